From an optimization exercise on the open Yosys and OpenROAD flow, aimed at small area, a short achievable clock period and few clock cycles; shortcuts taken in it are not production practice. At most, simulation tests tie the RTL to the original design; equivalence was not proved. Runs are listed by start time; runs that overlapped did not see each other's results, and the first one shown may already differ from the original design. Some runs may be left out. An edit can pass the tests and still lose a function that they never use. For run 1, only the layout was checked, not whether the RTL still works. Power figures rest on the tool's default switching activity, not on a simulated workload.

==> flow/design.v <==
module DPDDecode(i, o);
input [9:0] i;
output [11:0] o;
wire a,b,c,d,e,f,g,h,ii,j,k,m;
wire y,x,w,v,u,t,s,r,q,p;
assign {p,q,r,s,t,u,v,w,x,y} = i;
assign a = (v & w) & (~s | t | ~x);
assign b = p & (~v | ~w | (s & ~t & x));
assign c = q & (~v | ~w | (s & ~t & x));
assign d = r;
assign e = v & ((~w & x) | (~t & x) | (s & x));
assign f = (s & (~v | ~x)) | (p & ~s & t & v & w & x);
assign g = (t & (~v | ~x)) | (q & ~s & t & w);
assign h = u;
assign ii = v & ((~w & ~x) | (w & x & (s | t)));
assign j = (~v & w) | (s & v & ~w & x) | (p & w & (~x | (~s & ~t)));
assign k = (~v & x) | (t & ~w & x) | (q & v & w & (~x | (~s & ~t)));
assign m = y;
assign o = {a,b,c,d,e,f,g,h,ii,j,k,m};
endmodule
module DPDDecodeN(i, o);
parameter N=11;
input [N*10-1:0] i;
output [N*12-1:0] o;
genvar g;
generate begin : gDPD
	for (g = 0; g < N; g = g + 1)
		DPDDecode u1 (i[g*10+9:g*10], o[g*12+11:g*12]);
end
endgenerate
endmodule
module dfp_mul128(clk, ld, a, b, o, sign_exe, inf, overflow, underflow, done);
input clk;
input ld;
input [127:0] a;
input [127:0] b;
output [298:0] o;
output reg sign_exe;
output reg inf;
output reg overflow;
output reg underflow;
output reg done;
wire [135:0] ad, bd;
DPDDecodeN #(.N(11)) uda (a[109:0], ad[131:0]);
DPDDecodeN #(.N(11)) udb (b[109:0], bd[131:0]);
assign ad[135:132] = a[126:125]==2'b11 ? {3'b100,a[122]} : {1'b0,a[124:122]};
assign bd[135:132] = b[126:125]==2'b11 ? {3'b100,b[122]} : {1'b0,b[124:122]};
wire [13:0] aexp = {a[126:125]==2'b11 ? a[124:123] : a[126:125], a[121:110]};
wire [13:0] bexp = {b[126:125]==2'b11 ? b[124:123] : b[126:125], b[121:110]};
reg [15:0] sum_ex;
reg anan, bnan, ainf, binf, asig, bsig, az, bz, sa, sb;
always @(posedge clk) begin
	sum_ex <= {2'b0,aexp} + {2'b0,bexp} - 16'h17FF;
	anan <= a[126:122]==5'b11111;
	bnan <= b[126:122]==5'b11111;
	asig <= a[121];
	bsig <= b[121];
	ainf <= a[126:122]==5'b11110;
	binf <= b[126:122]==5'b11110;
	az <= aexp==14'd0 && ad==136'd0;
	bz <= bexp==14'd0 && bd==136'd0;
	sa <= a[127];
	sb <= b[127];
end
wire under = &sum_ex[15:14];
wire over = sum_ex > 16'h2FFF;
wire qnanout = (ainf & bz) | (binf & az);
wire nanany = anan | bnan | qnanout;
wire zsig = anan | bnan | ainf | binf | over | under;	 
function [3:0] dbl;	 
input [3:0] d;
	dbl = d >= 4'd5 ? (d << 1) - 4'd10 : (d << 1);
endfunction
reg [135:0] rb1;
always @(posedge clk) rb1 <= bd;
wire [139:0] mb1 = {4'd0, rb1[135:0]};
wire [139:0] mb2;
assign mb2[3:0] = dbl(rb1[3:0]) + (4'd0 >= 4'd5 ? 4'd1 : 4'd0);
assign mb2[7:4] = dbl(rb1[7:4]) + (rb1[3:0] >= 4'd5 ? 4'd1 : 4'd0);
assign mb2[11:8] = dbl(rb1[11:8]) + (rb1[7:4] >= 4'd5 ? 4'd1 : 4'd0);
assign mb2[15:12] = dbl(rb1[15:12]) + (rb1[11:8] >= 4'd5 ? 4'd1 : 4'd0);
assign mb2[19:16] = dbl(rb1[19:16]) + (rb1[15:12] >= 4'd5 ? 4'd1 : 4'd0);
assign mb2[23:20] = dbl(rb1[23:20]) + (rb1[19:16] >= 4'd5 ? 4'd1 : 4'd0);
assign mb2[27:24] = dbl(rb1[27:24]) + (rb1[23:20] >= 4'd5 ? 4'd1 : 4'd0);
assign mb2[31:28] = dbl(rb1[31:28]) + (rb1[27:24] >= 4'd5 ? 4'd1 : 4'd0);
assign mb2[35:32] = dbl(rb1[35:32]) + (rb1[31:28] >= 4'd5 ? 4'd1 : 4'd0);
assign mb2[39:36] = dbl(rb1[39:36]) + (rb1[35:32] >= 4'd5 ? 4'd1 : 4'd0);
assign mb2[43:40] = dbl(rb1[43:40]) + (rb1[39:36] >= 4'd5 ? 4'd1 : 4'd0);
assign mb2[47:44] = dbl(rb1[47:44]) + (rb1[43:40] >= 4'd5 ? 4'd1 : 4'd0);
assign mb2[51:48] = dbl(rb1[51:48]) + (rb1[47:44] >= 4'd5 ? 4'd1 : 4'd0);
assign mb2[55:52] = dbl(rb1[55:52]) + (rb1[51:48] >= 4'd5 ? 4'd1 : 4'd0);
assign mb2[59:56] = dbl(rb1[59:56]) + (rb1[55:52] >= 4'd5 ? 4'd1 : 4'd0);
assign mb2[63:60] = dbl(rb1[63:60]) + (rb1[59:56] >= 4'd5 ? 4'd1 : 4'd0);
assign mb2[67:64] = dbl(rb1[67:64]) + (rb1[63:60] >= 4'd5 ? 4'd1 : 4'd0);
assign mb2[71:68] = dbl(rb1[71:68]) + (rb1[67:64] >= 4'd5 ? 4'd1 : 4'd0);
assign mb2[75:72] = dbl(rb1[75:72]) + (rb1[71:68] >= 4'd5 ? 4'd1 : 4'd0);
assign mb2[79:76] = dbl(rb1[79:76]) + (rb1[75:72] >= 4'd5 ? 4'd1 : 4'd0);
assign mb2[83:80] = dbl(rb1[83:80]) + (rb1[79:76] >= 4'd5 ? 4'd1 : 4'd0);
assign mb2[87:84] = dbl(rb1[87:84]) + (rb1[83:80] >= 4'd5 ? 4'd1 : 4'd0);
assign mb2[91:88] = dbl(rb1[91:88]) + (rb1[87:84] >= 4'd5 ? 4'd1 : 4'd0);
assign mb2[95:92] = dbl(rb1[95:92]) + (rb1[91:88] >= 4'd5 ? 4'd1 : 4'd0);
assign mb2[99:96] = dbl(rb1[99:96]) + (rb1[95:92] >= 4'd5 ? 4'd1 : 4'd0);
assign mb2[103:100] = dbl(rb1[103:100]) + (rb1[99:96] >= 4'd5 ? 4'd1 : 4'd0);
assign mb2[107:104] = dbl(rb1[107:104]) + (rb1[103:100] >= 4'd5 ? 4'd1 : 4'd0);
assign mb2[111:108] = dbl(rb1[111:108]) + (rb1[107:104] >= 4'd5 ? 4'd1 : 4'd0);
assign mb2[115:112] = dbl(rb1[115:112]) + (rb1[111:108] >= 4'd5 ? 4'd1 : 4'd0);
assign mb2[119:116] = dbl(rb1[119:116]) + (rb1[115:112] >= 4'd5 ? 4'd1 : 4'd0);
assign mb2[123:120] = dbl(rb1[123:120]) + (rb1[119:116] >= 4'd5 ? 4'd1 : 4'd0);
assign mb2[127:124] = dbl(rb1[127:124]) + (rb1[123:120] >= 4'd5 ? 4'd1 : 4'd0);
assign mb2[131:128] = dbl(rb1[131:128]) + (rb1[127:124] >= 4'd5 ? 4'd1 : 4'd0);
assign mb2[135:132] = dbl(rb1[135:132]) + (rb1[131:128] >= 4'd5 ? 4'd1 : 4'd0);
assign mb2[139:136] = dbl(4'd0) + (rb1[135:132] >= 4'd5 ? 4'd1 : 4'd0);
wire [139:0] mb4;
assign mb4[3:0] = dbl(mb2[3:0]) + (4'd0 >= 4'd5 ? 4'd1 : 4'd0);
assign mb4[7:4] = dbl(mb2[7:4]) + (mb2[3:0] >= 4'd5 ? 4'd1 : 4'd0);
assign mb4[11:8] = dbl(mb2[11:8]) + (mb2[7:4] >= 4'd5 ? 4'd1 : 4'd0);
assign mb4[15:12] = dbl(mb2[15:12]) + (mb2[11:8] >= 4'd5 ? 4'd1 : 4'd0);
assign mb4[19:16] = dbl(mb2[19:16]) + (mb2[15:12] >= 4'd5 ? 4'd1 : 4'd0);
assign mb4[23:20] = dbl(mb2[23:20]) + (mb2[19:16] >= 4'd5 ? 4'd1 : 4'd0);
assign mb4[27:24] = dbl(mb2[27:24]) + (mb2[23:20] >= 4'd5 ? 4'd1 : 4'd0);
assign mb4[31:28] = dbl(mb2[31:28]) + (mb2[27:24] >= 4'd5 ? 4'd1 : 4'd0);
assign mb4[35:32] = dbl(mb2[35:32]) + (mb2[31:28] >= 4'd5 ? 4'd1 : 4'd0);
assign mb4[39:36] = dbl(mb2[39:36]) + (mb2[35:32] >= 4'd5 ? 4'd1 : 4'd0);
assign mb4[43:40] = dbl(mb2[43:40]) + (mb2[39:36] >= 4'd5 ? 4'd1 : 4'd0);
assign mb4[47:44] = dbl(mb2[47:44]) + (mb2[43:40] >= 4'd5 ? 4'd1 : 4'd0);
assign mb4[51:48] = dbl(mb2[51:48]) + (mb2[47:44] >= 4'd5 ? 4'd1 : 4'd0);
assign mb4[55:52] = dbl(mb2[55:52]) + (mb2[51:48] >= 4'd5 ? 4'd1 : 4'd0);
assign mb4[59:56] = dbl(mb2[59:56]) + (mb2[55:52] >= 4'd5 ? 4'd1 : 4'd0);
assign mb4[63:60] = dbl(mb2[63:60]) + (mb2[59:56] >= 4'd5 ? 4'd1 : 4'd0);
assign mb4[67:64] = dbl(mb2[67:64]) + (mb2[63:60] >= 4'd5 ? 4'd1 : 4'd0);
assign mb4[71:68] = dbl(mb2[71:68]) + (mb2[67:64] >= 4'd5 ? 4'd1 : 4'd0);
assign mb4[75:72] = dbl(mb2[75:72]) + (mb2[71:68] >= 4'd5 ? 4'd1 : 4'd0);
assign mb4[79:76] = dbl(mb2[79:76]) + (mb2[75:72] >= 4'd5 ? 4'd1 : 4'd0);
assign mb4[83:80] = dbl(mb2[83:80]) + (mb2[79:76] >= 4'd5 ? 4'd1 : 4'd0);
assign mb4[87:84] = dbl(mb2[87:84]) + (mb2[83:80] >= 4'd5 ? 4'd1 : 4'd0);
assign mb4[91:88] = dbl(mb2[91:88]) + (mb2[87:84] >= 4'd5 ? 4'd1 : 4'd0);
assign mb4[95:92] = dbl(mb2[95:92]) + (mb2[91:88] >= 4'd5 ? 4'd1 : 4'd0);
assign mb4[99:96] = dbl(mb2[99:96]) + (mb2[95:92] >= 4'd5 ? 4'd1 : 4'd0);
assign mb4[103:100] = dbl(mb2[103:100]) + (mb2[99:96] >= 4'd5 ? 4'd1 : 4'd0);
assign mb4[107:104] = dbl(mb2[107:104]) + (mb2[103:100] >= 4'd5 ? 4'd1 : 4'd0);
assign mb4[111:108] = dbl(mb2[111:108]) + (mb2[107:104] >= 4'd5 ? 4'd1 : 4'd0);
assign mb4[115:112] = dbl(mb2[115:112]) + (mb2[111:108] >= 4'd5 ? 4'd1 : 4'd0);
assign mb4[119:116] = dbl(mb2[119:116]) + (mb2[115:112] >= 4'd5 ? 4'd1 : 4'd0);
assign mb4[123:120] = dbl(mb2[123:120]) + (mb2[119:116] >= 4'd5 ? 4'd1 : 4'd0);
assign mb4[127:124] = dbl(mb2[127:124]) + (mb2[123:120] >= 4'd5 ? 4'd1 : 4'd0);
assign mb4[131:128] = dbl(mb2[131:128]) + (mb2[127:124] >= 4'd5 ? 4'd1 : 4'd0);
assign mb4[135:132] = dbl(mb2[135:132]) + (mb2[131:128] >= 4'd5 ? 4'd1 : 4'd0);
assign mb4[139:136] = dbl(mb2[139:136]) + (mb2[135:132] >= 4'd5 ? 4'd1 : 4'd0);
wire [139:0] mb5;
assign mb5[3:0] = (rb1[0] ? 4'd5 : 4'd0) + {1'b0, 3'd0};
assign mb5[7:4] = (rb1[4] ? 4'd5 : 4'd0) + {1'b0, rb1[3:1]};
assign mb5[11:8] = (rb1[8] ? 4'd5 : 4'd0) + {1'b0, rb1[7:5]};
assign mb5[15:12] = (rb1[12] ? 4'd5 : 4'd0) + {1'b0, rb1[11:9]};
assign mb5[19:16] = (rb1[16] ? 4'd5 : 4'd0) + {1'b0, rb1[15:13]};
assign mb5[23:20] = (rb1[20] ? 4'd5 : 4'd0) + {1'b0, rb1[19:17]};
assign mb5[27:24] = (rb1[24] ? 4'd5 : 4'd0) + {1'b0, rb1[23:21]};
assign mb5[31:28] = (rb1[28] ? 4'd5 : 4'd0) + {1'b0, rb1[27:25]};
assign mb5[35:32] = (rb1[32] ? 4'd5 : 4'd0) + {1'b0, rb1[31:29]};
assign mb5[39:36] = (rb1[36] ? 4'd5 : 4'd0) + {1'b0, rb1[35:33]};
assign mb5[43:40] = (rb1[40] ? 4'd5 : 4'd0) + {1'b0, rb1[39:37]};
assign mb5[47:44] = (rb1[44] ? 4'd5 : 4'd0) + {1'b0, rb1[43:41]};
assign mb5[51:48] = (rb1[48] ? 4'd5 : 4'd0) + {1'b0, rb1[47:45]};
assign mb5[55:52] = (rb1[52] ? 4'd5 : 4'd0) + {1'b0, rb1[51:49]};
assign mb5[59:56] = (rb1[56] ? 4'd5 : 4'd0) + {1'b0, rb1[55:53]};
assign mb5[63:60] = (rb1[60] ? 4'd5 : 4'd0) + {1'b0, rb1[59:57]};
assign mb5[67:64] = (rb1[64] ? 4'd5 : 4'd0) + {1'b0, rb1[63:61]};
assign mb5[71:68] = (rb1[68] ? 4'd5 : 4'd0) + {1'b0, rb1[67:65]};
assign mb5[75:72] = (rb1[72] ? 4'd5 : 4'd0) + {1'b0, rb1[71:69]};
assign mb5[79:76] = (rb1[76] ? 4'd5 : 4'd0) + {1'b0, rb1[75:73]};
assign mb5[83:80] = (rb1[80] ? 4'd5 : 4'd0) + {1'b0, rb1[79:77]};
assign mb5[87:84] = (rb1[84] ? 4'd5 : 4'd0) + {1'b0, rb1[83:81]};
assign mb5[91:88] = (rb1[88] ? 4'd5 : 4'd0) + {1'b0, rb1[87:85]};
assign mb5[95:92] = (rb1[92] ? 4'd5 : 4'd0) + {1'b0, rb1[91:89]};
assign mb5[99:96] = (rb1[96] ? 4'd5 : 4'd0) + {1'b0, rb1[95:93]};
assign mb5[103:100] = (rb1[100] ? 4'd5 : 4'd0) + {1'b0, rb1[99:97]};
assign mb5[107:104] = (rb1[104] ? 4'd5 : 4'd0) + {1'b0, rb1[103:101]};
assign mb5[111:108] = (rb1[108] ? 4'd5 : 4'd0) + {1'b0, rb1[107:105]};
assign mb5[115:112] = (rb1[112] ? 4'd5 : 4'd0) + {1'b0, rb1[111:109]};
assign mb5[119:116] = (rb1[116] ? 4'd5 : 4'd0) + {1'b0, rb1[115:113]};
assign mb5[123:120] = (rb1[120] ? 4'd5 : 4'd0) + {1'b0, rb1[119:117]};
assign mb5[127:124] = (rb1[124] ? 4'd5 : 4'd0) + {1'b0, rb1[123:121]};
assign mb5[131:128] = (rb1[128] ? 4'd5 : 4'd0) + {1'b0, rb1[127:125]};
assign mb5[135:132] = (rb1[132] ? 4'd5 : 4'd0) + {1'b0, rb1[131:129]};
assign mb5[139:136] = (1'b0 ? 4'd5 : 4'd0) + {1'b0, rb1[135:133]};
function [4:0] enc;
input [3:0] d;
	case (d)
	4'd1: enc = 5'b10000;
	4'd2: enc = 5'b00010;
	4'd3: enc = 5'b10010;
	4'd4: enc = 5'b01000;
	4'd5: enc = 5'b00100;
	4'd6: enc = 5'b01010;
	4'd7: enc = 5'b00110;
	4'd8: enc = 5'b01001;
	4'd9: enc = 5'b00101;
	default: enc = 5'b00000;
	endcase
endfunction
reg [5:0] cnt;		 
reg [9:0] grp;
always @*
	if (ld)
		grp = {enc(ad[7:4]), enc(ad[3:0])};
	else
		case (cnt)
		6'd0: grp = {enc(ad[15:12]), enc(ad[11:8])};
		6'd1: grp = {enc(ad[23:20]), enc(ad[19:16])};
		6'd2: grp = {enc(ad[31:28]), enc(ad[27:24])};
		6'd3: grp = {enc(ad[39:36]), enc(ad[35:32])};
		6'd4: grp = {enc(ad[47:44]), enc(ad[43:40])};
		6'd5: grp = {enc(ad[55:52]), enc(ad[51:48])};
		6'd6: grp = {enc(ad[63:60]), enc(ad[59:56])};
		6'd7: grp = {enc(ad[71:68]), enc(ad[67:64])};
		6'd8: grp = {enc(ad[79:76]), enc(ad[75:72])};
		6'd9: grp = {enc(ad[87:84]), enc(ad[83:80])};
		6'd10: grp = {enc(ad[95:92]), enc(ad[91:88])};
		6'd11: grp = {enc(ad[103:100]), enc(ad[99:96])};
		6'd12: grp = {enc(ad[111:108]), enc(ad[107:104])};
		6'd13: grp = {enc(ad[119:116]), enc(ad[115:112])};
		6'd14: grp = {enc(ad[127:124]), enc(ad[123:120])};
		6'd15: grp = {enc(ad[135:132]), enc(ad[131:128])};
		default: grp = 10'd0;
		endcase
reg [9:0] sel;	 
always @(posedge clk) begin
	cnt <= ld ? 6'd0 : (cnt == 6'd19) ? cnt : cnt + 6'd1;
	sel <= grp;
	done <= !ld && cnt == 6'd18;
end
function [6:0] dm10;	 
input [5:0] t;
reg [2:0] q;
reg [5:0] r;
begin
	q = t >= 6'd50 ? 3'd5 : t >= 6'd40 ? 3'd4 : t >= 6'd30 ? 3'd3 : t >= 6'd20 ? 3'd2 : t >= 6'd10 ? 3'd1 : 3'd0;
	r = t - q * 6'd10;
	dm10 = {q, r[3:0]};
end
endfunction
reg [203:0] R;	 
reg [11:0] stage;	 
reg [143:0] lo;	 
wire [6:0] d0 = dm10(R[5:0]);
wire [6:0] d1 = dm10(R[11:6]);
wire [6:0] d2 = dm10(R[17:12]);
wire [6:0] d3 = dm10(R[23:18]);
wire [6:0] d4 = dm10(R[29:24]);
wire [6:0] d5 = dm10(R[35:30]);
wire [6:0] d6 = dm10(R[41:36]);
wire [6:0] d7 = dm10(R[47:42]);
wire [6:0] d8 = dm10(R[53:48]);
wire [6:0] d9 = dm10(R[59:54]);
wire [6:0] d10 = dm10(R[65:60]);
wire [6:0] d11 = dm10(R[71:66]);
wire [6:0] d12 = dm10(R[77:72]);
wire [6:0] d13 = dm10(R[83:78]);
wire [6:0] d14 = dm10(R[89:84]);
wire [6:0] d15 = dm10(R[95:90]);
wire [6:0] d16 = dm10(R[101:96]);
wire [6:0] d17 = dm10(R[107:102]);
wire [6:0] d18 = dm10(R[113:108]);
wire [6:0] d19 = dm10(R[119:114]);
wire [6:0] d20 = dm10(R[125:120]);
wire [6:0] d21 = dm10(R[131:126]);
wire [6:0] d22 = dm10(R[137:132]);
wire [6:0] d23 = dm10(R[143:138]);
wire [6:0] d24 = dm10(R[149:144]);
wire [6:0] d25 = dm10(R[155:150]);
wire [6:0] d26 = dm10(R[161:156]);
wire [6:0] d27 = dm10(R[167:162]);
wire [6:0] d28 = dm10(R[173:168]);
wire [6:0] d29 = dm10(R[179:174]);
wire [6:0] d30 = dm10(R[185:180]);
wire [6:0] d31 = dm10(R[191:186]);
wire [6:0] d32 = dm10(R[197:192]);
wire [6:0] d33 = dm10(R[203:198]);
wire [6:0] q0 = dm10(stage[5:0]);
wire [6:0] q1 = dm10(stage[11:6]);
wire [7:0] bdig;
wire [4:0] u0 = {1'b0, q0[3:0]};
wire bc0 = u0 >= 5'd10;
wire [4:0] uf0 = bc0 ? u0 - 5'd10 : u0;
assign bdig[3:0] = uf0[3:0];
wire [4:0] u1 = {1'b0, q1[3:0]} + {2'd0, q0[6:4]} + {4'd0, bc0};
wire bc1 = u1 >= 5'd10;
wire [4:0] uf1 = bc1 ? u1 - 5'd10 : u1;
assign bdig[7:4] = uf1[3:0];
wire bg = bc1;
wire [3:0] c0_o0 = d0[3:0];
wire [2:0] c0_o1 = q1[6:4];
wire [3:0] c0_o2 = (({4{sel[4]}} & mb1[3:0]) | ({4{sel[3]}} & mb4[3:0]) | ({4{sel[2]}} & mb5[3:0]));
wire [3:0] c0_o3 = (({4{sel[1]}} & mb2[3:0]) | ({4{sel[0]}} & mb4[3:0]));
wire c0_s1 = c0_o0[0] ^ c0_o1[0];
wire c0_c1 = c0_o0[0] & c0_o1[0];
wire c0_s2 = c0_o0[1] ^ c0_o1[1] ^ c0_o2[1];
wire c0_c2 = (c0_o0[1] & c0_o1[1]) | (c0_o0[1] & c0_o2[1]) | (c0_o1[1] & c0_o2[1]);
wire c0_s3 = c0_o0[2] ^ c0_o1[2] ^ c0_o2[2];
wire c0_c3 = (c0_o0[2] & c0_o1[2]) | (c0_o0[2] & c0_o2[2]) | (c0_o1[2] & c0_o2[2]);
wire c0_s4 = c0_o0[3] ^ c0_o2[3];
wire c0_c4 = c0_o0[3] & c0_o2[3];
wire c0_s5 = c0_o2[0] ^ c0_o3[0];
wire c0_c5 = c0_o2[0] & c0_o3[0];
wire c0_s6 = c0_o3[1] ^ c0_s2 ^ c0_c1;
wire c0_c6 = (c0_o3[1] & c0_s2) | (c0_o3[1] & c0_c1) | (c0_s2 & c0_c1);
wire c0_s7 = c0_o3[2] ^ c0_s3 ^ c0_c2;
wire c0_c7 = (c0_o3[2] & c0_s3) | (c0_o3[2] & c0_c2) | (c0_s3 & c0_c2);
wire c0_s8 = c0_o3[3] ^ c0_s4 ^ c0_c3;
wire c0_c8 = (c0_o3[3] & c0_s4) | (c0_o3[3] & c0_c3) | (c0_s4 & c0_c3);
wire [5:0] c0_a = {1'b0, c0_c4, c0_s8, c0_s7, c0_s6, c0_s1};
wire [5:0] c0_b = {1'b0, c0_c8, c0_c7, c0_c6, c0_c5, c0_s5};
wire [5:0] t0 = c0_a + c0_b + {5'd0, bg};
wire [3:0] c1_o0 = d1[3:0];
wire [2:0] c1_o1 = d0[6:4];
wire [3:0] c1_o2 = (({4{sel[4]}} & mb1[7:4]) | ({4{sel[3]}} & mb4[7:4]) | ({4{sel[2]}} & mb5[7:4]));
wire [3:0] c1_o3 = (({4{sel[1]}} & mb2[7:4]) | ({4{sel[0]}} & mb4[7:4]));
wire [3:0] c1_o4 = (({4{sel[9]}} & mb1[3:0]) | ({4{sel[8]}} & mb4[3:0]) | ({4{sel[7]}} & mb5[3:0]));
wire [3:0] c1_o5 = (({4{sel[6]}} & mb2[3:0]) | ({4{sel[5]}} & mb4[3:0]));
wire c1_s9 = c1_o0[0] ^ c1_o1[0] ^ c1_o2[0];
wire c1_c9 = (c1_o0[0] & c1_o1[0]) | (c1_o0[0] & c1_o2[0]) | (c1_o1[0] & c1_o2[0]);
wire c1_s10 = c1_o0[1] ^ c1_o1[1] ^ c1_o2[1];
wire c1_c10 = (c1_o0[1] & c1_o1[1]) | (c1_o0[1] & c1_o2[1]) | (c1_o1[1] & c1_o2[1]);
wire c1_s11 = c1_o3[1] ^ c1_o4[1];
wire c1_c11 = c1_o3[1] & c1_o4[1];
wire c1_s12 = c1_o0[2] ^ c1_o1[2] ^ c1_o2[2];
wire c1_c12 = (c1_o0[2] & c1_o1[2]) | (c1_o0[2] & c1_o2[2]) | (c1_o1[2] & c1_o2[2]);
wire c1_s13 = c1_o3[2] ^ c1_o4[2] ^ c1_o5[2];
wire c1_c13 = (c1_o3[2] & c1_o4[2]) | (c1_o3[2] & c1_o5[2]) | (c1_o4[2] & c1_o5[2]);
wire c1_s14 = c1_o0[3] ^ c1_o2[3] ^ c1_o3[3];
wire c1_c14 = (c1_o0[3] & c1_o2[3]) | (c1_o0[3] & c1_o3[3]) | (c1_o2[3] & c1_o3[3]);
wire c1_s15 = c1_o4[3] ^ c1_o5[3];
wire c1_c15 = c1_o4[3] & c1_o5[3];
wire c1_s16 = c1_o3[0] ^ c1_o4[0];
wire c1_c16 = c1_o3[0] & c1_o4[0];
wire c1_s17 = c1_o5[1] ^ c1_s10 ^ c1_s11;
wire c1_c17 = (c1_o5[1] & c1_s10) | (c1_o5[1] & c1_s11) | (c1_s10 & c1_s11);
wire c1_s18 = c1_s12 ^ c1_s13 ^ c1_c10;
wire c1_c18 = (c1_s12 & c1_s13) | (c1_s12 & c1_c10) | (c1_s13 & c1_c10);
wire c1_s19 = c1_s14 ^ c1_s15 ^ c1_c12;
wire c1_c19 = (c1_s14 & c1_s15) | (c1_s14 & c1_c12) | (c1_s15 & c1_c12);
wire c1_s20 = c1_o5[0] ^ c1_s9;
wire c1_c20 = c1_o5[0] & c1_s9;
wire c1_s21 = c1_c9 ^ c1_s17 ^ c1_c16;
wire c1_c21 = (c1_c9 & c1_s17) | (c1_c9 & c1_c16) | (c1_s17 & c1_c16);
wire c1_s22 = c1_c11 ^ c1_s18 ^ c1_c17;
wire c1_c22 = (c1_c11 & c1_s18) | (c1_c11 & c1_c17) | (c1_s18 & c1_c17);
wire c1_s23 = c1_c13 ^ c1_s19 ^ c1_c18;
wire c1_c23 = (c1_c13 & c1_s19) | (c1_c13 & c1_c18) | (c1_s19 & c1_c18);
wire c1_s24 = c1_c14 ^ c1_c15 ^ c1_c19;
wire c1_c24 = (c1_c14 & c1_c15) | (c1_c14 & c1_c19) | (c1_c15 & c1_c19);
wire [5:0] c1_a = {c1_c24, c1_s24, c1_s23, c1_s22, c1_s21, c1_s16};
wire [5:0] c1_b = {1'b0, c1_c23, c1_c22, c1_c21, c1_c20, c1_s20};
wire [5:0] t1 = c1_a + c1_b;
wire [3:0] c2_o0 = d2[3:0];
wire [2:0] c2_o1 = d1[6:4];
wire [3:0] c2_o2 = (({4{sel[4]}} & mb1[11:8]) | ({4{sel[3]}} & mb4[11:8]) | ({4{sel[2]}} & mb5[11:8]));
wire [3:0] c2_o3 = (({4{sel[1]}} & mb2[11:8]) | ({4{sel[0]}} & mb4[11:8]));
wire [3:0] c2_o4 = (({4{sel[9]}} & mb1[7:4]) | ({4{sel[8]}} & mb4[7:4]) | ({4{sel[7]}} & mb5[7:4]));
wire [3:0] c2_o5 = (({4{sel[6]}} & mb2[7:4]) | ({4{sel[5]}} & mb4[7:4]));
wire c2_s25 = c2_o0[0] ^ c2_o1[0] ^ c2_o2[0];
wire c2_c25 = (c2_o0[0] & c2_o1[0]) | (c2_o0[0] & c2_o2[0]) | (c2_o1[0] & c2_o2[0]);
wire c2_s26 = c2_o0[1] ^ c2_o1[1] ^ c2_o2[1];
wire c2_c26 = (c2_o0[1] & c2_o1[1]) | (c2_o0[1] & c2_o2[1]) | (c2_o1[1] & c2_o2[1]);
wire c2_s27 = c2_o3[1] ^ c2_o4[1];
wire c2_c27 = c2_o3[1] & c2_o4[1];
wire c2_s28 = c2_o0[2] ^ c2_o1[2] ^ c2_o2[2];
wire c2_c28 = (c2_o0[2] & c2_o1[2]) | (c2_o0[2] & c2_o2[2]) | (c2_o1[2] & c2_o2[2]);
wire c2_s29 = c2_o3[2] ^ c2_o4[2] ^ c2_o5[2];
wire c2_c29 = (c2_o3[2] & c2_o4[2]) | (c2_o3[2] & c2_o5[2]) | (c2_o4[2] & c2_o5[2]);
wire c2_s30 = c2_o0[3] ^ c2_o2[3] ^ c2_o3[3];
wire c2_c30 = (c2_o0[3] & c2_o2[3]) | (c2_o0[3] & c2_o3[3]) | (c2_o2[3] & c2_o3[3]);
wire c2_s31 = c2_o4[3] ^ c2_o5[3];
wire c2_c31 = c2_o4[3] & c2_o5[3];
wire c2_s32 = c2_o3[0] ^ c2_o4[0];
wire c2_c32 = c2_o3[0] & c2_o4[0];
wire c2_s33 = c2_o5[1] ^ c2_s26 ^ c2_s27;
wire c2_c33 = (c2_o5[1] & c2_s26) | (c2_o5[1] & c2_s27) | (c2_s26 & c2_s27);
wire c2_s34 = c2_s28 ^ c2_s29 ^ c2_c26;
wire c2_c34 = (c2_s28 & c2_s29) | (c2_s28 & c2_c26) | (c2_s29 & c2_c26);
wire c2_s35 = c2_s30 ^ c2_s31 ^ c2_c28;
wire c2_c35 = (c2_s30 & c2_s31) | (c2_s30 & c2_c28) | (c2_s31 & c2_c28);
wire c2_s36 = c2_o5[0] ^ c2_s25;
wire c2_c36 = c2_o5[0] & c2_s25;
wire c2_s37 = c2_c25 ^ c2_s33 ^ c2_c32;
wire c2_c37 = (c2_c25 & c2_s33) | (c2_c25 & c2_c32) | (c2_s33 & c2_c32);
wire c2_s38 = c2_c27 ^ c2_s34 ^ c2_c33;
wire c2_c38 = (c2_c27 & c2_s34) | (c2_c27 & c2_c33) | (c2_s34 & c2_c33);
wire c2_s39 = c2_c29 ^ c2_s35 ^ c2_c34;
wire c2_c39 = (c2_c29 & c2_s35) | (c2_c29 & c2_c34) | (c2_s35 & c2_c34);
wire c2_s40 = c2_c30 ^ c2_c31 ^ c2_c35;
wire c2_c40 = (c2_c30 & c2_c31) | (c2_c30 & c2_c35) | (c2_c31 & c2_c35);
wire [5:0] c2_a = {c2_c40, c2_s40, c2_s39, c2_s38, c2_s37, c2_s32};
wire [5:0] c2_b = {1'b0, c2_c39, c2_c38, c2_c37, c2_c36, c2_s36};
wire [5:0] t2 = c2_a + c2_b;
wire [3:0] c3_o0 = d3[3:0];
wire [2:0] c3_o1 = d2[6:4];
wire [3:0] c3_o2 = (({4{sel[4]}} & mb1[15:12]) | ({4{sel[3]}} & mb4[15:12]) | ({4{sel[2]}} & mb5[15:12]));
wire [3:0] c3_o3 = (({4{sel[1]}} & mb2[15:12]) | ({4{sel[0]}} & mb4[15:12]));
wire [3:0] c3_o4 = (({4{sel[9]}} & mb1[11:8]) | ({4{sel[8]}} & mb4[11:8]) | ({4{sel[7]}} & mb5[11:8]));
wire [3:0] c3_o5 = (({4{sel[6]}} & mb2[11:8]) | ({4{sel[5]}} & mb4[11:8]));
wire c3_s41 = c3_o0[0] ^ c3_o1[0] ^ c3_o2[0];
wire c3_c41 = (c3_o0[0] & c3_o1[0]) | (c3_o0[0] & c3_o2[0]) | (c3_o1[0] & c3_o2[0]);
wire c3_s42 = c3_o0[1] ^ c3_o1[1] ^ c3_o2[1];
wire c3_c42 = (c3_o0[1] & c3_o1[1]) | (c3_o0[1] & c3_o2[1]) | (c3_o1[1] & c3_o2[1]);
wire c3_s43 = c3_o3[1] ^ c3_o4[1];
wire c3_c43 = c3_o3[1] & c3_o4[1];
wire c3_s44 = c3_o0[2] ^ c3_o1[2] ^ c3_o2[2];
wire c3_c44 = (c3_o0[2] & c3_o1[2]) | (c3_o0[2] & c3_o2[2]) | (c3_o1[2] & c3_o2[2]);
wire c3_s45 = c3_o3[2] ^ c3_o4[2] ^ c3_o5[2];
wire c3_c45 = (c3_o3[2] & c3_o4[2]) | (c3_o3[2] & c3_o5[2]) | (c3_o4[2] & c3_o5[2]);
wire c3_s46 = c3_o0[3] ^ c3_o2[3] ^ c3_o3[3];
wire c3_c46 = (c3_o0[3] & c3_o2[3]) | (c3_o0[3] & c3_o3[3]) | (c3_o2[3] & c3_o3[3]);
wire c3_s47 = c3_o4[3] ^ c3_o5[3];
wire c3_c47 = c3_o4[3] & c3_o5[3];
wire c3_s48 = c3_o3[0] ^ c3_o4[0];
wire c3_c48 = c3_o3[0] & c3_o4[0];
wire c3_s49 = c3_o5[1] ^ c3_s42 ^ c3_s43;
wire c3_c49 = (c3_o5[1] & c3_s42) | (c3_o5[1] & c3_s43) | (c3_s42 & c3_s43);
wire c3_s50 = c3_s44 ^ c3_s45 ^ c3_c42;
wire c3_c50 = (c3_s44 & c3_s45) | (c3_s44 & c3_c42) | (c3_s45 & c3_c42);
wire c3_s51 = c3_s46 ^ c3_s47 ^ c3_c44;
wire c3_c51 = (c3_s46 & c3_s47) | (c3_s46 & c3_c44) | (c3_s47 & c3_c44);
wire c3_s52 = c3_o5[0] ^ c3_s41;
wire c3_c52 = c3_o5[0] & c3_s41;
wire c3_s53 = c3_c41 ^ c3_s49 ^ c3_c48;
wire c3_c53 = (c3_c41 & c3_s49) | (c3_c41 & c3_c48) | (c3_s49 & c3_c48);
wire c3_s54 = c3_c43 ^ c3_s50 ^ c3_c49;
wire c3_c54 = (c3_c43 & c3_s50) | (c3_c43 & c3_c49) | (c3_s50 & c3_c49);
wire c3_s55 = c3_c45 ^ c3_s51 ^ c3_c50;
wire c3_c55 = (c3_c45 & c3_s51) | (c3_c45 & c3_c50) | (c3_s51 & c3_c50);
wire c3_s56 = c3_c46 ^ c3_c47 ^ c3_c51;
wire c3_c56 = (c3_c46 & c3_c47) | (c3_c46 & c3_c51) | (c3_c47 & c3_c51);
wire [5:0] c3_a = {c3_c56, c3_s56, c3_s55, c3_s54, c3_s53, c3_s48};
wire [5:0] c3_b = {1'b0, c3_c55, c3_c54, c3_c53, c3_c52, c3_s52};
wire [5:0] t3 = c3_a + c3_b;
wire [3:0] c4_o0 = d4[3:0];
wire [2:0] c4_o1 = d3[6:4];
wire [3:0] c4_o2 = (({4{sel[4]}} & mb1[19:16]) | ({4{sel[3]}} & mb4[19:16]) | ({4{sel[2]}} & mb5[19:16]));
wire [3:0] c4_o3 = (({4{sel[1]}} & mb2[19:16]) | ({4{sel[0]}} & mb4[19:16]));
wire [3:0] c4_o4 = (({4{sel[9]}} & mb1[15:12]) | ({4{sel[8]}} & mb4[15:12]) | ({4{sel[7]}} & mb5[15:12]));
wire [3:0] c4_o5 = (({4{sel[6]}} & mb2[15:12]) | ({4{sel[5]}} & mb4[15:12]));
wire c4_s57 = c4_o0[0] ^ c4_o1[0] ^ c4_o2[0];
wire c4_c57 = (c4_o0[0] & c4_o1[0]) | (c4_o0[0] & c4_o2[0]) | (c4_o1[0] & c4_o2[0]);
wire c4_s58 = c4_o0[1] ^ c4_o1[1] ^ c4_o2[1];
wire c4_c58 = (c4_o0[1] & c4_o1[1]) | (c4_o0[1] & c4_o2[1]) | (c4_o1[1] & c4_o2[1]);
wire c4_s59 = c4_o3[1] ^ c4_o4[1];
wire c4_c59 = c4_o3[1] & c4_o4[1];
wire c4_s60 = c4_o0[2] ^ c4_o1[2] ^ c4_o2[2];
wire c4_c60 = (c4_o0[2] & c4_o1[2]) | (c4_o0[2] & c4_o2[2]) | (c4_o1[2] & c4_o2[2]);
wire c4_s61 = c4_o3[2] ^ c4_o4[2] ^ c4_o5[2];
wire c4_c61 = (c4_o3[2] & c4_o4[2]) | (c4_o3[2] & c4_o5[2]) | (c4_o4[2] & c4_o5[2]);
wire c4_s62 = c4_o0[3] ^ c4_o2[3] ^ c4_o3[3];
wire c4_c62 = (c4_o0[3] & c4_o2[3]) | (c4_o0[3] & c4_o3[3]) | (c4_o2[3] & c4_o3[3]);
wire c4_s63 = c4_o4[3] ^ c4_o5[3];
wire c4_c63 = c4_o4[3] & c4_o5[3];
wire c4_s64 = c4_o3[0] ^ c4_o4[0];
wire c4_c64 = c4_o3[0] & c4_o4[0];
wire c4_s65 = c4_o5[1] ^ c4_s58 ^ c4_s59;
wire c4_c65 = (c4_o5[1] & c4_s58) | (c4_o5[1] & c4_s59) | (c4_s58 & c4_s59);
wire c4_s66 = c4_s60 ^ c4_s61 ^ c4_c58;
wire c4_c66 = (c4_s60 & c4_s61) | (c4_s60 & c4_c58) | (c4_s61 & c4_c58);
wire c4_s67 = c4_s62 ^ c4_s63 ^ c4_c60;
wire c4_c67 = (c4_s62 & c4_s63) | (c4_s62 & c4_c60) | (c4_s63 & c4_c60);
wire c4_s68 = c4_o5[0] ^ c4_s57;
wire c4_c68 = c4_o5[0] & c4_s57;
wire c4_s69 = c4_c57 ^ c4_s65 ^ c4_c64;
wire c4_c69 = (c4_c57 & c4_s65) | (c4_c57 & c4_c64) | (c4_s65 & c4_c64);
wire c4_s70 = c4_c59 ^ c4_s66 ^ c4_c65;
wire c4_c70 = (c4_c59 & c4_s66) | (c4_c59 & c4_c65) | (c4_s66 & c4_c65);
wire c4_s71 = c4_c61 ^ c4_s67 ^ c4_c66;
wire c4_c71 = (c4_c61 & c4_s67) | (c4_c61 & c4_c66) | (c4_s67 & c4_c66);
wire c4_s72 = c4_c62 ^ c4_c63 ^ c4_c67;
wire c4_c72 = (c4_c62 & c4_c63) | (c4_c62 & c4_c67) | (c4_c63 & c4_c67);
wire [5:0] c4_a = {c4_c72, c4_s72, c4_s71, c4_s70, c4_s69, c4_s64};
wire [5:0] c4_b = {1'b0, c4_c71, c4_c70, c4_c69, c4_c68, c4_s68};
wire [5:0] t4 = c4_a + c4_b;
wire [3:0] c5_o0 = d5[3:0];
wire [2:0] c5_o1 = d4[6:4];
wire [3:0] c5_o2 = (({4{sel[4]}} & mb1[23:20]) | ({4{sel[3]}} & mb4[23:20]) | ({4{sel[2]}} & mb5[23:20]));
wire [3:0] c5_o3 = (({4{sel[1]}} & mb2[23:20]) | ({4{sel[0]}} & mb4[23:20]));
wire [3:0] c5_o4 = (({4{sel[9]}} & mb1[19:16]) | ({4{sel[8]}} & mb4[19:16]) | ({4{sel[7]}} & mb5[19:16]));
wire [3:0] c5_o5 = (({4{sel[6]}} & mb2[19:16]) | ({4{sel[5]}} & mb4[19:16]));
wire c5_s73 = c5_o0[0] ^ c5_o1[0] ^ c5_o2[0];
wire c5_c73 = (c5_o0[0] & c5_o1[0]) | (c5_o0[0] & c5_o2[0]) | (c5_o1[0] & c5_o2[0]);
wire c5_s74 = c5_o0[1] ^ c5_o1[1] ^ c5_o2[1];
wire c5_c74 = (c5_o0[1] & c5_o1[1]) | (c5_o0[1] & c5_o2[1]) | (c5_o1[1] & c5_o2[1]);
wire c5_s75 = c5_o3[1] ^ c5_o4[1];
wire c5_c75 = c5_o3[1] & c5_o4[1];
wire c5_s76 = c5_o0[2] ^ c5_o1[2] ^ c5_o2[2];
wire c5_c76 = (c5_o0[2] & c5_o1[2]) | (c5_o0[2] & c5_o2[2]) | (c5_o1[2] & c5_o2[2]);
wire c5_s77 = c5_o3[2] ^ c5_o4[2] ^ c5_o5[2];
wire c5_c77 = (c5_o3[2] & c5_o4[2]) | (c5_o3[2] & c5_o5[2]) | (c5_o4[2] & c5_o5[2]);
wire c5_s78 = c5_o0[3] ^ c5_o2[3] ^ c5_o3[3];
wire c5_c78 = (c5_o0[3] & c5_o2[3]) | (c5_o0[3] & c5_o3[3]) | (c5_o2[3] & c5_o3[3]);
wire c5_s79 = c5_o4[3] ^ c5_o5[3];
wire c5_c79 = c5_o4[3] & c5_o5[3];
wire c5_s80 = c5_o3[0] ^ c5_o4[0];
wire c5_c80 = c5_o3[0] & c5_o4[0];
wire c5_s81 = c5_o5[1] ^ c5_s74 ^ c5_s75;
wire c5_c81 = (c5_o5[1] & c5_s74) | (c5_o5[1] & c5_s75) | (c5_s74 & c5_s75);
wire c5_s82 = c5_s76 ^ c5_s77 ^ c5_c74;
wire c5_c82 = (c5_s76 & c5_s77) | (c5_s76 & c5_c74) | (c5_s77 & c5_c74);
wire c5_s83 = c5_s78 ^ c5_s79 ^ c5_c76;
wire c5_c83 = (c5_s78 & c5_s79) | (c5_s78 & c5_c76) | (c5_s79 & c5_c76);
wire c5_s84 = c5_o5[0] ^ c5_s73;
wire c5_c84 = c5_o5[0] & c5_s73;
wire c5_s85 = c5_c73 ^ c5_s81 ^ c5_c80;
wire c5_c85 = (c5_c73 & c5_s81) | (c5_c73 & c5_c80) | (c5_s81 & c5_c80);
wire c5_s86 = c5_c75 ^ c5_s82 ^ c5_c81;
wire c5_c86 = (c5_c75 & c5_s82) | (c5_c75 & c5_c81) | (c5_s82 & c5_c81);
wire c5_s87 = c5_c77 ^ c5_s83 ^ c5_c82;
wire c5_c87 = (c5_c77 & c5_s83) | (c5_c77 & c5_c82) | (c5_s83 & c5_c82);
wire c5_s88 = c5_c78 ^ c5_c79 ^ c5_c83;
wire c5_c88 = (c5_c78 & c5_c79) | (c5_c78 & c5_c83) | (c5_c79 & c5_c83);
wire [5:0] c5_a = {c5_c88, c5_s88, c5_s87, c5_s86, c5_s85, c5_s80};
wire [5:0] c5_b = {1'b0, c5_c87, c5_c86, c5_c85, c5_c84, c5_s84};
wire [5:0] t5 = c5_a + c5_b;
wire [3:0] c6_o0 = d6[3:0];
wire [2:0] c6_o1 = d5[6:4];
wire [3:0] c6_o2 = (({4{sel[4]}} & mb1[27:24]) | ({4{sel[3]}} & mb4[27:24]) | ({4{sel[2]}} & mb5[27:24]));
wire [3:0] c6_o3 = (({4{sel[1]}} & mb2[27:24]) | ({4{sel[0]}} & mb4[27:24]));
wire [3:0] c6_o4 = (({4{sel[9]}} & mb1[23:20]) | ({4{sel[8]}} & mb4[23:20]) | ({4{sel[7]}} & mb5[23:20]));
wire [3:0] c6_o5 = (({4{sel[6]}} & mb2[23:20]) | ({4{sel[5]}} & mb4[23:20]));
wire c6_s89 = c6_o0[0] ^ c6_o1[0] ^ c6_o2[0];
wire c6_c89 = (c6_o0[0] & c6_o1[0]) | (c6_o0[0] & c6_o2[0]) | (c6_o1[0] & c6_o2[0]);
wire c6_s90 = c6_o0[1] ^ c6_o1[1] ^ c6_o2[1];
wire c6_c90 = (c6_o0[1] & c6_o1[1]) | (c6_o0[1] & c6_o2[1]) | (c6_o1[1] & c6_o2[1]);
wire c6_s91 = c6_o3[1] ^ c6_o4[1];
wire c6_c91 = c6_o3[1] & c6_o4[1];
wire c6_s92 = c6_o0[2] ^ c6_o1[2] ^ c6_o2[2];
wire c6_c92 = (c6_o0[2] & c6_o1[2]) | (c6_o0[2] & c6_o2[2]) | (c6_o1[2] & c6_o2[2]);
wire c6_s93 = c6_o3[2] ^ c6_o4[2] ^ c6_o5[2];
wire c6_c93 = (c6_o3[2] & c6_o4[2]) | (c6_o3[2] & c6_o5[2]) | (c6_o4[2] & c6_o5[2]);
wire c6_s94 = c6_o0[3] ^ c6_o2[3] ^ c6_o3[3];
wire c6_c94 = (c6_o0[3] & c6_o2[3]) | (c6_o0[3] & c6_o3[3]) | (c6_o2[3] & c6_o3[3]);
wire c6_s95 = c6_o4[3] ^ c6_o5[3];
wire c6_c95 = c6_o4[3] & c6_o5[3];
wire c6_s96 = c6_o3[0] ^ c6_o4[0];
wire c6_c96 = c6_o3[0] & c6_o4[0];
wire c6_s97 = c6_o5[1] ^ c6_s90 ^ c6_s91;
wire c6_c97 = (c6_o5[1] & c6_s90) | (c6_o5[1] & c6_s91) | (c6_s90 & c6_s91);
wire c6_s98 = c6_s92 ^ c6_s93 ^ c6_c90;
wire c6_c98 = (c6_s92 & c6_s93) | (c6_s92 & c6_c90) | (c6_s93 & c6_c90);
wire c6_s99 = c6_s94 ^ c6_s95 ^ c6_c92;
wire c6_c99 = (c6_s94 & c6_s95) | (c6_s94 & c6_c92) | (c6_s95 & c6_c92);
wire c6_s100 = c6_o5[0] ^ c6_s89;
wire c6_c100 = c6_o5[0] & c6_s89;
wire c6_s101 = c6_c89 ^ c6_s97 ^ c6_c96;
wire c6_c101 = (c6_c89 & c6_s97) | (c6_c89 & c6_c96) | (c6_s97 & c6_c96);
wire c6_s102 = c6_c91 ^ c6_s98 ^ c6_c97;
wire c6_c102 = (c6_c91 & c6_s98) | (c6_c91 & c6_c97) | (c6_s98 & c6_c97);
wire c6_s103 = c6_c93 ^ c6_s99 ^ c6_c98;
wire c6_c103 = (c6_c93 & c6_s99) | (c6_c93 & c6_c98) | (c6_s99 & c6_c98);
wire c6_s104 = c6_c94 ^ c6_c95 ^ c6_c99;
wire c6_c104 = (c6_c94 & c6_c95) | (c6_c94 & c6_c99) | (c6_c95 & c6_c99);
wire [5:0] c6_a = {c6_c104, c6_s104, c6_s103, c6_s102, c6_s101, c6_s96};
wire [5:0] c6_b = {1'b0, c6_c103, c6_c102, c6_c101, c6_c100, c6_s100};
wire [5:0] t6 = c6_a + c6_b;
wire [3:0] c7_o0 = d7[3:0];
wire [2:0] c7_o1 = d6[6:4];
wire [3:0] c7_o2 = (({4{sel[4]}} & mb1[31:28]) | ({4{sel[3]}} & mb4[31:28]) | ({4{sel[2]}} & mb5[31:28]));
wire [3:0] c7_o3 = (({4{sel[1]}} & mb2[31:28]) | ({4{sel[0]}} & mb4[31:28]));
wire [3:0] c7_o4 = (({4{sel[9]}} & mb1[27:24]) | ({4{sel[8]}} & mb4[27:24]) | ({4{sel[7]}} & mb5[27:24]));
wire [3:0] c7_o5 = (({4{sel[6]}} & mb2[27:24]) | ({4{sel[5]}} & mb4[27:24]));
wire c7_s105 = c7_o0[0] ^ c7_o1[0] ^ c7_o2[0];
wire c7_c105 = (c7_o0[0] & c7_o1[0]) | (c7_o0[0] & c7_o2[0]) | (c7_o1[0] & c7_o2[0]);
wire c7_s106 = c7_o0[1] ^ c7_o1[1] ^ c7_o2[1];
wire c7_c106 = (c7_o0[1] & c7_o1[1]) | (c7_o0[1] & c7_o2[1]) | (c7_o1[1] & c7_o2[1]);
wire c7_s107 = c7_o3[1] ^ c7_o4[1];
wire c7_c107 = c7_o3[1] & c7_o4[1];
wire c7_s108 = c7_o0[2] ^ c7_o1[2] ^ c7_o2[2];
wire c7_c108 = (c7_o0[2] & c7_o1[2]) | (c7_o0[2] & c7_o2[2]) | (c7_o1[2] & c7_o2[2]);
wire c7_s109 = c7_o3[2] ^ c7_o4[2] ^ c7_o5[2];
wire c7_c109 = (c7_o3[2] & c7_o4[2]) | (c7_o3[2] & c7_o5[2]) | (c7_o4[2] & c7_o5[2]);
wire c7_s110 = c7_o0[3] ^ c7_o2[3] ^ c7_o3[3];
wire c7_c110 = (c7_o0[3] & c7_o2[3]) | (c7_o0[3] & c7_o3[3]) | (c7_o2[3] & c7_o3[3]);
wire c7_s111 = c7_o4[3] ^ c7_o5[3];
wire c7_c111 = c7_o4[3] & c7_o5[3];
wire c7_s112 = c7_o3[0] ^ c7_o4[0];
wire c7_c112 = c7_o3[0] & c7_o4[0];
wire c7_s113 = c7_o5[1] ^ c7_s106 ^ c7_s107;
wire c7_c113 = (c7_o5[1] & c7_s106) | (c7_o5[1] & c7_s107) | (c7_s106 & c7_s107);
wire c7_s114 = c7_s108 ^ c7_s109 ^ c7_c106;
wire c7_c114 = (c7_s108 & c7_s109) | (c7_s108 & c7_c106) | (c7_s109 & c7_c106);
wire c7_s115 = c7_s110 ^ c7_s111 ^ c7_c108;
wire c7_c115 = (c7_s110 & c7_s111) | (c7_s110 & c7_c108) | (c7_s111 & c7_c108);
wire c7_s116 = c7_o5[0] ^ c7_s105;
wire c7_c116 = c7_o5[0] & c7_s105;
wire c7_s117 = c7_c105 ^ c7_s113 ^ c7_c112;
wire c7_c117 = (c7_c105 & c7_s113) | (c7_c105 & c7_c112) | (c7_s113 & c7_c112);
wire c7_s118 = c7_c107 ^ c7_s114 ^ c7_c113;
wire c7_c118 = (c7_c107 & c7_s114) | (c7_c107 & c7_c113) | (c7_s114 & c7_c113);
wire c7_s119 = c7_c109 ^ c7_s115 ^ c7_c114;
wire c7_c119 = (c7_c109 & c7_s115) | (c7_c109 & c7_c114) | (c7_s115 & c7_c114);
wire c7_s120 = c7_c110 ^ c7_c111 ^ c7_c115;
wire c7_c120 = (c7_c110 & c7_c111) | (c7_c110 & c7_c115) | (c7_c111 & c7_c115);
wire [5:0] c7_a = {c7_c120, c7_s120, c7_s119, c7_s118, c7_s117, c7_s112};
wire [5:0] c7_b = {1'b0, c7_c119, c7_c118, c7_c117, c7_c116, c7_s116};
wire [5:0] t7 = c7_a + c7_b;
wire [3:0] c8_o0 = d8[3:0];
wire [2:0] c8_o1 = d7[6:4];
wire [3:0] c8_o2 = (({4{sel[4]}} & mb1[35:32]) | ({4{sel[3]}} & mb4[35:32]) | ({4{sel[2]}} & mb5[35:32]));
wire [3:0] c8_o3 = (({4{sel[1]}} & mb2[35:32]) | ({4{sel[0]}} & mb4[35:32]));
wire [3:0] c8_o4 = (({4{sel[9]}} & mb1[31:28]) | ({4{sel[8]}} & mb4[31:28]) | ({4{sel[7]}} & mb5[31:28]));
wire [3:0] c8_o5 = (({4{sel[6]}} & mb2[31:28]) | ({4{sel[5]}} & mb4[31:28]));
wire c8_s121 = c8_o0[0] ^ c8_o1[0] ^ c8_o2[0];
wire c8_c121 = (c8_o0[0] & c8_o1[0]) | (c8_o0[0] & c8_o2[0]) | (c8_o1[0] & c8_o2[0]);
wire c8_s122 = c8_o0[1] ^ c8_o1[1] ^ c8_o2[1];
wire c8_c122 = (c8_o0[1] & c8_o1[1]) | (c8_o0[1] & c8_o2[1]) | (c8_o1[1] & c8_o2[1]);
wire c8_s123 = c8_o3[1] ^ c8_o4[1];
wire c8_c123 = c8_o3[1] & c8_o4[1];
wire c8_s124 = c8_o0[2] ^ c8_o1[2] ^ c8_o2[2];
wire c8_c124 = (c8_o0[2] & c8_o1[2]) | (c8_o0[2] & c8_o2[2]) | (c8_o1[2] & c8_o2[2]);
wire c8_s125 = c8_o3[2] ^ c8_o4[2] ^ c8_o5[2];
wire c8_c125 = (c8_o3[2] & c8_o4[2]) | (c8_o3[2] & c8_o5[2]) | (c8_o4[2] & c8_o5[2]);
wire c8_s126 = c8_o0[3] ^ c8_o2[3] ^ c8_o3[3];
wire c8_c126 = (c8_o0[3] & c8_o2[3]) | (c8_o0[3] & c8_o3[3]) | (c8_o2[3] & c8_o3[3]);
wire c8_s127 = c8_o4[3] ^ c8_o5[3];
wire c8_c127 = c8_o4[3] & c8_o5[3];
wire c8_s128 = c8_o3[0] ^ c8_o4[0];
wire c8_c128 = c8_o3[0] & c8_o4[0];
wire c8_s129 = c8_o5[1] ^ c8_s122 ^ c8_s123;
wire c8_c129 = (c8_o5[1] & c8_s122) | (c8_o5[1] & c8_s123) | (c8_s122 & c8_s123);
wire c8_s130 = c8_s124 ^ c8_s125 ^ c8_c122;
wire c8_c130 = (c8_s124 & c8_s125) | (c8_s124 & c8_c122) | (c8_s125 & c8_c122);
wire c8_s131 = c8_s126 ^ c8_s127 ^ c8_c124;
wire c8_c131 = (c8_s126 & c8_s127) | (c8_s126 & c8_c124) | (c8_s127 & c8_c124);
wire c8_s132 = c8_o5[0] ^ c8_s121;
wire c8_c132 = c8_o5[0] & c8_s121;
wire c8_s133 = c8_c121 ^ c8_s129 ^ c8_c128;
wire c8_c133 = (c8_c121 & c8_s129) | (c8_c121 & c8_c128) | (c8_s129 & c8_c128);
wire c8_s134 = c8_c123 ^ c8_s130 ^ c8_c129;
wire c8_c134 = (c8_c123 & c8_s130) | (c8_c123 & c8_c129) | (c8_s130 & c8_c129);
wire c8_s135 = c8_c125 ^ c8_s131 ^ c8_c130;
wire c8_c135 = (c8_c125 & c8_s131) | (c8_c125 & c8_c130) | (c8_s131 & c8_c130);
wire c8_s136 = c8_c126 ^ c8_c127 ^ c8_c131;
wire c8_c136 = (c8_c126 & c8_c127) | (c8_c126 & c8_c131) | (c8_c127 & c8_c131);
wire [5:0] c8_a = {c8_c136, c8_s136, c8_s135, c8_s134, c8_s133, c8_s128};
wire [5:0] c8_b = {1'b0, c8_c135, c8_c134, c8_c133, c8_c132, c8_s132};
wire [5:0] t8 = c8_a + c8_b;
wire [3:0] c9_o0 = d9[3:0];
wire [2:0] c9_o1 = d8[6:4];
wire [3:0] c9_o2 = (({4{sel[4]}} & mb1[39:36]) | ({4{sel[3]}} & mb4[39:36]) | ({4{sel[2]}} & mb5[39:36]));
wire [3:0] c9_o3 = (({4{sel[1]}} & mb2[39:36]) | ({4{sel[0]}} & mb4[39:36]));
wire [3:0] c9_o4 = (({4{sel[9]}} & mb1[35:32]) | ({4{sel[8]}} & mb4[35:32]) | ({4{sel[7]}} & mb5[35:32]));
wire [3:0] c9_o5 = (({4{sel[6]}} & mb2[35:32]) | ({4{sel[5]}} & mb4[35:32]));
wire c9_s137 = c9_o0[0] ^ c9_o1[0] ^ c9_o2[0];
wire c9_c137 = (c9_o0[0] & c9_o1[0]) | (c9_o0[0] & c9_o2[0]) | (c9_o1[0] & c9_o2[0]);
wire c9_s138 = c9_o0[1] ^ c9_o1[1] ^ c9_o2[1];
wire c9_c138 = (c9_o0[1] & c9_o1[1]) | (c9_o0[1] & c9_o2[1]) | (c9_o1[1] & c9_o2[1]);
wire c9_s139 = c9_o3[1] ^ c9_o4[1];
wire c9_c139 = c9_o3[1] & c9_o4[1];
wire c9_s140 = c9_o0[2] ^ c9_o1[2] ^ c9_o2[2];
wire c9_c140 = (c9_o0[2] & c9_o1[2]) | (c9_o0[2] & c9_o2[2]) | (c9_o1[2] & c9_o2[2]);
wire c9_s141 = c9_o3[2] ^ c9_o4[2] ^ c9_o5[2];
wire c9_c141 = (c9_o3[2] & c9_o4[2]) | (c9_o3[2] & c9_o5[2]) | (c9_o4[2] & c9_o5[2]);
wire c9_s142 = c9_o0[3] ^ c9_o2[3] ^ c9_o3[3];
wire c9_c142 = (c9_o0[3] & c9_o2[3]) | (c9_o0[3] & c9_o3[3]) | (c9_o2[3] & c9_o3[3]);
wire c9_s143 = c9_o4[3] ^ c9_o5[3];
wire c9_c143 = c9_o4[3] & c9_o5[3];
wire c9_s144 = c9_o3[0] ^ c9_o4[0];
wire c9_c144 = c9_o3[0] & c9_o4[0];
wire c9_s145 = c9_o5[1] ^ c9_s138 ^ c9_s139;
wire c9_c145 = (c9_o5[1] & c9_s138) | (c9_o5[1] & c9_s139) | (c9_s138 & c9_s139);
wire c9_s146 = c9_s140 ^ c9_s141 ^ c9_c138;
wire c9_c146 = (c9_s140 & c9_s141) | (c9_s140 & c9_c138) | (c9_s141 & c9_c138);
wire c9_s147 = c9_s142 ^ c9_s143 ^ c9_c140;
wire c9_c147 = (c9_s142 & c9_s143) | (c9_s142 & c9_c140) | (c9_s143 & c9_c140);
wire c9_s148 = c9_o5[0] ^ c9_s137;
wire c9_c148 = c9_o5[0] & c9_s137;
wire c9_s149 = c9_c137 ^ c9_s145 ^ c9_c144;
wire c9_c149 = (c9_c137 & c9_s145) | (c9_c137 & c9_c144) | (c9_s145 & c9_c144);
wire c9_s150 = c9_c139 ^ c9_s146 ^ c9_c145;
wire c9_c150 = (c9_c139 & c9_s146) | (c9_c139 & c9_c145) | (c9_s146 & c9_c145);
wire c9_s151 = c9_c141 ^ c9_s147 ^ c9_c146;
wire c9_c151 = (c9_c141 & c9_s147) | (c9_c141 & c9_c146) | (c9_s147 & c9_c146);
wire c9_s152 = c9_c142 ^ c9_c143 ^ c9_c147;
wire c9_c152 = (c9_c142 & c9_c143) | (c9_c142 & c9_c147) | (c9_c143 & c9_c147);
wire [5:0] c9_a = {c9_c152, c9_s152, c9_s151, c9_s150, c9_s149, c9_s144};
wire [5:0] c9_b = {1'b0, c9_c151, c9_c150, c9_c149, c9_c148, c9_s148};
wire [5:0] t9 = c9_a + c9_b;
wire [3:0] c10_o0 = d10[3:0];
wire [2:0] c10_o1 = d9[6:4];
wire [3:0] c10_o2 = (({4{sel[4]}} & mb1[43:40]) | ({4{sel[3]}} & mb4[43:40]) | ({4{sel[2]}} & mb5[43:40]));
wire [3:0] c10_o3 = (({4{sel[1]}} & mb2[43:40]) | ({4{sel[0]}} & mb4[43:40]));
wire [3:0] c10_o4 = (({4{sel[9]}} & mb1[39:36]) | ({4{sel[8]}} & mb4[39:36]) | ({4{sel[7]}} & mb5[39:36]));
wire [3:0] c10_o5 = (({4{sel[6]}} & mb2[39:36]) | ({4{sel[5]}} & mb4[39:36]));
wire c10_s153 = c10_o0[0] ^ c10_o1[0] ^ c10_o2[0];
wire c10_c153 = (c10_o0[0] & c10_o1[0]) | (c10_o0[0] & c10_o2[0]) | (c10_o1[0] & c10_o2[0]);
wire c10_s154 = c10_o0[1] ^ c10_o1[1] ^ c10_o2[1];
wire c10_c154 = (c10_o0[1] & c10_o1[1]) | (c10_o0[1] & c10_o2[1]) | (c10_o1[1] & c10_o2[1]);
wire c10_s155 = c10_o3[1] ^ c10_o4[1];
wire c10_c155 = c10_o3[1] & c10_o4[1];
wire c10_s156 = c10_o0[2] ^ c10_o1[2] ^ c10_o2[2];
wire c10_c156 = (c10_o0[2] & c10_o1[2]) | (c10_o0[2] & c10_o2[2]) | (c10_o1[2] & c10_o2[2]);
wire c10_s157 = c10_o3[2] ^ c10_o4[2] ^ c10_o5[2];
wire c10_c157 = (c10_o3[2] & c10_o4[2]) | (c10_o3[2] & c10_o5[2]) | (c10_o4[2] & c10_o5[2]);
wire c10_s158 = c10_o0[3] ^ c10_o2[3] ^ c10_o3[3];
wire c10_c158 = (c10_o0[3] & c10_o2[3]) | (c10_o0[3] & c10_o3[3]) | (c10_o2[3] & c10_o3[3]);
wire c10_s159 = c10_o4[3] ^ c10_o5[3];
wire c10_c159 = c10_o4[3] & c10_o5[3];
wire c10_s160 = c10_o3[0] ^ c10_o4[0];
wire c10_c160 = c10_o3[0] & c10_o4[0];
wire c10_s161 = c10_o5[1] ^ c10_s154 ^ c10_s155;
wire c10_c161 = (c10_o5[1] & c10_s154) | (c10_o5[1] & c10_s155) | (c10_s154 & c10_s155);
wire c10_s162 = c10_s156 ^ c10_s157 ^ c10_c154;
wire c10_c162 = (c10_s156 & c10_s157) | (c10_s156 & c10_c154) | (c10_s157 & c10_c154);
wire c10_s163 = c10_s158 ^ c10_s159 ^ c10_c156;
wire c10_c163 = (c10_s158 & c10_s159) | (c10_s158 & c10_c156) | (c10_s159 & c10_c156);
wire c10_s164 = c10_o5[0] ^ c10_s153;
wire c10_c164 = c10_o5[0] & c10_s153;
wire c10_s165 = c10_c153 ^ c10_s161 ^ c10_c160;
wire c10_c165 = (c10_c153 & c10_s161) | (c10_c153 & c10_c160) | (c10_s161 & c10_c160);
wire c10_s166 = c10_c155 ^ c10_s162 ^ c10_c161;
wire c10_c166 = (c10_c155 & c10_s162) | (c10_c155 & c10_c161) | (c10_s162 & c10_c161);
wire c10_s167 = c10_c157 ^ c10_s163 ^ c10_c162;
wire c10_c167 = (c10_c157 & c10_s163) | (c10_c157 & c10_c162) | (c10_s163 & c10_c162);
wire c10_s168 = c10_c158 ^ c10_c159 ^ c10_c163;
wire c10_c168 = (c10_c158 & c10_c159) | (c10_c158 & c10_c163) | (c10_c159 & c10_c163);
wire [5:0] c10_a = {c10_c168, c10_s168, c10_s167, c10_s166, c10_s165, c10_s160};
wire [5:0] c10_b = {1'b0, c10_c167, c10_c166, c10_c165, c10_c164, c10_s164};
wire [5:0] t10 = c10_a + c10_b;
wire [3:0] c11_o0 = d11[3:0];
wire [2:0] c11_o1 = d10[6:4];
wire [3:0] c11_o2 = (({4{sel[4]}} & mb1[47:44]) | ({4{sel[3]}} & mb4[47:44]) | ({4{sel[2]}} & mb5[47:44]));
wire [3:0] c11_o3 = (({4{sel[1]}} & mb2[47:44]) | ({4{sel[0]}} & mb4[47:44]));
wire [3:0] c11_o4 = (({4{sel[9]}} & mb1[43:40]) | ({4{sel[8]}} & mb4[43:40]) | ({4{sel[7]}} & mb5[43:40]));
wire [3:0] c11_o5 = (({4{sel[6]}} & mb2[43:40]) | ({4{sel[5]}} & mb4[43:40]));
wire c11_s169 = c11_o0[0] ^ c11_o1[0] ^ c11_o2[0];
wire c11_c169 = (c11_o0[0] & c11_o1[0]) | (c11_o0[0] & c11_o2[0]) | (c11_o1[0] & c11_o2[0]);
wire c11_s170 = c11_o0[1] ^ c11_o1[1] ^ c11_o2[1];
wire c11_c170 = (c11_o0[1] & c11_o1[1]) | (c11_o0[1] & c11_o2[1]) | (c11_o1[1] & c11_o2[1]);
wire c11_s171 = c11_o3[1] ^ c11_o4[1];
wire c11_c171 = c11_o3[1] & c11_o4[1];
wire c11_s172 = c11_o0[2] ^ c11_o1[2] ^ c11_o2[2];
wire c11_c172 = (c11_o0[2] & c11_o1[2]) | (c11_o0[2] & c11_o2[2]) | (c11_o1[2] & c11_o2[2]);
wire c11_s173 = c11_o3[2] ^ c11_o4[2] ^ c11_o5[2];
wire c11_c173 = (c11_o3[2] & c11_o4[2]) | (c11_o3[2] & c11_o5[2]) | (c11_o4[2] & c11_o5[2]);
wire c11_s174 = c11_o0[3] ^ c11_o2[3] ^ c11_o3[3];
wire c11_c174 = (c11_o0[3] & c11_o2[3]) | (c11_o0[3] & c11_o3[3]) | (c11_o2[3] & c11_o3[3]);
wire c11_s175 = c11_o4[3] ^ c11_o5[3];
wire c11_c175 = c11_o4[3] & c11_o5[3];
wire c11_s176 = c11_o3[0] ^ c11_o4[0];
wire c11_c176 = c11_o3[0] & c11_o4[0];
wire c11_s177 = c11_o5[1] ^ c11_s170 ^ c11_s171;
wire c11_c177 = (c11_o5[1] & c11_s170) | (c11_o5[1] & c11_s171) | (c11_s170 & c11_s171);
wire c11_s178 = c11_s172 ^ c11_s173 ^ c11_c170;
wire c11_c178 = (c11_s172 & c11_s173) | (c11_s172 & c11_c170) | (c11_s173 & c11_c170);
wire c11_s179 = c11_s174 ^ c11_s175 ^ c11_c172;
wire c11_c179 = (c11_s174 & c11_s175) | (c11_s174 & c11_c172) | (c11_s175 & c11_c172);
wire c11_s180 = c11_o5[0] ^ c11_s169;
wire c11_c180 = c11_o5[0] & c11_s169;
wire c11_s181 = c11_c169 ^ c11_s177 ^ c11_c176;
wire c11_c181 = (c11_c169 & c11_s177) | (c11_c169 & c11_c176) | (c11_s177 & c11_c176);
wire c11_s182 = c11_c171 ^ c11_s178 ^ c11_c177;
wire c11_c182 = (c11_c171 & c11_s178) | (c11_c171 & c11_c177) | (c11_s178 & c11_c177);
wire c11_s183 = c11_c173 ^ c11_s179 ^ c11_c178;
wire c11_c183 = (c11_c173 & c11_s179) | (c11_c173 & c11_c178) | (c11_s179 & c11_c178);
wire c11_s184 = c11_c174 ^ c11_c175 ^ c11_c179;
wire c11_c184 = (c11_c174 & c11_c175) | (c11_c174 & c11_c179) | (c11_c175 & c11_c179);
wire [5:0] c11_a = {c11_c184, c11_s184, c11_s183, c11_s182, c11_s181, c11_s176};
wire [5:0] c11_b = {1'b0, c11_c183, c11_c182, c11_c181, c11_c180, c11_s180};
wire [5:0] t11 = c11_a + c11_b;
wire [3:0] c12_o0 = d12[3:0];
wire [2:0] c12_o1 = d11[6:4];
wire [3:0] c12_o2 = (({4{sel[4]}} & mb1[51:48]) | ({4{sel[3]}} & mb4[51:48]) | ({4{sel[2]}} & mb5[51:48]));
wire [3:0] c12_o3 = (({4{sel[1]}} & mb2[51:48]) | ({4{sel[0]}} & mb4[51:48]));
wire [3:0] c12_o4 = (({4{sel[9]}} & mb1[47:44]) | ({4{sel[8]}} & mb4[47:44]) | ({4{sel[7]}} & mb5[47:44]));
wire [3:0] c12_o5 = (({4{sel[6]}} & mb2[47:44]) | ({4{sel[5]}} & mb4[47:44]));
wire c12_s185 = c12_o0[0] ^ c12_o1[0] ^ c12_o2[0];
wire c12_c185 = (c12_o0[0] & c12_o1[0]) | (c12_o0[0] & c12_o2[0]) | (c12_o1[0] & c12_o2[0]);
wire c12_s186 = c12_o0[1] ^ c12_o1[1] ^ c12_o2[1];
wire c12_c186 = (c12_o0[1] & c12_o1[1]) | (c12_o0[1] & c12_o2[1]) | (c12_o1[1] & c12_o2[1]);
wire c12_s187 = c12_o3[1] ^ c12_o4[1];
wire c12_c187 = c12_o3[1] & c12_o4[1];
wire c12_s188 = c12_o0[2] ^ c12_o1[2] ^ c12_o2[2];
wire c12_c188 = (c12_o0[2] & c12_o1[2]) | (c12_o0[2] & c12_o2[2]) | (c12_o1[2] & c12_o2[2]);
wire c12_s189 = c12_o3[2] ^ c12_o4[2] ^ c12_o5[2];
wire c12_c189 = (c12_o3[2] & c12_o4[2]) | (c12_o3[2] & c12_o5[2]) | (c12_o4[2] & c12_o5[2]);
wire c12_s190 = c12_o0[3] ^ c12_o2[3] ^ c12_o3[3];
wire c12_c190 = (c12_o0[3] & c12_o2[3]) | (c12_o0[3] & c12_o3[3]) | (c12_o2[3] & c12_o3[3]);
wire c12_s191 = c12_o4[3] ^ c12_o5[3];
wire c12_c191 = c12_o4[3] & c12_o5[3];
wire c12_s192 = c12_o3[0] ^ c12_o4[0];
wire c12_c192 = c12_o3[0] & c12_o4[0];
wire c12_s193 = c12_o5[1] ^ c12_s186 ^ c12_s187;
wire c12_c193 = (c12_o5[1] & c12_s186) | (c12_o5[1] & c12_s187) | (c12_s186 & c12_s187);
wire c12_s194 = c12_s188 ^ c12_s189 ^ c12_c186;
wire c12_c194 = (c12_s188 & c12_s189) | (c12_s188 & c12_c186) | (c12_s189 & c12_c186);
wire c12_s195 = c12_s190 ^ c12_s191 ^ c12_c188;
wire c12_c195 = (c12_s190 & c12_s191) | (c12_s190 & c12_c188) | (c12_s191 & c12_c188);
wire c12_s196 = c12_o5[0] ^ c12_s185;
wire c12_c196 = c12_o5[0] & c12_s185;
wire c12_s197 = c12_c185 ^ c12_s193 ^ c12_c192;
wire c12_c197 = (c12_c185 & c12_s193) | (c12_c185 & c12_c192) | (c12_s193 & c12_c192);
wire c12_s198 = c12_c187 ^ c12_s194 ^ c12_c193;
wire c12_c198 = (c12_c187 & c12_s194) | (c12_c187 & c12_c193) | (c12_s194 & c12_c193);
wire c12_s199 = c12_c189 ^ c12_s195 ^ c12_c194;
wire c12_c199 = (c12_c189 & c12_s195) | (c12_c189 & c12_c194) | (c12_s195 & c12_c194);
wire c12_s200 = c12_c190 ^ c12_c191 ^ c12_c195;
wire c12_c200 = (c12_c190 & c12_c191) | (c12_c190 & c12_c195) | (c12_c191 & c12_c195);
wire [5:0] c12_a = {c12_c200, c12_s200, c12_s199, c12_s198, c12_s197, c12_s192};
wire [5:0] c12_b = {1'b0, c12_c199, c12_c198, c12_c197, c12_c196, c12_s196};
wire [5:0] t12 = c12_a + c12_b;
wire [3:0] c13_o0 = d13[3:0];
wire [2:0] c13_o1 = d12[6:4];
wire [3:0] c13_o2 = (({4{sel[4]}} & mb1[55:52]) | ({4{sel[3]}} & mb4[55:52]) | ({4{sel[2]}} & mb5[55:52]));
wire [3:0] c13_o3 = (({4{sel[1]}} & mb2[55:52]) | ({4{sel[0]}} & mb4[55:52]));
wire [3:0] c13_o4 = (({4{sel[9]}} & mb1[51:48]) | ({4{sel[8]}} & mb4[51:48]) | ({4{sel[7]}} & mb5[51:48]));
wire [3:0] c13_o5 = (({4{sel[6]}} & mb2[51:48]) | ({4{sel[5]}} & mb4[51:48]));
wire c13_s201 = c13_o0[0] ^ c13_o1[0] ^ c13_o2[0];
wire c13_c201 = (c13_o0[0] & c13_o1[0]) | (c13_o0[0] & c13_o2[0]) | (c13_o1[0] & c13_o2[0]);
wire c13_s202 = c13_o0[1] ^ c13_o1[1] ^ c13_o2[1];
wire c13_c202 = (c13_o0[1] & c13_o1[1]) | (c13_o0[1] & c13_o2[1]) | (c13_o1[1] & c13_o2[1]);
wire c13_s203 = c13_o3[1] ^ c13_o4[1];
wire c13_c203 = c13_o3[1] & c13_o4[1];
wire c13_s204 = c13_o0[2] ^ c13_o1[2] ^ c13_o2[2];
wire c13_c204 = (c13_o0[2] & c13_o1[2]) | (c13_o0[2] & c13_o2[2]) | (c13_o1[2] & c13_o2[2]);
wire c13_s205 = c13_o3[2] ^ c13_o4[2] ^ c13_o5[2];
wire c13_c205 = (c13_o3[2] & c13_o4[2]) | (c13_o3[2] & c13_o5[2]) | (c13_o4[2] & c13_o5[2]);
wire c13_s206 = c13_o0[3] ^ c13_o2[3] ^ c13_o3[3];
wire c13_c206 = (c13_o0[3] & c13_o2[3]) | (c13_o0[3] & c13_o3[3]) | (c13_o2[3] & c13_o3[3]);
wire c13_s207 = c13_o4[3] ^ c13_o5[3];
wire c13_c207 = c13_o4[3] & c13_o5[3];
wire c13_s208 = c13_o3[0] ^ c13_o4[0];
wire c13_c208 = c13_o3[0] & c13_o4[0];
wire c13_s209 = c13_o5[1] ^ c13_s202 ^ c13_s203;
wire c13_c209 = (c13_o5[1] & c13_s202) | (c13_o5[1] & c13_s203) | (c13_s202 & c13_s203);
wire c13_s210 = c13_s204 ^ c13_s205 ^ c13_c202;
wire c13_c210 = (c13_s204 & c13_s205) | (c13_s204 & c13_c202) | (c13_s205 & c13_c202);
wire c13_s211 = c13_s206 ^ c13_s207 ^ c13_c204;
wire c13_c211 = (c13_s206 & c13_s207) | (c13_s206 & c13_c204) | (c13_s207 & c13_c204);
wire c13_s212 = c13_o5[0] ^ c13_s201;
wire c13_c212 = c13_o5[0] & c13_s201;
wire c13_s213 = c13_c201 ^ c13_s209 ^ c13_c208;
wire c13_c213 = (c13_c201 & c13_s209) | (c13_c201 & c13_c208) | (c13_s209 & c13_c208);
wire c13_s214 = c13_c203 ^ c13_s210 ^ c13_c209;
wire c13_c214 = (c13_c203 & c13_s210) | (c13_c203 & c13_c209) | (c13_s210 & c13_c209);
wire c13_s215 = c13_c205 ^ c13_s211 ^ c13_c210;
wire c13_c215 = (c13_c205 & c13_s211) | (c13_c205 & c13_c210) | (c13_s211 & c13_c210);
wire c13_s216 = c13_c206 ^ c13_c207 ^ c13_c211;
wire c13_c216 = (c13_c206 & c13_c207) | (c13_c206 & c13_c211) | (c13_c207 & c13_c211);
wire [5:0] c13_a = {c13_c216, c13_s216, c13_s215, c13_s214, c13_s213, c13_s208};
wire [5:0] c13_b = {1'b0, c13_c215, c13_c214, c13_c213, c13_c212, c13_s212};
wire [5:0] t13 = c13_a + c13_b;
wire [3:0] c14_o0 = d14[3:0];
wire [2:0] c14_o1 = d13[6:4];
wire [3:0] c14_o2 = (({4{sel[4]}} & mb1[59:56]) | ({4{sel[3]}} & mb4[59:56]) | ({4{sel[2]}} & mb5[59:56]));
wire [3:0] c14_o3 = (({4{sel[1]}} & mb2[59:56]) | ({4{sel[0]}} & mb4[59:56]));
wire [3:0] c14_o4 = (({4{sel[9]}} & mb1[55:52]) | ({4{sel[8]}} & mb4[55:52]) | ({4{sel[7]}} & mb5[55:52]));
wire [3:0] c14_o5 = (({4{sel[6]}} & mb2[55:52]) | ({4{sel[5]}} & mb4[55:52]));
wire c14_s217 = c14_o0[0] ^ c14_o1[0] ^ c14_o2[0];
wire c14_c217 = (c14_o0[0] & c14_o1[0]) | (c14_o0[0] & c14_o2[0]) | (c14_o1[0] & c14_o2[0]);
wire c14_s218 = c14_o0[1] ^ c14_o1[1] ^ c14_o2[1];
wire c14_c218 = (c14_o0[1] & c14_o1[1]) | (c14_o0[1] & c14_o2[1]) | (c14_o1[1] & c14_o2[1]);
wire c14_s219 = c14_o3[1] ^ c14_o4[1];
wire c14_c219 = c14_o3[1] & c14_o4[1];
wire c14_s220 = c14_o0[2] ^ c14_o1[2] ^ c14_o2[2];
wire c14_c220 = (c14_o0[2] & c14_o1[2]) | (c14_o0[2] & c14_o2[2]) | (c14_o1[2] & c14_o2[2]);
wire c14_s221 = c14_o3[2] ^ c14_o4[2] ^ c14_o5[2];
wire c14_c221 = (c14_o3[2] & c14_o4[2]) | (c14_o3[2] & c14_o5[2]) | (c14_o4[2] & c14_o5[2]);
wire c14_s222 = c14_o0[3] ^ c14_o2[3] ^ c14_o3[3];
wire c14_c222 = (c14_o0[3] & c14_o2[3]) | (c14_o0[3] & c14_o3[3]) | (c14_o2[3] & c14_o3[3]);
wire c14_s223 = c14_o4[3] ^ c14_o5[3];
wire c14_c223 = c14_o4[3] & c14_o5[3];
wire c14_s224 = c14_o3[0] ^ c14_o4[0];
wire c14_c224 = c14_o3[0] & c14_o4[0];
wire c14_s225 = c14_o5[1] ^ c14_s218 ^ c14_s219;
wire c14_c225 = (c14_o5[1] & c14_s218) | (c14_o5[1] & c14_s219) | (c14_s218 & c14_s219);
wire c14_s226 = c14_s220 ^ c14_s221 ^ c14_c218;
wire c14_c226 = (c14_s220 & c14_s221) | (c14_s220 & c14_c218) | (c14_s221 & c14_c218);
wire c14_s227 = c14_s222 ^ c14_s223 ^ c14_c220;
wire c14_c227 = (c14_s222 & c14_s223) | (c14_s222 & c14_c220) | (c14_s223 & c14_c220);
wire c14_s228 = c14_o5[0] ^ c14_s217;
wire c14_c228 = c14_o5[0] & c14_s217;
wire c14_s229 = c14_c217 ^ c14_s225 ^ c14_c224;
wire c14_c229 = (c14_c217 & c14_s225) | (c14_c217 & c14_c224) | (c14_s225 & c14_c224);
wire c14_s230 = c14_c219 ^ c14_s226 ^ c14_c225;
wire c14_c230 = (c14_c219 & c14_s226) | (c14_c219 & c14_c225) | (c14_s226 & c14_c225);
wire c14_s231 = c14_c221 ^ c14_s227 ^ c14_c226;
wire c14_c231 = (c14_c221 & c14_s227) | (c14_c221 & c14_c226) | (c14_s227 & c14_c226);
wire c14_s232 = c14_c222 ^ c14_c223 ^ c14_c227;
wire c14_c232 = (c14_c222 & c14_c223) | (c14_c222 & c14_c227) | (c14_c223 & c14_c227);
wire [5:0] c14_a = {c14_c232, c14_s232, c14_s231, c14_s230, c14_s229, c14_s224};
wire [5:0] c14_b = {1'b0, c14_c231, c14_c230, c14_c229, c14_c228, c14_s228};
wire [5:0] t14 = c14_a + c14_b;
wire [3:0] c15_o0 = d15[3:0];
wire [2:0] c15_o1 = d14[6:4];
wire [3:0] c15_o2 = (({4{sel[4]}} & mb1[63:60]) | ({4{sel[3]}} & mb4[63:60]) | ({4{sel[2]}} & mb5[63:60]));
wire [3:0] c15_o3 = (({4{sel[1]}} & mb2[63:60]) | ({4{sel[0]}} & mb4[63:60]));
wire [3:0] c15_o4 = (({4{sel[9]}} & mb1[59:56]) | ({4{sel[8]}} & mb4[59:56]) | ({4{sel[7]}} & mb5[59:56]));
wire [3:0] c15_o5 = (({4{sel[6]}} & mb2[59:56]) | ({4{sel[5]}} & mb4[59:56]));
wire c15_s233 = c15_o0[0] ^ c15_o1[0] ^ c15_o2[0];
wire c15_c233 = (c15_o0[0] & c15_o1[0]) | (c15_o0[0] & c15_o2[0]) | (c15_o1[0] & c15_o2[0]);
wire c15_s234 = c15_o0[1] ^ c15_o1[1] ^ c15_o2[1];
wire c15_c234 = (c15_o0[1] & c15_o1[1]) | (c15_o0[1] & c15_o2[1]) | (c15_o1[1] & c15_o2[1]);
wire c15_s235 = c15_o3[1] ^ c15_o4[1];
wire c15_c235 = c15_o3[1] & c15_o4[1];
wire c15_s236 = c15_o0[2] ^ c15_o1[2] ^ c15_o2[2];
wire c15_c236 = (c15_o0[2] & c15_o1[2]) | (c15_o0[2] & c15_o2[2]) | (c15_o1[2] & c15_o2[2]);
wire c15_s237 = c15_o3[2] ^ c15_o4[2] ^ c15_o5[2];
wire c15_c237 = (c15_o3[2] & c15_o4[2]) | (c15_o3[2] & c15_o5[2]) | (c15_o4[2] & c15_o5[2]);
wire c15_s238 = c15_o0[3] ^ c15_o2[3] ^ c15_o3[3];
wire c15_c238 = (c15_o0[3] & c15_o2[3]) | (c15_o0[3] & c15_o3[3]) | (c15_o2[3] & c15_o3[3]);
wire c15_s239 = c15_o4[3] ^ c15_o5[3];
wire c15_c239 = c15_o4[3] & c15_o5[3];
wire c15_s240 = c15_o3[0] ^ c15_o4[0];
wire c15_c240 = c15_o3[0] & c15_o4[0];
wire c15_s241 = c15_o5[1] ^ c15_s234 ^ c15_s235;
wire c15_c241 = (c15_o5[1] & c15_s234) | (c15_o5[1] & c15_s235) | (c15_s234 & c15_s235);
wire c15_s242 = c15_s236 ^ c15_s237 ^ c15_c234;
wire c15_c242 = (c15_s236 & c15_s237) | (c15_s236 & c15_c234) | (c15_s237 & c15_c234);
wire c15_s243 = c15_s238 ^ c15_s239 ^ c15_c236;
wire c15_c243 = (c15_s238 & c15_s239) | (c15_s238 & c15_c236) | (c15_s239 & c15_c236);
wire c15_s244 = c15_o5[0] ^ c15_s233;
wire c15_c244 = c15_o5[0] & c15_s233;
wire c15_s245 = c15_c233 ^ c15_s241 ^ c15_c240;
wire c15_c245 = (c15_c233 & c15_s241) | (c15_c233 & c15_c240) | (c15_s241 & c15_c240);
wire c15_s246 = c15_c235 ^ c15_s242 ^ c15_c241;
wire c15_c246 = (c15_c235 & c15_s242) | (c15_c235 & c15_c241) | (c15_s242 & c15_c241);
wire c15_s247 = c15_c237 ^ c15_s243 ^ c15_c242;
wire c15_c247 = (c15_c237 & c15_s243) | (c15_c237 & c15_c242) | (c15_s243 & c15_c242);
wire c15_s248 = c15_c238 ^ c15_c239 ^ c15_c243;
wire c15_c248 = (c15_c238 & c15_c239) | (c15_c238 & c15_c243) | (c15_c239 & c15_c243);
wire [5:0] c15_a = {c15_c248, c15_s248, c15_s247, c15_s246, c15_s245, c15_s240};
wire [5:0] c15_b = {1'b0, c15_c247, c15_c246, c15_c245, c15_c244, c15_s244};
wire [5:0] t15 = c15_a + c15_b;
wire [3:0] c16_o0 = d16[3:0];
wire [2:0] c16_o1 = d15[6:4];
wire [3:0] c16_o2 = (({4{sel[4]}} & mb1[67:64]) | ({4{sel[3]}} & mb4[67:64]) | ({4{sel[2]}} & mb5[67:64]));
wire [3:0] c16_o3 = (({4{sel[1]}} & mb2[67:64]) | ({4{sel[0]}} & mb4[67:64]));
wire [3:0] c16_o4 = (({4{sel[9]}} & mb1[63:60]) | ({4{sel[8]}} & mb4[63:60]) | ({4{sel[7]}} & mb5[63:60]));
wire [3:0] c16_o5 = (({4{sel[6]}} & mb2[63:60]) | ({4{sel[5]}} & mb4[63:60]));
wire c16_s249 = c16_o0[0] ^ c16_o1[0] ^ c16_o2[0];
wire c16_c249 = (c16_o0[0] & c16_o1[0]) | (c16_o0[0] & c16_o2[0]) | (c16_o1[0] & c16_o2[0]);
wire c16_s250 = c16_o0[1] ^ c16_o1[1] ^ c16_o2[1];
wire c16_c250 = (c16_o0[1] & c16_o1[1]) | (c16_o0[1] & c16_o2[1]) | (c16_o1[1] & c16_o2[1]);
wire c16_s251 = c16_o3[1] ^ c16_o4[1];
wire c16_c251 = c16_o3[1] & c16_o4[1];
wire c16_s252 = c16_o0[2] ^ c16_o1[2] ^ c16_o2[2];
wire c16_c252 = (c16_o0[2] & c16_o1[2]) | (c16_o0[2] & c16_o2[2]) | (c16_o1[2] & c16_o2[2]);
wire c16_s253 = c16_o3[2] ^ c16_o4[2] ^ c16_o5[2];
wire c16_c253 = (c16_o3[2] & c16_o4[2]) | (c16_o3[2] & c16_o5[2]) | (c16_o4[2] & c16_o5[2]);
wire c16_s254 = c16_o0[3] ^ c16_o2[3] ^ c16_o3[3];
wire c16_c254 = (c16_o0[3] & c16_o2[3]) | (c16_o0[3] & c16_o3[3]) | (c16_o2[3] & c16_o3[3]);
wire c16_s255 = c16_o4[3] ^ c16_o5[3];
wire c16_c255 = c16_o4[3] & c16_o5[3];
wire c16_s256 = c16_o3[0] ^ c16_o4[0];
wire c16_c256 = c16_o3[0] & c16_o4[0];
wire c16_s257 = c16_o5[1] ^ c16_s250 ^ c16_s251;
wire c16_c257 = (c16_o5[1] & c16_s250) | (c16_o5[1] & c16_s251) | (c16_s250 & c16_s251);
wire c16_s258 = c16_s252 ^ c16_s253 ^ c16_c250;
wire c16_c258 = (c16_s252 & c16_s253) | (c16_s252 & c16_c250) | (c16_s253 & c16_c250);
wire c16_s259 = c16_s254 ^ c16_s255 ^ c16_c252;
wire c16_c259 = (c16_s254 & c16_s255) | (c16_s254 & c16_c252) | (c16_s255 & c16_c252);
wire c16_s260 = c16_o5[0] ^ c16_s249;
wire c16_c260 = c16_o5[0] & c16_s249;
wire c16_s261 = c16_c249 ^ c16_s257 ^ c16_c256;
wire c16_c261 = (c16_c249 & c16_s257) | (c16_c249 & c16_c256) | (c16_s257 & c16_c256);
wire c16_s262 = c16_c251 ^ c16_s258 ^ c16_c257;
wire c16_c262 = (c16_c251 & c16_s258) | (c16_c251 & c16_c257) | (c16_s258 & c16_c257);
wire c16_s263 = c16_c253 ^ c16_s259 ^ c16_c258;
wire c16_c263 = (c16_c253 & c16_s259) | (c16_c253 & c16_c258) | (c16_s259 & c16_c258);
wire c16_s264 = c16_c254 ^ c16_c255 ^ c16_c259;
wire c16_c264 = (c16_c254 & c16_c255) | (c16_c254 & c16_c259) | (c16_c255 & c16_c259);
wire [5:0] c16_a = {c16_c264, c16_s264, c16_s263, c16_s262, c16_s261, c16_s256};
wire [5:0] c16_b = {1'b0, c16_c263, c16_c262, c16_c261, c16_c260, c16_s260};
wire [5:0] t16 = c16_a + c16_b;
wire [3:0] c17_o0 = d17[3:0];
wire [2:0] c17_o1 = d16[6:4];
wire [3:0] c17_o2 = (({4{sel[4]}} & mb1[71:68]) | ({4{sel[3]}} & mb4[71:68]) | ({4{sel[2]}} & mb5[71:68]));
wire [3:0] c17_o3 = (({4{sel[1]}} & mb2[71:68]) | ({4{sel[0]}} & mb4[71:68]));
wire [3:0] c17_o4 = (({4{sel[9]}} & mb1[67:64]) | ({4{sel[8]}} & mb4[67:64]) | ({4{sel[7]}} & mb5[67:64]));
wire [3:0] c17_o5 = (({4{sel[6]}} & mb2[67:64]) | ({4{sel[5]}} & mb4[67:64]));
wire c17_s265 = c17_o0[0] ^ c17_o1[0] ^ c17_o2[0];
wire c17_c265 = (c17_o0[0] & c17_o1[0]) | (c17_o0[0] & c17_o2[0]) | (c17_o1[0] & c17_o2[0]);
wire c17_s266 = c17_o0[1] ^ c17_o1[1] ^ c17_o2[1];
wire c17_c266 = (c17_o0[1] & c17_o1[1]) | (c17_o0[1] & c17_o2[1]) | (c17_o1[1] & c17_o2[1]);
wire c17_s267 = c17_o3[1] ^ c17_o4[1];
wire c17_c267 = c17_o3[1] & c17_o4[1];
wire c17_s268 = c17_o0[2] ^ c17_o1[2] ^ c17_o2[2];
wire c17_c268 = (c17_o0[2] & c17_o1[2]) | (c17_o0[2] & c17_o2[2]) | (c17_o1[2] & c17_o2[2]);
wire c17_s269 = c17_o3[2] ^ c17_o4[2] ^ c17_o5[2];
wire c17_c269 = (c17_o3[2] & c17_o4[2]) | (c17_o3[2] & c17_o5[2]) | (c17_o4[2] & c17_o5[2]);
wire c17_s270 = c17_o0[3] ^ c17_o2[3] ^ c17_o3[3];
wire c17_c270 = (c17_o0[3] & c17_o2[3]) | (c17_o0[3] & c17_o3[3]) | (c17_o2[3] & c17_o3[3]);
wire c17_s271 = c17_o4[3] ^ c17_o5[3];
wire c17_c271 = c17_o4[3] & c17_o5[3];
wire c17_s272 = c17_o3[0] ^ c17_o4[0];
wire c17_c272 = c17_o3[0] & c17_o4[0];
wire c17_s273 = c17_o5[1] ^ c17_s266 ^ c17_s267;
wire c17_c273 = (c17_o5[1] & c17_s266) | (c17_o5[1] & c17_s267) | (c17_s266 & c17_s267);
wire c17_s274 = c17_s268 ^ c17_s269 ^ c17_c266;
wire c17_c274 = (c17_s268 & c17_s269) | (c17_s268 & c17_c266) | (c17_s269 & c17_c266);
wire c17_s275 = c17_s270 ^ c17_s271 ^ c17_c268;
wire c17_c275 = (c17_s270 & c17_s271) | (c17_s270 & c17_c268) | (c17_s271 & c17_c268);
wire c17_s276 = c17_o5[0] ^ c17_s265;
wire c17_c276 = c17_o5[0] & c17_s265;
wire c17_s277 = c17_c265 ^ c17_s273 ^ c17_c272;
wire c17_c277 = (c17_c265 & c17_s273) | (c17_c265 & c17_c272) | (c17_s273 & c17_c272);
wire c17_s278 = c17_c267 ^ c17_s274 ^ c17_c273;
wire c17_c278 = (c17_c267 & c17_s274) | (c17_c267 & c17_c273) | (c17_s274 & c17_c273);
wire c17_s279 = c17_c269 ^ c17_s275 ^ c17_c274;
wire c17_c279 = (c17_c269 & c17_s275) | (c17_c269 & c17_c274) | (c17_s275 & c17_c274);
wire c17_s280 = c17_c270 ^ c17_c271 ^ c17_c275;
wire c17_c280 = (c17_c270 & c17_c271) | (c17_c270 & c17_c275) | (c17_c271 & c17_c275);
wire [5:0] c17_a = {c17_c280, c17_s280, c17_s279, c17_s278, c17_s277, c17_s272};
wire [5:0] c17_b = {1'b0, c17_c279, c17_c278, c17_c277, c17_c276, c17_s276};
wire [5:0] t17 = c17_a + c17_b;
wire [3:0] c18_o0 = d18[3:0];
wire [2:0] c18_o1 = d17[6:4];
wire [3:0] c18_o2 = (({4{sel[4]}} & mb1[75:72]) | ({4{sel[3]}} & mb4[75:72]) | ({4{sel[2]}} & mb5[75:72]));
wire [3:0] c18_o3 = (({4{sel[1]}} & mb2[75:72]) | ({4{sel[0]}} & mb4[75:72]));
wire [3:0] c18_o4 = (({4{sel[9]}} & mb1[71:68]) | ({4{sel[8]}} & mb4[71:68]) | ({4{sel[7]}} & mb5[71:68]));
wire [3:0] c18_o5 = (({4{sel[6]}} & mb2[71:68]) | ({4{sel[5]}} & mb4[71:68]));
wire c18_s281 = c18_o0[0] ^ c18_o1[0] ^ c18_o2[0];
wire c18_c281 = (c18_o0[0] & c18_o1[0]) | (c18_o0[0] & c18_o2[0]) | (c18_o1[0] & c18_o2[0]);
wire c18_s282 = c18_o0[1] ^ c18_o1[1] ^ c18_o2[1];
wire c18_c282 = (c18_o0[1] & c18_o1[1]) | (c18_o0[1] & c18_o2[1]) | (c18_o1[1] & c18_o2[1]);
wire c18_s283 = c18_o3[1] ^ c18_o4[1];
wire c18_c283 = c18_o3[1] & c18_o4[1];
wire c18_s284 = c18_o0[2] ^ c18_o1[2] ^ c18_o2[2];
wire c18_c284 = (c18_o0[2] & c18_o1[2]) | (c18_o0[2] & c18_o2[2]) | (c18_o1[2] & c18_o2[2]);
wire c18_s285 = c18_o3[2] ^ c18_o4[2] ^ c18_o5[2];
wire c18_c285 = (c18_o3[2] & c18_o4[2]) | (c18_o3[2] & c18_o5[2]) | (c18_o4[2] & c18_o5[2]);
wire c18_s286 = c18_o0[3] ^ c18_o2[3] ^ c18_o3[3];
wire c18_c286 = (c18_o0[3] & c18_o2[3]) | (c18_o0[3] & c18_o3[3]) | (c18_o2[3] & c18_o3[3]);
wire c18_s287 = c18_o4[3] ^ c18_o5[3];
wire c18_c287 = c18_o4[3] & c18_o5[3];
wire c18_s288 = c18_o3[0] ^ c18_o4[0];
wire c18_c288 = c18_o3[0] & c18_o4[0];
wire c18_s289 = c18_o5[1] ^ c18_s282 ^ c18_s283;
wire c18_c289 = (c18_o5[1] & c18_s282) | (c18_o5[1] & c18_s283) | (c18_s282 & c18_s283);
wire c18_s290 = c18_s284 ^ c18_s285 ^ c18_c282;
wire c18_c290 = (c18_s284 & c18_s285) | (c18_s284 & c18_c282) | (c18_s285 & c18_c282);
wire c18_s291 = c18_s286 ^ c18_s287 ^ c18_c284;
wire c18_c291 = (c18_s286 & c18_s287) | (c18_s286 & c18_c284) | (c18_s287 & c18_c284);
wire c18_s292 = c18_o5[0] ^ c18_s281;
wire c18_c292 = c18_o5[0] & c18_s281;
wire c18_s293 = c18_c281 ^ c18_s289 ^ c18_c288;
wire c18_c293 = (c18_c281 & c18_s289) | (c18_c281 & c18_c288) | (c18_s289 & c18_c288);
wire c18_s294 = c18_c283 ^ c18_s290 ^ c18_c289;
wire c18_c294 = (c18_c283 & c18_s290) | (c18_c283 & c18_c289) | (c18_s290 & c18_c289);
wire c18_s295 = c18_c285 ^ c18_s291 ^ c18_c290;
wire c18_c295 = (c18_c285 & c18_s291) | (c18_c285 & c18_c290) | (c18_s291 & c18_c290);
wire c18_s296 = c18_c286 ^ c18_c287 ^ c18_c291;
wire c18_c296 = (c18_c286 & c18_c287) | (c18_c286 & c18_c291) | (c18_c287 & c18_c291);
wire [5:0] c18_a = {c18_c296, c18_s296, c18_s295, c18_s294, c18_s293, c18_s288};
wire [5:0] c18_b = {1'b0, c18_c295, c18_c294, c18_c293, c18_c292, c18_s292};
wire [5:0] t18 = c18_a + c18_b;
wire [3:0] c19_o0 = d19[3:0];
wire [2:0] c19_o1 = d18[6:4];
wire [3:0] c19_o2 = (({4{sel[4]}} & mb1[79:76]) | ({4{sel[3]}} & mb4[79:76]) | ({4{sel[2]}} & mb5[79:76]));
wire [3:0] c19_o3 = (({4{sel[1]}} & mb2[79:76]) | ({4{sel[0]}} & mb4[79:76]));
wire [3:0] c19_o4 = (({4{sel[9]}} & mb1[75:72]) | ({4{sel[8]}} & mb4[75:72]) | ({4{sel[7]}} & mb5[75:72]));
wire [3:0] c19_o5 = (({4{sel[6]}} & mb2[75:72]) | ({4{sel[5]}} & mb4[75:72]));
wire c19_s297 = c19_o0[0] ^ c19_o1[0] ^ c19_o2[0];
wire c19_c297 = (c19_o0[0] & c19_o1[0]) | (c19_o0[0] & c19_o2[0]) | (c19_o1[0] & c19_o2[0]);
wire c19_s298 = c19_o0[1] ^ c19_o1[1] ^ c19_o2[1];
wire c19_c298 = (c19_o0[1] & c19_o1[1]) | (c19_o0[1] & c19_o2[1]) | (c19_o1[1] & c19_o2[1]);
wire c19_s299 = c19_o3[1] ^ c19_o4[1];
wire c19_c299 = c19_o3[1] & c19_o4[1];
wire c19_s300 = c19_o0[2] ^ c19_o1[2] ^ c19_o2[2];
wire c19_c300 = (c19_o0[2] & c19_o1[2]) | (c19_o0[2] & c19_o2[2]) | (c19_o1[2] & c19_o2[2]);
wire c19_s301 = c19_o3[2] ^ c19_o4[2] ^ c19_o5[2];
wire c19_c301 = (c19_o3[2] & c19_o4[2]) | (c19_o3[2] & c19_o5[2]) | (c19_o4[2] & c19_o5[2]);
wire c19_s302 = c19_o0[3] ^ c19_o2[3] ^ c19_o3[3];
wire c19_c302 = (c19_o0[3] & c19_o2[3]) | (c19_o0[3] & c19_o3[3]) | (c19_o2[3] & c19_o3[3]);
wire c19_s303 = c19_o4[3] ^ c19_o5[3];
wire c19_c303 = c19_o4[3] & c19_o5[3];
wire c19_s304 = c19_o3[0] ^ c19_o4[0];
wire c19_c304 = c19_o3[0] & c19_o4[0];
wire c19_s305 = c19_o5[1] ^ c19_s298 ^ c19_s299;
wire c19_c305 = (c19_o5[1] & c19_s298) | (c19_o5[1] & c19_s299) | (c19_s298 & c19_s299);
wire c19_s306 = c19_s300 ^ c19_s301 ^ c19_c298;
wire c19_c306 = (c19_s300 & c19_s301) | (c19_s300 & c19_c298) | (c19_s301 & c19_c298);
wire c19_s307 = c19_s302 ^ c19_s303 ^ c19_c300;
wire c19_c307 = (c19_s302 & c19_s303) | (c19_s302 & c19_c300) | (c19_s303 & c19_c300);
wire c19_s308 = c19_o5[0] ^ c19_s297;
wire c19_c308 = c19_o5[0] & c19_s297;
wire c19_s309 = c19_c297 ^ c19_s305 ^ c19_c304;
wire c19_c309 = (c19_c297 & c19_s305) | (c19_c297 & c19_c304) | (c19_s305 & c19_c304);
wire c19_s310 = c19_c299 ^ c19_s306 ^ c19_c305;
wire c19_c310 = (c19_c299 & c19_s306) | (c19_c299 & c19_c305) | (c19_s306 & c19_c305);
wire c19_s311 = c19_c301 ^ c19_s307 ^ c19_c306;
wire c19_c311 = (c19_c301 & c19_s307) | (c19_c301 & c19_c306) | (c19_s307 & c19_c306);
wire c19_s312 = c19_c302 ^ c19_c303 ^ c19_c307;
wire c19_c312 = (c19_c302 & c19_c303) | (c19_c302 & c19_c307) | (c19_c303 & c19_c307);
wire [5:0] c19_a = {c19_c312, c19_s312, c19_s311, c19_s310, c19_s309, c19_s304};
wire [5:0] c19_b = {1'b0, c19_c311, c19_c310, c19_c309, c19_c308, c19_s308};
wire [5:0] t19 = c19_a + c19_b;
wire [3:0] c20_o0 = d20[3:0];
wire [2:0] c20_o1 = d19[6:4];
wire [3:0] c20_o2 = (({4{sel[4]}} & mb1[83:80]) | ({4{sel[3]}} & mb4[83:80]) | ({4{sel[2]}} & mb5[83:80]));
wire [3:0] c20_o3 = (({4{sel[1]}} & mb2[83:80]) | ({4{sel[0]}} & mb4[83:80]));
wire [3:0] c20_o4 = (({4{sel[9]}} & mb1[79:76]) | ({4{sel[8]}} & mb4[79:76]) | ({4{sel[7]}} & mb5[79:76]));
wire [3:0] c20_o5 = (({4{sel[6]}} & mb2[79:76]) | ({4{sel[5]}} & mb4[79:76]));
wire c20_s313 = c20_o0[0] ^ c20_o1[0] ^ c20_o2[0];
wire c20_c313 = (c20_o0[0] & c20_o1[0]) | (c20_o0[0] & c20_o2[0]) | (c20_o1[0] & c20_o2[0]);
wire c20_s314 = c20_o0[1] ^ c20_o1[1] ^ c20_o2[1];
wire c20_c314 = (c20_o0[1] & c20_o1[1]) | (c20_o0[1] & c20_o2[1]) | (c20_o1[1] & c20_o2[1]);
wire c20_s315 = c20_o3[1] ^ c20_o4[1];
wire c20_c315 = c20_o3[1] & c20_o4[1];
wire c20_s316 = c20_o0[2] ^ c20_o1[2] ^ c20_o2[2];
wire c20_c316 = (c20_o0[2] & c20_o1[2]) | (c20_o0[2] & c20_o2[2]) | (c20_o1[2] & c20_o2[2]);
wire c20_s317 = c20_o3[2] ^ c20_o4[2] ^ c20_o5[2];
wire c20_c317 = (c20_o3[2] & c20_o4[2]) | (c20_o3[2] & c20_o5[2]) | (c20_o4[2] & c20_o5[2]);
wire c20_s318 = c20_o0[3] ^ c20_o2[3] ^ c20_o3[3];
wire c20_c318 = (c20_o0[3] & c20_o2[3]) | (c20_o0[3] & c20_o3[3]) | (c20_o2[3] & c20_o3[3]);
wire c20_s319 = c20_o4[3] ^ c20_o5[3];
wire c20_c319 = c20_o4[3] & c20_o5[3];
wire c20_s320 = c20_o3[0] ^ c20_o4[0];
wire c20_c320 = c20_o3[0] & c20_o4[0];
wire c20_s321 = c20_o5[1] ^ c20_s314 ^ c20_s315;
wire c20_c321 = (c20_o5[1] & c20_s314) | (c20_o5[1] & c20_s315) | (c20_s314 & c20_s315);
wire c20_s322 = c20_s316 ^ c20_s317 ^ c20_c314;
wire c20_c322 = (c20_s316 & c20_s317) | (c20_s316 & c20_c314) | (c20_s317 & c20_c314);
wire c20_s323 = c20_s318 ^ c20_s319 ^ c20_c316;
wire c20_c323 = (c20_s318 & c20_s319) | (c20_s318 & c20_c316) | (c20_s319 & c20_c316);
wire c20_s324 = c20_o5[0] ^ c20_s313;
wire c20_c324 = c20_o5[0] & c20_s313;
wire c20_s325 = c20_c313 ^ c20_s321 ^ c20_c320;
wire c20_c325 = (c20_c313 & c20_s321) | (c20_c313 & c20_c320) | (c20_s321 & c20_c320);
wire c20_s326 = c20_c315 ^ c20_s322 ^ c20_c321;
wire c20_c326 = (c20_c315 & c20_s322) | (c20_c315 & c20_c321) | (c20_s322 & c20_c321);
wire c20_s327 = c20_c317 ^ c20_s323 ^ c20_c322;
wire c20_c327 = (c20_c317 & c20_s323) | (c20_c317 & c20_c322) | (c20_s323 & c20_c322);
wire c20_s328 = c20_c318 ^ c20_c319 ^ c20_c323;
wire c20_c328 = (c20_c318 & c20_c319) | (c20_c318 & c20_c323) | (c20_c319 & c20_c323);
wire [5:0] c20_a = {c20_c328, c20_s328, c20_s327, c20_s326, c20_s325, c20_s320};
wire [5:0] c20_b = {1'b0, c20_c327, c20_c326, c20_c325, c20_c324, c20_s324};
wire [5:0] t20 = c20_a + c20_b;
wire [3:0] c21_o0 = d21[3:0];
wire [2:0] c21_o1 = d20[6:4];
wire [3:0] c21_o2 = (({4{sel[4]}} & mb1[87:84]) | ({4{sel[3]}} & mb4[87:84]) | ({4{sel[2]}} & mb5[87:84]));
wire [3:0] c21_o3 = (({4{sel[1]}} & mb2[87:84]) | ({4{sel[0]}} & mb4[87:84]));
wire [3:0] c21_o4 = (({4{sel[9]}} & mb1[83:80]) | ({4{sel[8]}} & mb4[83:80]) | ({4{sel[7]}} & mb5[83:80]));
wire [3:0] c21_o5 = (({4{sel[6]}} & mb2[83:80]) | ({4{sel[5]}} & mb4[83:80]));
wire c21_s329 = c21_o0[0] ^ c21_o1[0] ^ c21_o2[0];
wire c21_c329 = (c21_o0[0] & c21_o1[0]) | (c21_o0[0] & c21_o2[0]) | (c21_o1[0] & c21_o2[0]);
wire c21_s330 = c21_o0[1] ^ c21_o1[1] ^ c21_o2[1];
wire c21_c330 = (c21_o0[1] & c21_o1[1]) | (c21_o0[1] & c21_o2[1]) | (c21_o1[1] & c21_o2[1]);
wire c21_s331 = c21_o3[1] ^ c21_o4[1];
wire c21_c331 = c21_o3[1] & c21_o4[1];
wire c21_s332 = c21_o0[2] ^ c21_o1[2] ^ c21_o2[2];
wire c21_c332 = (c21_o0[2] & c21_o1[2]) | (c21_o0[2] & c21_o2[2]) | (c21_o1[2] & c21_o2[2]);
wire c21_s333 = c21_o3[2] ^ c21_o4[2] ^ c21_o5[2];
wire c21_c333 = (c21_o3[2] & c21_o4[2]) | (c21_o3[2] & c21_o5[2]) | (c21_o4[2] & c21_o5[2]);
wire c21_s334 = c21_o0[3] ^ c21_o2[3] ^ c21_o3[3];
wire c21_c334 = (c21_o0[3] & c21_o2[3]) | (c21_o0[3] & c21_o3[3]) | (c21_o2[3] & c21_o3[3]);
wire c21_s335 = c21_o4[3] ^ c21_o5[3];
wire c21_c335 = c21_o4[3] & c21_o5[3];
wire c21_s336 = c21_o3[0] ^ c21_o4[0];
wire c21_c336 = c21_o3[0] & c21_o4[0];
wire c21_s337 = c21_o5[1] ^ c21_s330 ^ c21_s331;
wire c21_c337 = (c21_o5[1] & c21_s330) | (c21_o5[1] & c21_s331) | (c21_s330 & c21_s331);
wire c21_s338 = c21_s332 ^ c21_s333 ^ c21_c330;
wire c21_c338 = (c21_s332 & c21_s333) | (c21_s332 & c21_c330) | (c21_s333 & c21_c330);
wire c21_s339 = c21_s334 ^ c21_s335 ^ c21_c332;
wire c21_c339 = (c21_s334 & c21_s335) | (c21_s334 & c21_c332) | (c21_s335 & c21_c332);
wire c21_s340 = c21_o5[0] ^ c21_s329;
wire c21_c340 = c21_o5[0] & c21_s329;
wire c21_s341 = c21_c329 ^ c21_s337 ^ c21_c336;
wire c21_c341 = (c21_c329 & c21_s337) | (c21_c329 & c21_c336) | (c21_s337 & c21_c336);
wire c21_s342 = c21_c331 ^ c21_s338 ^ c21_c337;
wire c21_c342 = (c21_c331 & c21_s338) | (c21_c331 & c21_c337) | (c21_s338 & c21_c337);
wire c21_s343 = c21_c333 ^ c21_s339 ^ c21_c338;
wire c21_c343 = (c21_c333 & c21_s339) | (c21_c333 & c21_c338) | (c21_s339 & c21_c338);
wire c21_s344 = c21_c334 ^ c21_c335 ^ c21_c339;
wire c21_c344 = (c21_c334 & c21_c335) | (c21_c334 & c21_c339) | (c21_c335 & c21_c339);
wire [5:0] c21_a = {c21_c344, c21_s344, c21_s343, c21_s342, c21_s341, c21_s336};
wire [5:0] c21_b = {1'b0, c21_c343, c21_c342, c21_c341, c21_c340, c21_s340};
wire [5:0] t21 = c21_a + c21_b;
wire [3:0] c22_o0 = d22[3:0];
wire [2:0] c22_o1 = d21[6:4];
wire [3:0] c22_o2 = (({4{sel[4]}} & mb1[91:88]) | ({4{sel[3]}} & mb4[91:88]) | ({4{sel[2]}} & mb5[91:88]));
wire [3:0] c22_o3 = (({4{sel[1]}} & mb2[91:88]) | ({4{sel[0]}} & mb4[91:88]));
wire [3:0] c22_o4 = (({4{sel[9]}} & mb1[87:84]) | ({4{sel[8]}} & mb4[87:84]) | ({4{sel[7]}} & mb5[87:84]));
wire [3:0] c22_o5 = (({4{sel[6]}} & mb2[87:84]) | ({4{sel[5]}} & mb4[87:84]));
wire c22_s345 = c22_o0[0] ^ c22_o1[0] ^ c22_o2[0];
wire c22_c345 = (c22_o0[0] & c22_o1[0]) | (c22_o0[0] & c22_o2[0]) | (c22_o1[0] & c22_o2[0]);
wire c22_s346 = c22_o0[1] ^ c22_o1[1] ^ c22_o2[1];
wire c22_c346 = (c22_o0[1] & c22_o1[1]) | (c22_o0[1] & c22_o2[1]) | (c22_o1[1] & c22_o2[1]);
wire c22_s347 = c22_o3[1] ^ c22_o4[1];
wire c22_c347 = c22_o3[1] & c22_o4[1];
wire c22_s348 = c22_o0[2] ^ c22_o1[2] ^ c22_o2[2];
wire c22_c348 = (c22_o0[2] & c22_o1[2]) | (c22_o0[2] & c22_o2[2]) | (c22_o1[2] & c22_o2[2]);
wire c22_s349 = c22_o3[2] ^ c22_o4[2] ^ c22_o5[2];
wire c22_c349 = (c22_o3[2] & c22_o4[2]) | (c22_o3[2] & c22_o5[2]) | (c22_o4[2] & c22_o5[2]);
wire c22_s350 = c22_o0[3] ^ c22_o2[3] ^ c22_o3[3];
wire c22_c350 = (c22_o0[3] & c22_o2[3]) | (c22_o0[3] & c22_o3[3]) | (c22_o2[3] & c22_o3[3]);
wire c22_s351 = c22_o4[3] ^ c22_o5[3];
wire c22_c351 = c22_o4[3] & c22_o5[3];
wire c22_s352 = c22_o3[0] ^ c22_o4[0];
wire c22_c352 = c22_o3[0] & c22_o4[0];
wire c22_s353 = c22_o5[1] ^ c22_s346 ^ c22_s347;
wire c22_c353 = (c22_o5[1] & c22_s346) | (c22_o5[1] & c22_s347) | (c22_s346 & c22_s347);
wire c22_s354 = c22_s348 ^ c22_s349 ^ c22_c346;
wire c22_c354 = (c22_s348 & c22_s349) | (c22_s348 & c22_c346) | (c22_s349 & c22_c346);
wire c22_s355 = c22_s350 ^ c22_s351 ^ c22_c348;
wire c22_c355 = (c22_s350 & c22_s351) | (c22_s350 & c22_c348) | (c22_s351 & c22_c348);
wire c22_s356 = c22_o5[0] ^ c22_s345;
wire c22_c356 = c22_o5[0] & c22_s345;
wire c22_s357 = c22_c345 ^ c22_s353 ^ c22_c352;
wire c22_c357 = (c22_c345 & c22_s353) | (c22_c345 & c22_c352) | (c22_s353 & c22_c352);
wire c22_s358 = c22_c347 ^ c22_s354 ^ c22_c353;
wire c22_c358 = (c22_c347 & c22_s354) | (c22_c347 & c22_c353) | (c22_s354 & c22_c353);
wire c22_s359 = c22_c349 ^ c22_s355 ^ c22_c354;
wire c22_c359 = (c22_c349 & c22_s355) | (c22_c349 & c22_c354) | (c22_s355 & c22_c354);
wire c22_s360 = c22_c350 ^ c22_c351 ^ c22_c355;
wire c22_c360 = (c22_c350 & c22_c351) | (c22_c350 & c22_c355) | (c22_c351 & c22_c355);
wire [5:0] c22_a = {c22_c360, c22_s360, c22_s359, c22_s358, c22_s357, c22_s352};
wire [5:0] c22_b = {1'b0, c22_c359, c22_c358, c22_c357, c22_c356, c22_s356};
wire [5:0] t22 = c22_a + c22_b;
wire [3:0] c23_o0 = d23[3:0];
wire [2:0] c23_o1 = d22[6:4];
wire [3:0] c23_o2 = (({4{sel[4]}} & mb1[95:92]) | ({4{sel[3]}} & mb4[95:92]) | ({4{sel[2]}} & mb5[95:92]));
wire [3:0] c23_o3 = (({4{sel[1]}} & mb2[95:92]) | ({4{sel[0]}} & mb4[95:92]));
wire [3:0] c23_o4 = (({4{sel[9]}} & mb1[91:88]) | ({4{sel[8]}} & mb4[91:88]) | ({4{sel[7]}} & mb5[91:88]));
wire [3:0] c23_o5 = (({4{sel[6]}} & mb2[91:88]) | ({4{sel[5]}} & mb4[91:88]));
wire c23_s361 = c23_o0[0] ^ c23_o1[0] ^ c23_o2[0];
wire c23_c361 = (c23_o0[0] & c23_o1[0]) | (c23_o0[0] & c23_o2[0]) | (c23_o1[0] & c23_o2[0]);
wire c23_s362 = c23_o0[1] ^ c23_o1[1] ^ c23_o2[1];
wire c23_c362 = (c23_o0[1] & c23_o1[1]) | (c23_o0[1] & c23_o2[1]) | (c23_o1[1] & c23_o2[1]);
wire c23_s363 = c23_o3[1] ^ c23_o4[1];
wire c23_c363 = c23_o3[1] & c23_o4[1];
wire c23_s364 = c23_o0[2] ^ c23_o1[2] ^ c23_o2[2];
wire c23_c364 = (c23_o0[2] & c23_o1[2]) | (c23_o0[2] & c23_o2[2]) | (c23_o1[2] & c23_o2[2]);
wire c23_s365 = c23_o3[2] ^ c23_o4[2] ^ c23_o5[2];
wire c23_c365 = (c23_o3[2] & c23_o4[2]) | (c23_o3[2] & c23_o5[2]) | (c23_o4[2] & c23_o5[2]);
wire c23_s366 = c23_o0[3] ^ c23_o2[3] ^ c23_o3[3];
wire c23_c366 = (c23_o0[3] & c23_o2[3]) | (c23_o0[3] & c23_o3[3]) | (c23_o2[3] & c23_o3[3]);
wire c23_s367 = c23_o4[3] ^ c23_o5[3];
wire c23_c367 = c23_o4[3] & c23_o5[3];
wire c23_s368 = c23_o3[0] ^ c23_o4[0];
wire c23_c368 = c23_o3[0] & c23_o4[0];
wire c23_s369 = c23_o5[1] ^ c23_s362 ^ c23_s363;
wire c23_c369 = (c23_o5[1] & c23_s362) | (c23_o5[1] & c23_s363) | (c23_s362 & c23_s363);
wire c23_s370 = c23_s364 ^ c23_s365 ^ c23_c362;
wire c23_c370 = (c23_s364 & c23_s365) | (c23_s364 & c23_c362) | (c23_s365 & c23_c362);
wire c23_s371 = c23_s366 ^ c23_s367 ^ c23_c364;
wire c23_c371 = (c23_s366 & c23_s367) | (c23_s366 & c23_c364) | (c23_s367 & c23_c364);
wire c23_s372 = c23_o5[0] ^ c23_s361;
wire c23_c372 = c23_o5[0] & c23_s361;
wire c23_s373 = c23_c361 ^ c23_s369 ^ c23_c368;
wire c23_c373 = (c23_c361 & c23_s369) | (c23_c361 & c23_c368) | (c23_s369 & c23_c368);
wire c23_s374 = c23_c363 ^ c23_s370 ^ c23_c369;
wire c23_c374 = (c23_c363 & c23_s370) | (c23_c363 & c23_c369) | (c23_s370 & c23_c369);
wire c23_s375 = c23_c365 ^ c23_s371 ^ c23_c370;
wire c23_c375 = (c23_c365 & c23_s371) | (c23_c365 & c23_c370) | (c23_s371 & c23_c370);
wire c23_s376 = c23_c366 ^ c23_c367 ^ c23_c371;
wire c23_c376 = (c23_c366 & c23_c367) | (c23_c366 & c23_c371) | (c23_c367 & c23_c371);
wire [5:0] c23_a = {c23_c376, c23_s376, c23_s375, c23_s374, c23_s373, c23_s368};
wire [5:0] c23_b = {1'b0, c23_c375, c23_c374, c23_c373, c23_c372, c23_s372};
wire [5:0] t23 = c23_a + c23_b;
wire [3:0] c24_o0 = d24[3:0];
wire [2:0] c24_o1 = d23[6:4];
wire [3:0] c24_o2 = (({4{sel[4]}} & mb1[99:96]) | ({4{sel[3]}} & mb4[99:96]) | ({4{sel[2]}} & mb5[99:96]));
wire [3:0] c24_o3 = (({4{sel[1]}} & mb2[99:96]) | ({4{sel[0]}} & mb4[99:96]));
wire [3:0] c24_o4 = (({4{sel[9]}} & mb1[95:92]) | ({4{sel[8]}} & mb4[95:92]) | ({4{sel[7]}} & mb5[95:92]));
wire [3:0] c24_o5 = (({4{sel[6]}} & mb2[95:92]) | ({4{sel[5]}} & mb4[95:92]));
wire c24_s377 = c24_o0[0] ^ c24_o1[0] ^ c24_o2[0];
wire c24_c377 = (c24_o0[0] & c24_o1[0]) | (c24_o0[0] & c24_o2[0]) | (c24_o1[0] & c24_o2[0]);
wire c24_s378 = c24_o0[1] ^ c24_o1[1] ^ c24_o2[1];
wire c24_c378 = (c24_o0[1] & c24_o1[1]) | (c24_o0[1] & c24_o2[1]) | (c24_o1[1] & c24_o2[1]);
wire c24_s379 = c24_o3[1] ^ c24_o4[1];
wire c24_c379 = c24_o3[1] & c24_o4[1];
wire c24_s380 = c24_o0[2] ^ c24_o1[2] ^ c24_o2[2];
wire c24_c380 = (c24_o0[2] & c24_o1[2]) | (c24_o0[2] & c24_o2[2]) | (c24_o1[2] & c24_o2[2]);
wire c24_s381 = c24_o3[2] ^ c24_o4[2] ^ c24_o5[2];
wire c24_c381 = (c24_o3[2] & c24_o4[2]) | (c24_o3[2] & c24_o5[2]) | (c24_o4[2] & c24_o5[2]);
wire c24_s382 = c24_o0[3] ^ c24_o2[3] ^ c24_o3[3];
wire c24_c382 = (c24_o0[3] & c24_o2[3]) | (c24_o0[3] & c24_o3[3]) | (c24_o2[3] & c24_o3[3]);
wire c24_s383 = c24_o4[3] ^ c24_o5[3];
wire c24_c383 = c24_o4[3] & c24_o5[3];
wire c24_s384 = c24_o3[0] ^ c24_o4[0];
wire c24_c384 = c24_o3[0] & c24_o4[0];
wire c24_s385 = c24_o5[1] ^ c24_s378 ^ c24_s379;
wire c24_c385 = (c24_o5[1] & c24_s378) | (c24_o5[1] & c24_s379) | (c24_s378 & c24_s379);
wire c24_s386 = c24_s380 ^ c24_s381 ^ c24_c378;
wire c24_c386 = (c24_s380 & c24_s381) | (c24_s380 & c24_c378) | (c24_s381 & c24_c378);
wire c24_s387 = c24_s382 ^ c24_s383 ^ c24_c380;
wire c24_c387 = (c24_s382 & c24_s383) | (c24_s382 & c24_c380) | (c24_s383 & c24_c380);
wire c24_s388 = c24_o5[0] ^ c24_s377;
wire c24_c388 = c24_o5[0] & c24_s377;
wire c24_s389 = c24_c377 ^ c24_s385 ^ c24_c384;
wire c24_c389 = (c24_c377 & c24_s385) | (c24_c377 & c24_c384) | (c24_s385 & c24_c384);
wire c24_s390 = c24_c379 ^ c24_s386 ^ c24_c385;
wire c24_c390 = (c24_c379 & c24_s386) | (c24_c379 & c24_c385) | (c24_s386 & c24_c385);
wire c24_s391 = c24_c381 ^ c24_s387 ^ c24_c386;
wire c24_c391 = (c24_c381 & c24_s387) | (c24_c381 & c24_c386) | (c24_s387 & c24_c386);
wire c24_s392 = c24_c382 ^ c24_c383 ^ c24_c387;
wire c24_c392 = (c24_c382 & c24_c383) | (c24_c382 & c24_c387) | (c24_c383 & c24_c387);
wire [5:0] c24_a = {c24_c392, c24_s392, c24_s391, c24_s390, c24_s389, c24_s384};
wire [5:0] c24_b = {1'b0, c24_c391, c24_c390, c24_c389, c24_c388, c24_s388};
wire [5:0] t24 = c24_a + c24_b;
wire [3:0] c25_o0 = d25[3:0];
wire [2:0] c25_o1 = d24[6:4];
wire [3:0] c25_o2 = (({4{sel[4]}} & mb1[103:100]) | ({4{sel[3]}} & mb4[103:100]) | ({4{sel[2]}} & mb5[103:100]));
wire [3:0] c25_o3 = (({4{sel[1]}} & mb2[103:100]) | ({4{sel[0]}} & mb4[103:100]));
wire [3:0] c25_o4 = (({4{sel[9]}} & mb1[99:96]) | ({4{sel[8]}} & mb4[99:96]) | ({4{sel[7]}} & mb5[99:96]));
wire [3:0] c25_o5 = (({4{sel[6]}} & mb2[99:96]) | ({4{sel[5]}} & mb4[99:96]));
wire c25_s393 = c25_o0[0] ^ c25_o1[0] ^ c25_o2[0];
wire c25_c393 = (c25_o0[0] & c25_o1[0]) | (c25_o0[0] & c25_o2[0]) | (c25_o1[0] & c25_o2[0]);
wire c25_s394 = c25_o0[1] ^ c25_o1[1] ^ c25_o2[1];
wire c25_c394 = (c25_o0[1] & c25_o1[1]) | (c25_o0[1] & c25_o2[1]) | (c25_o1[1] & c25_o2[1]);
wire c25_s395 = c25_o3[1] ^ c25_o4[1];
wire c25_c395 = c25_o3[1] & c25_o4[1];
wire c25_s396 = c25_o0[2] ^ c25_o1[2] ^ c25_o2[2];
wire c25_c396 = (c25_o0[2] & c25_o1[2]) | (c25_o0[2] & c25_o2[2]) | (c25_o1[2] & c25_o2[2]);
wire c25_s397 = c25_o3[2] ^ c25_o4[2] ^ c25_o5[2];
wire c25_c397 = (c25_o3[2] & c25_o4[2]) | (c25_o3[2] & c25_o5[2]) | (c25_o4[2] & c25_o5[2]);
wire c25_s398 = c25_o0[3] ^ c25_o2[3] ^ c25_o3[3];
wire c25_c398 = (c25_o0[3] & c25_o2[3]) | (c25_o0[3] & c25_o3[3]) | (c25_o2[3] & c25_o3[3]);
wire c25_s399 = c25_o4[3] ^ c25_o5[3];
wire c25_c399 = c25_o4[3] & c25_o5[3];
wire c25_s400 = c25_o3[0] ^ c25_o4[0];
wire c25_c400 = c25_o3[0] & c25_o4[0];
wire c25_s401 = c25_o5[1] ^ c25_s394 ^ c25_s395;
wire c25_c401 = (c25_o5[1] & c25_s394) | (c25_o5[1] & c25_s395) | (c25_s394 & c25_s395);
wire c25_s402 = c25_s396 ^ c25_s397 ^ c25_c394;
wire c25_c402 = (c25_s396 & c25_s397) | (c25_s396 & c25_c394) | (c25_s397 & c25_c394);
wire c25_s403 = c25_s398 ^ c25_s399 ^ c25_c396;
wire c25_c403 = (c25_s398 & c25_s399) | (c25_s398 & c25_c396) | (c25_s399 & c25_c396);
wire c25_s404 = c25_o5[0] ^ c25_s393;
wire c25_c404 = c25_o5[0] & c25_s393;
wire c25_s405 = c25_c393 ^ c25_s401 ^ c25_c400;
wire c25_c405 = (c25_c393 & c25_s401) | (c25_c393 & c25_c400) | (c25_s401 & c25_c400);
wire c25_s406 = c25_c395 ^ c25_s402 ^ c25_c401;
wire c25_c406 = (c25_c395 & c25_s402) | (c25_c395 & c25_c401) | (c25_s402 & c25_c401);
wire c25_s407 = c25_c397 ^ c25_s403 ^ c25_c402;
wire c25_c407 = (c25_c397 & c25_s403) | (c25_c397 & c25_c402) | (c25_s403 & c25_c402);
wire c25_s408 = c25_c398 ^ c25_c399 ^ c25_c403;
wire c25_c408 = (c25_c398 & c25_c399) | (c25_c398 & c25_c403) | (c25_c399 & c25_c403);
wire [5:0] c25_a = {c25_c408, c25_s408, c25_s407, c25_s406, c25_s405, c25_s400};
wire [5:0] c25_b = {1'b0, c25_c407, c25_c406, c25_c405, c25_c404, c25_s404};
wire [5:0] t25 = c25_a + c25_b;
wire [3:0] c26_o0 = d26[3:0];
wire [2:0] c26_o1 = d25[6:4];
wire [3:0] c26_o2 = (({4{sel[4]}} & mb1[107:104]) | ({4{sel[3]}} & mb4[107:104]) | ({4{sel[2]}} & mb5[107:104]));
wire [3:0] c26_o3 = (({4{sel[1]}} & mb2[107:104]) | ({4{sel[0]}} & mb4[107:104]));
wire [3:0] c26_o4 = (({4{sel[9]}} & mb1[103:100]) | ({4{sel[8]}} & mb4[103:100]) | ({4{sel[7]}} & mb5[103:100]));
wire [3:0] c26_o5 = (({4{sel[6]}} & mb2[103:100]) | ({4{sel[5]}} & mb4[103:100]));
wire c26_s409 = c26_o0[0] ^ c26_o1[0] ^ c26_o2[0];
wire c26_c409 = (c26_o0[0] & c26_o1[0]) | (c26_o0[0] & c26_o2[0]) | (c26_o1[0] & c26_o2[0]);
wire c26_s410 = c26_o0[1] ^ c26_o1[1] ^ c26_o2[1];
wire c26_c410 = (c26_o0[1] & c26_o1[1]) | (c26_o0[1] & c26_o2[1]) | (c26_o1[1] & c26_o2[1]);
wire c26_s411 = c26_o3[1] ^ c26_o4[1];
wire c26_c411 = c26_o3[1] & c26_o4[1];
wire c26_s412 = c26_o0[2] ^ c26_o1[2] ^ c26_o2[2];
wire c26_c412 = (c26_o0[2] & c26_o1[2]) | (c26_o0[2] & c26_o2[2]) | (c26_o1[2] & c26_o2[2]);
wire c26_s413 = c26_o3[2] ^ c26_o4[2] ^ c26_o5[2];
wire c26_c413 = (c26_o3[2] & c26_o4[2]) | (c26_o3[2] & c26_o5[2]) | (c26_o4[2] & c26_o5[2]);
wire c26_s414 = c26_o0[3] ^ c26_o2[3] ^ c26_o3[3];
wire c26_c414 = (c26_o0[3] & c26_o2[3]) | (c26_o0[3] & c26_o3[3]) | (c26_o2[3] & c26_o3[3]);
wire c26_s415 = c26_o4[3] ^ c26_o5[3];
wire c26_c415 = c26_o4[3] & c26_o5[3];
wire c26_s416 = c26_o3[0] ^ c26_o4[0];
wire c26_c416 = c26_o3[0] & c26_o4[0];
wire c26_s417 = c26_o5[1] ^ c26_s410 ^ c26_s411;
wire c26_c417 = (c26_o5[1] & c26_s410) | (c26_o5[1] & c26_s411) | (c26_s410 & c26_s411);
wire c26_s418 = c26_s412 ^ c26_s413 ^ c26_c410;
wire c26_c418 = (c26_s412 & c26_s413) | (c26_s412 & c26_c410) | (c26_s413 & c26_c410);
wire c26_s419 = c26_s414 ^ c26_s415 ^ c26_c412;
wire c26_c419 = (c26_s414 & c26_s415) | (c26_s414 & c26_c412) | (c26_s415 & c26_c412);
wire c26_s420 = c26_o5[0] ^ c26_s409;
wire c26_c420 = c26_o5[0] & c26_s409;
wire c26_s421 = c26_c409 ^ c26_s417 ^ c26_c416;
wire c26_c421 = (c26_c409 & c26_s417) | (c26_c409 & c26_c416) | (c26_s417 & c26_c416);
wire c26_s422 = c26_c411 ^ c26_s418 ^ c26_c417;
wire c26_c422 = (c26_c411 & c26_s418) | (c26_c411 & c26_c417) | (c26_s418 & c26_c417);
wire c26_s423 = c26_c413 ^ c26_s419 ^ c26_c418;
wire c26_c423 = (c26_c413 & c26_s419) | (c26_c413 & c26_c418) | (c26_s419 & c26_c418);
wire c26_s424 = c26_c414 ^ c26_c415 ^ c26_c419;
wire c26_c424 = (c26_c414 & c26_c415) | (c26_c414 & c26_c419) | (c26_c415 & c26_c419);
wire [5:0] c26_a = {c26_c424, c26_s424, c26_s423, c26_s422, c26_s421, c26_s416};
wire [5:0] c26_b = {1'b0, c26_c423, c26_c422, c26_c421, c26_c420, c26_s420};
wire [5:0] t26 = c26_a + c26_b;
wire [3:0] c27_o0 = d27[3:0];
wire [2:0] c27_o1 = d26[6:4];
wire [3:0] c27_o2 = (({4{sel[4]}} & mb1[111:108]) | ({4{sel[3]}} & mb4[111:108]) | ({4{sel[2]}} & mb5[111:108]));
wire [3:0] c27_o3 = (({4{sel[1]}} & mb2[111:108]) | ({4{sel[0]}} & mb4[111:108]));
wire [3:0] c27_o4 = (({4{sel[9]}} & mb1[107:104]) | ({4{sel[8]}} & mb4[107:104]) | ({4{sel[7]}} & mb5[107:104]));
wire [3:0] c27_o5 = (({4{sel[6]}} & mb2[107:104]) | ({4{sel[5]}} & mb4[107:104]));
wire c27_s425 = c27_o0[0] ^ c27_o1[0] ^ c27_o2[0];
wire c27_c425 = (c27_o0[0] & c27_o1[0]) | (c27_o0[0] & c27_o2[0]) | (c27_o1[0] & c27_o2[0]);
wire c27_s426 = c27_o0[1] ^ c27_o1[1] ^ c27_o2[1];
wire c27_c426 = (c27_o0[1] & c27_o1[1]) | (c27_o0[1] & c27_o2[1]) | (c27_o1[1] & c27_o2[1]);
wire c27_s427 = c27_o3[1] ^ c27_o4[1];
wire c27_c427 = c27_o3[1] & c27_o4[1];
wire c27_s428 = c27_o0[2] ^ c27_o1[2] ^ c27_o2[2];
wire c27_c428 = (c27_o0[2] & c27_o1[2]) | (c27_o0[2] & c27_o2[2]) | (c27_o1[2] & c27_o2[2]);
wire c27_s429 = c27_o3[2] ^ c27_o4[2] ^ c27_o5[2];
wire c27_c429 = (c27_o3[2] & c27_o4[2]) | (c27_o3[2] & c27_o5[2]) | (c27_o4[2] & c27_o5[2]);
wire c27_s430 = c27_o0[3] ^ c27_o2[3] ^ c27_o3[3];
wire c27_c430 = (c27_o0[3] & c27_o2[3]) | (c27_o0[3] & c27_o3[3]) | (c27_o2[3] & c27_o3[3]);
wire c27_s431 = c27_o4[3] ^ c27_o5[3];
wire c27_c431 = c27_o4[3] & c27_o5[3];
wire c27_s432 = c27_o3[0] ^ c27_o4[0];
wire c27_c432 = c27_o3[0] & c27_o4[0];
wire c27_s433 = c27_o5[1] ^ c27_s426 ^ c27_s427;
wire c27_c433 = (c27_o5[1] & c27_s426) | (c27_o5[1] & c27_s427) | (c27_s426 & c27_s427);
wire c27_s434 = c27_s428 ^ c27_s429 ^ c27_c426;
wire c27_c434 = (c27_s428 & c27_s429) | (c27_s428 & c27_c426) | (c27_s429 & c27_c426);
wire c27_s435 = c27_s430 ^ c27_s431 ^ c27_c428;
wire c27_c435 = (c27_s430 & c27_s431) | (c27_s430 & c27_c428) | (c27_s431 & c27_c428);
wire c27_s436 = c27_o5[0] ^ c27_s425;
wire c27_c436 = c27_o5[0] & c27_s425;
wire c27_s437 = c27_c425 ^ c27_s433 ^ c27_c432;
wire c27_c437 = (c27_c425 & c27_s433) | (c27_c425 & c27_c432) | (c27_s433 & c27_c432);
wire c27_s438 = c27_c427 ^ c27_s434 ^ c27_c433;
wire c27_c438 = (c27_c427 & c27_s434) | (c27_c427 & c27_c433) | (c27_s434 & c27_c433);
wire c27_s439 = c27_c429 ^ c27_s435 ^ c27_c434;
wire c27_c439 = (c27_c429 & c27_s435) | (c27_c429 & c27_c434) | (c27_s435 & c27_c434);
wire c27_s440 = c27_c430 ^ c27_c431 ^ c27_c435;
wire c27_c440 = (c27_c430 & c27_c431) | (c27_c430 & c27_c435) | (c27_c431 & c27_c435);
wire [5:0] c27_a = {c27_c440, c27_s440, c27_s439, c27_s438, c27_s437, c27_s432};
wire [5:0] c27_b = {1'b0, c27_c439, c27_c438, c27_c437, c27_c436, c27_s436};
wire [5:0] t27 = c27_a + c27_b;
wire [3:0] c28_o0 = d28[3:0];
wire [2:0] c28_o1 = d27[6:4];
wire [3:0] c28_o2 = (({4{sel[4]}} & mb1[115:112]) | ({4{sel[3]}} & mb4[115:112]) | ({4{sel[2]}} & mb5[115:112]));
wire [3:0] c28_o3 = (({4{sel[1]}} & mb2[115:112]) | ({4{sel[0]}} & mb4[115:112]));
wire [3:0] c28_o4 = (({4{sel[9]}} & mb1[111:108]) | ({4{sel[8]}} & mb4[111:108]) | ({4{sel[7]}} & mb5[111:108]));
wire [3:0] c28_o5 = (({4{sel[6]}} & mb2[111:108]) | ({4{sel[5]}} & mb4[111:108]));
wire c28_s441 = c28_o0[0] ^ c28_o1[0] ^ c28_o2[0];
wire c28_c441 = (c28_o0[0] & c28_o1[0]) | (c28_o0[0] & c28_o2[0]) | (c28_o1[0] & c28_o2[0]);
wire c28_s442 = c28_o0[1] ^ c28_o1[1] ^ c28_o2[1];
wire c28_c442 = (c28_o0[1] & c28_o1[1]) | (c28_o0[1] & c28_o2[1]) | (c28_o1[1] & c28_o2[1]);
wire c28_s443 = c28_o3[1] ^ c28_o4[1];
wire c28_c443 = c28_o3[1] & c28_o4[1];
wire c28_s444 = c28_o0[2] ^ c28_o1[2] ^ c28_o2[2];
wire c28_c444 = (c28_o0[2] & c28_o1[2]) | (c28_o0[2] & c28_o2[2]) | (c28_o1[2] & c28_o2[2]);
wire c28_s445 = c28_o3[2] ^ c28_o4[2] ^ c28_o5[2];
wire c28_c445 = (c28_o3[2] & c28_o4[2]) | (c28_o3[2] & c28_o5[2]) | (c28_o4[2] & c28_o5[2]);
wire c28_s446 = c28_o0[3] ^ c28_o2[3] ^ c28_o3[3];
wire c28_c446 = (c28_o0[3] & c28_o2[3]) | (c28_o0[3] & c28_o3[3]) | (c28_o2[3] & c28_o3[3]);
wire c28_s447 = c28_o4[3] ^ c28_o5[3];
wire c28_c447 = c28_o4[3] & c28_o5[3];
wire c28_s448 = c28_o3[0] ^ c28_o4[0];
wire c28_c448 = c28_o3[0] & c28_o4[0];
wire c28_s449 = c28_o5[1] ^ c28_s442 ^ c28_s443;
wire c28_c449 = (c28_o5[1] & c28_s442) | (c28_o5[1] & c28_s443) | (c28_s442 & c28_s443);
wire c28_s450 = c28_s444 ^ c28_s445 ^ c28_c442;
wire c28_c450 = (c28_s444 & c28_s445) | (c28_s444 & c28_c442) | (c28_s445 & c28_c442);
wire c28_s451 = c28_s446 ^ c28_s447 ^ c28_c444;
wire c28_c451 = (c28_s446 & c28_s447) | (c28_s446 & c28_c444) | (c28_s447 & c28_c444);
wire c28_s452 = c28_o5[0] ^ c28_s441;
wire c28_c452 = c28_o5[0] & c28_s441;
wire c28_s453 = c28_c441 ^ c28_s449 ^ c28_c448;
wire c28_c453 = (c28_c441 & c28_s449) | (c28_c441 & c28_c448) | (c28_s449 & c28_c448);
wire c28_s454 = c28_c443 ^ c28_s450 ^ c28_c449;
wire c28_c454 = (c28_c443 & c28_s450) | (c28_c443 & c28_c449) | (c28_s450 & c28_c449);
wire c28_s455 = c28_c445 ^ c28_s451 ^ c28_c450;
wire c28_c455 = (c28_c445 & c28_s451) | (c28_c445 & c28_c450) | (c28_s451 & c28_c450);
wire c28_s456 = c28_c446 ^ c28_c447 ^ c28_c451;
wire c28_c456 = (c28_c446 & c28_c447) | (c28_c446 & c28_c451) | (c28_c447 & c28_c451);
wire [5:0] c28_a = {c28_c456, c28_s456, c28_s455, c28_s454, c28_s453, c28_s448};
wire [5:0] c28_b = {1'b0, c28_c455, c28_c454, c28_c453, c28_c452, c28_s452};
wire [5:0] t28 = c28_a + c28_b;
wire [3:0] c29_o0 = d29[3:0];
wire [2:0] c29_o1 = d28[6:4];
wire [3:0] c29_o2 = (({4{sel[4]}} & mb1[119:116]) | ({4{sel[3]}} & mb4[119:116]) | ({4{sel[2]}} & mb5[119:116]));
wire [3:0] c29_o3 = (({4{sel[1]}} & mb2[119:116]) | ({4{sel[0]}} & mb4[119:116]));
wire [3:0] c29_o4 = (({4{sel[9]}} & mb1[115:112]) | ({4{sel[8]}} & mb4[115:112]) | ({4{sel[7]}} & mb5[115:112]));
wire [3:0] c29_o5 = (({4{sel[6]}} & mb2[115:112]) | ({4{sel[5]}} & mb4[115:112]));
wire c29_s457 = c29_o0[0] ^ c29_o1[0] ^ c29_o2[0];
wire c29_c457 = (c29_o0[0] & c29_o1[0]) | (c29_o0[0] & c29_o2[0]) | (c29_o1[0] & c29_o2[0]);
wire c29_s458 = c29_o0[1] ^ c29_o1[1] ^ c29_o2[1];
wire c29_c458 = (c29_o0[1] & c29_o1[1]) | (c29_o0[1] & c29_o2[1]) | (c29_o1[1] & c29_o2[1]);
wire c29_s459 = c29_o3[1] ^ c29_o4[1];
wire c29_c459 = c29_o3[1] & c29_o4[1];
wire c29_s460 = c29_o0[2] ^ c29_o1[2] ^ c29_o2[2];
wire c29_c460 = (c29_o0[2] & c29_o1[2]) | (c29_o0[2] & c29_o2[2]) | (c29_o1[2] & c29_o2[2]);
wire c29_s461 = c29_o3[2] ^ c29_o4[2] ^ c29_o5[2];
wire c29_c461 = (c29_o3[2] & c29_o4[2]) | (c29_o3[2] & c29_o5[2]) | (c29_o4[2] & c29_o5[2]);
wire c29_s462 = c29_o0[3] ^ c29_o2[3] ^ c29_o3[3];
wire c29_c462 = (c29_o0[3] & c29_o2[3]) | (c29_o0[3] & c29_o3[3]) | (c29_o2[3] & c29_o3[3]);
wire c29_s463 = c29_o4[3] ^ c29_o5[3];
wire c29_c463 = c29_o4[3] & c29_o5[3];
wire c29_s464 = c29_o3[0] ^ c29_o4[0];
wire c29_c464 = c29_o3[0] & c29_o4[0];
wire c29_s465 = c29_o5[1] ^ c29_s458 ^ c29_s459;
wire c29_c465 = (c29_o5[1] & c29_s458) | (c29_o5[1] & c29_s459) | (c29_s458 & c29_s459);
wire c29_s466 = c29_s460 ^ c29_s461 ^ c29_c458;
wire c29_c466 = (c29_s460 & c29_s461) | (c29_s460 & c29_c458) | (c29_s461 & c29_c458);
wire c29_s467 = c29_s462 ^ c29_s463 ^ c29_c460;
wire c29_c467 = (c29_s462 & c29_s463) | (c29_s462 & c29_c460) | (c29_s463 & c29_c460);
wire c29_s468 = c29_o5[0] ^ c29_s457;
wire c29_c468 = c29_o5[0] & c29_s457;
wire c29_s469 = c29_c457 ^ c29_s465 ^ c29_c464;
wire c29_c469 = (c29_c457 & c29_s465) | (c29_c457 & c29_c464) | (c29_s465 & c29_c464);
wire c29_s470 = c29_c459 ^ c29_s466 ^ c29_c465;
wire c29_c470 = (c29_c459 & c29_s466) | (c29_c459 & c29_c465) | (c29_s466 & c29_c465);
wire c29_s471 = c29_c461 ^ c29_s467 ^ c29_c466;
wire c29_c471 = (c29_c461 & c29_s467) | (c29_c461 & c29_c466) | (c29_s467 & c29_c466);
wire c29_s472 = c29_c462 ^ c29_c463 ^ c29_c467;
wire c29_c472 = (c29_c462 & c29_c463) | (c29_c462 & c29_c467) | (c29_c463 & c29_c467);
wire [5:0] c29_a = {c29_c472, c29_s472, c29_s471, c29_s470, c29_s469, c29_s464};
wire [5:0] c29_b = {1'b0, c29_c471, c29_c470, c29_c469, c29_c468, c29_s468};
wire [5:0] t29 = c29_a + c29_b;
wire [3:0] c30_o0 = d30[3:0];
wire [2:0] c30_o1 = d29[6:4];
wire [3:0] c30_o2 = (({4{sel[4]}} & mb1[123:120]) | ({4{sel[3]}} & mb4[123:120]) | ({4{sel[2]}} & mb5[123:120]));
wire [3:0] c30_o3 = (({4{sel[1]}} & mb2[123:120]) | ({4{sel[0]}} & mb4[123:120]));
wire [3:0] c30_o4 = (({4{sel[9]}} & mb1[119:116]) | ({4{sel[8]}} & mb4[119:116]) | ({4{sel[7]}} & mb5[119:116]));
wire [3:0] c30_o5 = (({4{sel[6]}} & mb2[119:116]) | ({4{sel[5]}} & mb4[119:116]));
wire c30_s473 = c30_o0[0] ^ c30_o1[0] ^ c30_o2[0];
wire c30_c473 = (c30_o0[0] & c30_o1[0]) | (c30_o0[0] & c30_o2[0]) | (c30_o1[0] & c30_o2[0]);
wire c30_s474 = c30_o0[1] ^ c30_o1[1] ^ c30_o2[1];
wire c30_c474 = (c30_o0[1] & c30_o1[1]) | (c30_o0[1] & c30_o2[1]) | (c30_o1[1] & c30_o2[1]);
wire c30_s475 = c30_o3[1] ^ c30_o4[1];
wire c30_c475 = c30_o3[1] & c30_o4[1];
wire c30_s476 = c30_o0[2] ^ c30_o1[2] ^ c30_o2[2];
wire c30_c476 = (c30_o0[2] & c30_o1[2]) | (c30_o0[2] & c30_o2[2]) | (c30_o1[2] & c30_o2[2]);
wire c30_s477 = c30_o3[2] ^ c30_o4[2] ^ c30_o5[2];
wire c30_c477 = (c30_o3[2] & c30_o4[2]) | (c30_o3[2] & c30_o5[2]) | (c30_o4[2] & c30_o5[2]);
wire c30_s478 = c30_o0[3] ^ c30_o2[3] ^ c30_o3[3];
wire c30_c478 = (c30_o0[3] & c30_o2[3]) | (c30_o0[3] & c30_o3[3]) | (c30_o2[3] & c30_o3[3]);
wire c30_s479 = c30_o4[3] ^ c30_o5[3];
wire c30_c479 = c30_o4[3] & c30_o5[3];
wire c30_s480 = c30_o3[0] ^ c30_o4[0];
wire c30_c480 = c30_o3[0] & c30_o4[0];
wire c30_s481 = c30_o5[1] ^ c30_s474 ^ c30_s475;
wire c30_c481 = (c30_o5[1] & c30_s474) | (c30_o5[1] & c30_s475) | (c30_s474 & c30_s475);
wire c30_s482 = c30_s476 ^ c30_s477 ^ c30_c474;
wire c30_c482 = (c30_s476 & c30_s477) | (c30_s476 & c30_c474) | (c30_s477 & c30_c474);
wire c30_s483 = c30_s478 ^ c30_s479 ^ c30_c476;
wire c30_c483 = (c30_s478 & c30_s479) | (c30_s478 & c30_c476) | (c30_s479 & c30_c476);
wire c30_s484 = c30_o5[0] ^ c30_s473;
wire c30_c484 = c30_o5[0] & c30_s473;
wire c30_s485 = c30_c473 ^ c30_s481 ^ c30_c480;
wire c30_c485 = (c30_c473 & c30_s481) | (c30_c473 & c30_c480) | (c30_s481 & c30_c480);
wire c30_s486 = c30_c475 ^ c30_s482 ^ c30_c481;
wire c30_c486 = (c30_c475 & c30_s482) | (c30_c475 & c30_c481) | (c30_s482 & c30_c481);
wire c30_s487 = c30_c477 ^ c30_s483 ^ c30_c482;
wire c30_c487 = (c30_c477 & c30_s483) | (c30_c477 & c30_c482) | (c30_s483 & c30_c482);
wire c30_s488 = c30_c478 ^ c30_c479 ^ c30_c483;
wire c30_c488 = (c30_c478 & c30_c479) | (c30_c478 & c30_c483) | (c30_c479 & c30_c483);
wire [5:0] c30_a = {c30_c488, c30_s488, c30_s487, c30_s486, c30_s485, c30_s480};
wire [5:0] c30_b = {1'b0, c30_c487, c30_c486, c30_c485, c30_c484, c30_s484};
wire [5:0] t30 = c30_a + c30_b;
wire [3:0] c31_o0 = d31[3:0];
wire [2:0] c31_o1 = d30[6:4];
wire [3:0] c31_o2 = (({4{sel[4]}} & mb1[127:124]) | ({4{sel[3]}} & mb4[127:124]) | ({4{sel[2]}} & mb5[127:124]));
wire [3:0] c31_o3 = (({4{sel[1]}} & mb2[127:124]) | ({4{sel[0]}} & mb4[127:124]));
wire [3:0] c31_o4 = (({4{sel[9]}} & mb1[123:120]) | ({4{sel[8]}} & mb4[123:120]) | ({4{sel[7]}} & mb5[123:120]));
wire [3:0] c31_o5 = (({4{sel[6]}} & mb2[123:120]) | ({4{sel[5]}} & mb4[123:120]));
wire c31_s489 = c31_o0[0] ^ c31_o1[0] ^ c31_o2[0];
wire c31_c489 = (c31_o0[0] & c31_o1[0]) | (c31_o0[0] & c31_o2[0]) | (c31_o1[0] & c31_o2[0]);
wire c31_s490 = c31_o0[1] ^ c31_o1[1] ^ c31_o2[1];
wire c31_c490 = (c31_o0[1] & c31_o1[1]) | (c31_o0[1] & c31_o2[1]) | (c31_o1[1] & c31_o2[1]);
wire c31_s491 = c31_o3[1] ^ c31_o4[1];
wire c31_c491 = c31_o3[1] & c31_o4[1];
wire c31_s492 = c31_o0[2] ^ c31_o1[2] ^ c31_o2[2];
wire c31_c492 = (c31_o0[2] & c31_o1[2]) | (c31_o0[2] & c31_o2[2]) | (c31_o1[2] & c31_o2[2]);
wire c31_s493 = c31_o3[2] ^ c31_o4[2] ^ c31_o5[2];
wire c31_c493 = (c31_o3[2] & c31_o4[2]) | (c31_o3[2] & c31_o5[2]) | (c31_o4[2] & c31_o5[2]);
wire c31_s494 = c31_o0[3] ^ c31_o2[3] ^ c31_o3[3];
wire c31_c494 = (c31_o0[3] & c31_o2[3]) | (c31_o0[3] & c31_o3[3]) | (c31_o2[3] & c31_o3[3]);
wire c31_s495 = c31_o4[3] ^ c31_o5[3];
wire c31_c495 = c31_o4[3] & c31_o5[3];
wire c31_s496 = c31_o3[0] ^ c31_o4[0];
wire c31_c496 = c31_o3[0] & c31_o4[0];
wire c31_s497 = c31_o5[1] ^ c31_s490 ^ c31_s491;
wire c31_c497 = (c31_o5[1] & c31_s490) | (c31_o5[1] & c31_s491) | (c31_s490 & c31_s491);
wire c31_s498 = c31_s492 ^ c31_s493 ^ c31_c490;
wire c31_c498 = (c31_s492 & c31_s493) | (c31_s492 & c31_c490) | (c31_s493 & c31_c490);
wire c31_s499 = c31_s494 ^ c31_s495 ^ c31_c492;
wire c31_c499 = (c31_s494 & c31_s495) | (c31_s494 & c31_c492) | (c31_s495 & c31_c492);
wire c31_s500 = c31_o5[0] ^ c31_s489;
wire c31_c500 = c31_o5[0] & c31_s489;
wire c31_s501 = c31_c489 ^ c31_s497 ^ c31_c496;
wire c31_c501 = (c31_c489 & c31_s497) | (c31_c489 & c31_c496) | (c31_s497 & c31_c496);
wire c31_s502 = c31_c491 ^ c31_s498 ^ c31_c497;
wire c31_c502 = (c31_c491 & c31_s498) | (c31_c491 & c31_c497) | (c31_s498 & c31_c497);
wire c31_s503 = c31_c493 ^ c31_s499 ^ c31_c498;
wire c31_c503 = (c31_c493 & c31_s499) | (c31_c493 & c31_c498) | (c31_s499 & c31_c498);
wire c31_s504 = c31_c494 ^ c31_c495 ^ c31_c499;
wire c31_c504 = (c31_c494 & c31_c495) | (c31_c494 & c31_c499) | (c31_c495 & c31_c499);
wire [5:0] c31_a = {c31_c504, c31_s504, c31_s503, c31_s502, c31_s501, c31_s496};
wire [5:0] c31_b = {1'b0, c31_c503, c31_c502, c31_c501, c31_c500, c31_s500};
wire [5:0] t31 = c31_a + c31_b;
wire [3:0] c32_o0 = d32[3:0];
wire [2:0] c32_o1 = d31[6:4];
wire [3:0] c32_o2 = (({4{sel[4]}} & mb1[131:128]) | ({4{sel[3]}} & mb4[131:128]) | ({4{sel[2]}} & mb5[131:128]));
wire [3:0] c32_o3 = (({4{sel[1]}} & mb2[131:128]) | ({4{sel[0]}} & mb4[131:128]));
wire [3:0] c32_o4 = (({4{sel[9]}} & mb1[127:124]) | ({4{sel[8]}} & mb4[127:124]) | ({4{sel[7]}} & mb5[127:124]));
wire [3:0] c32_o5 = (({4{sel[6]}} & mb2[127:124]) | ({4{sel[5]}} & mb4[127:124]));
wire c32_s505 = c32_o0[0] ^ c32_o1[0] ^ c32_o2[0];
wire c32_c505 = (c32_o0[0] & c32_o1[0]) | (c32_o0[0] & c32_o2[0]) | (c32_o1[0] & c32_o2[0]);
wire c32_s506 = c32_o0[1] ^ c32_o1[1] ^ c32_o2[1];
wire c32_c506 = (c32_o0[1] & c32_o1[1]) | (c32_o0[1] & c32_o2[1]) | (c32_o1[1] & c32_o2[1]);
wire c32_s507 = c32_o3[1] ^ c32_o4[1];
wire c32_c507 = c32_o3[1] & c32_o4[1];
wire c32_s508 = c32_o0[2] ^ c32_o1[2] ^ c32_o2[2];
wire c32_c508 = (c32_o0[2] & c32_o1[2]) | (c32_o0[2] & c32_o2[2]) | (c32_o1[2] & c32_o2[2]);
wire c32_s509 = c32_o3[2] ^ c32_o4[2] ^ c32_o5[2];
wire c32_c509 = (c32_o3[2] & c32_o4[2]) | (c32_o3[2] & c32_o5[2]) | (c32_o4[2] & c32_o5[2]);
wire c32_s510 = c32_o0[3] ^ c32_o2[3] ^ c32_o3[3];
wire c32_c510 = (c32_o0[3] & c32_o2[3]) | (c32_o0[3] & c32_o3[3]) | (c32_o2[3] & c32_o3[3]);
wire c32_s511 = c32_o4[3] ^ c32_o5[3];
wire c32_c511 = c32_o4[3] & c32_o5[3];
wire c32_s512 = c32_o3[0] ^ c32_o4[0];
wire c32_c512 = c32_o3[0] & c32_o4[0];
wire c32_s513 = c32_o5[1] ^ c32_s506 ^ c32_s507;
wire c32_c513 = (c32_o5[1] & c32_s506) | (c32_o5[1] & c32_s507) | (c32_s506 & c32_s507);
wire c32_s514 = c32_s508 ^ c32_s509 ^ c32_c506;
wire c32_c514 = (c32_s508 & c32_s509) | (c32_s508 & c32_c506) | (c32_s509 & c32_c506);
wire c32_s515 = c32_s510 ^ c32_s511 ^ c32_c508;
wire c32_c515 = (c32_s510 & c32_s511) | (c32_s510 & c32_c508) | (c32_s511 & c32_c508);
wire c32_s516 = c32_o5[0] ^ c32_s505;
wire c32_c516 = c32_o5[0] & c32_s505;
wire c32_s517 = c32_c505 ^ c32_s513 ^ c32_c512;
wire c32_c517 = (c32_c505 & c32_s513) | (c32_c505 & c32_c512) | (c32_s513 & c32_c512);
wire c32_s518 = c32_c507 ^ c32_s514 ^ c32_c513;
wire c32_c518 = (c32_c507 & c32_s514) | (c32_c507 & c32_c513) | (c32_s514 & c32_c513);
wire c32_s519 = c32_c509 ^ c32_s515 ^ c32_c514;
wire c32_c519 = (c32_c509 & c32_s515) | (c32_c509 & c32_c514) | (c32_s515 & c32_c514);
wire c32_s520 = c32_c510 ^ c32_c511 ^ c32_c515;
wire c32_c520 = (c32_c510 & c32_c511) | (c32_c510 & c32_c515) | (c32_c511 & c32_c515);
wire [5:0] c32_a = {c32_c520, c32_s520, c32_s519, c32_s518, c32_s517, c32_s512};
wire [5:0] c32_b = {1'b0, c32_c519, c32_c518, c32_c517, c32_c516, c32_s516};
wire [5:0] t32 = c32_a + c32_b;
wire [3:0] c33_o0 = d33[3:0];
wire [2:0] c33_o1 = d32[6:4];
wire [3:0] c33_o2 = (({4{sel[4]}} & mb1[135:132]) | ({4{sel[3]}} & mb4[135:132]) | ({4{sel[2]}} & mb5[135:132]));
wire [3:0] c33_o3 = (({4{sel[1]}} & mb2[135:132]) | ({4{sel[0]}} & mb4[135:132]));
wire [3:0] c33_o4 = (({4{sel[9]}} & mb1[131:128]) | ({4{sel[8]}} & mb4[131:128]) | ({4{sel[7]}} & mb5[131:128]));
wire [3:0] c33_o5 = (({4{sel[6]}} & mb2[131:128]) | ({4{sel[5]}} & mb4[131:128]));
wire c33_s521 = c33_o0[0] ^ c33_o1[0] ^ c33_o2[0];
wire c33_c521 = (c33_o0[0] & c33_o1[0]) | (c33_o0[0] & c33_o2[0]) | (c33_o1[0] & c33_o2[0]);
wire c33_s522 = c33_o0[1] ^ c33_o1[1] ^ c33_o2[1];
wire c33_c522 = (c33_o0[1] & c33_o1[1]) | (c33_o0[1] & c33_o2[1]) | (c33_o1[1] & c33_o2[1]);
wire c33_s523 = c33_o3[1] ^ c33_o4[1];
wire c33_c523 = c33_o3[1] & c33_o4[1];
wire c33_s524 = c33_o0[2] ^ c33_o1[2] ^ c33_o2[2];
wire c33_c524 = (c33_o0[2] & c33_o1[2]) | (c33_o0[2] & c33_o2[2]) | (c33_o1[2] & c33_o2[2]);
wire c33_s525 = c33_o3[2] ^ c33_o4[2] ^ c33_o5[2];
wire c33_c525 = (c33_o3[2] & c33_o4[2]) | (c33_o3[2] & c33_o5[2]) | (c33_o4[2] & c33_o5[2]);
wire c33_s526 = c33_o0[3] ^ c33_o2[3] ^ c33_o3[3];
wire c33_c526 = (c33_o0[3] & c33_o2[3]) | (c33_o0[3] & c33_o3[3]) | (c33_o2[3] & c33_o3[3]);
wire c33_s527 = c33_o4[3] ^ c33_o5[3];
wire c33_c527 = c33_o4[3] & c33_o5[3];
wire c33_s528 = c33_o3[0] ^ c33_o4[0];
wire c33_c528 = c33_o3[0] & c33_o4[0];
wire c33_s529 = c33_o5[1] ^ c33_s522 ^ c33_s523;
wire c33_c529 = (c33_o5[1] & c33_s522) | (c33_o5[1] & c33_s523) | (c33_s522 & c33_s523);
wire c33_s530 = c33_s524 ^ c33_s525 ^ c33_c522;
wire c33_c530 = (c33_s524 & c33_s525) | (c33_s524 & c33_c522) | (c33_s525 & c33_c522);
wire c33_s531 = c33_s526 ^ c33_s527 ^ c33_c524;
wire c33_c531 = (c33_s526 & c33_s527) | (c33_s526 & c33_c524) | (c33_s527 & c33_c524);
wire c33_s532 = c33_o5[0] ^ c33_s521;
wire c33_c532 = c33_o5[0] & c33_s521;
wire c33_s533 = c33_c521 ^ c33_s529 ^ c33_c528;
wire c33_c533 = (c33_c521 & c33_s529) | (c33_c521 & c33_c528) | (c33_s529 & c33_c528);
wire c33_s534 = c33_c523 ^ c33_s530 ^ c33_c529;
wire c33_c534 = (c33_c523 & c33_s530) | (c33_c523 & c33_c529) | (c33_s530 & c33_c529);
wire c33_s535 = c33_c525 ^ c33_s531 ^ c33_c530;
wire c33_c535 = (c33_c525 & c33_s531) | (c33_c525 & c33_c530) | (c33_s531 & c33_c530);
wire c33_s536 = c33_c526 ^ c33_c527 ^ c33_c531;
wire c33_c536 = (c33_c526 & c33_c527) | (c33_c526 & c33_c531) | (c33_c527 & c33_c531);
wire [5:0] c33_a = {c33_c536, c33_s536, c33_s535, c33_s534, c33_s533, c33_s528};
wire [5:0] c33_b = {1'b0, c33_c535, c33_c534, c33_c533, c33_c532, c33_s532};
wire [5:0] t33 = c33_a + c33_b;
wire [2:0] c34_o0 = d33[6:4];
wire [3:0] c34_o1 = (({4{sel[4]}} & mb1[139:136]) | ({4{sel[3]}} & mb4[139:136]) | ({4{sel[2]}} & mb5[139:136]));
wire [3:0] c34_o2 = (({4{sel[1]}} & mb2[139:136]) | ({4{sel[0]}} & mb4[139:136]));
wire [3:0] c34_o3 = (({4{sel[9]}} & mb1[135:132]) | ({4{sel[8]}} & mb4[135:132]) | ({4{sel[7]}} & mb5[135:132]));
wire [3:0] c34_o4 = (({4{sel[6]}} & mb2[135:132]) | ({4{sel[5]}} & mb4[135:132]));
wire c34_s537 = c34_o0[0] ^ c34_o1[0];
wire c34_c537 = c34_o0[0] & c34_o1[0];
wire c34_s538 = c34_o0[1] ^ c34_o1[1] ^ c34_o2[1];
wire c34_c538 = (c34_o0[1] & c34_o1[1]) | (c34_o0[1] & c34_o2[1]) | (c34_o1[1] & c34_o2[1]);
wire c34_s539 = c34_o0[2] ^ c34_o1[2] ^ c34_o2[2];
wire c34_c539 = (c34_o0[2] & c34_o1[2]) | (c34_o0[2] & c34_o2[2]) | (c34_o1[2] & c34_o2[2]);
wire c34_s540 = c34_o1[3] ^ c34_o2[3];
wire c34_c540 = c34_o1[3] & c34_o2[3];
wire c34_s541 = c34_o2[0] ^ c34_o3[0];
wire c34_c541 = c34_o2[0] & c34_o3[0];
wire c34_s542 = c34_o3[1] ^ c34_o4[1] ^ c34_s538;
wire c34_c542 = (c34_o3[1] & c34_o4[1]) | (c34_o3[1] & c34_s538) | (c34_o4[1] & c34_s538);
wire c34_s543 = c34_o3[2] ^ c34_o4[2] ^ c34_s539;
wire c34_c543 = (c34_o3[2] & c34_o4[2]) | (c34_o3[2] & c34_s539) | (c34_o4[2] & c34_s539);
wire c34_s544 = c34_o3[3] ^ c34_o4[3] ^ c34_s540;
wire c34_c544 = (c34_o3[3] & c34_o4[3]) | (c34_o3[3] & c34_s540) | (c34_o4[3] & c34_s540);
wire c34_s545 = c34_o4[0] ^ c34_s537;
wire c34_c545 = c34_o4[0] & c34_s537;
wire c34_s546 = c34_c537 ^ c34_s542 ^ c34_c541;
wire c34_c546 = (c34_c537 & c34_s542) | (c34_c537 & c34_c541) | (c34_s542 & c34_c541);
wire c34_s547 = c34_c538 ^ c34_s543 ^ c34_c542;
wire c34_c547 = (c34_c538 & c34_s543) | (c34_c538 & c34_c542) | (c34_s543 & c34_c542);
wire c34_s548 = c34_c539 ^ c34_s544 ^ c34_c543;
wire c34_c548 = (c34_c539 & c34_s544) | (c34_c539 & c34_c543) | (c34_s544 & c34_c543);
wire c34_s549 = c34_c540 ^ c34_c544;
wire c34_c549 = c34_c540 & c34_c544;
wire [5:0] c34_a = {c34_c549, c34_s549, c34_s548, c34_s547, c34_s546, c34_s541};
wire [5:0] c34_b = {1'b0, c34_c548, c34_c547, c34_c546, c34_c545, c34_s545};
wire [5:0] t34 = c34_a + c34_b;
wire [3:0] c35_o0 = (({4{sel[9]}} & mb1[139:136]) | ({4{sel[8]}} & mb4[139:136]) | ({4{sel[7]}} & mb5[139:136]));
wire [3:0] c35_o1 = (({4{sel[6]}} & mb2[139:136]) | ({4{sel[5]}} & mb4[139:136]));
wire [5:0] c35_a = {1'b0, 1'b0, c35_o0[3], c35_o0[2], c35_o0[1], c35_o0[0]};
wire [5:0] c35_b = {1'b0, 1'b0, c35_o1[3], c35_o1[2], c35_o1[1], c35_o1[0]};
wire [5:0] t35 = c35_a + c35_b;
always @(posedge clk) begin
	R <= ld ? 204'd0 : {t35, t34, t33, t32, t31, t30, t29, t28, t27, t26, t25, t24, t23, t22, t21, t20, t19, t18, t17, t16, t15, t14, t13, t12, t11, t10, t9, t8, t7, t6, t5, t4, t3, t2};
	stage <= ld ? 12'd0 : {t1, t0};
	lo <= {zsig ? 8'd0 : bdig, lo[143:8]};
end
wire [203:0] v = {R[191:0], stage};
reg [33:0] g0, p0, gg, pp;
reg [135:0] hi_sum;
reg [5:0] vi, v0, v1;
integer i, dd;
always @* begin
	for (i = 0; i < 34; i = i + 1) begin
		vi = v[i*6 +: 6];
		g0[i] = vi >= 6'd10;
		p0[i] = vi == 6'd9;
	end
	gg = g0;
	pp = p0;
	for (dd = 1; dd < 34; dd = dd * 2) begin
		gg = gg | (pp & (gg << dd));
		pp = pp & (pp << dd);
	end
	for (i = 0; i < 34; i = i + 1) begin
		vi = v[i*6 +: 6];
		v0 = vi >= 6'd10 ? vi - 6'd10 : vi;
		v1 = vi >= 6'd9 ? vi - 6'd9 : vi + 6'd1;
		hi_sum[i*4 +: 4] = (i > 0 && gg[i > 0 ? i-1 : 0]) ? v1[3:0] : v0[3:0];
	end
end
reg [135:0] hi;
reg f_nan, f_qnan, f_snan, f_inf, f_sign;
reg [13:0] f_exp;
always @(posedge clk) begin
	hi <= anan ? {8'h10, a} : bnan ? {8'h10, b} : qnanout ? ((136'd1 << 104) | 136'd4) :
		zsig ? 136'd0 : hi_sum;
	f_nan <= nanany;
	f_qnan <= qnanout | (anan & ~asig) | (bnan & ~bsig);
	f_snan <= qnanout ? 1'b0 : (anan & asig) | (bnan & bsig);
	f_inf <= ainf | binf | over;
	f_sign <= sa ^ sb;
	f_exp <= (nanany | ainf | binf | over) ? 14'h2FFF : sum_ex[13:0];
	sign_exe <= sa & sb;
	inf <= over;
	overflow <= over;
	underflow <= under;
end
assign o = {f_nan, f_qnan, f_snan, f_inf, f_sign, f_exp, hi, lo[135:0], 8'h00};
endmodule
==> flow/run.sh <==
#!/bin/bash
# synth_recipe.tcl (not shown) runs the flow's synth.tcl, then flattens the netlist and writes it again
# the make line also repeats each setting of config.mk as NAME=value (left out here)
make -C /OpenROAD-flow-scripts/flow DESIGN_CONFIG=/design/flow/config.mk WORK_HOME=/design/flow/orfs CLKGATE_MAP_FILE= SYNTH_SCRIPT=/design/flow/synth_recipe.tcl finish
==> flow/config.mk <==
export PLATFORM = sky130hd
export DESIGN_NAME = dfp_mul128
export DESIGN_NICKNAME = dfp_mul128
export VERILOG_FILES = /design/flow/design.v
export SDC_FILE = /design/flow/constraint.sdc
export NUM_CORES = 4
export LEC_CHECK = 0
export CAP_MARGIN = 20
export CORE_MARGIN = 2
export CORE_UTILIZATION = 40
export SLEW_MARGIN = 20
==> flow/constraint.sdc <==
create_clock -name core_clock -period 5.0 [get_ports {clk}]
set_input_delay 1.0000 -clock core_clock [delete_from_list [all_inputs] [get_ports {clk}]]
set_output_delay 1.0000 -clock core_clock [all_outputs]
set_load 0.01 [all_outputs]
==> results.ini, run 1 <==
[run_status]
outcome=finished with violations
failed_checks=negative setup slack

[drt]
dr.pass1.iters=14
vias_per_cell=5.695
drt-initial-drc-count=7563
totalWireLength_mm=293.3
drc=0
ant_nets=0
vias=68620
wl_per_cell_um=24.34

[floorplanning]
core_area_um2=174200
row_count=153
fp.dieArea_um2=178800
top_level_ports=562
start_util=0.4029
fp.dieW_um=422.9
chipHeight_um=422.9

[synthesis]
ys_warn_count=1
yosysSeqAreaShare=0.1982
yosysTopAreaCell=dfxtp_1
synth_top_area_frac=0.1982
synth_cell_type_count=108
mappedNetlistArea_um2=70190
ys_ff_latch=695
synth_edf_count=0
async_reset_ff_frac=0
ys.flop_type=dfxtp_1
synthTopCellsByArea=dfxtp_1 (20%), ha_1 (15%), fa_1 (15%)
postSynthAreaPerCell_um2=8.441
synthCells=8315

[worst_setup_path]
crit_end=R[124]
crit_slowest_cell=fa_1
crit_required_ns=5.64
worst_setup_path_end_kind=flop
cp-start-kind=flop
r2r_slack_ns=-0.20
path_depth=23
critPathKind=reg -> reg
path_delay_family=adder cells
crit_buf_inv=6
critPathLaunch=rb1[89]
r2r-end=R[124]
path_cells=inv_2 -> ha_4 -> nand2b_4 -> a21o_1 -> inv_2 -> xnor2_4 -> inv_2 -> ha_4 -> nand2b_4 -> a21o_4 -> xnor2_2 -> a222oi_1 -> buf_4 -> fa_1 -> fa_1 -> fa_1 -> inv_2 -> buf_4 -> fa_2 -> a21o_1 -> a21oi_2 -> xor2_1 -> nor2_1
ff2ff_path_depth=23
rr_startpoint=rb1[89]
critPathMaxFanout=3
arrival_ns=5.84
cpPeakStageDelay_ns=0.52
cpMostUsedCell=inv_2

[pwr]
power_frac_seq=0.122
power_density_nw_per_um2=785.9
p_leak_nw=43.21
pwr-share-clk=0.096
power.total_w=0.07325
vdd.ir_drop.worst_mv=0.4900
combPwrFrac=0.782
p_sw_frac=0.4579
p_int_w=0.03971
p_sw_w=0.03354

[clock_network]
cts_root_buffer=clkbuf_16
cts_tree=built
cts_buffers=89
h-tree-depth=3
clock_path_buffers=3
cts-hold-fix-buffers=0
clk-insertion-delay-late_ns=0.80
cts_sinks=695
clkSlewWorstSetupHoldPaths_ns=0.07

[timing]
final_max_slew_viol_count=0
timing.final.ws_setup_ns=-0.1963
worstMarginPinSlew_ns=1.120
rsz0062_at_grt=yes
min_period_ns=5.196
hold_viol_final=0
post-route-period-util=1.039
setup_viol=27
relSlewSlack=0.2482
fmax_ghz=0.1924
timing.setup.tns_ns=-1.586
skew_ns=0.09654

[run]
drv_cap=0

[grt]
grt_pass1_wl_mm=422.6
track_usage=0.3132
antenna_found_initial=53
overflow=0
grt_start_max_net_pins=91
grt_pass1_vias=66410

[placed_design]
dp.cells=11640
routabilityCongestion=1.064
io_buffer_count=553
place_hpwl_mm=232.8

[worst_hold_path]
hp-class=reg -> reg

[layout]
drive_gt1_frac=0.2365
fin_util=0.5350
area_growth_pct=32.79
fin_cells=12050
num-fill-cells=15950
fin_nets=11210
layout_commonest_cell=buf_4
final_cell_mix=buf_4 (1,141), inv_1 (891), ha_1 (640)

worst min path at each step:
stage	from	end	slack, ns	cells after the start
floorplan	lo[136]	lo[128]	0.31	0
global placement	lo[141]	lo[133]	0.31	0
detailed placement	lo[143]	lo[135]	0.31	0
CTS	lo[143]	lo[135]	0.33	0
global route	lo[143]	lo[135]	0.33	0
finish	lo[142]	lo[134]	0.33	0
cell families (layout without fill, tap and decap cells):
family | count (synthesis) | in the layout | share of synthesized area
other cells | 1 | 42 | 0.00005343
flops | 695 | 695 | 0.1982
simple gates | 2043 | 2043 | 0.1385
compound gates | 2142 | 2142 | 0.2155
buf+inv | 1635 | 3004 | 0.09610
xor+xnor | 412 | 412 | 0.05141
fa+ha+maj | 1332 | 1332 | 0.2922
mux | 55 | 55 | 0.008057
layer usage:
metal  vias up  track usage  part of all wire
li1      31280            -                 -
met1     32950       0.3774              0.38
met2      3411       0.4922              0.45
met3       957      0.06052             0.079
met4        20       0.2418             0.089
met5         -            0           0.00047
per-stage QoR:
stage | hold slack (ns) | worst slack, ns | area (um^2)
finish | 0.3257 | -0.1963 | 93210
global route | 0.3317 | -0.2777 | 93180
CTS | 0.3268 | -0.1007 | 89440
detailed placement | 0.3121 | -0.2411 | 84570
global placement | 0.3097 | -0.1509 | 84570
floorplan | 0.3096 | -0.01061 | 71100
cell type report:
| cell class | instances | area [um^2] | share of cell area |
|---|---|---|---|
| inverter | 1069 | 4040 | 0.04335 |
| antenna | 34 | 85.08 | 0.0009128 |
| multi-input combinational | 5992 | 53700 | 0.5761 |
| sequential | 695 | 14120 | 0.1515 |
| clock inverter | 49 | 710.7 | 0.007625 |
| clock buffer | 115 | 2465 | 0.02645 |
| tap | 2325 | 2909 | 0.03121 |
| timing repair buffer | 1771 | 15180 | 0.1629 |
cell usage after synthesis, types with 81 or more instances:
master / number
a222oi_1: 223
and2_1: 81
dfxtp_1: 695
a22o_1: 222
clkbuf_1: 391
a31oi_1: 100
buf_4: 152
nand3_1: 110
nor2b_1: 192
nor2_1: 556
fa_1: 512
a22oi_1: 173
xnor2_1: 270
xor2_1: 142
nor3_1: 108
o21ai_0: 391
inv_1: 1067
a21oi_1: 418
a21o_1: 237
nand2_1: 623
nand2b_1: 99
ha_1: 820
power groups by stage:
stage          Combinational, W  Sequential, W  Clock, W
2_1_floorplan            0.0336        0.00877         0
3_3_place_gp             0.0489        0.00897         0
3_5_place_dp             0.0500        0.00901         0
4_1_cts                  0.0518        0.00891   0.00717
5_1_grt                  0.0637        0.00919   0.00738
6_report                 0.0572        0.00896   0.00704
repair_timing:
action                                  4_1_cts  5_1_grt
setup buffers                               111      120
gates resized for setup                     260      617
endpoints found under the setup margin       74      115
pin swaps                                   388      708
state kept, by name (all words and copies together) (netlist names), 6 cells and up:
| name | count |
|---|---|
| f_exp | 14 |
| stage | 12 |
| R | 202 |
| lo | 144 |
| hi | 136 |
| sum_ex | 16 |
| rb1 | 136 |
| cnt | 6 |
| sel | 10 |
## Run 2: large edit since run 1, in outline
flow/design.v: 1752 -> 1825 lines; modules unchanged: 2
  dfp_mul128: edited, 1721 -> 1794 lines, shown in part
==> module dfp_mul128, changes in run 2, first 41 of 3069 lines <==
@@ -36,121 +36,200 @@
 wire qnanout = (ainf & bz) | (binf & az);
 wire nanany = anan | bnan | qnanout;
 wire zsig = anan | bnan | ainf | binf | over | under;	 
-function [3:0] dbl;	 
+function [2:0] hlf;	 
 input [3:0] d;
-	dbl = d >= 4'd5 ? (d << 1) - 4'd10 : (d << 1);
+	hlf = d >= 4'd5 ? d[2:0] + 3'd3 : d[2:0];
 endfunction
-reg [135:0] rb1;
-always @(posedge clk) rb1 <= bd;
-wire [139:0] mb1 = {4'd0, rb1[135:0]};
+function [3:0] five;	 
+input odd;
+input [2:0] h;
+	five = odd ? {1'b0, h} + 4'd5 : {1'b0, h};
+endfunction
+wire [139:0] ib1 = {4'd0, bd[135:0]};
+wire [139:0] ib2;
+assign ib2[3:0] = {hlf(bd[3:0]), 4'd0 >= 4'd5};
+assign ib2[7:4] = {hlf(bd[7:4]), bd[3:0] >= 4'd5};
+assign ib2[11:8] = {hlf(bd[11:8]), bd[7:4] >= 4'd5};
+assign ib2[15:12] = {hlf(bd[15:12]), bd[11:8] >= 4'd5};
+assign ib2[19:16] = {hlf(bd[19:16]), bd[15:12] >= 4'd5};
+assign ib2[23:20] = {hlf(bd[23:20]), bd[19:16] >= 4'd5};
+assign ib2[27:24] = {hlf(bd[27:24]), bd[23:20] >= 4'd5};
+assign ib2[31:28] = {hlf(bd[31:28]), bd[27:24] >= 4'd5};
+assign ib2[35:32] = {hlf(bd[35:32]), bd[31:28] >= 4'd5};
+assign ib2[39:36] = {hlf(bd[39:36]), bd[35:32] >= 4'd5};
+assign ib2[43:40] = {hlf(bd[43:40]), bd[39:36] >= 4'd5};
+assign ib2[47:44] = {hlf(bd[47:44]), bd[43:40] >= 4'd5};
+assign ib2[51:48] = {hlf(bd[51:48]), bd[47:44] >= 4'd5};
+assign ib2[55:52] = {hlf(bd[55:52]), bd[51:48] >= 4'd5};
+assign ib2[59:56] = {hlf(bd[59:56]), bd[55:52] >= 4'd5};
+assign ib2[63:60] = {hlf(bd[63:60]), bd[59:56] >= 4'd5};
+assign ib2[67:64] = {hlf(bd[67:64]), bd[63:60] >= 4'd5};
+assign ib2[71:68] = {hlf(bd[71:68]), bd[67:64] >= 4'd5};
+assign ib2[75:72] = {hlf(bd[75:72]), bd[71:68] >= 4'd5};
+assign ib2[79:76] = {hlf(bd[79:76]), bd[75:72] >= 4'd5};
+assign ib2[83:80] = {hlf(bd[83:80]), bd[79:76] >= 4'd5};
--- a/flow/config.mk
+++ b/flow/config.mk
@@ -5,7 +5,9 @@
 export SDC_FILE = /design/flow/constraint.sdc
 export NUM_CORES = 4
 export LEC_CHECK = 0
+export ABC_CLOCK_PERIOD_IN_PS = 4000
 export CAP_MARGIN = 20
 export CORE_MARGIN = 2
 export CORE_UTILIZATION = 40
+export SETUP_SLACK_MARGIN = 1.0
 export SLEW_MARGIN = 20
==> results.ini, run 2 <==
[timing]
final_max_slew_viol_count=0  ; unchanged
min_period_ns=4.723  ; -0.4735 ns
timing.final.ws_setup_ns=0.2772  ; +0.4735 ns
holdWs_ns=0.3268  ; +0.001134 ns
hold_viol_final=0  ; unchanged
fmax_ghz=0.2117  ; +10%
post-route-period-util=0.9446  ; -0.09470
skew_ns=0.06002  ; -0.03652 ns
rsz0062_at_grt=yes
relSlewSlack=0.2858  ; +0.03762
timing.setup.tns_ns=0  ; +1.586 ns
setup_viol=0  ; -100%
worstMarginPinSlew_ns=1.060  ; -0.06012 ns

[layout]
num-fill-cells=17110  ; +7.2%
layout_commonest_cell=inv_1
largest_reg_flops=202  ; unchanged
fin_util=0.5160  ; -0.01902
multi_input_area_um2=54950  ; +2.3%
reg_top3=R x202, lo x144, rb4 x137
drive_gt1_frac=0.1896  ; -0.04692
fin_nets=11270  ; +0.59%
regMostFlops=R
area_growth_pct=28.02
final_cell_mix=inv_1 (1,083), dfxtp_1 (682), ha_1 (682)
seqCellArea_um2=17140  ; +21%
stdcell_area_um2=95890  ; +2.9%

[synthesis]
synth_xor_area_frac=0.05777  ; +0.006356
ys_ff_latch=835  ; +20%
synthTopCellsByArea=dfxtp_1 (22%), ha_1 (14%), fa_1 (14%)
synthAdderAreaFrac=0.2773  ; -0.01493
synth_edf_count=0  ; unchanged
ys.flop_type=dfxtp_1
synthMuxAreaShare=0.01645  ; +0.008397
synthCells=8737  ; +5.1%
ys_warn_count=1  ; unchanged
yosysTopAreaCell=dfxtp_1
synth_top_family_by_area=adder cells
synthTopCellsByCount=inv_1 (1,190), ha_1 (839), dfxtp_1 (835), nor2_1 (629), nand2_1 (603)
async_reset_ff_frac=0  ; unchanged
post-synth-top-count-cell=inv_1
synth_top_area_frac=0.2232  ; +0.02496
postSynthAreaPerCell_um2=8.573  ; +1.6%
synth-compound-area-share=0.2020  ; -0.01343
yosysSeqAreaShare=0.2232  ; +0.02496
synth_cell_type_count=88  ; -19%
yosys.area_share.simple=0.1295  ; -0.009043
mappedNetlistArea_um2=74900  ; +6.7%

[clock_network]
clock_path_buffers=3  ; unchanged
cts_tree=built
cts-hold-fix-buffers=0  ; unchanged
clk-insertion-delay-late_ns=0.82  ; +0.02 ns
cts_root_buffer=clkbuf_16
h-tree-depth=3  ; unchanged
cts_sinks=835  ; +20%
cts_buffers=108  ; +21%
clkSlewWorstSetupHoldPaths_ns=0.06  ; about the same

[grt]
track_usage=0.3129  ; about the same
grt_pass1_wl_mm=448.9  ; +6.2%
overflow=0  ; unchanged
grt_pass1_vias=69290  ; +4.3%
antenna_found_initial=53  ; unchanged
grt_start_max_net_pins=111  ; +22%

[worst_setup_path]
crit_required_ns=5.63  ; about the same
critPathMaxFanout=4  ; +1
arrival_ns=5.36  ; -0.48 ns
critPathKind=reg -> reg
worst_setup_path_end_kind=flop
cp-start-kind=flop

[pwr]
vdd.ir_drop.worst_mv=0.5851  ; +19%
power_density_nw_per_um2=863.4  ; +9.9%
p_leak_nw=44.10  ; +2.0%

[floorplanning]
core_area_um2=185800  ; +6.7%
start_util=0.4031  ; about the same
chipHeight_um=436.7  ; +3.3%
fp.dieW_um=436.7  ; +3.3%
row_count=158  ; +3.3%
top_level_ports=562  ; unchanged
fp.dieArea_um2=190700  ; +6.6%

[run]
drv_cap=0  ; unchanged

[drt]
vias_per_cell=5.709  ; +0.26%
wl_per_cell_um=25.13  ; +3.3%
dr.pass1.iters=13  ; -1
drc=0  ; unchanged
drt-initial-drc-count=7216  ; -4.6%
ant_nets=0  ; unchanged
vias=70060  ; +2.1%
totalWireLength_mm=308.4  ; +5.2%

[run_status]
outcome=no timing/DRC/antenna violations

[placed_design]
post_dp_cell_area_um2=85680  ; +1.3%
routabilityCongestion=1.040  ; -2.2%
place_hpwl_mm=240.3  ; +3.2%
io_buffer_count=553  ; unchanged
post-place-ws_ns=0.07327  ; +0.3143 ns

[worst_hold_path]
hp-class=reg -> reg

-- run 2: routing by layer --
metal	part of all wire	track usage
met1	0.38	0.3702
met2	0.45	0.4935
met3	0.078	0.06199
met4	0.093	0.2527
met5	0.00056	0
-- run 2: worst max-delay path, stage by stage (launching register included) --
cell and delay [ns]:
dfxtp_4 0.37, inv_4 0.07, ha_4 0.14, nand2b_4 0.05, a21boi_2 0.16, nor2_1 0.08
a21oi_2 0.14, o21a_1 0.16, ha_2 0.18, inv_2 0.04, fa_2 0.54, inv_1 0.07
fa_1 0.47, fa_1 0.50, inv_1 0.06, fa_1 0.52, ha_4 0.22, a21o_1 0.22
a21o_1 0.19, a21oi_2 0.14, xor2_1 0.18, nor2_1 0.06
-- run 2: what timing repair did --
action | CTS | global route
resized for setup | 476 | 209
endpoints found under the setup margin | 207 | 256
pin swaps | 415 | 236
buffers inserted | 390 | 60
-- run 2: logic make-up (layout without fill, tap and decap cells) --
family,after synthesis,count (layout)
XOR/XNOR,494,494
other,1,40
AND/OR/NAND/NOR,2057,2057
multiplexers,118,118
flip-flops,835,835
adder cells (fa/ha/maj),1353,1353
AO/OA/AOI/OAI,2166,2166
buffers and inverters,1713,2727
-- run 2: path summary, 6_finish.rpt --
check           from  cells after the start  slack (ns)  endpoint
min          lo[141]                      0        0.33   lo[133]
max           R[122]                     21        0.28    R[113]
max reg2reg   R[122]                     21        0.28    R[113]
min reg2reg  lo[141]                      0        0.33   lo[133]
-- run 2: area by class of cell --
type                    count  area share
multi-input cells        6196      0.5730
flip-flops and latches    835      0.1787
repair buffers           1332      0.1268
inverters                1192     0.04750
well taps                2480     0.03236
clock buffers             139     0.03189
clock inverters            64    0.008873
diodes                     32   0.0008351
-- run 2: stage by stage --
stage / instances / total power (W)
after floorplan: 8744 / 0.04814
after global placement: 11590 / 0.06051
after detailed placement: 11590 / 0.06148
after CTS: 12180 / 0.07952
after global routing: 12260 / 0.08977
final: 12270 / 0.08279
-- run 2: power breakdown --
part	switching [W]	internal, W	total (W)
combinational	0.0308	0.0321	0.0629
sequential	0.00236	0.00899	0.0113
clock	0.00350	0.00501	0.00851
total	0.0367	0.0461	0.0828
Testbench counts for the RTL of run 2, summed over its fixed seeds: cycles 5,120.
--- run 3: outline of the changes from run 2 ---
flow/design.v: 1825 -> 1767 lines; modules unchanged: 2
  dfp_mul128: edited, 1794 -> 1736 lines, shown in part
==> module dfp_mul128, changes in run 3, first 53 of 2749 lines <==
@@ -16,18 +16,21 @@
 assign bd[135:132] = b[126:125]==2'b11 ? {3'b100,b[122]} : {1'b0,b[124:122]};
 wire [13:0] aexp = {a[126:125]==2'b11 ? a[124:123] : a[126:125], a[121:110]};
 wire [13:0] bexp = {b[126:125]==2'b11 ? b[124:123] : b[126:125], b[121:110]};
+reg [13:0] aexp_r, bexp_r;
 reg [15:0] sum_ex;
 reg anan, bnan, ainf, binf, asig, bsig, az, bz, sa, sb;
 always @(posedge clk) begin
-	sum_ex <= {2'b0,aexp} + {2'b0,bexp} - 16'h17FF;
+	aexp_r <= aexp;
+	bexp_r <= bexp;
+	sum_ex <= {2'b0,aexp_r} + {2'b0,bexp_r} - 16'h17FF;
 	anan <= a[126:122]==5'b11111;
 	bnan <= b[126:122]==5'b11111;
 	asig <= a[121];
 	bsig <= b[121];
 	ainf <= a[126:122]==5'b11110;
 	binf <= b[126:122]==5'b11110;
-	az <= aexp==14'd0 && ad==136'd0;
-	bz <= bexp==14'd0 && bd==136'd0;
+	az <= aexp==14'd0 && a[126:125]!=2'b11 && a[124:122]==3'd0 && a[109:0]==110'd0;
+	bz <= bexp==14'd0 && b[126:125]!=2'b11 && b[124:122]==3'd0 && b[109:0]==110'd0;
 	sa <= a[127];
 	sb <= b[127];
 end
@@ -272,9 +275,9 @@
 		endcase
 reg [9:0] sel;	 
 always @(posedge clk) begin
-	cnt <= ld ? 6'd0 : (cnt == 6'd19) ? cnt : cnt + 6'd1;
+	cnt <= ld ? 6'd0 : (cnt == 6'd20) ? cnt : cnt + 6'd1;
 	sel <= grp;
-	done <= !ld && cnt == 6'd18;
+	done <= !ld && cnt == 6'd19;
 end
 function [6:0] dm10;	 
 input [5:0] t;
@@ -327,1420 +330,1347 @@
 wire [6:0] q0 = dm10(stage[5:0]);
 wire [6:0] q1 = dm10(stage[11:6]);
 wire [7:0] bdig;
-wire [4:0] u0 = {1'b0, q0[3:0]} + {2'd0, cy};
-wire bc0 = u0 >= 5'd10;
-wire [4:0] uf0 = bc0 ? u0 - 5'd10 : u0;
-assign bdig[3:0] = uf0[3:0];
-wire [4:0] u1 = {1'b0, q1[3:0]} + {2'd0, q0[6:4]} + {4'd0, bc0};
-wire bc1 = u1 >= 5'd10;
-wire [4:0] uf1 = bc1 ? u1 - 5'd10 : u1;
-assign bdig[7:4] = uf1[3:0];
-wire [2:0] cy_n = (q1[6:4]) + {2'd0, bc1};
+wire bc0 = 1'b0;
+function [9:0] addcy;
+input [6:0] x;
==> flow/config.mk (replaced) <==
export PLATFORM = sky130hd
export DESIGN_NAME = dfp_mul128
export DESIGN_NICKNAME = dfp_mul128
export VERILOG_FILES = /design/flow/design.v
export SDC_FILE = /design/flow/constraint.sdc
export NUM_CORES = 4
export LEC_CHECK = 0
export CAP_MARGIN = 20
export CORE_MARGIN = 2
export CORE_UTILIZATION = 60
export SETUP_SLACK_MARGIN = 1.5
export SLEW_MARGIN = 20
==> results.ini, run 3 <==
[worst_hold_path]
hold_end=lo[131]
hp-start=lo[139]
hp-class=reg -> reg
hold_depth=0  ; unchanged

[worst_setup_path]
cp-start-kind=flop
r2r-end=P21_0[4]
critPathKind=reg -> reg
path_cells=inv_4 -> ha_4 -> nand2b_4 -> a21o_4 -> a21oi_2 -> a22oi_2 -> fa_1 -> fa_1 -> inv_1 -> ha_1 -> a21o_1 -> a21oi_2 -> xor2_2 -> nor2_1
path_delay_family=adder cells
worst_setup_path_end_kind=flop
arrival_ns=4.44  ; -0.92 ns
crit_required_ns=5.64  ; about the same
ff2ff_path_depth=14  ; -33%
rr_startpoint=rb1[85]
critPathMaxFanout=5  ; +1
r2r_slack_ns=1.20  ; +0.92 ns
cpPeakStageDelay_ns=0.60  ; +0.06 ns
crit_slowest_cell=fa_1
crit_buf_inv=2  ; -2

[drt]
dr.pass1.iters=15  ; +2
drt-initial-drc-count=13130  ; +82%
vias_per_cell=6.679  ; +17%
drc=0  ; unchanged
totalWireLength_mm=351.5  ; +14%
ant_nets=0  ; unchanged
wl_per_cell_um=28.95  ; +15%
vias=81090  ; +16%

[timing]
skew_ns=0.09172  ; +0.03171 ns
timing.setup.tns_ns=0  ; unchanged
final_max_slew_viol_count=0  ; unchanged
post-route-period-util=0.7606  ; -0.1839
timing.final.ws_setup_ns=1.197  ; +0.9196 ns
fmax_ghz=0.2629  ; +24%
relSlewSlack=0.08746  ; -0.1984
setup_viol=0  ; unchanged
hold_viol_final=0  ; unchanged
rsz0062_at_grt=yes
worstMarginPinSlew_ns=1.358  ; +0.2983 ns
min_period_ns=3.803  ; -0.9196 ns

[clock_network]
clock_path_buffers=3  ; unchanged
clk-insertion-delay-late_ns=0.82  ; about the same
cts_tree=built
h-tree-depth=3  ; unchanged
cts_root_buffer=clkbuf_16
cts_sinks=1074  ; +29%
cts_buffers=117  ; +8.3%
clkSlewWorstSetupHoldPaths_ns=0.07  ; about the same

[floorplanning]
chipHeight_um=370.5  ; -15%
fp.dieArea_um2=137300  ; -28%
row_count=134  ; -15%
top_level_ports=562  ; unchanged
core_area_um2=133500  ; -28%
start_util=0.6039  ; +0.2008
fp.dieW_um=370.5  ; -15%

[layout]
reg_top3=R x202, lo x144, rb4 x137
fin_nets=11660  ; +3.5%
drive_gt1_frac=0.2003  ; +0.01076
area_growth_pct=25.98
multi_input_area_um2=57350  ; +4.4%
layout_commonest_cell=inv_1
largest_reg_flops=202  ; unchanged
num-fill-cells=8885  ; -48%
regMostFlops=R
seqCellArea_um2=22260  ; +30%
final_cell_mix=inv_1 (954), dfxtp_1 (823), nand2_1 (687)

[pwr]
power_density_nw_per_um2=522.5  ; -39%
p_leak_nw=45.47  ; +3.1%
vdd.ir_drop.worst_mv=0.4947  ; -15%

[grt]
antenna_found_initial=62  ; +17%
overflow=0  ; unchanged
grt_pass1_vias=73630  ; +6.3%
track_usage=0.4586  ; +0.1456
grt_pass1_wl_mm=470.7  ; +4.9%
grt_start_max_net_pins=120  ; +8.1%

[placed_design]
post-place-ws_ns=0.2664  ; +0.1931 ns
routabilityCongestion=1.060  ; +1.9%
place_hpwl_mm=245.3  ; +2.1%
io_buffer_count=553  ; unchanged

[synthesis]
ys.flop_type=dfxtp_1
synthTopCellsByCount=dfxtp_1 (1,074), inv_1 (1,055), ha_1 (790), nand2_1 (703), nor2_1 (684)
ys_warn_count=2  ; +1
synth_top_area_frac=0.2668  ; +0.04361
mappedNetlistArea_um2=80590  ; +7.6%
synth_cell_type_count=94  ; +6.8%
ys_ff_latch=1074  ; +29%
yosysTopAreaCell=dfxtp_1
async_reset_ff_frac=0  ; unchanged
synthCells=9542  ; +9.2%
synthTopCellsByArea=dfxtp_1 (27%), ha_1 (12%), fa_1 (9.3%)
post-synth-top-count-cell=dfxtp_1
postSynthAreaPerCell_um2=8.446  ; -1.5%
yosysSeqAreaShare=0.2668  ; +0.04361
synth_edf_count=0  ; unchanged

[run]
drv_cap=0  ; unchanged

[run_status]
outcome=no timing/DRC/antenna violations

run 3: changes by cell type in the layout (fill, tap and decap cells not counted), sizes merged, moves of 117 or more:
cell	delta
dfxtp	+239
nor2b	+146
inv	-145
fa	-139
buf	-117
o21ai	+117
run 3: power breakdown:
group	internal, W	leakage, nW	switching (W)
sequential	0.0109	8.99	0.00254
combinational	0.0135	34.5	0.0166
clock	0.00535	1.98	0.00412
total	0.0298	45.5	0.0233
run 3: cell type report:
| class | count | share of cell area |
|---|---|---|
| Inverter | 1057 | 0.04029 |
| Tap cell | 1768 | 0.02179 |
| Sequential cell | 1074 | 0.2193 |
| Clock inverter | 62 | 0.009193 |
| Multi-Input combinational cell | 6770 | 0.5649 |
| Timing Repair Buffer | 1223 | 0.1122 |
| Clock buffer | 156 | 0.03166 |
| Antenna cell | 30 | 0.0007394 |
run 3: timing repair:
item | CTS | global route
pin swaps | 156 | 576
gates resized for setup | 682 | 994
endpoints found under the hold margin | 0 | 0
hold buffers | 0 | 0
setup buffers | 139 | 274
endpoints found under the setup margin | 357 | 359
gates cloned | 1 | 8
run 3: worst max-delay path by stage:
stage                  from  endpoint  cells past startpoint
floorplan             b[32]   rb4[46]                     16
global placement      b[32]   rb4[46]                     16
detailed placement    cy[0]   hi[129]                     12
CTS                 rb1[85]  P21_0[4]                     15
global route        rb1[85]  P21_0[4]                     14
finish              rb1[85]  P21_0[4]                     14
run 3: kinds of logic after synthesis:
logic type | after synthesis | synth area share
AO/OA/AOI/OAI | 2386 | 0.2022
XOR/XNOR | 480 | 0.05216
adder cells (fa/ha/maj) | 1189 | 0.2185
buffers and inverters | 1706 | 0.08666
flip-flops | 1074 | 0.2668
multiplexers | 167 | 0.02156
other | 1 | 0.00004653
AND/OR/NAND/NOR | 2539 | 0.1520
run 3: metal layers:
metal,global-route usage,vias to the layer above,part of all wire
met5,0,-,0.00090
met4,0.2937,48,0.087
met3,0.1763,1867,0.15
met2,0.6630,6485,0.41
met1,0.5701,38220,0.35
li1,-,34470,-
run 3: worst register-to-register path: stages, from the launching register on:
cell      delay (ns)
dfxtp_4         0.41
inv_4           0.07
ha_4            0.16
nand2b_4        0.15
a21o_4          0.25
a21oi_2         0.21
a22oi_2         0.09
fa_1            0.58
fa_1            0.60
inv_1           0.06
ha_1            0.36
a21o_1          0.21
a21oi_2         0.17
xor2_2          0.25
nor2_1          0.06
run 3: per-stage QoR:
step	area, um^2	util	hold slack (ns)	total power (W)	instances
floorplan	80850	-	0.3096	0.02985	9549
global placement	87630	0.6566	0.3130	0.03621	11470
detailed placement	87630	0.6566	0.3121	0.03717	11470
CTS	94870	0.7109	0.3299	0.04808	11830
global route	101500	0.7603	0.3367	0.05568	12120
finish	101500	0.7608	0.3302	0.05305	12140
Testbench counts for the RTL of run 3, summed over its fixed seeds: cycles 5,376.
==> run 4: changes to the inputs <==
--- a/flow/design.v
+++ b/flow/design.v
@@ -310,14 +310,16 @@
 	sel <= grp;
 	done <= !ld && cnt == 6'd19;
 end
-function [6:0] dm10;	 
+function [6:0] dm10;
 input [5:0] t;
-reg [2:0] q;
-reg [3:0] r;
 begin
-	q = t >= 6'd40 ? 3'd4 : t >= 6'd30 ? 3'd3 : t >= 6'd20 ? 3'd2 : t >= 6'd10 ? 3'd1 : 3'd0;
-	r = t[3:0] - q * 4'd10;	 
-	dm10 = {q, r};
+	dm10[0] = (t == 6'd1) | (t == 6'd3) | (t == 6'd5) | (t == 6'd7) | (t == 6'd9) | (t == 6'd11) | (t == 6'd13) | (t == 6'd15) | (t == 6'd17) | (t == 6'd19) | (t == 6'd21) | (t == 6'd23) | (t == 6'd25) | (t == 6'd27) | (t == 6'd29) | (t == 6'd31) | (t == 6'd33) | (t == 6'd35) | (t == 6'd37) | (t == 6'd39) | (t == 6'd41) | (t == 6'd43) | (t == 6'd45) | (t == 6'd47) | (t == 6'd49);
+	dm10[1] = (t == 6'd2) | (t == 6'd3) | (t == 6'd6) | (t == 6'd7) | (t == 6'd12) | (t == 6'd13) | (t == 6'd16) | (t == 6'd17) | (t == 6'd22) | (t == 6'd23) | (t == 6'd26) | (t == 6'd27) | (t == 6'd32) | (t == 6'd33) | (t == 6'd36) | (t == 6'd37) | (t == 6'd42) | (t == 6'd43) | (t == 6'd46) | (t == 6'd47);
+	dm10[2] = (t == 6'd4) | (t == 6'd5) | (t == 6'd6) | (t == 6'd7) | (t == 6'd14) | (t == 6'd15) | (t == 6'd16) | (t == 6'd17) | (t == 6'd24) | (t == 6'd25) | (t == 6'd26) | (t == 6'd27) | (t == 6'd34) | (t == 6'd35) | (t == 6'd36) | (t == 6'd37) | (t == 6'd44) | (t == 6'd45) | (t == 6'd46) | (t == 6'd47);
+	dm10[3] = (t == 6'd8) | (t == 6'd9) | (t == 6'd18) | (t == 6'd19) | (t == 6'd28) | (t == 6'd29) | (t == 6'd38) | (t == 6'd39) | (t == 6'd48) | (t == 6'd49);
+	dm10[4] = (t == 6'd10) | (t == 6'd11) | (t == 6'd12) | (t == 6'd13) | (t == 6'd14) | (t == 6'd15) | (t == 6'd16) | (t == 6'd17) | (t == 6'd18) | (t == 6'd19) | (t == 6'd30) | (t == 6'd31) | (t == 6'd32) | (t == 6'd33) | (t == 6'd34) | (t == 6'd35) | (t == 6'd36) | (t == 6'd37) | (t == 6'd38) | (t == 6'd39);
+	dm10[5] = (t == 6'd20) | (t == 6'd21) | (t == 6'd22) | (t == 6'd23) | (t == 6'd24) | (t == 6'd25) | (t == 6'd26) | (t == 6'd27) | (t == 6'd28) | (t == 6'd29) | (t == 6'd30) | (t == 6'd31) | (t == 6'd32) | (t == 6'd33) | (t == 6'd34) | (t == 6'd35) | (t == 6'd36) | (t == 6'd37) | (t == 6'd38) | (t == 6'd39);
+	dm10[6] = (t == 6'd40) | (t == 6'd41) | (t == 6'd42) | (t == 6'd43) | (t == 6'd44) | (t == 6'd45) | (t == 6'd46) | (t == 6'd47) | (t == 6'd48) | (t == 6'd49);
 end
 endfunction
 reg [203:0] R;	 
--- a/flow/config.mk
+++ b/flow/config.mk
@@ -5,8 +5,8 @@
 export SDC_FILE = /design/flow/constraint.sdc
 export NUM_CORES = 4
 export LEC_CHECK = 0
-export CAP_MARGIN = 20
+export CAP_MARGIN = 35
 export CORE_MARGIN = 2
 export CORE_UTILIZATION = 60
 export SETUP_SLACK_MARGIN = 1.5
-export SLEW_MARGIN = 20
+export SLEW_MARGIN = 25
==> results.ini, run 4 <==
[run_status]
outcome=no timing/DRC/antenna violations

[layout]
final_cell_mix=dfxtp_1 (853), nand2_1 (825), inv_1 (720)
seqCellArea_um2=22110  ; -0.67%
regMostFlops=R
area_growth_pct=19.99
drive_gt1_frac=0.1579  ; -0.04249
layout_commonest_cell=dfxtp_1
reg_top3=R x202, lo x144, rb4 x137
num-fill-cells=10520  ; +18%
multi_input_area_um2=60020  ; +4.7%
fin_nets=11810  ; +1.2%
largest_reg_flops=202  ; unchanged

[grt]
overflow=0  ; unchanged
grt_pass1_vias=74300  ; +0.90%
grt_start_max_net_pins=192  ; +60%
antenna_found_initial=53  ; -15%
track_usage=0.4278  ; -0.03074
grt_pass1_wl_mm=464.9  ; -1.2%

[synthesis]
yosysSeqAreaShare=0.2549  ; -0.01191
ys.flop_type=dfxtp_1
yosysTopAreaCell=dfxtp_1
ys_ff_latch=1074  ; unchanged
async_reset_ff_frac=0  ; unchanged
mappedNetlistArea_um2=84360  ; +4.7%
synthCells=10110  ; +5.9%
ys_warn_count=2  ; unchanged
synthTopCellsByCount=dfxtp_1 (1,074), nand2_1 (832), inv_1 (769), ha_1 (759), nor2_1 (705)
synthTopCellsByArea=dfxtp_1 (25%), ha_1 (11%), fa_1 (8.0%)
post-synth-top-count-cell=dfxtp_1
postSynthAreaPerCell_um2=8.347  ; -1.2%
synth_cell_type_count=110  ; +17%
synth_edf_count=0  ; unchanged
synth_top_area_frac=0.2549  ; -0.01191

[worst_setup_path]
cp-start-kind=flop
critPathKind=reg -> reg
crit_required_ns=5.65  ; about the same
path_cells=ha_4 -> mux2_4 -> a222oi_1 -> fa_1 -> inv_2 -> fa_2 -> fa_2 -> a21o_1 -> a21oi_2 -> xor2_1 -> nor2_1
crit_slowest_cell=a222oi_1
critPathMaxFanout=4  ; -1
arrival_ns=4.29  ; -0.15 ns
cpMostUsedCell=fa_2
cpPeakStageDelay_ns=0.63  ; +0.03 ns
worst_setup_path_end_kind=flop

[timing]
skew_ns=0.04453  ; -0.04719 ns
min_period_ns=3.643  ; -0.1597 ns
timing.setup.tns_ns=0  ; unchanged
hold_viol_final=0  ; unchanged
worstMarginPinSlew_ns=1.082  ; -0.2765 ns
final_max_slew_viol_count=0  ; unchanged
fmax_ghz=0.2745  ; +4.4%
rsz0062_at_grt=yes
post-route-period-util=0.7287  ; -0.03195
setup_viol=0  ; unchanged
relSlewSlack=0.2712  ; +0.1837
holdWs_ns=0.3264  ; -0.003753 ns

[floorplanning]
core_area_um2=139500  ; +4.6%
start_util=0.6046  ; +0.0006979
fp.dieW_um=379.0  ; +2.3%
chipHeight_um=379.0  ; +2.3%
row_count=137  ; +2.2%
fp.dieArea_um2=143600  ; +4.6%
top_level_ports=562  ; unchanged

[drt]
drc=0  ; unchanged
vias=81870  ; +0.97%
wl_per_cell_um=26.42  ; -8.8%
vias_per_cell=6.576  ; -1.6%
dr.pass1.iters=11  ; -4
drt-initial-drc-count=12430  ; -5.3%
ant_nets=0  ; unchanged
totalWireLength_mm=328.9  ; -6.4%

[pwr]
p_leak_nw=45.00  ; -1.0%
power_density_nw_per_um2=474.3  ; -9.2%
vdd.ir_drop.worst_mv=0.3619  ; -27%

[placed_design]
routabilityCongestion=1.094  ; +3.2%
place_hpwl_mm=246.4  ; +0.45%
io_buffer_count=553  ; unchanged

[clock_network]
cts_tree=built
clock_path_buffers=3  ; unchanged
clkSlewWorstSetupHoldPaths_ns=0.06  ; about the same
cts_root_buffer=clkbuf_16
h-tree-depth=3  ; unchanged
cts_sinks=1074  ; unchanged
cts_buffers=117  ; unchanged
clk-insertion-delay-late_ns=0.78  ; -0.04 ns
cts-hold-fix-buffers=0  ; unchanged

[run]
drv_cap=0  ; unchanged

[worst_hold_path]
hp-class=reg -> reg

[run 4: layout make-up]
cell class / instances / share of cell area
well taps: 1876 / 0.02319
inverters: 775 / 0.02937
clock buffers: 154 / 0.03237
diodes: 21 / 0.0005192
multi-input cells: 7457 / 0.5930
clock inverters: 65 / 0.007973
flip-flops and latches: 1074 / 0.2185
repair buffers: 1029 / 0.09509
[run 4: path summary, 6_finish.rpt]
path             from  endpoint  slack, ns  cells past startpoint
max reg2reg  rb1[101]  P27_0[4]       1.36                     11
min           lo[138]   lo[130]       0.33                      0
max          rb1[101]  P27_0[4]       1.36                     11
min reg2reg   lo[138]   lo[130]       0.33                      0
[run 4: metrics by stage]
step	instances	total power (W)	setup WS [ns]	util	area [um^2]
2_1_floorplan	10110	0.02926	1.505	-	84630
3_3_place_gp	11980	0.03495	0.2786	0.6515	90910
3_5_place_dp	11980	0.03575	0.2657	0.6521	90990
4_1_cts	12260	0.04550	1.381	0.6936	96790
5_1_grt	12440	0.05098	1.284	0.7252	101200
6_report	12450	0.04801	1.357	0.7254	101200
[run 4: cells by family (layout without fill, tap and decap cells)]
logic type / after synthesis / after routing / share of synthesized area
simple gates: 2954 / 2954 / 0.1727
flops: 1074 / 1074 / 0.2549
mux: 238 / 238 / 0.02969
fa+ha+maj: 1099 / 1099 / 0.1930
xor+xnor: 495 / 495 / 0.05139
compound gates: 2663 / 2663 / 0.2205
other cells: 1 / 29 / 0.00004445
buf+inv: 1582 / 2023 / 0.07775
[run 4: routing by layer]
metal | part of all wire | track usage | vias to the layer above | wire, um
met1 | 0.38 | 0.5540 | 38700 | 123700
met5 | 0.0012 | 0.004117 | - | 409
met3 | 0.15 | 0.1592 | 1196 | 48740
li1 | - | - | 36390 | -
met4 | 0.068 | 0.2422 | 42 | 22290
met2 | 0.41 | 0.6086 | 5551 | 133700
[run 4: critical path, delay by kind of cell (launching register included)]
family,cells,cell delay [ns]
compound gates,3,0.95
xor+xnor,1,0.18
fa+ha+maj,4,1.58
buf+inv,1,0.08
flops,1,0.41
mux,1,0.26
simple gates,1,0.06
[run 4: what timing repair did]
| action | CTS | global route |
|---|---|---|
| pin swaps | 102 | 425 |
| cloned | 0 | 1 |
| setup endpoints to repair | 297 | 316 |
| buffers inserted | 55 | 168 |
| resized for setup | 436 | 746 |
[run 4: report_power, final]
group / total, W / internal [W] / leakage, nW / switching (W)
Clock: 0.00917 / 0.00523 / 1.95 / 0.00394
Sequential: 0.0137 / 0.0107 / 8.96 / 0.00292
Combinational: 0.0252 / 0.0115 / 34.1 / 0.0137
Total: 0.0480 / 0.0275 / 45.0 / 0.0205
Testbench counts for the RTL of run 4, summed over its fixed seeds: cycles 5,376.
==> run 5: changes to the inputs <==
--- a/flow/design.v
+++ b/flow/design.v
@@ -310,16 +310,14 @@
 	sel <= grp;
 	done <= !ld && cnt == 6'd19;
 end
-function [6:0] dm10;
+function [6:0] dm10;	 
 input [5:0] t;
+reg [2:0] q;
+reg [3:0] r;
 begin
-	dm10[0] = (t == 6'd1) | (t == 6'd3) | (t == 6'd5) | (t == 6'd7) | (t == 6'd9) | (t == 6'd11) | (t == 6'd13) | (t == 6'd15) | (t == 6'd17) | (t == 6'd19) | (t == 6'd21) | (t == 6'd23) | (t == 6'd25) | (t == 6'd27) | (t == 6'd29) | (t == 6'd31) | (t == 6'd33) | (t == 6'd35) | (t == 6'd37) | (t == 6'd39) | (t == 6'd41) | (t == 6'd43) | (t == 6'd45) | (t == 6'd47) | (t == 6'd49);
-	dm10[1] = (t == 6'd2) | (t == 6'd3) | (t == 6'd6) | (t == 6'd7) | (t == 6'd12) | (t == 6'd13) | (t == 6'd16) | (t == 6'd17) | (t == 6'd22) | (t == 6'd23) | (t == 6'd26) | (t == 6'd27) | (t == 6'd32) | (t == 6'd33) | (t == 6'd36) | (t == 6'd37) | (t == 6'd42) | (t == 6'd43) | (t == 6'd46) | (t == 6'd47);
-	dm10[2] = (t == 6'd4) | (t == 6'd5) | (t == 6'd6) | (t == 6'd7) | (t == 6'd14) | (t == 6'd15) | (t == 6'd16) | (t == 6'd17) | (t == 6'd24) | (t == 6'd25) | (t == 6'd26) | (t == 6'd27) | (t == 6'd34) | (t == 6'd35) | (t == 6'd36) | (t == 6'd37) | (t == 6'd44) | (t == 6'd45) | (t == 6'd46) | (t == 6'd47);
-	dm10[3] = (t == 6'd8) | (t == 6'd9) | (t == 6'd18) | (t == 6'd19) | (t == 6'd28) | (t == 6'd29) | (t == 6'd38) | (t == 6'd39) | (t == 6'd48) | (t == 6'd49);
-	dm10[4] = (t == 6'd10) | (t == 6'd11) | (t == 6'd12) | (t == 6'd13) | (t == 6'd14) | (t == 6'd15) | (t == 6'd16) | (t == 6'd17) | (t == 6'd18) | (t == 6'd19) | (t == 6'd30) | (t == 6'd31) | (t == 6'd32) | (t == 6'd33) | (t == 6'd34) | (t == 6'd35) | (t == 6'd36) | (t == 6'd37) | (t == 6'd38) | (t == 6'd39);
-	dm10[5] = (t == 6'd20) | (t == 6'd21) | (t == 6'd22) | (t == 6'd23) | (t == 6'd24) | (t == 6'd25) | (t == 6'd26) | (t == 6'd27) | (t == 6'd28) | (t == 6'd29) | (t == 6'd30) | (t == 6'd31) | (t == 6'd32) | (t == 6'd33) | (t == 6'd34) | (t == 6'd35) | (t == 6'd36) | (t == 6'd37) | (t == 6'd38) | (t == 6'd39);
-	dm10[6] = (t == 6'd40) | (t == 6'd41) | (t == 6'd42) | (t == 6'd43) | (t == 6'd44) | (t == 6'd45) | (t == 6'd46) | (t == 6'd47) | (t == 6'd48) | (t == 6'd49);
+	q = t >= 6'd40 ? 3'd4 : t >= 6'd30 ? 3'd3 : t >= 6'd20 ? 3'd2 : t >= 6'd10 ? 3'd1 : 3'd0;
+	r = t[3:0] - q * 4'd10;	 
+	dm10 = {q, r};
 end
 endfunction
 reg [203:0] R;	 
==> flow/config.mk (replaced) <==
export PLATFORM = sky130hd
export DESIGN_NAME = dfp_mul128
export DESIGN_NICKNAME = dfp_mul128
export VERILOG_FILES = /design/flow/design.v
export SDC_FILE = /design/flow/constraint.sdc
export NUM_CORES = 4
export LEC_CHECK = 0
export CAP_MARGIN = 30
export CORE_MARGIN = 2
export CORE_UTILIZATION = 60
export SETUP_SLACK_MARGIN = 1.0
export SLEW_MARGIN = 20
==> results.ini, run 5 <==
[layout]
area_growth_pct=14.62
layout_commonest_cell=inv_1
reg_top3=R x202, lo x144, rb4 x137
regMostFlops=R
fin_nets=11260  ; -4.6%
largest_reg_flops=202  ; unchanged
seqCellArea_um2=21670  ; -2.0%
final_cell_mix=inv_1 (1,052), dfxtp_1 (984), ha_1 (790)
multi_input_area_um2=52530  ; -12%
drive_gt1_frac=0.07244  ; -0.08541
stdcell_area_um2=92380  ; -8.7%
num-fill-cells=10440  ; -0.76%

[timing]
fmax_ghz=0.2451  ; -11%
holdWs_ns=0.3160  ; -0.01036 ns
timing.setup.tns_ns=0  ; unchanged
post-route-period-util=0.8158  ; +0.08715
worstMarginPinSlew_ns=1.214  ; +0.1326 ns
final_max_slew_viol_count=0  ; unchanged
relSlewSlack=0.1904  ; -0.08078
setup_viol=0  ; unchanged
hold_viol_final=0  ; unchanged
skew_ns=0.06205  ; +0.01752 ns
rsz0062_at_grt=yes
timing.final.ws_setup_ns=0.9208  ; -0.4358 ns
min_period_ns=4.079  ; +0.4358 ns

[placed_design]
routabilityCongestion=1.063  ; -2.9%
place_hpwl_mm=247.3  ; +0.38%
post-place-ws_ns=0.2132  ; -0.05250 ns
io_buffer_count=553  ; unchanged
post_dp_cell_area_um2=87640  ; -3.7%

[drt]
ant_nets=0  ; unchanged
drc=0  ; unchanged
vias_per_cell=6.487  ; -1.3%
dr.pass1.iters=11  ; unchanged
drt-initial-drc-count=11460  ; -7.8%
wl_per_cell_um=27.28  ; +3.3%
totalWireLength_mm=320.3  ; -2.6%
vias=76180  ; -7.0%

[synthesis]
yosysTopAreaCell=dfxtp_1
synth-compound-area-share=0.2022  ; -0.01822
synthCells=9542  ; -5.6%
ys_warn_count=2  ; unchanged
postSynthAreaPerCell_um2=8.446  ; +1.2%
synth_top_area_frac=0.2668  ; +0.01191
synthTopCellsByCount=dfxtp_1 (1,074), inv_1 (1,055), ha_1 (790), nand2_1 (703), nor2_1 (684)
synthAdderAreaFrac=0.2185  ; +0.02551
synth_top_family_by_area=adder cells
async_reset_ff_frac=0  ; unchanged
ys_ff_latch=1074  ; unchanged
synth_xor_area_frac=0.05217  ; +0.0007708
synthTopCellsByArea=dfxtp_1 (27%), ha_1 (12%), fa_1 (9.3%)
synth_edf_count=0  ; unchanged
ys.flop_type=dfxtp_1
yosysSeqAreaShare=0.2668  ; +0.01191
synthMuxAreaShare=0.02156  ; -0.008130
synth_cell_type_count=94  ; -15%
yosys.area_share.simple=0.1520  ; -0.02075
post-synth-top-count-cell=dfxtp_1
mappedNetlistArea_um2=80590  ; -4.5%

[pwr]
power_density_nw_per_um2=510.9  ; +7.7%
pwr-share-clk=0.192  ; about the same
p_leak_nw=42.32  ; -5.9%
p_int_w=0.02665  ; -3.0%
power_frac_seq=0.283  ; -0.002
p_sw_w=0.02054  ; about the same
combPwrFrac=0.526  ; about the same
p_sw_frac=0.4352  ; +0.007594
vdd.ir_drop.worst_mv=0.3901  ; +7.8%
power.total_w=0.04719  ; -1.7%

[worst_setup_path]
cp-start-kind=flop
crit_slowest_cell=o311ai_0
path_cells=nor3b_1 -> nand3_1 -> a211oi_2 -> nor3_1 -> o31a_1 -> nor4_2 -> buf_4 -> o21a_1 -> o311ai_0 -> a22oi_1
cpPeakStageDelay_ns=0.96  ; +0.33 ns
crit_buf_inv=1  ; unchanged
ff2ff_path_depth=10  ; -1
critPathMaxFanout=11  ; +7
path_delay_family=compound AO/OA/AOI/OAI gates
path_depth=10  ; -1
critPathKind=reg -> reg
worst_setup_path_end_kind=flop
arrival_ns=4.68  ; +0.39 ns
crit_required_ns=5.60  ; -0.05 ns

[grt]
grt_start_max_net_pins=183  ; -4.7%
track_usage=0.4479  ; +0.02010
grt_pass1_wl_mm=459.1  ; -1.2%
antenna_found_initial=54  ; +1.9%
overflow=0  ; unchanged
grt_pass1_vias=71360  ; -3.9%

[floorplanning]
core_area_um2=133500  ; -4.4%
start_util=0.6039  ; -0.0006979
chipHeight_um=370.5  ; -2.2%
fp.dieArea_um2=137300  ; -4.4%
fp.dieW_um=370.5  ; -2.2%
top_level_ports=562  ; unchanged
row_count=134  ; -2.2%

[clock_network]
clk-insertion-delay-late_ns=0.79  ; about the same
cts_sinks=1074  ; unchanged
cts_buffers=115  ; -1.7%
clkSlewWorstSetupHoldPaths_ns=0.07  ; about the same
cts_tree=built
cts-hold-fix-buffers=0  ; unchanged
cts_root_buffer=clkbuf_16
h-tree-depth=3  ; unchanged
clock_path_buffers=3  ; unchanged

[worst_hold_path]
hp-class=reg -> reg
hold_depth=0  ; unchanged

[run]
drv_cap=0  ; unchanged

[run_status]
outcome=no timing/DRC/antenna violations

-- run 5: cell count changes after synthesis, moves of 38 or more --
cell,change
inv_1,+286
nand2_1,-129
nor2b_1,-38
clkbuf_1,-122
o22ai_1,-79
nand2b_1,-119
-- run 5: layout make-up --
type,instances,area share
antenna,36,0.0009752
clock buffer,154,0.03524
timing repair buffer,823,0.08533
clock inverter,62,0.008167
sequential,1074,0.2346
tap,1768,0.02395
inverter,1057,0.04306
multi-input combinational,6769,0.5687
-- run 5: worst paths after layout --
kind	start	endpoint	slack, ns
setup / recovery	R[53]	hi[124]	0.92
hold / removal	lo[137]	lo[129]	0.32
hold reg to reg	lo[137]	lo[129]	0.32
setup reg to reg	R[53]	hi[124]	0.92
-- run 5: cells by family after synthesis --
logic type / after synthesis
xor+xnor: 480
compound gates: 2386
fa+ha+maj: 1189
simple gates: 2539
flops: 1074
mux: 167
other cells: 1
buf+inv: 1706
-- run 5: routing by layer --
metal | vias up | global-route usage | part of all wire
met5 | - | 0 | 0.00089
met2 | 5269 | 0.6481 | 0.41
li1 | 33620 | - | -
met3 | 1041 | 0.1532 | 0.15
met4 | 40 | 0.2562 | 0.067
met1 | 36210 | 0.5804 | 0.37
-- run 5: stage by stage --
stage / utilization / instances
final: 0.6922 / 11740
after global routing: 0.6916 / 11710
after CTS: 0.6877 / 11700
after detailed placement: 0.6567 / 11480
after global placement: 0.6566 / 11480
after floorplan: - / 9549
-- run 5: power groups by stage --
| stage | clock [W] | combinational [W] | sequential (W) |
|---|---|---|---|
| 4_1_cts | 0.00907 | 0.0242 | 0.0132 |
| 2_1_floorplan | 0 | 0.0177 | 0.0120 |
| 6_report | 0.00905 | 0.0248 | 0.0133 |
| 5_1_grt | 0.00937 | 0.0274 | 0.0135 |
| 3_3_place_gp | 0 | 0.0230 | 0.0132 |
| 3_5_place_dp | 0 | 0.0238 | 0.0133 |
-- run 5: what timing repair did --
item | CTS | global route
buffers inserted | 4 | 6
resized for setup | 25 | 157
hold endpoints to repair | 0 | 0
pin swaps | 4 | 7
endpoints found under the setup margin | 69 | 174
Testbench counts for the RTL of run 5, summed over its fixed seeds: cycles 5,376.

[afterwards: timing with drivers on the ports]
In the flow no input, the clock included, has a driving cell. The finished layouts below were timed again as built, in two steps. Step 1 assumes that a clkbuf_16 drives the clock port and a buf_2 every other input. Step 2 also shifts input and output timing later by t, the mid clock arrival at the registers, as if the neighbouring blocks saw the same clock. a / b / c = ideal / step 1 / step 2; a / b = the first two.
| run | t, ns | slack for setup (ns) | clock arrival spread, ns | worst register clock-pin slew, ns |
|---|---|---|---|---|
| run 1 | 0.823 | -0.196 / -0.196 / -0.196 | 0.097 / 0.096 | 0.07 / 0.07 |
| run 2 | 0.875 | 0.277 / 0.277 / 0.137 | 0.062 / 0.061 | 0.07 / 0.07 |
| run 3 | 0.858 | 1.197 / 1.197 / 0.398 | 0.093 / 0.094 | 0.07 / 0.07 |
| run 4 | 0.845 | 1.357 / 1.357 / 0.627 | 0.045 / 0.046 | 0.07 / 0.07 |
| run 5 | 0.845 | 0.921 / 0.921 / 0.211 | 0.062 / 0.062 | 0.07 / 0.07 |
The setup slack of run 3, which loses most, moves by 0.000 ns with the drivers and by -0.799 ns with both steps.
